Context: an optimization exercise on an open-source flow, tuned for small area. The choices shown serve that exercise and are no tape-out recipe. RTL that was checked went through simulation tests only; none was proved equivalent to the original. Order is by start time. A run may have started before the one above it ended, and the first run may already hold edits. Not every run is shown, and edits may drop behaviour that the tests do not exercise. Function not checked in run 4: the RTL went through the layout flow alone. The flow treats the clock pin as an ideal source, which a real chip does not have. Power figures rest on the tool's default switching activity, not on a simulated workload.

==> flow/design.v <==
module axi_stream_insert_header#(
    parameter DATA_WD = 32,
    parameter DATA_BYTE_WD = DATA_WD / 8,
    parameter BYTE_CNT_WD = $clog2(DATA_BYTE_WD)
    )(
    input 						clk,
    input 						rst_n,
    input 						valid_in,
    input [DATA_WD-1 : 0]		data_in,
    input [DATA_BYTE_WD-1 : 0]	keep_in,
    input 						last_in,
    output 						ready_in,
    output 						valid_out,
    output [DATA_WD-1 : 0] 		data_out,
    output [DATA_BYTE_WD-1 : 0] keep_out,
    output 						last_out,
    input 						ready_out,
    input 						valid_insert,
    input [DATA_WD-1 : 0] 		header_insert,
    input [DATA_BYTE_WD-1 : 0] 	keep_insert,
    input [BYTE_CNT_WD : 0] 	byte_insert_cnt,
    output 						ready_insert
);
reg 				last_in_reg_1;
reg 				last_in_reg_2;
reg [DATA_WD-1 : 0] 		data_out_reg_1;
reg [DATA_WD-1 : 0] 		data_out_reg_2;
reg [DATA_BYTE_WD-1 : 0] 	keep_in_reg;
reg [DATA_WD-1 : 0]		header_out_reg;
reg 			        insert_flag;
reg [DATA_BYTE_WD-1 : 0]        keep_insert_out_reg;
reg [DATA_WD-1 : 0]	        header_data_out_reg;
reg                            ready_insert_flag;
reg [DATA_BYTE_WD-1 : 0]       keep_out_reg;      
reg [1:0]                    insert_flag_reg             ;
reg [1:0]                   last_out_reg                ;
wire 						last_in_pulse		 	    ;
wire 						axi_ready_in			    ;
wire                        last_out_pulse              ;
assign last_in_pulse  = ~last_in_reg_1 & last_in_reg_2                  ;
assign axi_ready_in   = last_in_pulse ? 1'b0 : 1'b1                     ;
assign ready_in       = axi_ready_in                                    ;
assign data_out       = ready_out ? header_data_out_reg : data_out_reg_2;
assign negedge_flag   = ~insert_flag_reg[1] & insert_flag_reg[0]        ;
assign valid_out      = negedge_flag ? 'd0 : 'd1                        ;
assign ready_insert	  =	ready_insert_flag                               ;
assign keep_out       = keep_out_reg                                    ;
assign last_out_pulse = ~last_out_reg[0]&last_out_reg[1]                ;
assign last_out       = last_out_pulse                                  ;
always@(posedge clk or negedge rst_n)begin
	  if(!rst_n)begin
	  	last_in_reg_1 <= 'd0;
	  	last_in_reg_2 <= 'd0;
	  end
	  else begin
	  	last_in_reg_1 <= last_in;
	  	last_in_reg_2 <= last_in_reg_1;
	  end
end
always@(posedge clk or negedge rst_n)begin
	  if(!rst_n)begin
	  	keep_in_reg	<= 'd0;
	  	data_out_reg_1 <= 'd0;
	  	data_out_reg_2 <= 'd0;
	  end
	  else if(valid_in && axi_ready_in)begin
	  	keep_in_reg 	<= keep_in;
	  	data_out_reg_1 <= data_in;
	  	data_out_reg_2 <= data_out_reg_1;
	  end
	  else begin
	  	keep_in_reg	<= keep_in_reg;
	  	data_out_reg_1 <= data_out_reg_1;
	  	data_out_reg_2 <= data_out_reg_2;
	  end
end
always@(posedge clk or negedge rst_n)begin
	  if(!rst_n)begin
	  	header_out_reg 		<= 'd0;
	  	insert_flag 		<= 'd0;
	  	keep_insert_out_reg	<= 'd0;
	  end
	  else if(valid_insert && ready_insert)begin
	  	case(keep_insert)
	  	4'b1111:begin 
	  		header_out_reg <= header_insert;
	  		insert_flag <= 'd1;end
	  	4'b0111:begin 
	  		header_out_reg <= {8'b0,header_insert[23:0]};
	  		insert_flag <= 'd1;end
	  	4'b0011:begin 
	  		header_out_reg <= {16'b0,header_insert[15:0]};
	  		insert_flag <= 'd1;end
	  	4'b0001:begin 
	  		header_out_reg <= {24'b0,header_insert[7:0]};
	  		insert_flag <= 'd1;end
	  	default:begin 
	  		header_out_reg <= header_out_reg;
	  		insert_flag <= 'd1;end
	  	endcase
	  	keep_insert_out_reg <= keep_insert;
	  end
	  else if(insert_flag)
	  	insert_flag <= 'd0;
end
always@(posedge clk or negedge rst_n)begin
	  if(!rst_n)begin
	  	header_data_out_reg <= 'd0;
	  end
	  else if(insert_flag)begin
	  	case(keep_insert)
	  	4'b1111: header_data_out_reg <= header_out_reg;
	  	4'b0111: header_data_out_reg <= {header_insert[23:0],data_out_reg_1[31:24]};
	  	4'b0011: header_data_out_reg <= {header_insert[15:0],data_out_reg_1[31:16]};
	  	4'b0001: header_data_out_reg <= {header_insert[7:0],data_out_reg_1[31:8]};
	  	default: header_data_out_reg <= header_data_out_reg;
	  	endcase
	  end
	  else begin
        case(keep_insert_out_reg)
        4'b1111:header_data_out_reg <= data_out_reg_2; 
        4'b0111:header_data_out_reg <= {data_out_reg_2[23:0],data_out_reg_1[31:24]};
        4'b0011:header_data_out_reg <= {data_out_reg_2[15:0],data_out_reg_1[31:16]};
        4'b0001:header_data_out_reg <= {data_out_reg_2[7:0],data_out_reg_1[31:8]};
        default:header_data_out_reg <= header_data_out_reg;
	  	endcase
      end
end
always@(posedge clk or negedge rst_n)begin
      if(!rst_n)
          ready_insert_flag <= 'd0;
      else
          ready_insert_flag <= insert_flag=='d1 ? 'd0 : 'd1;
end  
always@(posedge clk or negedge rst_n)begin
      if(!rst_n)
          insert_flag_reg <= 'd0;
      else
          insert_flag_reg <= {insert_flag_reg[0], insert_flag};
end
always@(posedge clk or negedge rst_n)begin
      if(!rst_n)
          keep_out_reg	<= 'd0;
      else if(valid_out)
          keep_out_reg 	<= 4'b1111;
      else if(last_out_pulse)begin
          case(keep_insert)
              4'b1111: keep_out_reg <= keep_in_reg;
              4'b0111: keep_out_reg <= keep_in_reg << 1;
              4'b0011: keep_out_reg <= keep_in_reg << 2;
              4'b0001: keep_out_reg <= keep_in_reg << 3;
          endcase
      end
      else
          keep_out_reg	<= 'd0;
end
always@(posedge clk or negedge rst_n)begin
      if(!rst_n)
          last_out_reg <= 'd0;
      else 
      begin
          last_out_reg <= {last_out_reg[0],last_in_pulse};
      end     
end
endmodule
==> flow/run.sh <==
#!/bin/bash
# synth_recipe.tcl (not shown) runs the flow's synth.tcl, then flattens the netlist and writes it again
# the make line also repeats each setting of config.mk as NAME=value (left out here)
make -C /OpenROAD-flow-scripts/flow DESIGN_CONFIG=/design/flow/config.mk WORK_HOME=/design/flow/orfs CLKGATE_MAP_FILE= SYNTH_SCRIPT=/design/flow/synth_recipe.tcl finish
==> flow/config.mk <==
export PLATFORM = sky130hd
export DESIGN_NAME = axi_stream_insert_header
export DESIGN_NICKNAME = axi_stream_insert_header
export VERILOG_FILES = /design/flow/design.v
export SDC_FILE = /design/flow/constraint.sdc
export NUM_CORES = 4
export LEC_CHECK = 0
export CAP_MARGIN = 20
export CORE_MARGIN = 2
export CORE_UTILIZATION = 40
export SLEW_MARGIN = 20
==> flow/constraint.sdc <==
create_clock -name core_clock -period 4.0 [get_ports {clk}]
set_input_delay 0.8000 -clock core_clock [delete_from_list [all_inputs] [get_ports {clk}]]
set_output_delay 0.8000 -clock core_clock [all_outputs]
set_load 0.01 [all_outputs]
==> reports/results.txt, run 1 <==
The run finished with no timing, DRC or antenna violations. The total via count in the routed design is 6902, and the total congestion overflow after global routing is 0. The HPWL after detailed placement is 17690 µm, and the final setup skew is 8.315 ps. The xor/xnor cell area share of the yosys netlist works out to 0. The tools report the number of detailed-route iterations in the first pass as 6. In this run the tool buffered the top-level ports with 117 buffer cells.

The largest vdd supply drop came out at 333.7 µV. For the pin with the worst max-slew slack, the measured transition is 1110 ps. In this run the remaining antenna-violating nets after routing total 0. In the final layout, the multi-input gates occupy 4174 µm². The flip-flop and latch count after synthesis is 148, and the area overhead of the layout relative to synthesis is 23.32%. Setup repair after global routing left no endpoint under its margin.

For the number of antenna violations at the first check in global routing, the log shows 1. The portion of netlist area occupied by mux cells is 0.2125. The post-cts hold buffer count is 0. In this run, post-CTS repair resized a total of 0 instances. The length in cells of the worst reg-to-reg path is 5. The most used flip-flop cell after synthesis is dfrtp_1. After clock tree synthesis, the clock-pin slew on the worst setup and hold paths is 60 ps. 121 I/O pins were placed. The maximum number of pins on one net before global-route repair is 85, and the final non-filler cell total is 1152.

STA classifies the critical path endpoint as an output port. The average instance area after synthesis was 10.61 µm². The fraction of layout instances using a drive strength above 1 came out at 0.2472. TritonCTS built the clock tree.

The sequential area share after synthesis was 0.4465. The clock latency reported for the late side of the worst-skew pair is 440 ps, and the proportion of power drawn by the clock network is 0.296. Final count of pins violating max slew: 0. The cell-internal power is 0.003500 W. The type of the tightest min-delay check was reg2reg. Counting tap cells, the placed design contains a total of 1120 instances. The final net count came out at 950. The via density per instance is 5.991. The cell count after synthesis came out at 782.

The fraction of registers with async set or reset after synthesis was 1.000; the sequential standard cell area was 3705 µm². The tightest hold path in the finished design has a slack of 369.7 ps. At the worst endpoint, the arrival time is 2480 ps. The die covers 21910 µm². The area share of and/or/nand/nor cells after synthesis is 0.07692. The number of hold violations in the final report was 0. The number of setup buffers added after CTS came out at 0. The fraction of the mapped netlist area in compound gates is 0.2119. The utilization of the core after routing was 0.5039; the vertical die dimension was 148.0 µm. The tools report the master cell of the clock root buffer as clkbuf_16. The worst hold path was traced through 0 stages. The logs give 0.4087 for the starting density of the core and 0.2454 for the total track usage. The routed design could run at a clock period as short as 3277 ps. Fill cells in the final layout number 1874. The logs give 0.419 for the relative contribution of sequential cells to total power and 0.001745 W for the net switching power. In the routed design, unresolved DRC markers number 0. The wire length per cell came out at 22.76 µm. The routed wire length was 26220 µm; the total CTS buffers was 17.

By area, the combinational part of the netlist is dominated by multiplexers. The static leakage was 4.201 nW; the relative max-transition margin was 0.2598. The arithmetic-cell share of the synthesized area counting full adders, half adders and majority gates is 0, and the final estimated routing congestion in global placement is 0.8313. The number of sinks driven by the clock tree is 148. The highest clock rate was 305.1 MHz; the critical path required time was 3200 ps. The first global-routing pass estimated 40880 µm of wire. The number of DRC markers in iteration 0 was 659. Category of the most critical setup path: in2out. The number of placement rows is 52, and the placeable core region is 20300 µm². The count of flip-flops with a built-in enable after synthesis came out at 0. Via count of the first global-routing pass: 6920. Setup violations remaining at the end of the flow were counted as 0. Switching part of the total power: 0.3326. In this run the worst path has a maximum fanout of 37. The total negative slack for setup checks was 0 ps; the die extent in x was 148.0 µm. The tools report the post-synthesis cell type count as 49. The final antenna diode count was 0.

For this design the ratio of total power to cell area is 512.7 nW/µm². In this run the cell area of the synthesized design comes to 8295 µm². Max-cap violations in this run came to 0. The H-tree was split into 4 levels. The part of the cycle the worst path needs is 0.8193. The run gives 863 as the number of nets produced by synthesis.

STA classifies the critical path startpoint as an input pin. The longest clock path from root to sink contains 2 buffers. The combinational power share was 0.285; the number of warnings reported in the yosys synthesis log was 2.
## path summary, 6_finish.rpt
kind | from | end | slack (ps)
max in group asynchronous | rst_n | header_data_out_reg[6] | 2670
min in group asynchronous | rst_n | last_in_reg_2 | 430
max reg2reg | keep_insert_out_reg[3] | header_data_out_reg[27] | 1540
min reg2reg | insert_flag_reg[0] | insert_flag_reg[1] | 370
max | ready_out | data_out[29] | 720
min | insert_flag_reg[0] | insert_flag_reg[1] | 370
## power by group through the flow
stage	registers (W)	clock network (W)	logic, W
6_report	0.00220	0.00155	0.00149
5_1_grt	0.00224	0.00163	0.00163
4_1_cts	0.00219	0.00158	0.00150
3_5_place_dp	0.00221	0	0.00149
3_3_place_gp	0.00221	0	0.00147
2_1_floorplan	0.00205	0	0.000986
## cell usage after synthesis (13+ instances only)
master	count	area (µm²)
mux2i_1	13	130.1
a21oi_1	17	85.08
inv_1	18	67.56
o21ai_0	44	220.2
o221ai_1	16	140.1
nand2_1	82	307.8
mux2_2	145	1633
clkbuf_1	25	93.84
o22ai_1	64	400.4
a211oi_1	15	112.6
a2bb2oi_1	16	140.1
dfrtp_1	148	3704
a221o_1	13	130.1
a221oi_1	20	175.2
nor2_1	13	48.80
buf_2	28	140.1
## cells by family (layout without fill, tap and decap cells)
family | count (synthesis) | after routing
buffers and inverters | 91 | 191
DFF | 148 | 148
muxes | 158 | 158
AOI/OAI and AO/OA | 246 | 246
and+or+nand+nor | 139 | 139
## area by class of cell
type	instances	share of cell area
Multi-Input combinational cell	543	0.4080
Sequential cell	148	0.3622
Timing Repair Buffer	140	0.1347
Clock buffer	17	0.04159
Tap cell	270	0.03302
Clock inverter	15	0.01358
Inverter	19	0.006972
## through the flow
step	setup WS (ps)	power (W)	area, µm²
floorplan	1334	0.003034	8295
detailed placement	725.1	0.003703	9666
finish	722.7	0.005245	10230
global placement	738.5	0.003680	9666
global route	691.4	0.005504	10230
CTS	718.7	0.005267	10230
## critical path, stage by stage
cell and delay (ps):
clkdlybuf4s50_1 510, buf_12 240, mux2_2 410, clkdlybuf4s50_1 490
## per-layer routing
| layer | global-route usage | wire length (µm) | share of wire |
|---|---|---|---|
| met3 | 0.05648 | 1750 | 0.067 |
| met5 | 0 | 0 | 0 |
| met4 | 0.1148 | 1016 | 0.039 |
| met2 | 0.3833 | 12330 | 0.47 |
| met1 | 0.3242 | 11130 | 0.42 |
## cells in the final DEF, fill, tap and decap left out, drive strengths merged, types with 11 or more instances in the layout
master / netlist / final
clkdlybuf4s50: 0 / 115
a211o: 11 / 11
o221ai: 16 / 16
nor2: 14 / 14
buf: 46 / 25
o21ai: 44 / 44
mux2i: 13 / 13
a221o: 13 / 13
a221oi: 20 / 20
a211oi: 15 / 15
clkbuf: 26 / 17
inv: 19 / 29
a2bb2oi: 16 / 16
o22ai: 68 / 68
dfrtp: 148 / 148
a21oi: 17 / 17
nand2: 82 / 82
mux2: 145 / 145
==> run 2, diff against run 1 <==
==> flow/design.v (replaced) <==
module axi_stream_insert_header#(
    parameter DATA_WD = 32,
    parameter DATA_BYTE_WD = DATA_WD / 8,
    parameter BYTE_CNT_WD = $clog2(DATA_BYTE_WD)
    )(
    input 						clk,
    input 						rst_n,
    input 						valid_in,
    input [DATA_WD-1 : 0]		data_in,
    input [DATA_BYTE_WD-1 : 0]	keep_in,
    input 						last_in,
    output 						ready_in,
    output 						valid_out,
    output [DATA_WD-1 : 0] 		data_out,
    output [DATA_BYTE_WD-1 : 0] keep_out,
    output 						last_out,
    input 						ready_out,
    input 						valid_insert,
    input [DATA_WD-1 : 0] 		header_insert,
    input [DATA_BYTE_WD-1 : 0] 	keep_insert,
    input [BYTE_CNT_WD : 0] 	byte_insert_cnt,
    output 						ready_insert
);
reg ins;         
reg rdy;         
reg vo;          
wire hs = valid_insert & rdy;
always @(posedge clk or negedge rst_n) begin
    if (!rst_n) begin
        ins <= 1'b0;
        rdy <= 1'b0;
    end else begin
        ins <= hs;
        rdy <= ~ins;
    end
end
always @(posedge clk or negedge rst_n) begin
    if (!rst_n)
        vo <= 1'b1;
    else
        vo <= ~(ins & rdy);
end
assign ready_insert = rdy;
assign valid_out    = vo;
reg l1, l2, p1, p2;
wire pulse = ~l1 & l2;
always @(posedge clk or negedge rst_n) begin
    if (!rst_n) begin
        l1 <= 1'b0;
        l2 <= 1'b0;
        p1 <= 1'b0;
        p2 <= 1'b0;
    end else begin
        l1 <= last_in;
        l2 <= l1;
        p1 <= pulse;
        p2 <= p1;
    end
end
assign ready_in = ~pulse;
assign last_out = p2;
wire c4 = (keep_insert == 4'b1111);
wire c3 = (keep_insert == 4'b0111);
wire c2 = (keep_insert == 4'b0011);
wire c1 = (keep_insert == 4'b0001);
wire cv = c4 | c3 | c2 | c1;
wire en = valid_in & ready_in;
reg [31:0] d1, d2;
reg [3:0]  kin;
reg        d1v, d2v;
always @(posedge clk) begin
    if (en) begin
        d1  <= data_in;
        d2  <= d1;
        kin <= keep_in;
    end
end
always @(posedge clk or negedge rst_n) begin
    if (!rst_n) begin
        d1v <= 1'b0;
        d2v <= 1'b0;
    end else if (en) begin
        d1v <= 1'b1;
        d2v <= d1v;
    end
end
wire [31:0] d1s = d1 & {32{d1v}};
wire [31:0] d2s = d2 & {32{d2v}};
wire [3:0]  kins = kin & {4{d1v}};
reg [31:0] hdr;
reg [3:0]  hm;       
reg [3:0]  k;        
always @(posedge clk) begin
    if (hs & cv)
        hdr <= header_insert;
end
always @(posedge clk or negedge rst_n) begin
    if (!rst_n) begin
        hm <= 4'b0;
        k  <= 4'b0;
    end else if (hs) begin
        if (cv)
            hm <= {c4, c4 | c3, c4 | c3 | c2, 1'b1};
        k <= {c4, c3, c2, c1};
    end
end
wire [31:0] hdrs = hdr & {{8{hm[3]}}, {8{hm[2]}}, {8{hm[1]}}, {8{hm[0]}}};
wire s4 = ins ? c4 : k[3];
wire s3 = ins ? c3 : k[2];
wire s2 = ins ? c2 : k[1];
wire s1 = ins ? c1 : k[0];
wire ld = s4 | s3 | s2 | s1;
wire [31:0] x = ins ? header_insert : d2s;
wire [31:0] y = ins ? hdrs : d2s;
wire [31:0] hn = ({32{s4}} & y)
               | ({32{s3}} & {x[23:0], d1s[31:24]})
               | ({32{s2}} & {x[15:0], d1s[31:16]})
               | ({32{s1}} & {x[7:0],  d1s[31:8]});
reg [31:0] h;
reg        hv;
always @(posedge clk) begin
    if (ld)
        h <= hn;
end
always @(posedge clk or negedge rst_n) begin
    if (!rst_n)
        hv <= 1'b0;
    else if (ld)
        hv <= 1'b1;
end
assign data_out = ({32{ready_out & hv}} & h) | ({32{~ready_out & d2v}} & d2);
reg [3:0] ko;
always @(posedge clk or negedge rst_n) begin
    if (!rst_n)
        ko <= 4'b0;
    else if (vo)
        ko <= 4'b1111;
    else if (p2) begin
        if (cv)
            ko <= ({4{c4}} & kins)
                | ({4{c3}} & {kins[2:0], 1'b0})
                | ({4{c2}} & {kins[1:0], 2'b0})
                | ({4{c1}} & {kins[0],   3'b0});
    end else
        ko <= 4'b0;
end
assign keep_out = ko;
endmodule
==> run 2 against run 1 <==
  * Largest power group unchanged
  * Synthesized area shrank 20%
  * Non-clock buffer count is 8 lower
  * Register-to-register slack improved by 90 ps
  * Combinational power decreased by 66%
==> reports/results.txt, run 2 <==
The run finished with no timing, DRC or antenna violations. The final setup skew was 4.465 ps. The post-route DRC violation count is 0. Using the TritonRoute via totals, the vias-per-cell ratio works out to 5.808. The detail route stage leaves a number of antenna-violating nets equal to 0. The vertical die dimension is 132.8 µm. Counting flops and latches in the post-synthesis netlist gives 154. Post-CTS timing repair inserted 0 buffers for setup. The number of hold violations in the final report came out at 0.

The H-tree was split into 4 levels. Die extent in x: 132.8 µm. The post-layout minimum cycle time is 3375 ps, and the cell area after technology mapping is 6633 µm².

Final count of pins violating max slew: 0. For the routed wire length, the log shows 17910 µm. The combinational power share is 0.127.

The tools report the type of origin of the critical path as an input pin. The floorplan step defined a die boundary enclosing 17630 µm². When the netlist entered floorplanning its net count stood at 555.

The total CTS buffers was 17. The signal on the critical path passes through clkdlybuf4s50_1 -> nor2b_2 -> buf_4 -> a22o_1 -> clkdlybuf4s50_1. For the post-synthesis cell type count, the log shows 46.

The relative contribution of sequential cells to total power is 0.485, and the wire length on met3 is 1519 µm. The run gives 0 as the max-capacitance violation count. The total track usage was 0.2087; the power density of the placed cells was 457.5 nW/µm². The fraction of layout instances using a drive strength above 1 was 0.09950.

The area share of the leading cell type in the synthesized netlist is 0.5976. Among all flip-flop cells after synthesis, the most frequent one is edfxtp_1. The total overflow left after global routing is 0. The actual transition at the worst max-transition pin works out to 815.5 ps. Ranked by total cell area, the synthesized netlist is headed by edfxtp_1 60%, a22o_1 9.4%, dfrtp_1 7.9%. The commonest cells after synthesis are 132 x edfxtp_1, 71 x a22o_1, 63 x nand2_1. In this run the static leakage power is 3.118 nW.

The number of sinks driven by the clock tree is 154. The sequential area share after synthesis came out at 0.6808. After legalization and detailed placement, the total HPWL measured 11340 µm. Along the worst path, the maximum fanout reaches 32.

The final net count came out at 671. Port buffering added 117 buffers. Setup violations remaining at the end of the flow were counted as 0. The clock transition at the registers of the reported paths works out to 60 ps.

The longest clock path from root to sink contains 2 buffers. The area growth from synthesis to layout is 30.60%. Entering global routing, the biggest net connects 43 pins. Number of detailed-route iterations in the first pass: 6. In this run the clock root is driven by a clkbuf_16. In this run the worst hold path is classified as in2async.

The critical path required time was 3200 ps; the part of the cycle the worst path needs was 0.8439. The largest vdd supply drop was 327.5 µV. For the total routed wire length on the met1 layer, the log shows 7592 µm. The net switching power was 0.0009375 W; the wire length per cell was 21.76 µm. The largest single stage delay on the critical path is 560 ps.

After clock tree synthesis, the repair step resized 0 gates. Leaving out fill and tap cells, the most frequent cell in the layout is edfxtp_1. The run gives 344.1 ps as the final hold slack. The cell-internal power was 0.003025 W.

The library cell appearing most often on the critical path was clkdlybuf4s50_1. The completed layout was analyzed and its total power is 0.003963 W. The switching part of the total power is 0.2366. The critical path is of the in2out type. The relative max-transition margin came out at 0.4563. The starting density of the core came out at 0.4043. The tools report the critical path data arrival time as 2580 ps.

Leaving out fill and tap cells, the most frequent cells in the layout are 132 x edfxtp_1, 116 x clkdlybuf4s50_1, 71 x a22o_1, 63 x nand2_1, 24 x a22oi_1. The most common cell in the synthesized netlist is edfxtp_1. The routed layout has 4780 vias. The worst-path cell with the longest stage delay was clkdlybuf4s50_1.

Fraction of registers with async set or reset after synthesis: 0.1429. TritonCTS built the clock tree. For the via count of the first global-routing pass, the log shows 4824. In this run the count of I/O pins placed on the die edge is 121. In this run the core area contains 47 standard-cell rows.

Placeable core region: 16410 µm². For the total negative slack for setup checks, the log shows 0 ps. Setup repair after global routing left no endpoint under its margin. The first global-routing pass estimated 27730 µm of wire.

In this run, synthesis inferred 132 flip-flops with an integrated enable. The largest area contributor in the netlist was edfxtp_1. The logs give 296.3 MHz for the highest clock rate and 0.388 for the proportion of power drawn by the clock network.

The run gives 1 as the number of warnings reported in the yosys synthesis log. The highest metal layer carrying signal wires in the routed design is met4. STA classifies the critical path endpoint as an output port.

The filler cell count in the final layout was 1354. The later pin in the worst-skew pair is clocked with a latency of 420 ps. Detailed routing placed a total of 8456 µm of wire on met2. For the post-cts hold buffer count, the log shows 0.

The tools report the number of DRC markers in iteration 0 as 592. The average instance area after synthesis was 13.99 µm²; the final antenna diode count was 0. The congestion estimate from routability-driven global placement came to 0.8358.

The logs give 474 for the instance count of the mapped netlist and 0 for the number of antenna violations at the first check in global routing.
[run 2: changes by cell type in the layout (fill, tap and decap cells not counted), sizes merged, moves of 14 or more]
cell	change
mux2	-140
edfxtp	+132
dfrtp	-127
a22o	+71
o22ai	-66
o21ai	-36
a22oi	+23
a221oi	-20
nand2	-19
a2bb2oi	-16
inv	-16
o221ai	-16
a211oi	-15
a21oi	-14
[run 2: critical path: cells and delay by family]
kind                   cells  cell delay, ps
AO/OA/AOI/OAI              1             260
buffers and inverters      3            1360
AND/OR/NAND/NOR            1             110
[run 2: stage by stage]
| step | util | cells | setup WS, ps | area, µm² |
|---|---|---|---|---|
| 6_report | 0.5279 | 823 | 624.6 | 8662 |
| 5_1_grt | 0.5279 | 823 | 519.9 | 8662 |
| 4_1_cts | 0.5283 | 823 | 628.2 | 8667 |
| 3_5_place_dp | 0.4940 | 791 | 652.1 | 8105 |
| 3_3_place_gp | 0.4940 | 791 | 638.8 | 8105 |
| 2_1_floorplan | - | 474 | 783.9 | 6633 |
[run 2: power groups by stage]
stage               clock (W)  combinational (W)  sequential, W
floorplan                   0           0.000246        0.00194
global route          0.00164           0.000540        0.00193
detailed placement          0           0.000503        0.00195
finish                0.00154           0.000505        0.00192
global placement            0           0.000501        0.00195
CTS                   0.00156           0.000507        0.00192
[run 2: logic make-up after synthesis]
logic type / synth area share
flops: 0.6808
compound gates: 0.2035
buf+inv: 0.03150
mux: 0.009998
simple gates: 0.07414
[run 2: worst paths after layout]
check / startpoint / cells after the start / to / slack, ps
worst max-delay path: ready_out / 5 / data_out[21] / 620
worst min-delay path: rst_n / 1 / l2 / 340
worst max register to register: ins / 6 / h[9] / 1630
worst min register to register: p1 / 0 / p2 / 360
max in group asynchronous: rst_n / 1 / vo / 3300
min in group core_clock: p1 / 0 / p2 / 360
[run 2: final cells by class]
class / count / area (µm²) / share of cell area
Clock buffer: 19 / 432.9 / 0.04998
Inverter: 13 / 48.80 / 0.005633
Tap cell: 220 / 275.3 / 0.03178
Clock inverter: 13 / 128.9 / 0.01488
Timing Repair Buffer: 132 / 1329 / 0.1534
Sequential cell: 154 / 4516 / 0.5213
Multi-Input combinational cell: 272 / 1932 / 0.2230
[run 2: routing by layer]
metal | GRT usage | up-vias
met5 | 0 | -
met4 | 0.07826 | 0
met3 | 0.05556 | 30
met2 | 0.3250 | 297
met1 | 0.2821 | 2309
li1 | - | 2144
==> run 3, diff against run 2 <==
--- a/flow/design.v
+++ b/flow/design.v
@@ -85,6 +85,4 @@
     end
 end
-wire [31:0] d1s = d1 & {32{d1v}};
-wire [31:0] d2s = d2 & {32{d2v}};
 wire [3:0]  kins = kin & {4{d1v}};
 reg [31:0] hdr;
@@ -105,5 +103,4 @@
     end
 end
-wire [31:0] hdrs = hdr & {{8{hm[3]}}, {8{hm[2]}}, {8{hm[1]}}, {8{hm[0]}}};
 wire s4 = ins ? c4 : k[3];
 wire s3 = ins ? c3 : k[2];
@@ -111,10 +108,30 @@
 wire s1 = ins ? c1 : k[0];
 wire ld = s4 | s3 | s2 | s1;
-wire [31:0] x = ins ? header_insert : d2s;
-wire [31:0] y = ins ? hdrs : d2s;
-wire [31:0] hn = ({32{s4}} & y)
-               | ({32{s3}} & {x[23:0], d1s[31:24]})
-               | ({32{s2}} & {x[15:0], d1s[31:16]})
-               | ({32{s1}} & {x[7:0],  d1s[31:8]});
+wire [3:0] th = {4{ins & c4}} & hm;         
+wire       t4 = ~ins & k[3] & d2v;          
+wire       a3 = ins & c3, b3 = ~ins & k[2] & d2v;
+wire       a2 = ins & c2, b2 = ~ins & k[1] & d2v;
+wire       a1 = ins & c1, b1 = ~ins & k[0] & d2v;
+wire       e3 = s3 & d1v, e2 = s2 & d1v, e1 = s1 & d1v;
+wire [7:0] hi0 = header_insert[7:0],  hi1 = header_insert[15:8], hi2 = header_insert[23:16];
+wire [7:0] q0 = d2[7:0], q1 = d2[15:8], q2 = d2[23:16], q3 = d2[31:24];
+wire [7:0] r1 = d1[15:8], r2 = d1[23:16], r3 = d1[31:24];
+wire [7:0] hn3 = ({8{th[3]}} & hdr[31:24]) | ({8{t4}} & q3)
+               | ({8{a3}} & hi2) | ({8{b3}} & q2)
+               | ({8{a2}} & hi1) | ({8{b2}} & q1)
+               | ({8{a1}} & hi0) | ({8{b1}} & q0);
+wire [7:0] hn2 = ({8{th[2]}} & hdr[23:16]) | ({8{t4}} & q2)
+               | ({8{a3}} & hi1) | ({8{b3}} & q1)
+               | ({8{a2}} & hi0) | ({8{b2}} & q0)
+               | ({8{e1}} & r3);
+wire [7:0] hn1 = ({8{th[1]}} & hdr[15:8]) | ({8{t4}} & q1)
+               | ({8{a3}} & hi0) | ({8{b3}} & q0)
+               | ({8{e2}} & r3)
+               | ({8{e1}} & r2);
+wire [7:0] hn0 = ({8{th[0]}} & hdr[7:0]) | ({8{t4}} & q0)
+               | ({8{e3}} & r3)
+               | ({8{e2}} & r2)
+               | ({8{e1}} & r1);
+wire [31:0] hn = {hn3, hn2, hn1, hn0};
 reg [31:0] h;
 reg        hv;
==> flow/flow/run.sh (new file) <==
#!/bin/bash
# Layout flow: the standard ORFS flow (standard.sh), with
#  - the standard synthesis script, its ABC mapping step given an area-oriented script,
#  - port buffers of the smallest buffer cell (buf_1),
#  - CTS with small clock buffers and no dummy loads.
set -euo pipefail
W=$(pwd)
cat > "$W/synth_area.tcl" <<EOT
proc abc {args} {
  set i [lsearch \$args -script]
  lset args [expr {\$i + 1}] $W/flow/abc_area.script
  yosys abc {*}\$args
}
EOT
cat "$W/synth_recipe.tcl" >> "$W/synth_area.tcl"
bash "$W/standard.sh" \
  "SYNTH_SCRIPT=$W/synth_area.tcl" \
  "BUFFER_PORTS_ARGS=-buffer_cell sky130_fd_sc_hd__buf_1" \
  "CTS_ARGS=-sink_clustering_enable -repair_clock_nets -dont_use_dummy_load -buf_list {sky130_fd_sc_hd__clkbuf_4 sky130_fd_sc_hd__clkbuf_8}" \
  finish > "$W/standard_make.log" 2>&1
==> flow/flow/abc_area.script (new file) <==
strash
&get -n
&st
&dch -f
&nf -a
&put
topo
stime -c
==> flow/standard.sh (new file) <==
#!/bin/bash
# synth_recipe.tcl (not shown) runs the flow's synth.tcl, then flattens the netlist and writes it again
# the make line also repeats each setting of config.mk as NAME=value (left out here)
make -C /OpenROAD-flow-scripts/flow DESIGN_CONFIG=/design/flow/config.mk WORK_HOME=/design/flow/orfs CLKGATE_MAP_FILE= SYNTH_SCRIPT=/design/flow/synth_recipe.tcl "${@:-finish}"
removed: flow/run.sh
==> run 3 against run 2 <==
  * Core utilization is 4.6 points lower
  * Register-to-register slack lost 330 ps
  * Total power decreased by 22%
  * Final cell count decreased by 6.6%
  * Routed wire length down 4.2%
  * Non-clock buffer count is 1 higher
  * Largest power group unchanged
==> reports/results.txt, run 3 <==
The flow ran to the end and the layout has no timing, DRC or antenna violations. After clock tree synthesis, the clock-pin slew on the worst setup and hold paths is 80 ps. The area share of and/or/nand/nor cells after synthesis came out at 0.1120. The most common flop cell mapped by yosys is edfxtp_1. The fraction of registers with async set or reset after synthesis works out to 0.1429.

In this design, the stage delay of the slowest critical-path cell is 800 ps. After filler insertion, the fill cell instance count of the layout stands at 1445. For the utilization of the core after routing, the log shows 0.4822. Relative to the synthesized area, the layout overhead comes to 16.99%.

The sequential standard cell area came out at 4516 µm². The combinational power share is 0.100, and the final antenna diode count is 0. Summing all multi-input logic gate instances after layout gives 1777 µm². The run gives 0 as the number of setup buffers added after CTS.

Dividing the detail-routed wire length by the instance count gives 22.30 µm. In this run the mean area of a mapped cell was 15.47 µm². The largest buffer count on any clock path is 2, and the xor/xnor cell area share of the yosys netlist is 0. The total track usage was 0.2128. Type of the tightest min-delay check: in2async. The routed wire length was 17150 µm.

The via density per instance was 6.027; the fraction of met2 tracks used by global routing was 0.3302. The part of the cycle the worst path needs is 0.6744, and the total I/O pin count is 121. Via count of the first global-routing pass: 4594.

For this design, the CTS-stage hold fixing added 0 buffers. The design draws 0.003106 W. The region available for standard cell placement spans 15310 µm². Setup violations remaining at the end of the flow were counted as 0. The total via count in the routed design is 4635. The largest individual stage delay along the critical path comes from the cell dfrtp_1.

The master cell of the clock root buffer is clkbuf_8. Power spread over the standard cell area amounts to 420.7 nW/µm². The first TritonRoute pass finished after 8 iterations. The global routing usage on met3 is 0.05078.

The type of origin of the critical path is a flip-flop. The arithmetic-cell share of the synthesized area counting full adders, half adders and majority gates was 0; the final setup skew was 25.43 ps. Most numerous cell in the Yosys netlist: edfxtp_1. The met1 usage in global routing is 0.2836. In this run the static leakage power is 2.522 nW. The worst path needs 2698 ps of the cycle, external delays included. The tool flagged a number of max-cap violations equal to 0. For this run, the post-layout net count is 641. Counting flops and latches in the post-synthesis netlist gives 154.

The die is 129.6 µm tall. The floorplan step set the die width to 129.6 µm. The top cell types in the final layout, fill and taps aside, are 132 x edfxtp_1, 117 x buf_1, 73 x nand3_1, 41 x a22o_1, 21 x dfrtp_1.

The fraction of the mapped netlist area in compound gates works out to 0.1495. The final count of pins violating max slew is 0. Leaving out fill and tap cells, the most frequent cell in the layout is edfxtp_1. The tools report the number of warnings reported in the yosys synthesis log as 1. After synthesis, the largest family of logic cells by area is compound AO/OA/AOI/OAI gates.

The relative contribution of sequential cells to total power is 0.625, and the proportion of power drawn by the clock network is 0.275. Sequential area share after synthesis: 0.7154. The mapped netlist covers 6312 µm². The instance count of the mapped netlist is 408, and the critical path data arrival time is 2880 ps. Sorting the synthesized cells by how often they occur yields 132 x edfxtp_1, 73 x nand3_1, 41 x a22o_1. The cell-internal power was 0.002364 W; the switching part of the total power was 0.2390.

The layer flagged by global routing as most heavily used is met2. In this run, CTS created clock tree buffers numbering 17. The run gives 0.3061 as the relative max-transition margin. The analysis attributes to net switching a power of 0.0007424 W. The post-synthesis cell type count was 33; the area share of the leading cell type in the synthesized netlist was 0.6279. For the worst setup path, the data required time is 4180 ps. The clock net in this run drives a total of 154 sinks.

The endpoint class of the critical path was a flip-flop. Walking the worst path, the cells encountered are mux2_1 -> and2_0 -> a221o_1. The number of DRC markers in iteration 0 is 763. The number of nets produced by synthesis was 489. The starting density of the core is 0.4122, and the number of placement rows is 45.

The critical path is of the reg2reg type. IR analysis of the VDD net gives a maximum drop of 239.8 µV. The count of buffers inserted at the top-level ports is 117. In the final timing run, aggregate negative setup slack is 0 ps.

The clock latency reported for the late side of the worst-skew pair was 450 ps; the post-route DRC violation count was 0. The HPWL after detailed placement is 11030 µm. For the maximum number of pins on one net before global-route repair, the log shows 37. Of all nets on the critical path, the largest fanout is 22. Sorting the synthesized cells by area gives the leading types as edfxtp_1 63%, dfrtp_1 8.3%, nand3_1 5.8%. The first global-routing pass estimated 25940 µm of wire.

The portion of netlist area occupied by mux cells works out to 0.01962. Summed over all instances, the cell type with the most area after synthesis is edfxtp_1. Counting flops with a built-in enable in the synthesized netlist gives 132.

TritonCTS built the clock tree. Summed over all layers, the global routing overflow is 0. The number of antenna violations at the first check in global routing was 0; the die outline area was 16800 µm².

For the remaining antenna violation count, the log shows 0. The fraction of layout instances using a drive strength above 1 works out to 0.06452. Setup repair after global routing left no endpoint under its margin. At the end of routability-driven placement, the weighted congestion stood at 0.8141. The number of hold violations in the final report was 0.

The clock tree synthesis step divided the H-tree into 4 levels. The actual transition at the worst max-transition pin is 1040 ps, and the number of cells upsized or downsized after cts is 0. Derived from the worst setup path, the maximum achievable clock frequency is 370.7 MHz.
==> run 3: kinds of logic after synthesis <==
logic type / after synthesis
flops: 154
simple gates: 129
compound gates: 108
mux: 11
buf+inv: 6
==> run 3: path summary, 6_finish.rpt <==
path	cells after the start	slack [ps]	start	end
max	3	1300	ins	h[10]
min reg2reg	0	360	p1	p2
min in group core_clock	0	360	p1	p2
max reg2reg	3	1300	ins	h[10]
max in group asynchronous	2	3420	rst_n	vo
min	2	310	rst_n	ko[2]
==> run 3: critical path, delay by kind of cell, from the launching register on <==
kind,cells,cell delay [ps]
flip-flops,1,800
multiplexers,1,630
AND/OR/NAND/NOR,1,540
AO/OA/AOI/OAI,1,460
==> run 3: layout make-up <==
class / instances / area share
multi-input combinational: 248 / 0.2406
clock buffer: 17 / 0.03168
timing repair buffer: 133 / 0.07743
inverter: 6 / 0.003050
sequential: 154 / 0.6115
tap: 211 / 0.03575
==> run 3: power by group through the flow <==
| stage | sequential [W] | clock [W] | combinational [W] |
|---|---|---|---|
| floorplan | 0.00195 | 0 | 0.000165 |
| global placement | 0.00197 | 0 | 0.000311 |
| detailed placement | 0.00197 | 0 | 0.000315 |
| global route | 0.00195 | 0.000939 | 0.000342 |
| CTS | 0.00194 | 0.000877 | 0.000315 |
| finish | 0.00194 | 0.000853 | 0.000312 |
==> run 3: routing by layer <==
metal,vias up,part of all wire
li1,2066,-
met4,0,0.028
met3,42,0.098
met5,-,0
met2,273,0.48
met1,2254,0.40
==> run 3: per-stage QoR <==
step | cell area [µm²] | worst slack [ps] | std cells | hold slack, ps
after floorplan | 6312 | 847.0 | 408 | 331.2
after global placement | 7151 | 968.1 | 752 | 337.4
after CTS | 7385 | 1316 | 769 | 292.9
final | 7385 | 1302 | 769 | 305.9
after detailed placement | 7151 | 931.9 | 752 | 341.7
after global routing | 7385 | 1170 | 769 | 309.0
==> run 4, diff against run 3 <==
--- a/flow/design.v
+++ b/flow/design.v
@@ -69,10 +69,9 @@
 reg [3:0]  kin;
 reg        d1v, d2v;
+wire [31:0] en32 = {32{en}};
 always @(posedge clk) begin
-    if (en) begin
-        d1  <= data_in;
-        d2  <= d1;
-        kin <= keep_in;
-    end
+    d1  <= (data_in & en32) | (d1 & ~en32);
+    d2  <= (d1 & en32) | (d2 & ~en32);
+    kin <= (keep_in & en32[3:0]) | (kin & ~en32[3:0]);
 end
 always @(posedge clk or negedge rst_n) begin
@@ -89,7 +88,7 @@
 reg [3:0]  hm;       
 reg [3:0]  k;        
+wire [31:0] he32 = {32{hs & cv}};
 always @(posedge clk) begin
-    if (hs & cv)
-        hdr <= header_insert;
+    hdr <= (header_insert & he32) | (hdr & ~he32);
 end
 always @(posedge clk or negedge rst_n) begin
@@ -117,26 +116,27 @@
 wire [7:0] q0 = d2[7:0], q1 = d2[15:8], q2 = d2[23:16], q3 = d2[31:24];
 wire [7:0] r1 = d1[15:8], r2 = d1[23:16], r3 = d1[31:24];
-wire [7:0] hn3 = ({8{th[3]}} & hdr[31:24]) | ({8{t4}} & q3)
-               | ({8{a3}} & hi2) | ({8{b3}} & q2)
-               | ({8{a2}} & hi1) | ({8{b2}} & q1)
-               | ({8{a1}} & hi0) | ({8{b1}} & q0);
-wire [7:0] hn2 = ({8{th[2]}} & hdr[23:16]) | ({8{t4}} & q2)
-               | ({8{a3}} & hi1) | ({8{b3}} & q1)
-               | ({8{a2}} & hi0) | ({8{b2}} & q0)
-               | ({8{e1}} & r3);
-wire [7:0] hn1 = ({8{th[1]}} & hdr[15:8]) | ({8{t4}} & q1)
-               | ({8{a3}} & hi0) | ({8{b3}} & q0)
-               | ({8{e2}} & r3)
-               | ({8{e1}} & r2);
-wire [7:0] hn0 = ({8{th[0]}} & hdr[7:0]) | ({8{t4}} & q0)
-               | ({8{e3}} & r3)
-               | ({8{e2}} & r2)
-               | ({8{e1}} & r1);
-wire [31:0] hn = {hn3, hn2, hn1, hn0};
 reg [31:0] h;
 reg        hv;
+wire       nld = ~ld;
+wire [7:0] h3 = h[31:24], h2 = h[23:16], h1 = h[15:8], h0 = h[7:0];
+wire [7:0] hd3 = hdr[31:24], hd2 = hdr[23:16], hd1 = hdr[15:8], hd0 = hdr[7:0];
+wire [7:0] g31 = ~(({8{th[3]}} & hd3) | ({8{t4}} & q3) | ({8{a3}} & hi2));
+wire [7:0] g32 = ~(({8{b3}} & q2) | ({8{a2}} & hi1) | ({8{b2}} & q1));
+wire [7:0] g33 = ~(({8{a1}} & hi0) | ({8{b1}} & q0) | ({8{nld}} & h3));
+wire [7:0] g21 = ~(({8{th[2]}} & hd2) | ({8{t4}} & q2) | ({8{a3}} & hi1));
+wire [7:0] g22 = ~(({8{b3}} & q1) | ({8{a2}} & hi0) | ({8{b2}} & q0));
+wire [7:0] g23 = ~(({8{e1}} & r3) | ({8{nld}} & h2));
+wire [7:0] g11 = ~(({8{th[1]}} & hd1) | ({8{t4}} & q1) | ({8{a3}} & hi0));
+wire [7:0] g12 = ~(({8{b3}} & q0) | ({8{e2}} & r3) | ({8{e1}} & r2));
+wire [7:0] g13 = ~({8{nld}} & h1);
+wire [7:0] g01 = ~(({8{th[0]}} & hd0) | ({8{t4}} & q0) | ({8{e3}} & r3));
+wire [7:0] g02 = ~(({8{e2}} & r2) | ({8{e1}} & r1) | ({8{nld}} & h0));
+wire [7:0] hn3 = ~(g31 & g32 & g33);
+wire [7:0] hn2 = ~(g21 & g22 & g23);
+wire [7:0] hn1 = ~(g11 & g12 & g13);
+wire [7:0] hn0 = ~(g01 & g02);
+wire [31:0] hn = {hn3, hn2, hn1, hn0};
 always @(posedge clk) begin
-    if (ld)
-        h <= hn;
+    h <= hn;
 end
 always @(posedge clk or negedge rst_n) begin
==> flow/flow/abc_area.script (replaced) <==
strash
&get -n
&st
&nf -R 1000 -p -a
&put
topo
==> run 4 against run 3 <==
  * Highest routed layer unchanged
  * Final area decreased by 6.7%
  * Core utilization shrank 0.44 points
  * Sequential power is 4% higher
  * Hold slack better by 27 ps
  * Die area fell by 6.7%
  * Synthesized cell count fell by 5.1%
  * Global-route usage down 0.57 points
  * Final cell count fell by 6.8%
  * Routed wire length is 5.2% lower
  * Critical path depth increased by 1
  * Still clean
  * Via count fell by 2.0%
  * Clock power hardly changed
==> reports/results.txt, run 4 <==
The flow ran to the end and the layout has no timing, DRC or antenna violations. STA classifies the critical path startpoint as a flip-flop. In the synthesized netlist, the cells that appear most often are 100 x edfxtp_1, 72 x a222oi_1, 36 x nand2_1. Entering global routing, the biggest net connects 38 pins. In this run, synthesis produced a sequential element count of 154. At the pin with the least slew margin, the transition time is 1170 ps.

The run gives 4347 as the via count of the first global-routing pass. The clock transition at the registers of the reported paths is 60 ps, and the largest vdd supply drop is 395.3 µV. The overall power after layout is 0.003344 W, and the post-layout minimum cycle time is 2695 ps. The static leakage was 2.390 nW; the final count of pins violating max slew was 0. Final hold analysis gives a worst-case slack of 333.1 ps.

Leaving out fill and tap cells, the most frequent cell in the layout is buf_1. At the end of routability-driven placement, the weighted congestion stood at 0.8339. In this run the worst hold path is classified as in2async. In this run the tool buffered the top-level ports with 117 buffer cells. Once routing completed, OpenROAD measured the worst setup slack at 1305 ps. The most common flop cell mapped by yosys was edfxtp_1. At the later pin of the worst-skew pair, clock insertion delay measures 450 ps. The worst setup path is of the reg2out kind. The number of detailed-route iterations in the first pass is 12, and the number of sinks driven by the clock tree is 154. Yosys attributes the largest share of cell area to edfxtp_1 51%, a222oi_1 12%, dfxtp_1 11%. TritonCTS built the clock tree. At the worst endpoint, the required time is 3200 ps. The sequential area share after synthesis was 0.7137. The tools report the number of DRC markers in iteration 0 as 837. The number of setup buffers added after CTS is 0. The part of the cycle the worst path needs was 0.6738; the post-synthesis cell type count was 29. The critical path data arrival time was 1900 ps; the via density per instance was 6.336.

The detail route stage leaves a number of antenna-violating nets equal to 0. The fraction of layout instances using a drive strength above 1 is 0.06379, and the routed wire length is 16250 µm. The number of placement rows was 44. In the layout the commonest cells are 117 x buf_1, 100 x edfxtp_1, 72 x a222oi_1, 36 x nand2_1.

The die extent in x was 125.2 µm; the power density of the placed cells was 485.3 nW/µm². Synthesis produced a netlist whose cell count is 387. The floorplan step set the die height to 125.2 µm. The total track usage was 0.2070; the wire length of the first global-routing pass was 24650 µm.

The floorplan step defined a core boundary enclosing 14420 µm². The tools report the setup slack after placement as 975.7 ps. For the number of cells upsized or downsized after cts, the log shows 0. Relative to the synthesized area, the layout overhead comes to 17.24%. The worst setup path is captured at an output port.

The tools report the number of hold violations in the final report as 0. Yosys instantiated no cell more often than edfxtp_1. The number of antenna diodes in the final layout is 0. The cell area after technology mapping came out at 5878 µm². The area share of the leading cell type in the synthesized netlist was 0.5109; the total CTS buffers was 17. Average instance area after synthesis: 15.19 µm². For this run, design rule violations remaining after detail routing come to 0. For the final routed database, the setup TNS stands at 0 ps. The run gives 616 as the final net count. Max-capacitance violation count: 0.

Setup repair after global routing left no endpoint under its margin. The synthesized design spends more area on one cell type than any other, namely edfxtp_1. After global routing the overflow that remains totals 0. The starting density of the core is 0.4075.

Setup violations remaining at the end of the flow were counted as 0. The largest fanout of any net on the critical path is 32, and the final setup skew is 28.04 ps. 121 I/O pins were placed. The post-place instance area is 6658 µm², and the count of flip-flops with a built-in enable after synthesis is 100. The number of antenna violations at the first check in global routing was 0; the maximum level of the CTS H-tree was 4.

The relative max-transition margin is 0.2197. In this run the clock root is driven by a clkbuf_8. Detailed placement finished with a half-perimeter wire length of 9980 µm. The number of warnings reported in the yosys synthesis log is 1, and the post-cts hold buffer count is 0. After routing the design area is 6892 µm². The total via count in the routed design came out at 4543. The fraction of registers with async set or reset after synthesis is 0.1429, and the wire length per cell is 22.67 µm. Static timing analysis puts the maximum clock frequency at 371.0 MHz. The die outline area was 15680 µm²; the number of nets produced by synthesis was 468. Counting along the longest clock path gives a buffer depth of 2.
==> run 4: cells by family (layout without fill, tap and decap cells) <==
| kind of cell | Yosys count | after routing | synth area share |
|---|---|---|---|
| flip-flops | 154 | 154 | 0.7137 |
| AO/OA/AOI/OAI | 135 | 135 | 0.2029 |
| multiplexers | 3 | 3 | 0.005747 |
| buffers and inverters | 5 | 151 | 0.003193 |
| AND/OR/NAND/NOR | 90 | 90 | 0.07450 |
==> run 4: report_power, final <==
group | total, W | leakage, nW | internal [W] | switching (W)
registers | 0.00201 | 1.46 | 0.00190 | 0.000108
clock network | 0.000851 | 0.122 | 0.000374 | 0.000477
logic | 0.000487 | 0.803 | 0.000211 | 0.000276
==> run 4: through the flow <==
| step | instances | utilization |
|---|---|---|
| 6_report | 717 | 0.4778 |
| 2_1_floorplan | 387 | - |
| 5_1_grt | 717 | 0.4778 |
| 3_3_place_gp | 700 | 0.4616 |
| 4_1_cts | 717 | 0.4778 |
| 3_5_place_dp | 700 | 0.4616 |
==> run 4: worst max-delay path, cell delays in order (launching register included) <==
cell and delay (ps):
dfrtp_1 440, nor2b_2 170, buf_4 390, a22o_1 250, buf_1 180
==> run 4: routing by layer <==
metal	share of wire	wire length, µm	track usage	vias up
met4	0.017	278	0.07190	0
met3	0.12	1986	0.07488	25
li1	-	-	-	1995
met2	0.45	7277	0.2957	318
met1	0.41	6712	0.2935	2205
met5	0	0	0	-
==> run 4: area by class of cell <==
class	count	area, µm²
inverter	5	18.77
timing repair buffer	129	541.8
clock buffer	17	234.0
multi-input combinational	228	1672
tap	184	230.2
sequential	154	4195
fill	1333	7532
==> run 4: final timing paths <==
path                                end  slack (ps)  start  cells after the start
hold / removal                       l1         330  rst_n                      2
setup reg to reg                  h[28]        1690    ins                      8
setup / recovery           data_out[29]        1300    d2v                      4
hold reg to reg                      p2         360     p1                      0
min in group core_clock              p2         360     p1                      0
max in group asynchronous            vo        3390  rst_n                      2
==> run 5, diff against run 4 <==
--- a/flow/design.v
+++ b/flow/design.v
@@ -69,9 +69,10 @@
 reg [3:0]  kin;
 reg        d1v, d2v;
-wire [31:0] en32 = {32{en}};
 always @(posedge clk) begin
-    d1  <= (data_in & en32) | (d1 & ~en32);
-    d2  <= (d1 & en32) | (d2 & ~en32);
-    kin <= (keep_in & en32[3:0]) | (kin & ~en32[3:0]);
+    if (en) begin
+        d1  <= data_in;
+        d2  <= d1;
+        kin <= keep_in;
+    end
 end
 always @(posedge clk or negedge rst_n) begin
@@ -88,7 +89,7 @@
 reg [3:0]  hm;       
 reg [3:0]  k;        
-wire [31:0] he32 = {32{hs & cv}};
 always @(posedge clk) begin
-    hdr <= (header_insert & he32) | (hdr & ~he32);
+    if (hs & cv)
+        hdr <= header_insert;
 end
 always @(posedge clk or negedge rst_n) begin
==> run 5 against run 4 <==
  * Still clean on timing, DRC and antenna
  * Global-route usage shrank 0.096 points
  * Total power grew 0.14%
  * Combinational power grew 1%
  * Sequential power about the same
  * Clock-buffer cell count is the same
  * Flip-flop and latch count unchanged
  * Synthesized area did not move
  * Clock power about the same
  * Largest cell class unchanged
  * Highest routed layer unchanged
==> reports/results.txt, run 5 <==
On the final layout, the worst clock skew is 24.16 ps. In this run the power density over the cells is 483.8 nW/µm². Master cell of the clock root buffer: clkbuf_8. The cell-internal power was 0.002490 W. After global routing the overflow that remains totals 0. The mapped netlist covers 5878 µm². Once the clock tree was built, the resizer swapped 0 gates to a different size. Largest buffer count on any clock path: 2.

edfxtp_1 takes more of the synthesized area than any other cell. The tools report the combinational power share as 0.147. In the layout the commonest cells are 117 x buf_1, 100 x edfxtp_1, 72 x a222oi_1, 36 x nand2_1.

By count the netlist is led by 100 x edfxtp_1, 72 x a222oi_1, 36 x nand2_1. The switching part of the total power was 0.2564. For the pin with the worst max-slew slack, the measured transition is 1176 ps. The run gives 363.1 MHz as the highest clock rate. Compared with the post-synthesis result, the final layout area differs by 17.75%.

The flow ran to the end and the layout has no timing, DRC or antenna violations. The number of sinks driven by the clock tree is 154, and the part of the cycle the worst path needs is 0.6885. The first global-routing pass estimated 24790 µm of wire.

For the total track usage, the log shows 0.2061. After detailed placement, the total cell area comes to 6688 µm². The number of placement rows was 44.

The worst setup path is captured at an output port. For the final routed database, the setup TNS stands at 0 ps. STA classifies the critical path startpoint as an input pin. Along the worst path, the maximum fanout reaches 32. TritonCTS created 17 clock buffers. The critical path in this run is classified as in2out.

Using the TritonRoute via totals, the vias-per-cell ratio works out to 6.244. The clock latency reported for the late side of the worst-skew pair was 460 ps; the area share of the leading cell type in the synthesized netlist was 0.5109. The number of nets produced by synthesis was 468; the count of buffers inserted at the top-level ports was 117. At the end of routability-driven placement, the weighted congestion stood at 0.8500. Once the clock tree was built, the setup fixing pass inserted 0 buffers.

The area of the multi-input gates is 1672 µm². The number of failing setup endpoints in the final timing report is 0. After routing the design area is 6922 µm². In this run, the number of DRC markers left after iteration 0 of detailed routing was 625. In the synthesized netlist, the number of instances is 387. The net switching power is 0.0008586 W, and the total I/O pin count is 121.

Wire length per cell: 22.23 µm. Entering global routing, the biggest net connects 38 pins. The tools report the number of warnings reported in the yosys synthesis log as 1. Yosys instantiated no cell more often than edfxtp_1. The tools report the filler cell count in the final layout as 1340. Across the VDD grid, the largest voltage drop is 260.1 µV. Via count of the first global-routing pass: 4417. The flip-flop and latch count after synthesis came out at 154. The remaining antenna violation count was 0; the sequential area share after synthesis was 0.7137. For the post-synthesis cell type count, the log shows 29.

HPWL after detailed placement: 10420 µm. TritonCTS built the clock tree. The relative contribution of sequential cells to total power was 0.599; the fraction of layout instances using a drive strength above 1 was 0.06903. The most common flop cell mapped by yosys is edfxtp_1. The tools report the proportion of power drawn by the clock network as 0.254.

Setup repair after global routing left no endpoint under its margin. The final count of pins violating max slew came out at 0. The tools report the routed wire length as 16000 µm. The logs give 3200 ps for the critical path required time and 15680 µm² for the die outline area. After synthesis, the mean cell area works out to 15.19 µm².

In this run the vertical extent of the chip is 125.2 µm. The repair_antennas step left the layout with diodes totalling 0. The placeable core region was 14420 µm².

The post-route DRC violation count is 0, and the maximum level of the CTS H-tree is 4. The clock transition at the registers of the reported paths was 70 ps. Leaving out fill and tap cells, the most frequent cell in the layout is buf_1. The run gives 0 as the max-capacitance violation count. The smallest clock period supported by the final layout is computed as 2754 ps. The number of antenna violations at the first check in global routing came out at 0. The die is 125.2 µm wide. For this run, the post-layout net count is 619. Ranked by total cell area, the synthesized netlist is headed by edfxtp_1 51%, a222oi_1 12%, dfxtp_1 11%. The fraction of registers with async set or reset after synthesis was 0.1429; the relative max-transition margin was 0.2155. For this block, the via count after detailed routing is 4496. After clock tree synthesis, the flow added hold-fix buffers numbering 0. Static leakage: 2.408 nW.

The tightest min-delay check is of the in2async type. The sequential standard cell area is 4195 µm², and the starting density of the core is 0.4075. Number of hold violations in the final report: 0. The number of detailed-route iterations in the first pass was 9; the count of flip-flops with a built-in enable after synthesis was 100.

For the worst setup path, the data arrival time is 1950 ps.
-- run 5: cell counts after synthesis --
No cell type changed its count.
-- run 5: cell type report --
type / instances / share of cell area
multi-input cells: 228 / 0.2415
inverters: 5 / 0.002711
well taps: 184 / 0.03326
repair buffers: 132 / 0.08261
clock buffers: 17 / 0.03380
flip-flops and latches: 154 / 0.6061
-- run 5: worst paths after layout --
check                          start  slack [ps]  depth (start not counted)           end
hold / removal                 rst_n         320                          2            l2
setup / recovery           ready_out        1250                          5  data_out[30]
min in group core_clock           p1         360                          0            p2
setup reg to reg                 ins        1640                          8         h[30]
hold reg to reg                   p1         360                          0            p2
max in group asynchronous      rst_n        3400                          2            vo
-- run 5: logic make-up (layout without fill, tap and decap cells) --
family,count (synthesis),count (layout),synth area share
flip-flops,154,154,0.7137
buffers and inverters,5,154,0.003193
AO/OA/AOI/OAI,135,135,0.2029
multiplexers,3,3,0.005747
AND/OR/NAND/NOR,90,90,0.07450
-- run 5: layer usage --
layer	part of all wire	vias to the layer above	global-route usage
met5	0	-	0
met4	0.021	0	0.07843
met3	0.12	27	0.06889
met2	0.44	313	0.2970
met1	0.41	2153	0.2905
li1	-	2003	-
-- run 5: worst max-delay path: stages --
cell and delay (ps):
buf_1 170, and2_1 160, buf_4 360, a22o_1 250, buf_1 180
-- run 5: per-stage QoR --
step                      setup slack (ps)  hold slack [ps]    util  total power [W]  instances
after global placement                1186            339.4  0.4626         0.002509        702
after CTS                             1289            325.3  0.4799         0.003369        720
after detailed placement              1085            339.4  0.4637         0.002530        703
final                                 1246            324.6  0.4799         0.003349        720
after floorplan                      904.3            331.2       -         0.002318        387
after global routing                  1154            355.2  0.4799         0.003505        720
-- run 5: power groups by stage --
stage               logic [W]  registers (W)  clock network, W
floorplan            0.000309        0.00201                 0
global placement     0.000481        0.00203                 0
detailed placement   0.000493        0.00204                 0
CTS                  0.000495        0.00200          0.000870
global route         0.000546        0.00202          0.000933
finish               0.000493        0.00201          0.000851
==> run 6, diff against run 5 <==
--- a/flow/flow/run.sh
+++ b/flow/flow/run.sh
@@ -3,5 +3,6 @@
 #  - the standard synthesis script, its ABC mapping step given an area-oriented script,
 #  - port buffers of the smallest buffer cell (buf_1),
-#  - CTS with small clock buffers and no dummy loads.
+#  - CTS with small clock buffers and no dummy loads; afterwards (POST_CTS_TCL)
+#    clock buffers whose sinks see a high estimated slew are upsized.
 set -euo pipefail
 W=$(pwd)
@@ -17,4 +18,5 @@
   "SYNTH_SCRIPT=$W/synth_area.tcl" \
   "BUFFER_PORTS_ARGS=-buffer_cell sky130_fd_sc_hd__buf_1" \
-  "CTS_ARGS=-sink_clustering_enable -repair_clock_nets -dont_use_dummy_load -buf_list {sky130_fd_sc_hd__clkbuf_4 sky130_fd_sc_hd__clkbuf_8}" \
+  "CTS_ARGS=-sink_clustering_enable -repair_clock_nets -dont_use_dummy_load -buf_list {sky130_fd_sc_hd__clkbuf_4}" \
+  "POST_CTS_TCL=$W/flow/upsize_clk.tcl" \
   finish > "$W/standard_make.log" 2>&1
==> flow/flow/upsize_clk.tcl (new file) <==
# After CTS: clock buffers whose clock pins see a high estimated slew are
# swapped for the next larger clock buffer, then placement is legalised again.
proc uck_run { th } {
  set block [ord::get_db_block]
  for {set pass 0} {$pass < 3} {incr pass} {
    estimate_parasitics -placement
    set changed 0
    foreach inst [$block getInsts] {
      set m [[$inst getMaster] getName]
      if {![string match sky130_fd_sc_hd__clkbuf_* $m]} { continue }
      set out [$inst findITerm X]
      set net [$out getNet]
      if {$net == "NULL"} { continue }
      set mx 0
      foreach it [$net getITerms] {
        if {[$it isOutputSignal]} { continue }
        set p [get_pins [$it getName]]
        set s [get_property $p slew_max]
        if {$s > $mx} { set mx $s }
      }
      if {$mx > $th} {
        set next ""
        switch $m {
          sky130_fd_sc_hd__clkbuf_2 { set next sky130_fd_sc_hd__clkbuf_4 }
          sky130_fd_sc_hd__clkbuf_4 { set next sky130_fd_sc_hd__clkbuf_8 }
          sky130_fd_sc_hd__clkbuf_8 { set next sky130_fd_sc_hd__clkbuf_16 }
        }
        if {$next ne ""} {
          puts "UCK: [$inst getName] $m -> $next (slew [format %.4f $mx])"
          replace_cell [$inst getName] $next
          incr changed
        }
      }
    }
    if {$changed == 0} { break }
  }
}
uck_run 0.105
detailed_placement
==> run 6 against run 5 <==
  * Final area down 0.83%
  * Clock skew grew 4.2 ps
  * Core utilization shrank 0.40 points
  * Sequential share of layout area increased by 0.51 points
  * Clock-buffer cell count did not move
  * Synthesized area unchanged
  * First-iteration DRC count grew 12%
==> reports/results.txt, run 6 <==
The HPWL after detailed placement was 10420 µm; the die extent in x was 125.2 µm. Among all flip-flop cells after synthesis, the most frequent one is edfxtp_1. After detailed routing, the number of vias per cell comes to 6.275. The fraction of layout instances using a drive strength above 1 is 0.06903. The tools report the via count of the first global-routing pass as 4420. The tools report the filler cell count in the final layout as 1349. The run gives 0 as the total congestion overflow after global routing. The logs give 1 for the number of warnings reported in the yosys synthesis log and 0 for the number of antenna violations at the first check in global routing.

The area share of and/or/nand/nor cells after synthesis was 0.07450. The first global-routing pass estimated 24780 µm of wire. STA puts the critical path data arrival time at 1910 ps. The part of the cycle the worst path needs is 0.6782. Startpoint of the most critical hold path: p1. Fraction of the mapped netlist area in compound gates: 0.2029. The total I/O pin count is 121. The number of hold violations in the final report is 0.

The number of DRC markers in iteration 0 was 697; the fraction of registers with async set or reset after synthesis was 0.1429. The vertical die dimension came out at 125.2 µm. The average instance area after synthesis works out to 15.19 µm². In the final timing run, aggregate negative setup slack is 0 ps. The post-route DRC violation count came out at 0. The worst hold path stage count is 0. The library cells used most frequently in the layout, excluding fill and tap cells, are 117 x buf_1, 100 x edfxtp_1, 72 x a222oi_1, 36 x nand2_1. TritonCTS built the clock tree. The final estimated routing congestion in global placement is 0.8500, and the flip-flop and latch count after synthesis is 154. Dividing total power by cell area gives a power density of 472.1 nW/µm². The sequential area share after synthesis was 0.7137. Buffers placed on the I/O ports in this run total 117. In the final layout, the multi-input gates occupy 1672 µm². By startpoint and endpoint, the worst setup path is classified as in2out. Once placement finished, the instance area stood at 6688 µm².

The flow ran to the end and the layout has no timing, DRC or antenna violations. The final count of pins violating max slew was 0; the relative max-transition margin was 0.2423. The routed design has 16070 µm of wire. In this run the cell area of the synthesized design comes to 5878 µm². The register-to-register path setup slack was 1620 ps; the number of failing setup endpoints in the final timing report was 0.

The final instance area is 6864 µm². The area overhead of the layout relative to synthesis came out at 16.77%. 0 antenna diodes ended up in the layout.

The starting density of the core is 0.4075. The wire length per cell works out to 22.32 µm. The min-delay analysis places its worst path in the category reg2reg. The initialized floorplan defines 44 standard-cell rows.

By area, the combinational part of the netlist is dominated by compound AO/OA/AOI/OAI gates. The total via count in the routed design is 4518. The library cell appearing most often on the critical path is buf_1. The arithmetic-cell share of the synthesized area counting full adders, half adders and majority gates works out to 0. The overall power after layout came out at 0.003240 W. The post-synthesis cell type count is 29.

Sorting the synthesized cells by how often they occur yields 100 x edfxtp_1, 72 x a222oi_1, 36 x nand2_1. Leaving out fill and tap cells, the most frequent cell in the layout is buf_1. The clock transition at the registers of the reported paths was 100 ps; the post-layout minimum cycle time was 2713 ps.

The largest single stage delay on the critical path is 380 ps. The signal on the critical path passes through buf_1 -> and2_1 -> buf_4 -> a22o_1 -> buf_1. The synthesized design contains 100 enable-type register cells. The die covers 15680 µm². The placeable core region was 14420 µm²; the number of detailed-route iterations in the first pass was 13. Setup repair after global routing left no endpoint under its margin. The finished layout holds 720 standard cells, fillers aside.

Among all cell types in the netlist, the one instantiated most often is edfxtp_1. The final net count was 619. Across the run, the number of max-cap violations was 0.

The largest fanout of any net on the critical path works out to 32. The tree built by TritonCTS fans out to 154 sinks. The tools report the number of placed cells counting well taps as 703.

Critical register-to-register path startpoint: ins. Portion of netlist area occupied by mux cells: 0.005747. The xor/xnor cell area share of the yosys netlist works out to 0.

Instance count of the mapped netlist: 387. The number of cells on the worst reg-to-reg path is 8. End point of the worst hold path: p2. The total track usage is 0.2067, and the critical path required time is 3200 ps.

Across the VDD grid, the largest voltage drop is 260.8 µV. The highest clock rate is 368.6 MHz, and the maximum number of pins on one net before global-route repair is 38. At the pin with the least slew margin, the transition time is 1136 ps.

Tracing the worst setup path back leads to its startpoint at ready_out. The area share of the leading cell type in the synthesized netlist works out to 0.5109. Summing all flip-flop and latch instances after layout gives 4195 µm².

Synthesis produced a netlist with a net count of 468. The slowest stage of the critical path belongs to the cell buf_4. Final setup skew: 28.35 ps. The worst register-to-register path ends at h[30].

STA classifies the critical path endpoint as an output port. The analysis attributes to cell leakage a power of 2.384 nW. In this run the remaining antenna-violating nets after routing total 0. Yosys attributes the largest share of cell area to edfxtp_1 51%, a222oi_1 12%, dfxtp_1 11%. Clock latency reported for the late side of the worst-skew pair: 380 ps. Of all cell types, the one taking the most synthesized area is edfxtp_1. The tools report the type of origin of the critical path as an input pin.
-- run 6: worst max-delay path: cells and delay by family --
family | cells | cell delay, ps
buf+inv | 3 | 710
compound gates | 1 | 250
simple gates | 1 | 150
-- run 6: area by class of cell --
cell class	count	area share
Tap cell	184	0.03354
Sequential cell	154	0.6112
Timing Repair Buffer	132	0.08330
Multi-Input combinational cell	228	0.2435
Clock buffer	17	0.02570
Inverter	5	0.002734
-- run 6: logic make-up after synthesis --
group,after synthesis
buffers and inverters,5
multiplexers,3
AO/OA/AOI/OAI,135
AND/OR/NAND/NOR,90
flip-flops,154
-- run 6: per-stage QoR --
step           worst slack, ps  hold slack, ps    util
5_1_grt                   1157           391.5  0.4759
6_report                  1287           360.3  0.4759
3_5_place_dp              1085           339.4  0.4637
3_3_place_gp              1186           339.4  0.4626
2_1_floorplan            904.3           331.2       -
-- run 6: worst max-delay path by stage --
stage,endpoint,slack [ps],cells after the start
finish,data_out[30],1290,5
global route,data_out[30],1160,5
detailed placement,h[30],1090,9
global placement,h[24],1190,9
floorplan,h[24],900,6
-- run 6: per-layer routing --
| layer | global-route usage | wire (µm) | vias up |
|---|---|---|---|
| met4 | 0.07974 | 375 | 0 |
| met5 | 0 | 0 | - |
| met3 | 0.06889 | 1653 | 34 |
| met1 | 0.2925 | 6792 | 2185 |
| li1 | - | - | 2004 |
| met2 | 0.2964 | 7249 | 295 |
-- run 6: report_power, final --
group          total (W)  leakage (nW)  switching (W)  internal [W]
combinational   0.000493         0.821       0.000274      0.000218
sequential       0.00200          1.46       0.000108       0.00190
clock           0.000744        0.0989       0.000458      0.000286
==> run 7, diff against run 6 <==
==> flow/flow/run.sh (replaced) <==
#!/bin/bash
# Layout flow: the standard ORFS flow (standard.sh), with
#  - the standard synthesis script, its ABC mapping step given an area-oriented script,
#  - port buffers of the smallest buffer cell (buf_1),
#  - CTS with small clock buffers and no dummy loads.
set -euo pipefail
W=$(pwd)
cat > "$W/synth_area.tcl" <<EOT
proc abc {args} {
  set i [lsearch \$args -script]
  lset args [expr {\$i + 1}] $W/flow/abc_area.script
  yosys abc {*}\$args
}
EOT
cat "$W/synth_recipe.tcl" >> "$W/synth_area.tcl"
bash "$W/standard.sh" \
  "SYNTH_SCRIPT=$W/synth_area.tcl" \
  "BUFFER_PORTS_ARGS=-buffer_cell sky130_fd_sc_hd__buf_1" \
  "CTS_ARGS=-sink_clustering_enable -repair_clock_nets -dont_use_dummy_load -buf_list {sky130_fd_sc_hd__clkbuf_4 sky130_fd_sc_hd__clkbuf_8}" \
  finish > "$W/standard_make.log" 2>&1
--- a/flow/config.mk
+++ b/flow/config.mk
@@ -9,3 +9,4 @@
 export CORE_MARGIN = 2
 export CORE_UTILIZATION = 40
+export GPL_TIMING_DRIVEN = 0
 export SLEW_MARGIN = 20
removed: flow/flow/upsize_clk.tcl
==> run 7 against run 6 <==
  * Critical path type is now in2reg
  * Via count up 0.91%
  * Sequential power hardly changed
  * First-iteration DRC count is 20% higher
  * Die area unchanged
  * Combinational power decreased by 1%
  * Global-route usage rose by 0.13 points
  * Total power rose by 3.2%
  * Synthesized area unchanged
==> reports/results.txt, run 7 <==
Across the run, the number of max-cap violations was 0. The die outline area is 15680 µm². The worst hold path belongs to the class in2async. For this run, design rule violations remaining after detail routing come to 0. Counting flops with a built-in enable in the synthesized netlist gives 100. The switching part of the total power is 0.2571, and the total negative slack for setup checks is 0 ps. The number of detailed-route iterations in the first pass came out at 6. Detailed placement ended at an HPWL of 10410 µm. The logs give 2 for the largest buffer count on any clock path and 0 for the post-cts hold buffer count. The critical path in this run is classified as in2reg.

Summing all multi-input logic gate instances after layout gives 1689 µm². The worst register-to-register path begins at ins. The worst path buffer plus inverter count came out at 1. The run gives 0.4761 as the utilization of the core after routing. The area share of the leading cell type in the synthesized netlist is 0.5109. The number of hold violations in the final report is 0. The number of antenna violations at the first check in global routing was 0. The most critical setup path has its endpoint at h[30]. After synthesis, the largest family of logic cells by area is compound AO/OA/AOI/OAI gates.

The number of sinks driven by the clock tree came out at 154. The run gives 333.7 MHz as the highest clock rate. Measured in cells, the most critical reg-to-reg path has a length of 6.

The fraction of the mapped netlist area in compound gates came out at 0.2029. The maximum level of the CTS H-tree was 4; the arithmetic-cell share of the synthesized area counting full adders, half adders and majority gates was 0. Type of origin of the critical path: an input pin. The run gives 0 as the final count of pins violating max slew. The critical path required time is 4320 ps. The starting density of the core was 0.4075. The run gives 0.1967 as the relative max-transition margin. The number of DRC markers in iteration 0 was 837. Counting buffers and inverters, the worst setup path is 8 cells deep. Clock transition at the registers of the reported paths: 70 ps. Counting flops and latches in the post-synthesis netlist gives 154.

The total CTS buffers was 17. During placement, the flow inserted port buffers numbering 117. Yosys attributes the largest share of cell area to edfxtp_1 51%, a222oi_1 12%, dfxtp_1 11%. The worst setup path is captured at a flip-flop. The relative contribution of sequential cells to total power was 0.600; the post-synthesis cell type count was 29.

The power density of the placed cells came out at 486.9 nW/µm². The floorplan step defined a core boundary enclosing 14420 µm². Of all nets on the critical path, the largest fanout is 33. The cell area that synthesis handed to floorplanning was 5878 µm². Between clock sinks in the finished design, the worst skew comes to 12.98 ps. The tools report the number of placement rows as 44. The slowest stage of the critical path is the nor2_1 cell.

Dividing the synthesized area by the synthesized cell count gives 15.19 µm². The critical path goes through buf_1 -> nor2_1 -> nand3b_1 -> nor2_1 -> a21oi_1 -> and4_2 -> a222oi_1 -> nand3_1. For the combinational power share, the log shows 0.146. Dividing the detail-routed via count by the number of cells gives 6.439.

The instance count of the mapped netlist is 387, and the largest stage delay on the critical path is 760 ps. For the total track usage, the log shows 0.2080. Post-place instance area: 6634 µm².

Setup repair after global routing left no endpoint under its margin. The portion of netlist area occupied by mux cells is 0.005747, and the actual transition at the worst max-transition pin is 1204 ps. Most frequent standard cell in the layout excluding fill and tap cells: buf_1. The most common cell in the synthesized netlist is edfxtp_1. The total congestion overflow after global routing is 0. The xor/xnor cell area share of the yosys netlist is 0.

edfxtp_1 takes more of the synthesized area than any other cell. In this run the static leakage power is 2.368 nW. Entering global routing, the biggest net connects 69 pins. The final antenna diode count was 0; the largest vdd supply drop was 226.1 µV. The later pin in the worst-skew pair is clocked with a latency of 450 ps. Measured along the y axis, the die boundary spans 125.2 µm. Final estimated routing congestion in global placement: 0.8611. The register-to-register path setup slack came out at 1050 ps. The number of failing setup endpoints in the final timing report is 0, and the total via count in the routed design is 4559. The logs give 4469 for the via count of the first global-routing pass and 468 for the number of nets produced by synthesis. Counting I/O delays and the setup requirement, the final critical path takes 2997 ps.

TritonCTS built the clock tree. For the cell-internal power, the log shows 0.002484 W. The cell type group with the largest total delay on the critical path is simple AND/OR/NAND/NOR gates.

The routed wire length is 16260 µm. The number of gates resized after CTS was 0. Remaining antenna violation count: 0. The wire length per cell was 22.96 µm; the total I/O pin count was 121. The library cells used most frequently in the layout, excluding fill and tap cells, are 116 x buf_1, 100 x edfxtp_1, 72 x a222oi_1, 36 x nand2_1. The most common flop cell mapped by yosys is edfxtp_1. The sequential area share after synthesis was 0.7137. For the sequential standard cell area, the log shows 4195 µm². By count the netlist is led by 100 x edfxtp_1, 72 x a222oi_1, 36 x nand2_1. The tightest hold path in the finished design has a slack of 317.3 ps. The tools report the net switching power as 0.0008595 W. Compared with the post-synthesis result, the final layout area differs by 16.84%. The area share of and/or/nand/nor cells after synthesis was 0.07450. The wire length of the first global-routing pass was 24700 µm; the die extent in x was 125.2 µm. The final net count is 607, and the critical path data arrival time is 3310 ps.

The flow ran to the end and the layout has no timing, DRC or antenna violations. The run gives 0.254 as the proportion of power drawn by the clock network. After clock tree synthesis, the setup repair step added 0 buffers. After routing the design area is 6868 µm².

In this run the critical register-to-register path is captured at h[30]. The startpoint of the worst setup timing path was keep_insert[3]. Counting the fill cells in the layout gives 1332. The number of warnings reported in the yosys synthesis log came out at 1. The tools report the master cell of the clock root buffer as clkbuf_8.

By instance count, the cell type seen most on the critical path is nor2_1. The fraction of layout instances using a drive strength above 1 works out to 0.05916. The part of the cycle the worst path needs came out at 0.7492. The fraction of registers with async set or reset after synthesis came out at 0.1429.
==> run 7: cell counts after synthesis <==
No cell type changed its count.
==> run 7: kinds of logic (layout without fill, tap and decap cells) <==
| kind of cell | count (synthesis) | in the layout |
|---|---|---|
| buf+inv | 5 | 142 |
| mux | 3 | 3 |
| flops | 154 | 154 |
| compound gates | 135 | 135 |
| simple gates | 90 | 90 |
==> run 7: worst min-delay path by stage <==
stage | end | cells after the start | startpoint
finish | l1 | 1 | rst_n
global route | d2v | 1 | rst_n
CTS | l1 | 1 | rst_n
detailed placement | p2 | 0 | p1
global placement | p2 | 0 | p1
floorplan | p2 | 0 | p1
==> run 7: layer usage <==
layer	GRT usage	part of all wire	vias to the layer above
met2	0.3127	0.46	317
met3	0.05220	0.12	30
met5	0	0	-
li1	-	-	1981
met1	0.2889	0.40	2231
met4	0.08954	0.025	0
==> run 7: power by group through the flow <==
stage	combinational, W	clock, W	sequential, W
3_5_place_dp	0.000487	0	0.00204
6_report	0.000488	0.000850	0.00201
3_3_place_gp	0.000468	0	0.00203
2_1_floorplan	0.000309	0	0.00201
4_1_cts	0.000489	0.000882	0.00200
5_1_grt	0.000540	0.000945	0.00202
==> run 7: metrics by stage <==
| stage | power [W] | setup WS, ps | std cells |
|---|---|---|---|
| 3_3_place_gp | 0.002500 | -442.7 | 688 |
| 3_5_place_dp | 0.002524 | 595.8 | 691 |
| 5_1_grt | 0.003510 | 747.8 | 708 |
| 4_1_cts | 0.003375 | 1086 | 708 |
| 2_1_floorplan | 0.002318 | 904.3 | 387 |
| 6_report | 0.003344 | 1003 | 708 |
==> run 7: layout make-up <==
class,count,area share
clock buffer,17,0.03407
inverter,5,0.003644
multi-input combinational,228,0.2459
sequential,154,0.6109
tap,184,0.03352
timing repair buffer,120,0.07196
==> run 8, diff against run 7 <==
--- a/flow/flow/run.sh
+++ b/flow/flow/run.sh
@@ -3,5 +3,6 @@
 #  - the standard synthesis script, its ABC mapping step given an area-oriented script,
 #  - port buffers of the smallest buffer cell (buf_1),
-#  - CTS with small clock buffers and no dummy loads.
+#  - CTS with small clock buffers and no dummy loads; afterwards (POST_CTS_TCL)
+#    clock buffers whose sinks see a high estimated slew are upsized.
 set -euo pipefail
 W=$(pwd)
@@ -17,4 +18,5 @@
   "SYNTH_SCRIPT=$W/synth_area.tcl" \
   "BUFFER_PORTS_ARGS=-buffer_cell sky130_fd_sc_hd__buf_1" \
-  "CTS_ARGS=-sink_clustering_enable -repair_clock_nets -dont_use_dummy_load -buf_list {sky130_fd_sc_hd__clkbuf_4 sky130_fd_sc_hd__clkbuf_8}" \
+  "CTS_ARGS=-sink_clustering_enable -repair_clock_nets -dont_use_dummy_load -buf_list {sky130_fd_sc_hd__clkbuf_4}" \
+  "POST_CTS_TCL=$W/flow/upsize_clk.tcl" \
   finish > "$W/standard_make.log" 2>&1
==> flow/flow/upsize_clk.tcl (new file) <==
# After CTS: clock buffers whose clock pins see a high estimated slew are
# swapped for the next larger clock buffer, then placement is legalised again.
proc uck_run { th } {
  set block [ord::get_db_block]
  for {set pass 0} {$pass < 3} {incr pass} {
    estimate_parasitics -placement
    set changed 0
    foreach inst [$block getInsts] {
      set m [[$inst getMaster] getName]
      if {![string match sky130_fd_sc_hd__clkbuf_* $m]} { continue }
      set out [$inst findITerm X]
      set net [$out getNet]
      if {$net == "NULL"} { continue }
      set mx 0
      foreach it [$net getITerms] {
        if {[$it isOutputSignal]} { continue }
        set p [get_pins [$it getName]]
        set s [get_property $p slew_max]
        if {$s > $mx} { set mx $s }
      }
      if {$mx > $th} {
        set next ""
        switch $m {
          sky130_fd_sc_hd__clkbuf_2 { set next sky130_fd_sc_hd__clkbuf_4 }
          sky130_fd_sc_hd__clkbuf_4 { set next sky130_fd_sc_hd__clkbuf_8 }
          sky130_fd_sc_hd__clkbuf_8 { set next sky130_fd_sc_hd__clkbuf_16 }
        }
        if {$next ne ""} {
          puts "UCK: [$inst getName] $m -> $next (slew [format %.4f $mx])"
          replace_cell [$inst getName] $next
          incr changed
        }
      }
    }
    if {$changed == 0} { break }
  }
}
uck_run 0.105
detailed_placement
==> run 8 against run 7 <==
  * First-iteration DRC count shrank 8.2%
  * Worst setup slack got worse by 140 ps
  * Non-clock buffer count is the same
  * Critical path type unchanged
  * Clock power shrank 9.5%
  * Final area down 0.66%
  * Maximum frequency shrank 4.4%
  * Hold slack better by 43 ps
  * Via count shrank 0.42%
  * Synthesized area is the same
==> reports/results.txt, run 8 <==
The smallest clock period supported by the final layout is computed as 3134 ps. The detail route stage leaves a number of antenna-violating nets equal to 0. Setup repair after global routing left no endpoint under its margin. The number of nets handed over by synthesis was 468. Summing every instance area after synthesis gives 5878 µm².

Category of the most critical setup path: in2reg. The count of buffers inserted at the top-level ports is 117. For the instance count of the mapped netlist, the log shows 387. For the max-capacitance violation count, the log shows 0. The relative max-transition margin is 0.1943, and the final estimated routing congestion in global placement is 0.8611. The run gives 0.7137 as the sequential area share after synthesis.

The fraction of layout instances using a drive strength above 1 is 0.05916, and the total negative slack for setup checks is 0 ps. The run gives 28.47 ps as the final setup skew. Part of the cycle the worst path needs: 0.7836. The clock drives 154 sinks. The tools report the via count of the first global-routing pass as 4474.

In this run the critical register-to-register path is launched from ins. For the number of hold violations in the final report, the log shows 0. The largest total area in the synthesized netlist belongs to edfxtp_1. The count of flip-flops with a built-in enable after synthesis came out at 100. The most frequent standard cell in the layout excluding fill and tap cells is buf_1. After detailed routing, the number of remaining DRC violations is 0.

In the post-synthesis netlist, the biggest area contributors are edfxtp_1 51%, a222oi_1 12%, dfxtp_1 11%. TritonCTS built the clock tree. Vertical die dimension: 125.2 µm. Summing over every cut layer, the via total after detailed routing is 4540.

Setup violations remaining at the end of the flow were counted as 0. Largest fanout of any net on the critical path: 33. The run gives 1338 as the filler cell count in the final layout.

The area share of the leading cell type in the synthesized netlist is 0.5109, and the average instance area after synthesis is 15.19 µm². In this run the cell area measured after placement is 6634 µm². After synthesis the netlist holds a flip-flop and latch count of 154. In the final layout, the multi-input gates occupy 1689 µm². Type of the tightest min-delay check: reg2reg. The number of detailed-route iterations in the first pass is 6, and the area overhead of the layout relative to synthesis is 16.07%.

The slack of the critical path came out at 865.7 ps. Global routing finished with a remaining overflow of 0. Clock latency on the worst-skew pair, taken at its later pin, is 380 ps. The tools report the startpoint of the most critical hold path as p1. The final count of pins violating max slew is 0, and the total I/O pin count is 121. For the HPWL after detailed placement, the log shows 10410 µm. At the placement stage, the worst setup path has a slack of 595.8 ps. After floorplanning, the core was sized to cover 14420 µm².

The fraction of registers with async set or reset after synthesis is 0.1429, and the critical path required time is 4230 ps. The wire length per cell is 22.83 µm, and the via density per instance is 6.412. The final instance area was 6823 µm²; the starting density of the core was 0.4075.

The number of antenna violations at the first check in global routing came out at 0. STA classifies the critical path endpoint as a flip-flop. The wire length of the first global-routing pass came out at 24720 µm. The commonest cells after synthesis are 100 x edfxtp_1, 72 x a222oi_1, 36 x nand2_1. The final net count was 607; the clock transition at the registers of the reported paths was 90 ps.

For the number of warnings reported in the yosys synthesis log, the log shows 1. The die covers 15680 µm². 0 antenna diodes ended up in the layout. The actual transition at the worst max-transition pin was 1208 ps. In the layout the commonest cells are 116 x buf_1, 100 x edfxtp_1, 72 x a222oi_1, 36 x nand2_1.

The flow ran to the end and the layout has no timing, DRC or antenna violations. The tools report the startpoint of the worst setup timing path as keep_insert[3]. The sequential standard cell area was 4195 µm². The die is 125.2 µm wide.

The total track usage was 0.2081. The routed wire length is 16160 µm, and the highest clock rate is 319.0 MHz. VDD sags by at most 228.6 µV.

The run gives 69 as the maximum number of pins on one net before global-route repair. The worst setup path is launched from an input pin. The floorplan has 44 rows. Data arrives at the worst endpoint at 3360 ps.

In the synthesized netlist the dominant register cell turns out to be edfxtp_1. In this run the static leakage power is 2.349 nW. After synthesis, the netlist uses 29 different library cells.

The power density of the placed cells is 477.9 nW/µm². After the first detailed-routing iteration, the DRC count stood at 768. The most numerous cell in the Yosys netlist is edfxtp_1.
-- run 8: worst paths after layout --
check / to / slack, ps / cells after the start
min in group asynchronous: l1 / 380 / 1
min reg2reg: p2 / 360 / 0
max in group asynchronous: vo / 3260 / 1
max reg2reg: h[30] / 980 / 6
min: p2 / 360 / 0
max: h[30] / 870 / 8
-- run 8: cells by family after synthesis --
kind of cell           count (synthesis)  synth area share
muxes                                  3          0.005747
and+or+nand+nor                       90           0.07450
buffers and inverters                  5          0.003193
DFF                                  154            0.7137
AOI/OAI and AO/OA                    135            0.2029
-- run 8: metal layers --
layer | up-vias | wire length (µm) | global-route usage
met1 | 2226 | 6475 | 0.2883
met4 | 0 | 268 | 0.07516
met2 | 302 | 7496 | 0.3149
li1 | 1985 | - | -
met3 | 27 | 1921 | 0.05991
met5 | - | 0 | 0
-- run 8: area by class of cell --
cell class | instances | share of cell area
clock buffers | 17 | 0.02769
inverters | 5 | 0.003668
multi-input cells | 228 | 0.2476
flip-flops and latches | 154 | 0.6149
well taps | 184 | 0.03374
repair buffers | 120 | 0.07244
-- run 8: per-stage QoR --
stage	util	cells	hold WS [ps]	total power, W
after global routing	0.4730	708	379.0	0.003427
after detailed placement	0.4599	691	342.6	0.002524
after floorplan	-	387	331.2	0.002318
after global placement	0.4539	688	341.1	0.002500
final	0.4730	708	360.6	0.003261
-- run 8: worst max-delay path, cell delays in order --
cell and delay, ps:
buf_1 90, nor2_1 180, nand3b_1 180, nor2_1 800, a21oi_1 150, and4_2 560
a222oi_1 470, nand3_1 110
-- run 8: where the power goes --
group | internal (W) | switching, W | leakage (nW) | total (W)
registers | 0.00190 | 0.000108 | 1.46 | 0.00200
clock network | 0.000307 | 0.000462 | 0.104 | 0.000769
logic | 0.000211 | 0.000276 | 0.781 | 0.000487
total | 0.00242 | 0.000845 | 2.35 | 0.00326
==> run 9, diff against run 8 <==
--- a/flow/config.mk
+++ b/flow/config.mk
@@ -6,7 +6,7 @@
 export NUM_CORES = 4
 export LEC_CHECK = 0
-export CAP_MARGIN = 20
+export CAP_MARGIN = 0
 export CORE_MARGIN = 2
 export CORE_UTILIZATION = 40
 export GPL_TIMING_DRIVEN = 0
-export SLEW_MARGIN = 20
+export SLEW_MARGIN = 0
==> run 9 against run 8 <==
  * Final area rose by 0.64%
  * Global-route usage shrank 0.11 points
  * Critical endpoint unchanged
  * Die area unchanged
  * Hold slack got worse by 67 ps
  * Synthesized cell count stayed put
  * Still clean
  * Sequential power about the same
  * Via count barely moved
  * Combinational power up 1%
  * Core utilization grew 0.30 points
  * Maximum frequency down 1.1%
==> reports/results.txt, run 9 <==
Setup repair after global routing left no endpoint under its margin. Dividing the synthesized area by the synthesized cell count gives 15.19 µm². The area overhead of the layout relative to synthesis works out to 16.82%. The final instance area came out at 6867 µm². The type of the tightest min-delay check is in2async. The cell area that synthesis handed to floorplanning was 5878 µm².

During placement, the flow inserted port buffers numbering 117. The run gives 121 as the total I/O pin count. The run gives 6650 µm² as the post-place instance area. The most numerous cell in the Yosys netlist was edfxtp_1. The logs give 0.09192 for the relative max-transition margin and 0.7137 for the sequential area share after synthesis. The total congestion overflow after global routing came out at 0. Yosys mapped a number of flops with a built-in enable equal to 100.

Traced cell by cell, the critical path runs through buf_1 -> nor2_1 -> nand3b_1 -> nor2_1 -> a21oi_1 -> and4_2 -> a222oi_1 -> nand3_1. The largest vdd supply drop is 242.3 µV. The tool flagged a number of max-cap violations equal to 0.

Among cell families on the critical path, the largest total delay comes from simple AND/OR/NAND/NOR gates. In this run the vertical extent of the chip is 125.2 µm. Data arrives at the worst endpoint at 3390 ps.

The run gives 2.369 nW as the static leakage. The later pin in the worst-skew pair is clocked with a latency of 380 ps. The instance count of the mapped netlist came out at 387.

The endpoint class of the critical path was a flip-flop. The first TritonRoute pass finished after 7 iterations. The utilization of the core after routing was 0.4761; the largest fanout of any net on the critical path was 33. The post-synthesis cell type count came out at 29. After detailed routing, the number of vias per cell comes to 6.390. The largest stage delay on the critical path came out at 810 ps. Derived from the worst setup path, the maximum achievable clock frequency is 315.6 MHz. The largest individual stage delay along the critical path comes from the cell nor2_1. The HPWL after detailed placement is 10440 µm.

In the routed design, unresolved DRC markers number 0. The commonest cells after synthesis are 100 x edfxtp_1, 72 x a222oi_1, 36 x nand2_1. TritonCTS built the clock tree. The largest area contributor in the netlist was edfxtp_1. For the number of warnings reported in the yosys synthesis log, the log shows 1.

The run gives 0.4075 as the starting density of the core. The die covers 15680 µm². The logs give 4468 for the via count of the first global-routing pass and 293.5 ps for the final hold slack. In this run the core area contains 44 standard-cell rows. Number of failing setup endpoints in the final timing report: 0.

Subtracting the final worst setup slack from the clock period gives 3169 ps. At the pin with the least slew margin, the transition time is 1362 ps. The run gives 0.2070 as the total track usage.

The critical path in this run is classified as in2reg. The final antenna diode count is 0. Ranked by total cell area, the synthesized netlist is headed by edfxtp_1 51%, a222oi_1 12%, dfxtp_1 11%. The tools report the final setup skew as 30.85 ps. The congestion estimate from routability-driven global placement came to 0.8611. The most used flip-flop cell after synthesis is edfxtp_1.

The fraction of layout instances using a drive strength above 1 is 0.05693, and the final net count is 610. After clock tree synthesis, the clock-pin slew on the worst setup and hold paths is 100 ps. Data on the critical path is required at its endpoint by 4220 ps. Type of origin of the critical path: an input pin.

The tools report the number of DRC markers in iteration 0 as 642. The flow ran to the end and the layout has no timing, DRC or antenna violations. The part of the cycle the worst path needs works out to 0.7921. The fraction of registers with async set or reset after synthesis is 0.1429, and the total via count in the routed design is 4543. The number of hold violations in the final report is 0. Summed over all layers, the routed wires come to 16270 µm.

After synthesis the netlist holds a flip-flop and latch count of 154. The power density of the placed cells came out at 476.7 nW/µm². The library cell appearing most often on the critical path was nor2_1. After floorplanning, the core was sized to cover 14420 µm². Once detail routing completed, the nets flagged for antenna violations numbered 0. The worst path buffer plus inverter count is 1, and the number of antenna violations at the first check in global routing is 0. After detailed routing, the average wire length per cell comes to 22.89 µm. The die extent in x is 125.2 µm. Wire length of the first global-routing pass: 24850 µm. The most frequent standard cell in the layout excluding fill and tap cells is buf_1. Area share of the leading cell type in the synthesized netlist: 0.5109.

The run gives 154 as the number of sinks driven by the clock tree. Entering global routing, the biggest net connects 52 pins. The number of nets handed over by synthesis was 468. In the layout the commonest cells are 117 x buf_1, 100 x edfxtp_1, 72 x a222oi_1, 36 x nand2_1. Final count of pins violating max slew: 0.
-- run 9: through the flow --
step / std cells / total power (W) / worst slack [ps] / TNS, ps
after floorplan: 387 / 0.002318 / 904.3 / 0
after global placement: 688 / 0.002500 / -442.7 / -21280
after detailed placement: 692 / 0.002526 / 269.0 / 0
after global routing: 711 / 0.003422 / 686.7 / 0
final: 711 / 0.003273 / 831.4 / 0
-- run 9: area by class of cell --
type,instances,area (µm²)
Tap cell,184,230.2
Timing Repair Buffer,123,550.5
Clock buffer,17,188.9
Inverter,5,20.02
Multi-Input combinational cell,228,1682
Fill cell,1320,7557
Sequential cell,154,4195
-- run 9: layer usage --
metal	global-route usage	share of wire	vias up
met2	0.3149	0.47	302
met5	0	0	-
li1	-	-	1987
met3	0.04536	0.10	20
met1	0.2941	0.42	2234
met4	0.07647	0.014	0
-- run 9: power breakdown --
group / leakage (nW) / total [W] / switching (W) / internal [W]
sequential: 1.46 / 0.00201 / 0.000109 / 0.00190
clock: 0.104 / 0.000774 / 0.000467 / 0.000307
combinational: 0.801 / 0.000494 / 0.000278 / 0.000216
total: 2.37 / 0.00327 / 0.000854 / 0.00242
-- run 9: path summary, 6_finish.rpt --
| check | from | endpoint | slack, ps | cells after the start |
|---|---|---|---|---|
| hold / removal | rst_n | ko[2] | 290 | 1 |
| setup / recovery | keep_insert[3] | h[30] | 830 | 8 |
| hold reg to reg | p1 | p2 | 320 | 0 |
| setup reg to reg | ins | h[30] | 950 | 6 |
| min in group core_clock | p1 | p2 | 320 | 0 |
| max in group asynchronous | rst_n | vo | 3190 | 2 |
-- run 9: cells by family (layout without fill, tap and decap cells) --
logic type,count (synthesis),after routing,synth area share
flip-flops,154,154,0.7137
AO/OA/AOI/OAI,135,135,0.2029
AND/OR/NAND/NOR,90,90,0.07450
buffers and inverters,5,145,0.003193
multiplexers,3,3,0.005747
==> run 10, diff against run 9 <==
--- a/flow/design.v
+++ b/flow/design.v
@@ -87,20 +87,24 @@
 wire [3:0]  kins = kin & {4{d1v}};
 reg [31:0] hdr;
-reg [3:0]  hm;       
-reg [3:0]  k;        
+reg [1:0]  ks;
+reg        kv, hm0;
 always @(posedge clk) begin
-    if (hs & cv)
+    if (hs & cv) begin
         hdr <= header_insert;
+        ks  <= {c4 | c3, c4 | c2};
+    end
 end
 always @(posedge clk or negedge rst_n) begin
     if (!rst_n) begin
-        hm <= 4'b0;
-        k  <= 4'b0;
+        kv  <= 1'b0;
+        hm0 <= 1'b0;
     end else if (hs) begin
+        kv <= cv;
         if (cv)
-            hm <= {c4, c4 | c3, c4 | c3 | c2, 1'b1};
-        k <= {c4, c3, c2, c1};
+            hm0 <= 1'b1;
     end
 end
+wire [3:0] hm = {4{hm0}} & {ks == 2'd3, ks[1], ks != 2'd0, 1'b1};
+wire [3:0] k  = {4{kv}} & {ks == 2'd3, ks == 2'd2, ks == 2'd1, ks == 2'd0};
 wire s4 = ins ? c4 : k[3];
 wire s3 = ins ? c3 : k[2];
--- a/flow/config.mk
+++ b/flow/config.mk
@@ -6,7 +6,7 @@
 export NUM_CORES = 4
 export LEC_CHECK = 0
-export CAP_MARGIN = 0
+export CAP_MARGIN = 20
 export CORE_MARGIN = 2
 export CORE_UTILIZATION = 40
 export GPL_TIMING_DRIVEN = 0
-export SLEW_MARGIN = 0
+export SLEW_MARGIN = 20
==> run 10 against run 9 <==
  * Clock power shrank 5.3%
  * Sequential share of layout area decreased by 0.27 points
  * Die area shrank 1.9%
  * Synthesized cell count down 3.1%
  * First-iteration DRC count increased by 29%
  * Largest power group unchanged
  * Critical path depth is 2 lower
  * Critical path type is now reg2reg
  * Final area decreased by 1.7%
  * Via count shrank 0.77%
  * Maximum frequency grew 8.9%
  * Hold slack improved by 42 ps
  * Clock skew rose by 5.1 ps
==> reports/results.txt, run 10 <==
The count of buffers inserted at the top-level ports is 117. Summed over all layers, the global routing overflow is 0. The number of antenna violations at the first check in global routing was 0; the final net count was 599. Measured in cells, the most critical reg-to-reg path has a length of 6. The tools report the endpoint class of the critical path as a flip-flop. Dividing total power by cell area gives a power density of 443.3 nW/µm². The fraction of registers with async set or reset after synthesis came out at 0.1067. In this run the critical register-to-register path is launched from ins. After synthesis, the cell types taking the most area are edfxtp_1 53%, a222oi_1 13%, dfxtp_1 11%.

The largest fanout of any net on the critical path is 33, and the placeable core region is 13990 µm². The run gives 4220 ps as the critical path required time. Measured along the y axis, the die boundary spans 124.0 µm. Derived from the worst setup path, the maximum achievable clock frequency is 343.6 MHz.

In this run, distinct cell masters in the synthesized netlist total 33. The worst hold path belongs to the class reg2reg. The critical path data arrival time is 3130 ps, and the total track usage is 0.2160. The logs give 0.2634 for the relative max-transition margin and 121 for the total I/O pin count. The die extent in x was 124.0 µm.

The startpoint of the most critical hold path was p1. The repair_antennas step left the layout with diodes totalling 0. Setup repair after global routing left no endpoint under its margin. The tools report the type of origin of the critical path as a flip-flop.

For this run, design rule violations remaining after detail routing come to 0. The worst-path cell with the longest stage delay is nor2_4. The flip-flop and latch count after synthesis was 150. The tools report the total via count in the routed design as 4508. The most used flip-flop cell after synthesis is edfxtp_1.

The tools report the end point of the worst hold path as p2. The remaining antenna violation count was 0. For this run, the slowest stage of the critical path takes 730 ps.

Max-cap violations in this run came to 0. Summing every instance area after synthesis gives 5761 µm². edfxtp_1 is the most common cell in the netlist. After clock tree synthesis, the clock-pin slew on the worst setup and hold paths is 100 ps. The run gives 6749 µm² as the final instance area.

The starting density of the core was 0.4118. The final setup skew is 35.96 ps. The logs give 1 for the number of warnings reported in the yosys synthesis log and 1837 µm for the wire length on met3. Summed over all instances, the cell type with the most area after synthesis is edfxtp_1. The top cell types in the final layout, fill and taps aside, are 117 x buf_1, 102 x edfxtp_1, 72 x a222oi_1, 32 x a22o_1, 32 x dfxtp_1. The category of the most critical setup path is reg2reg. The clock reaches the later pin of the worst-skew pair after 380 ps.

The number of nets produced by synthesis was 456. The run finished with no timing, DRC or antenna violations. The tools report the instance count of the mapped netlist as 375. The endpoint identified for the worst register-to-register timing path is h[24]. In the final timing run, aggregate negative setup slack is 0 ps. The number of detailed-route iterations in the first pass was 6; the met2 wire length was 7442 µm. Summed over all nets, the half-perimeter wirelength after detailed placement is 10190 µm. TritonCTS built the clock tree.

The part of the cycle the worst path needs was 0.7277. Entering global routing, the biggest net connects 69 pins. A synthesized cell averages 15.36 µm².

Wires add up to 16130 µm. Via density per instance: 6.477. The synthesized design contains 102 enable-type register cells. Once placement finished, the instance area stood at 6573 µm². After synthesis, the most frequently instantiated cells are 102 x edfxtp_1, 72 x a222oi_1, 32 x a22o_1, 32 x dfxtp_1, 29 x nand2_1. Traced cell by cell, the critical path runs through clkinv_1 -> nor2_4 -> a311oi_1 -> and3_2 -> a222oi_1 -> nand3_1. The number of DRC markers in iteration 0 is 830, and the area share of the leading cell type in the synthesized netlist is 0.5317. The final count of pins violating max slew was 0; the wire length per cell was 23.17 µm.

After detailed routing, the wire length on met1 is 6408 µm. Row generation in the floorplan step produced 43 rows. The worst path buffer plus inverter count is 1. In this run the top signal layer used is met4. Subtracting the final worst setup slack from the clock period gives 2911 ps.

The worst hold path passes through 0 cells. The number of hold violations in the final report is 0. The most frequent standard cell in the layout excluding fill and tap cells was buf_1.

The via count of the first global-routing pass came out at 4325. Setup slack on the worst reg-to-reg path comes out at 1090 ps. The die covers 15380 µm². The fraction of layout instances using a drive strength above 1 is 0.06977. The cell type group with the largest total delay on the critical path was simple AND/OR/NAND/NOR gates. Setup violations remaining at the end of the flow were counted as 0. CTS saw 150 sinks. The tools report the sequential area share after synthesis as 0.7126.

The first global-routing pass estimated 24060 µm of wire. The worst-case IR drop observed on VDD is 236.0 µV. The area growth from synthesis to layout is 17.16%. The static leakage was 2.308 nW; the actual transition at the worst max-transition pin was 1105 ps.

The congestion estimate from routability-driven global placement came to 0.8834.
## run 10: cell type report
| type | instances | area, µm² |
|---|---|---|
| fillers | 1266 | 7239 |
| multi-input cells | 221 | 1689 |
| inverters | 4 | 20.02 |
| repair buffers | 124 | 533.0 |
| well taps | 180 | 225.2 |
| flip-flops and latches | 150 | 4105 |
| clock buffers | 17 | 176.4 |
## run 10: metrics by stage
step / hold WS (ps) / cells / worst slack [ps] / util / total power (W)
2_1_floorplan: 331.2 / 375 / 875.5 / - / 0.002110
3_3_place_gp: 333.2 / 672 / -585.4 / 0.4593 / 0.002268
3_5_place_dp: 335.8 / 679 / 793.4 / 0.4699 / 0.002290
5_1_grt: 358.5 / 696 / 876.7 / 0.4825 / 0.003121
6_report: 336.0 / 696 / 1089 / 0.4825 / 0.002992
## run 10: cells by family after synthesis
logic type / Yosys count / share of synthesized area
buf+inv: 4 / 0.002606
simple gates: 89 / 0.07841
compound gates: 131 / 0.2044
flops: 150 / 0.7126
mux: 1 / 0.001955
## run 10: worst reg2reg max path: stages (launching register included)
cell,delay (ps)
dfrtp_1,520
clkinv_1,350
nor2_4,730
a311oi_1,90
and3_2,490
a222oi_1,470
nand3_1,110
## run 10: worst max path at each step
stage                        start      to  slack (ps)  cells past startpoint
detailed placement  keep_insert[0]   h[26]         790                      7
finish                         ins   h[24]        1090                      6
global route                   ins   h[26]         880                      6
floorplan           keep_insert[3]  hdr[0]         880                      4
global placement                kv   h[11]        -590                      4
## run 10: report_power, final
group | leakage (nW) | switching [W] | total, W | internal [W]
Sequential | 1.40 | 0.0000795 | 0.00188 | 0.00180
Clock | 0.0989 | 0.000448 | 0.000733 | 0.000286
Combinational | 0.806 | 0.000228 | 0.000380 | 0.000152
Total | 2.31 | 0.000755 | 0.00299 | 0.00224
## run 10: layer usage
| layer | up-vias | track usage |
|---|---|---|
| met4 | 0 | 0.1074 |
| met2 | 317 | 0.3190 |
| li1 | 1965 | - |
| met5 | - | 0 |
| met1 | 2186 | 0.2911 |
| met3 | 40 | 0.06364 |
==> run 11, diff against run 10 <==
--- a/flow/flow/upsize_clk.tcl
+++ b/flow/flow/upsize_clk.tcl
@@ -36,4 +36,4 @@
   }
 }
-uck_run 0.105
+uck_run 0.115
 detailed_placement
==> run 11 against run 10 <==
  * Final area shrank 0.37%
  * Largest power group unchanged
  * Clock power shrank 6.8%
  * Register-to-register slack gained 70 ps
  * Highest routed layer unchanged
  * Global-route usage is essentially flat
  * Still clean
==> reports/results.txt, run 11 <==
The flow ran to the end and the layout has no timing, DRC or antenna violations. TritonCTS built the clock tree. In the synthesized netlist the dominant register cell turns out to be edfxtp_1. The flip-flop and latch count after synthesis is 150. The final route contains 4442 vias. For this design the ratio of total power to cell area is 437.2 nW/µm². Clock latency reported for the late side of the worst-skew pair: 370 ps. The path class of the tightest hold or removal check is reg2reg. Counting every net in the synthesized netlist gives 456. The run gives 4250 ps as the critical path required time. The starting density of the core was 0.4118. Setup repair after global routing left no endpoint under its margin. In this run, distinct cell masters in the synthesized netlist total 33. The tools report the die outline area as 15380 µm². Largest area contributor in the netlist: edfxtp_1. The die extent in x was 124.0 µm. Startpoint of the worst setup timing path: keep_insert[0]. The actual transition at the worst max-transition pin works out to 1105 ps. Most numerous cell in the Yosys netlist: edfxtp_1. Relative to the synthesized area, the layout overhead comes to 16.72%. Summing every instance area after synthesis gives 5761 µm². Counting flops with a built-in enable in the synthesized netlist gives 102. The wire-length estimate of the detail-placed layout is 10190 µm.

The die is 124.0 µm tall. The logs give 0 for the final count of pins violating max slew and 0.7126 for the sequential area share after synthesis. Number of sinks driven by the clock tree: 150. The tools report the number of failing setup endpoints in the final timing report as 0. The critical path data arrival time came out at 3100 ps. The instance count of the mapped netlist is 375. The slowest stage of the critical path is the nor2_4 cell.

At the end of routability-driven placement, the weighted congestion stood at 0.8834. The count of buffers inserted at the top-level ports works out to 117. Startpoint of the most critical hold path: l1. The fraction of layout instances using a drive strength above 1 came out at 0.06977. After synthesis, the cell types taking the most area are edfxtp_1 53%, a222oi_1 13%, dfxtp_1 11%. Number of placed cells counting well taps: 679. Category of the most critical setup path: in2reg.

For the routed wire length, the log shows 16030 µm. The total I/O pin count came out at 121. Summing internal, switching and leakage power gives 0.002940 W. The number of antenna violations at the first check in global routing came out at 0. The post-layout minimum cycle time was 2848 ps; the total track usage was 0.2158. The run gives 0.4807 as the utilization of the core after routing. Along the worst path, the maximum fanout reaches 33.

The most frequent standard cell in the layout excluding fill and tap cells is buf_1. The largest vdd supply drop is 235.8 µV, and the relative max-transition margin is 0.2636. On the final layout, the worst clock skew is 31.61 ps. The worst setup path is launched from an input pin. Walking the worst path, the cells encountered are buf_1 -> nand4b_1 -> nor2_4 -> a311oi_1 -> and3_2 -> a222oi_1 -> nand3_1. The maximum number of pins on one net before global-route repair is 69, and the via density per instance is 6.382.

The number of DRC markers in iteration 0 was 752. The static leakage is 2.297 nW. The tools report the highest clock rate as 351.1 MHz. The via count of the first global-routing pass was 4319.

The total area inside the core boundary comes to 13990 µm². The tools report the critical register-to-register path startpoint as ins. The area share of the leading cell type in the synthesized netlist works out to 0.5317. After the last flow step, the layout net total stands at 599.

The remaining antenna violation count is 0, and the number of hold violations in the final report is 0. Leaving out fill and tap cells, the most frequent cells in the layout are 117 x buf_1, 102 x edfxtp_1, 72 x a222oi_1, 32 x a22o_1, 32 x dfxtp_1. Row generation in the floorplan step produced 43 rows.

For this run the aggregate overflow at the end of global routing stands at 0. Before antenna repair, the detailed router went through 8 iterations. The largest stage delay on the critical path was 670 ps. The commonest cells after synthesis are 102 x edfxtp_1, 72 x a222oi_1, 32 x a22o_1, 32 x dfxtp_1, 29 x nand2_1.

The endpoint class of the critical path is a flip-flop. The wire length of the first global-routing pass was 24030 µm; the filler cell count in the final layout was 1271. Clock-pin slew was measured on the worst setup and hold paths at 100 ps. The number of warnings reported in the yosys synthesis log was 1; the fraction of registers with async set or reset after synthesis was 0.1067. The average instance area after synthesis was 15.36 µm². Dividing the detail-routed wire length by the instance count gives 23.03 µm. Part of the cycle the worst path needs: 0.7121.

The run gives 696 as the final non-filler cell total. The repair_antennas step left the layout with diodes totalling 0. In the routed design, unresolved DRC markers number 0. Across the run, the number of max-cap violations was 0.
## run 11: cell families after synthesis
kind of cell / Yosys count / synth area share
compound gates: 131 / 0.2044
mux: 1 / 0.001955
simple gates: 89 / 0.07841
buf+inv: 4 / 0.002606
flops: 150 / 0.7126
## run 11: where the power goes
part | total [W] | leakage, nW | internal, W | switching [W]
clock network | 0.000683 | 0.0885 | 0.000243 | 0.000439
registers | 0.00188 | 1.40 | 0.00180 | 0.0000797
logic | 0.000379 | 0.806 | 0.000152 | 0.000227
total | 0.00294 | 2.30 | 0.00219 | 0.000746
## run 11: path summary, 6_finish.rpt
kind                              end  slack [ps]  cells past startpoint
max in group asynchronous       ko[2]        2950                      1
worst min register to register     l2         380                      0
worst max register to register  h[24]        1160                      6
min in group asynchronous          l1         500                      1
worst max-delay path            h[24]        1150                      7
worst min-delay path               l2         380                      0
## run 11: cell type report
| class | instances | area (µm²) | area share |
|---|---|---|---|
| clock buffer | 17 | 151.4 | 0.02252 |
| sequential | 150 | 4105 | 0.6105 |
| timing repair buffer | 124 | 533.0 | 0.07927 |
| multi-input combinational | 221 | 1689 | 0.2512 |
| inverter | 4 | 20.02 | 0.002977 |
| tap | 180 | 225.2 | 0.03349 |
## run 11: routing by layer
layer / vias to the layer above / part of all wire / global-route usage
met5: - / 0 / 0
met2: 289 / 0.48 / 0.3177
met4: 0 / 0.023 / 0.1159
met3: 28 / 0.11 / 0.05815
li1: 1964 / - / -
met1: 2161 / 0.39 / 0.2917
## run 11: metrics by stage
step	TNS (ps)	hold WS, ps	instance area (µm²)	setup WS [ps]
final	0	380.4	6724	1152
after global routing	0	396.7	6724	902.1
after detailed placement	0	335.8	6573	793.4
after global placement	-45680	333.2	6425	-585.4
after floorplan	0	331.2	5761	875.5
## run 11: worst max-delay path: cells and delay by family
family,cells,cell delay (ps)
buffers and inverters,1,190
AO/OA/AOI/OAI,2,530
AND/OR/NAND/NOR,4,1560
==> run 12, diff against run 11 <==
--- a/flow/config.mk
+++ b/flow/config.mk
@@ -10,3 +10,4 @@
 export CORE_UTILIZATION = 40
 export GPL_TIMING_DRIVEN = 0
+export PLACE_DENSITY = 0.8
 export SLEW_MARGIN = 20
==> run 12 against run 11 <==
  * Still clean on timing, DRC and antenna
  * Core utilization grew 0.11 points
  * Routed wire length shrank 0.31%
  * Flip-flop and latch count unchanged
  * Synthesized cell count unchanged
  * Critical path depth is 1 lower
  * Clock skew fell by 2.0 ps
  * Largest power group unchanged
==> reports/results.txt, run 12 <==
For the final database, setup skew stands at 29.64 ps. The number of nets produced by synthesis is 456. The average instance area after synthesis came out at 15.36 µm². The area share of the leading cell type in the synthesized netlist is 0.5317.

In the synthesized netlist the dominant register cell turns out to be edfxtp_1. The part of the cycle the worst path needs was 0.7431; the register-to-register path setup slack was 1030 ps. Timing would allow up to 336.4 MHz. The path class of the tightest hold or removal check is reg2reg. The worst setup path is launched from a flip-flop. The first global-routing pass estimated 24050 µm of wire.

The most frequent standard cell in the layout excluding fill and tap cells was buf_1. Cell type group with the largest total delay on the critical path: simple AND/OR/NAND/NOR gates. The HPWL after detailed placement was 10480 µm; the number of DRC markers in iteration 0 was 785. In this run, synthesis inferred 102 flip-flops with an integrated enable. Sequential area share after synthesis: 0.7126. The die covers 15380 µm².

At the end of routability-driven placement, the weighted congestion stood at 0.8328. The startpoint identified for the worst register-to-register timing path is ins. The run gives 0 as the number of hold violations in the final report. The actual transition at the worst max-transition pin is 1049 ps. Count of buffers inserted at the top-level ports: 117. The final hold slack was 354.8 ps. On the critical path, the stage with the largest delay is an instance of nor2_4. After detailed routing, the number of remaining DRC violations is 0. Total negative slack for setup checks: 0 ps. The number of sinks driven by the clock tree is 150.

The worst hold path begins at p1. The run gives 0.3007 as the relative max-transition margin. Vertical die dimension: 124.0 µm.

The total via count in the routed design is 4525. The run gives 0.4118 as the starting density of the core. The critical path is of the reg2reg type.

Along the worst path, the maximum fanout reaches 33. The total track usage was 0.2150; the final net count was 599. The largest area contributor in the netlist is edfxtp_1. The wire length per cell was 22.96 µm; the via density per instance was 6.501. The largest vdd supply drop came out at 279.3 µV. The tools report the critical path data arrival time as 3200 ps. By area the synthesized netlist is led by edfxtp_1 53%, a222oi_1 13%, dfxtp_1 11%. The logs give 121 for the total I/O pin count and 4220 ps for the critical path required time. The final antenna diode count is 0. Max-cap violations in this run came to 0. The critical register-to-register path endpoint was h[26]. The number of placement rows was 43; the length in cells of the worst reg-to-reg path was 6. Number of warnings reported in the yosys synthesis log: 1. After layout, the minimum clock period comes to 2972 ps. Clock latency on the worst-skew pair, taken at its later pin, is 370 ps.

Setup repair after global routing left no endpoint under its margin. The worst setup path is captured at a flip-flop. The remaining antenna violation count came out at 0.

Power spread over the standard cell area amounts to 439.1 nW/µm². Worst hold path stage count: 0. The tools report the instance count of the mapped netlist as 375.

The fraction of layout instances using a drive strength above 1 was 0.06977; the largest stage delay on the critical path was 710 ps. The via count of the first global-routing pass is 4390. Traced cell by cell, the critical path runs through clkinv_1 -> nor2_4 -> a311oi_1 -> and3_2 -> a222oi_1 -> nand3_1. The post-synthesis cell type count was 33. Entering global routing, the biggest net connects 69 pins. In the layout the commonest cells are 117 x buf_1, 102 x edfxtp_1, 72 x a222oi_1, 32 x a22o_1, 32 x dfxtp_1. The fraction of registers with async set or reset after synthesis is 0.1067. Before antenna repair, the detailed router went through 11 iterations.

The number of antenna violations at the first check in global routing came out at 0. The final count of pins violating max slew is 0. The worst path buffer plus inverter count is 1, and the routed wire length is 15980 µm. The path with the worst hold slack has its endpoint at p2. TritonCTS built the clock tree. In the synthesized netlist, the cells that appear most often are 102 x edfxtp_1, 72 x a222oi_1, 32 x a22o_1, 32 x dfxtp_1, 29 x nand2_1.

Relative to the synthesized area, the layout overhead comes to 16.99%. Setup violations remaining at the end of the flow were counted as 0. The flip-flop and latch count after synthesis is 150, and the placeable core region is 13990 µm². Clock-pin slew was measured on the worst setup and hold paths at 100 ps.

The die is 124.0 µm wide. The flow ran to the end and the layout has no timing, DRC or antenna violations. Yosys instantiated no cell more often than edfxtp_1. After synthesis the cells add up to 5761 µm². For this design the static power due to leakage is 2.298 nW. For this run the aggregate overflow at the end of global routing stands at 0.
[run 12: how the worst max path moves through the flow]
stage	from	endpoint	slack [ps]	depth (start not counted)
after floorplan	keep_insert[3]	hdr[0]	880	4
after global placement	ready_out	data_out[13]	-330	4
after detailed placement	keep_insert[0]	h[26]	780	7
after global routing	ins	h[25]	910	6
final	ins	h[26]	1030	6
[run 12: metrics by stage]
step / cell area, µm² / worst slack, ps / total power [W] / instances / util
floorplan: 5761 / 875.5 / 0.002110 / 375 / -
global placement: 6425 / -329.6 / 0.002259 / 672 / 0.4593
detailed placement: 6581 / 781.0 / 0.002295 / 679 / 0.4705
global route: 6739 / 907.6 / 0.003090 / 696 / 0.4818
finish: 6739 / 1028 / 0.002959 / 696 / 0.4818
[run 12: logic make-up (layout without fill, tap and decap cells)]
kind of cell / after synthesis / in the layout / share of synthesized area
buffers and inverters: 4 / 145 / 0.002606
AOI/OAI and AO/OA: 131 / 131 / 0.2044
DFF: 150 / 150 / 0.7126
muxes: 1 / 1 / 0.001955
and+or+nand+nor: 89 / 89 / 0.07841
[run 12: worst reg2reg max path: cells and delay by family (launching register included)]
kind,cells,cell delay [ps]
AO/OA/AOI/OAI,2,590
buffers and inverters,1,360
flip-flops,1,530
AND/OR/NAND/NOR,3,1340
[run 12: layer usage]
| layer | share of wire | GRT usage | up-vias |
|---|---|---|---|
| met4 | 0.033 | 0.1081 | 0 |
| met2 | 0.47 | 0.3359 | 359 |
| met3 | 0.11 | 0.05769 | 59 |
| met5 | 0 | 0 | - |
| met1 | 0.38 | 0.2768 | 2149 |
| li1 | - | - | 1958 |
[run 12: cell type report]
cell class              count  area (µm²)
well taps                 180       225.2
repair buffers            124       546.8
fillers                  1257        7249
multi-input cells         221        1684
clock buffers              17       157.7
inverters                   4       20.02
flip-flops and latches    150        4105
[run 12: power breakdown]
group	switching, W	internal, W	total [W]	leakage, nW
clock	0.000439	0.000254	0.000693	0.0911
combinational	0.000231	0.000154	0.000385	0.805
sequential	0.0000821	0.00180	0.00188	1.40
==> run 13, diff against run 12 <==
--- a/flow/config.mk
+++ b/flow/config.mk
@@ -8,6 +8,6 @@
 export CAP_MARGIN = 20
 export CORE_MARGIN = 2
-export CORE_UTILIZATION = 40
+export CORE_UTILIZATION = 55
 export GPL_TIMING_DRIVEN = 0
-export PLACE_DENSITY = 0.8
+export PLACE_DENSITY = 0.7
 export SLEW_MARGIN = 20
==> run 13 against run 12 <==
  * Non-clock buffer count unchanged
  * Worst setup slack better by 79 ps
  * Final cell count down 6.3%
  * Sequential share of layout area up 0.55 points
  * First-iteration DRC count down 3.2%
  * Synthesized cell count unchanged
  * Total power down 0.25%
  * Global-route usage up 6.0 points
  * Sequential power about the same
  * Clock skew up 3.1 ps
  * Core utilization up 17 points
  * Critical endpoint is now h[25]
==> reports/results.txt, run 13 <==
In this run the remaining antenna-violating nets after routing total 0. The area share of the leading cell type in the synthesized netlist is 0.5317, and the cell area after technology mapping is 5761 µm². For the final routed database, the setup TNS stands at 0 ps. The logs give 4105 µm² for the sequential standard cell area and 1110 ps for the register-to-register path setup slack. Relative contribution of sequential cells to total power: 0.637. Setup repair after global routing left no endpoint under its margin. The post-place instance area is 6515 µm². The die outline area is 11310 µm². After routing the design area is 6679 µm². The worst setup path is of the reg2reg kind. The tools report the endpoint class of the critical path as a flip-flop. Subtracting the final worst setup slack from the clock period gives 2893 ps. Walking the worst path, the cells encountered are clkinv_1 -> nor2_4 -> a311oi_1 -> and3_2 -> a222oi_1 -> nand3_1. The worst register-to-register path has a depth of 6.

IR analysis of the VDD net gives a maximum drop of 299.6 µV. The clock transition at the registers of the reported paths came out at 80 ps. The worst hold path begins at p1.

The count of buffers added on input and output ports is 117. The library cell used most frequently in the layout, excluding fill and tap cells, is buf_1. The cell-internal power was 0.002214 W; the highest clock rate was 345.6 MHz. The clock drives 150 sinks. Counting instances, the worst hold path has a depth of 0. Number of nets produced by synthesis: 456.

The wire length of the first global-routing pass came out at 23010 µm. The proportion of power drawn by the clock network came out at 0.236. For this block, the routed nets add up to 15000 µm of wire.

For the number of placed cells counting well taps, the log shows 635. Part of the cycle the worst path needs: 0.7234. Among all flip-flop cells after synthesis, the most frequent one is edfxtp_1. By area the synthesized netlist is led by edfxtp_1 53%, a222oi_1 13%, dfxtp_1 11%.

The tools report the end point of the worst hold path as p2. The final route contains 4428 vias. The total congestion overflow after global routing was 0; the max-capacitance violation count was 0. The fraction of registers with async set or reset after synthesis was 0.1067; the sequential area share after synthesis was 0.7126. The worst path buffer plus inverter count was 1. The number of detailed-route iterations in the first pass is 8, and the maximum number of pins on one net before global-route repair is 69. The type of origin of the critical path is a flip-flop. The number of hold violations in the final report is 0, and the final non-filler cell total is 652. The endpoint identified for the worst register-to-register timing path is h[25].

The critical path data arrival time is 3110 ps, and the final count of pins violating max slew is 0. Setup violations remaining at the end of the flow were counted as 0. Fraction of layout instances using a drive strength above 1: 0.06977. The run finished with no timing, DRC or antenna violations. Hold is met by 353.6 ps.

The run gives 0 as the post-route DRC violation count. edfxtp_1 is the most common cell in the netlist. In the layout the commonest cells are 117 x buf_1, 102 x edfxtp_1, 72 x a222oi_1, 32 x a22o_1, 32 x dfxtp_1. Total track usage: 0.2749. Vertical die dimension: 106.3 µm. Worst-path cell with the longest stage delay: nor2_4. The commonest cells after synthesis are 102 x edfxtp_1, 72 x a222oi_1, 32 x a22o_1, 32 x dfxtp_1, 29 x nand2_1. The final layout contains 599 nets. The via density per instance is 6.791, and the die extent in x is 106.3 µm. The post-synthesis cell type count is 33, and the switching part of the total power is 0.2499. Compared with the post-synthesis result, the final layout area differs by 15.94%.

The tools report the area of the multi-input gates as 1684 µm². The detailed router finished its first iteration with 760 violations. Between clock sinks in the finished design, the worst skew comes to 32.77 ps.

Fill cells in the final layout number 808. The relative max-transition margin was 0.2944; the final estimated routing congestion in global placement was 0.8501. TritonCTS built the clock tree.

The total area inside the core boundary comes to 10230 µm². The logs give 37 for the number of placement rows and 0.5630 for the starting density of the core. Pin placement for this block handled 121 I/O pins. A synthesized cell averages 15.36 µm².

The via count of the first global-routing pass is 4300. The analysis attributes to net switching a power of 0.0007378 W. The critical path required time is 4220 ps, and the largest fanout of any net on the critical path is 33. The final antenna diode count is 0, and the actual transition at the worst max-transition pin is 1058 ps.

The most critical setup path has its startpoint at ins. The min-delay analysis places its worst path in the category reg2reg. The wire length per cell was 23.00 µm; the power density of the placed cells was 442.0 nW/µm².

Number of warnings reported in the yosys synthesis log: 1. For the clock latency reported for the late side of the worst-skew pair, the log shows 370 ps. Counting flops with a built-in enable in the synthesized netlist gives 102. For the combinational power share, the log shows 0.127. In this run the static leakage power is 2.296 nW. Counting every instance in the synthesized netlist gives 375.

For the HPWL after detailed placement, the log shows 9606 µm. The number of antenna violations at the first check in global routing is 0, and the flip-flop and latch count after synthesis is 150. The largest total area in the synthesized netlist belongs to edfxtp_1.

In this design, the stage delay of the slowest critical-path cell is 700 ps. The critical register-to-register path startpoint was ins. Cell type group with the largest total delay on the critical path: simple AND/OR/NAND/NOR gates.
==> run 13: cell counts after synthesis <==
No cell type changed its count.
==> run 13: layout make-up <==
| class | instances | share of cell area |
|---|---|---|
| clock buffer | 17 | 0.02454 |
| sequential | 150 | 0.6146 |
| timing repair buffer | 124 | 0.08018 |
| tap | 136 | 0.02548 |
| inverter | 4 | 0.002997 |
| multi-input combinational | 221 | 0.2522 |
==> run 13: worst reg2reg max path, cell delays in order (launching register included) <==
cell and delay [ps]:
dfrtp_1 560, clkinv_1 370, nor2_4 700, a311oi_1 90, and3_2 480, a222oi_1 440
nand3_1 130
==> run 13: how the worst max path moves through the flow <==
stage / to / cells after the start
after floorplan: hdr[0] / 4
after global placement: h[10] / 4
after detailed placement: h[25] / 7
after global routing: h[28] / 7
final: h[25] / 6
==> run 13: logic make-up after synthesis <==
logic type	share of synthesized area
muxes	0.001955
and+or+nand+nor	0.07841
DFF	0.7126
AOI/OAI and AO/OA	0.2044
buffers and inverters	0.002606
==> run 13: power groups by stage <==
stage          clock network (W)  logic [W]  registers [W]
6_report                0.000697   0.000374        0.00188
5_1_grt                 0.000777   0.000408        0.00189
3_5_place_dp                   0   0.000371        0.00191
3_3_place_gp                   0   0.000349        0.00191
2_1_floorplan                  0   0.000219        0.00189
==> run 13: layer usage <==
metal / GRT usage / wire length (µm)
met1: 0.3580 / 5719
met2: 0.4148 / 7094
met3: 0.1024 / 1885
met4: 0.1184 / 299
met5: 0 / 0
==> run 13: metrics by stage <==
step	total power (W)	setup slack (ps)	utilization
after global placement	0.002258	-483.7	0.6226
after global routing	0.003079	980.6	0.6528
after floorplan	0.002110	875.5	-
final	0.002952	1107	0.6528
after detailed placement	0.002284	850.9	0.6368
==> run 14, diff against run 13 <==
--- a/flow/design.v
+++ b/flow/design.v
@@ -85,5 +85,4 @@
     end
 end
-wire [3:0]  kins = kin & {4{d1v}};
 reg [31:0] hdr;
 reg [1:0]  ks;
@@ -153,17 +152,18 @@
 assign data_out = ({32{ready_out & hv}} & h) | ({32{~ready_out & d2v}} & d2);
 reg [3:0] ko;
+wire       kp4 = p2 & d1v & c4, kp3 = p2 & d1v & c3;
+wire       kp2 = p2 & d1v & c2, kp1 = p2 & d1v & c1;
+wire       khold = p2 & ~cv;
+wire [3:0] kon = {4{vo}}
+               | ({4{kp4}} & kin)
+               | ({4{kp3}} & {kin[2:0], 1'b0})
+               | ({4{kp2}} & {kin[1:0], 2'b0})
+               | ({4{kp1}} & {kin[0],   3'b0})
+               | ({4{khold}} & ko);
 always @(posedge clk or negedge rst_n) begin
     if (!rst_n)
         ko <= 4'b0;
-    else if (vo)
-        ko <= 4'b1111;
-    else if (p2) begin
-        if (cv)
-            ko <= ({4{c4}} & kins)
-                | ({4{c3}} & {kins[2:0], 1'b0})
-                | ({4{c2}} & {kins[1:0], 2'b0})
-                | ({4{c1}} & {kins[0],   3'b0});
-    end else
-        ko <= 4'b0;
+    else
+        ko <= kon;
 end
 assign keep_out = ko;
--- a/flow/config.mk
+++ b/flow/config.mk
@@ -8,6 +8,5 @@
 export CAP_MARGIN = 20
 export CORE_MARGIN = 2
-export CORE_UTILIZATION = 55
+export CORE_UTILIZATION = 40
 export GPL_TIMING_DRIVEN = 0
-export PLACE_DENSITY = 0.7
 export SLEW_MARGIN = 20
==> run 14 against run 13 <==
  * Register-to-register slack improved by 120 ps
  * Final area rose by 0.43%
  * Core utilization fell by 17 points
  * Flip-flop and latch count did not move
  * Die area rose by 35%
  * Hold slack improved by 3.2 ps
  * Largest power group unchanged
  * Routed wire length rose by 4.0%
  * Synthesized area fell by 0.50%
  * Synthesized cell count fell by 2.1%
  * First-iteration DRC count fell by 6.4%
  * Highest routed layer unchanged
  * Clock skew fell by 3.2 ps
==> reports/results.txt, run 14 <==
The fraction of the mapped netlist area in compound gates came out at 0.2032. The run finished with no timing, DRC or antenna violations. The post-layout minimum cycle time is 2871 ps, and the critical path data arrival time is 2070 ps.

The number of DRC markers in iteration 0 is 711, and the average instance area after synthesis is 15.62 µm². The type of the tightest min-delay check was reg2reg. Entering global routing, the biggest net connects 69 pins. The end of the critical path was data_out[12].

The startpoint of the worst setup timing path was ready_out. The most common flop cell mapped by yosys was edfxtp_1. Setup violations remaining at the end of the flow were counted as 0. Setup repair after global routing left no endpoint under its margin. Counting every instance in the synthesized netlist gives 367. Ranked by instance count, the synthesized netlist is headed by 102 x edfxtp_1, 72 x a222oi_1, 32 x a22o_1, 32 x dfxtp_1, 27 x nand2_1.

The clock transition at the registers of the reported paths is 80 ps. Summed over all instances, the cell type with the most area after synthesis is edfxtp_1. Counting distinct cell types in the post-synthesis netlist gives 32.

Fraction of registers with async set or reset after synthesis: 0.1067. After layout, the design draws a total of 0.002933 W. After detailed routing, the number of remaining DRC violations is 0.

Yosys attributes the largest share of cell area to edfxtp_1 53%, a222oi_1 13%, dfxtp_1 11%. Row generation in the floorplan step produced 43 rows. The area share of the leading cell type in the synthesized netlist is 0.5344, and the sequential area share after synthesis is 0.7162. The tools report the clock latency reported for the late side of the worst-skew pair as 370 ps. The library cells used most frequently in the layout, excluding fill and tap cells, are 117 x buf_1, 102 x edfxtp_1, 72 x a222oi_1, 32 x a22o_1, 32 x dfxtp_1.

The logs give 0 for the final count of pins violating max slew and 2.275 nW for the static leakage. Once placement finished, the instance area stood at 6556 µm². The logs give 1230 ps for the register-to-register path setup slack and 29.56 ps for the final setup skew. The number of warnings reported in the yosys synthesis log was 1; the total congestion overflow after global routing was 0. The run gives 0.231 as the proportion of power drawn by the clock network. The critical path required time came out at 3200 ps. Based on the critical path, the design can be clocked at up to 348.4 MHz.

Detailed placement finished with a half-perimeter wire length of 10150 µm. The power density of the placed cells was 437.2 nW/µm²; the count of buffers inserted at the top-level ports was 117. The filler cell count in the final layout was 1242.

In this run the critical register-to-register path is launched from ins. The total via count in the routed design came out at 4325. Portion of netlist area occupied by mux cells: 0.001965. The via count of the first global-routing pass was 4317; the vertical die dimension was 123.7 µm. At the pin with the least slew margin, the transition time is 1030 ps. IR analysis of the VDD net gives a maximum drop of 219.9 µV.

The run gives 0 as the remaining antenna violation count. In this run the critical register-to-register path is captured at h[24]. Via density per instance: 6.277.

The analysis attributes to net switching a power of 0.0007376 W. Number of hold violations in the final report: 0. The flip-flop and latch count after synthesis was 150; the combinational power share was 0.129. The wire length per cell is 22.63 µm, and the number of nets produced by synthesis is 448. The category of the most critical setup path is in2out. The area share of and/or/nand/nor cells after synthesis was 0.07597. The number of detailed-route iterations in the first pass is 11, and the count of flip-flops with a built-in enable after synthesis is 102. Most frequent standard cell in the layout excluding fill and tap cells: buf_1. The mapped netlist covers 5732 µm².

The relative max-transition margin is 0.3110. The largest family of logic cells by synthesized area is compound AO/OA/AOI/OAI gates. The total track usage is 0.2124, and the number of sinks driven by the clock tree is 150. The tool flagged a number of max-cap violations equal to 0. The first global-routing pass estimated 23620 µm of wire. At the end of routability-driven placement, the weighted congestion stood at 0.8696. The part of the cycle the worst path needs came out at 0.7176.

The final net count is 592. The internal portion of the total power is 0.002195 W. The worst hold path begins at p1. Along the worst path, the maximum fanout reaches 32. edfxtp_1 is the most common cell in the netlist. The final antenna diode count came out at 0. The fraction of layout instances using a drive strength above 1 was 0.07269; the die extent in x was 123.7 µm. Type of origin of the critical path: an input pin. The arithmetic-cell share of the synthesized area counting full adders, half adders and majority gates came out at 0. The number of antenna violations at the first check in global routing was 0. The length in cells of the worst reg-to-reg path came out at 6. TritonCTS built the clock tree.

For this block, the routed nets add up to 15590 µm of wire. For the final routed database, the setup TNS stands at 0 ps. The tools report the endpoint class of the critical path as an output port. From synthesis to final layout, the design area changed by 17.03%.

The xor/xnor cell area share of the yosys netlist was 0; the starting density of the core was 0.4113. The switching part of the total power is 0.2515, and the total I/O pin count is 121. The final instance area was 6708 µm². The relative contribution of sequential cells to total power is 0.640. The region available for standard cell placement spans 13930 µm². The run gives 15300 µm² as the die outline area.
run 14: worst min-delay path by stage:
| stage | to | slack (ps) | cells after the start |
|---|---|---|---|
| 3_5_place_dp | p2 | 340 | 0 |
| 5_1_grt | p2 | 390 | 0 |
| 3_3_place_gp | p2 | 330 | 0 |
| 2_1_floorplan | p2 | 330 | 0 |
| 6_report | p2 | 360 | 0 |
run 14: layer usage:
metal / track usage / vias up / part of all wire
li1: - / 1939 / -
met4: 0.08807 / 0 / 0.018
met1: 0.2808 / 2119 / 0.41
met5: 0 / - / 0
met2: 0.3235 / 245 / 0.47
met3: 0.06822 / 22 / 0.10
run 14: layout make-up:
class | count | area (µm²) | share of cell area
multi-input cells | 213 | 1655 | 0.2468
well taps | 180 | 225.2 | 0.03358
clock buffers | 17 | 151.4 | 0.02257
flip-flops and latches | 150 | 4105 | 0.6120
repair buffers | 125 | 550.5 | 0.08207
inverters | 4 | 20.02 | 0.002985
run 14: worst max-delay path, cell delays in order:
cell    delay, ps
buf_1         140
and2_2        660
a22o_1        280
buf_1         160
run 14: power groups by stage:
stage / Sequential, W / Clock, W / Combinational (W)
5_1_grt: 0.00189 / 0.000768 / 0.000416
2_1_floorplan: 0.00189 / 0 / 0.000218
3_5_place_dp: 0.00191 / 0 / 0.000377
6_report: 0.00188 / 0.000677 / 0.000378
3_3_place_gp: 0.00191 / 0 / 0.000357
run 14: cell families after synthesis:
kind of cell | after synthesis
buffers and inverters | 4
and+or+nand+nor | 87
DFF | 150
muxes | 1
AOI/OAI and AO/OA | 125
run 14: stage by stage:
stage	utilization	std cells	hold slack [ps]	worst slack [ps]
3_5_place_dp	0.4705	672	339.7	893.7
2_1_floorplan	-	367	331.2	918.8
6_report	0.4814	689	356.8	1129
3_3_place_gp	0.4590	664	331.3	-590.7
5_1_grt	0.4814	689	386.0	1067
==> run 15, diff against run 14 <==
--- a/flow/flow/run.sh
+++ b/flow/flow/run.sh
@@ -4,5 +4,6 @@
 #  - port buffers of the smallest buffer cell (buf_1),
 #  - CTS with small clock buffers and no dummy loads; afterwards (POST_CTS_TCL)
-#    clock buffers whose sinks see a high estimated slew are upsized.
+#    clock buffers whose sinks see a high estimated slew are upsized,
+#  - power recovery (downsizing of non-critical cells) after global routing.
 set -euo pipefail
 W=$(pwd)
@@ -20,3 +21,4 @@
   "CTS_ARGS=-sink_clustering_enable -repair_clock_nets -dont_use_dummy_load -buf_list {sky130_fd_sc_hd__clkbuf_4}" \
   "POST_CTS_TCL=$W/flow/upsize_clk.tcl" \
+  "RECOVER_POWER=100" \
   finish > "$W/standard_make.log" 2>&1
==> run 15 against run 14 <==
  * Now fails the layout checks on capacitance limit, slew limit
  * Synthesized cell count is the same
  * Non-clock buffer count is the same
  * Combinational power is essentially flat
  * Register-to-register slack got worse by 330 ps
  * Sequential power is essentially flat
  * Core utilization fell by 0.081 points
  * Die area is the same
  * Critical path depth is the same
  * Critical endpoint is now data_out[16]
==> reports/results.txt, run 15 <==
For the relative max-transition margin, the log shows -0.02277. Setup repair after global routing left no endpoint under its margin. On the worst path, the slowest cell contributes a delay of 1140 ps. For the worst setup path, the data arrival time is 2590 ps.

Timing would allow up to 294.6 MHz. The flip-flop and latch count after synthesis is 150, and the largest vdd supply drop is 220.1 µV. The count of buffers inserted at the top-level ports is 117. The final antenna diode count was 0; the number of cells on the critical path was 4.

The tools report the final setup skew as 28.06 ps. The worst path meets setup with 605.0 ps of slack. The number of placement rows came out at 43. Yosys attributes the largest share of cell area to edfxtp_1 53%, a222oi_1 13%, dfxtp_1 11%. Starting density of the core: 0.4113.

The library cell appearing most often on the critical path was buf_1. The tools report the number of nets produced by synthesis as 448. The number of DRC markers in iteration 0 was 693. The area share of the leading cell type in the synthesized netlist is 0.5344. Max-cap violations in this run came to 3. The run gives 32 as the post-synthesis cell type count.

Traced cell by cell, the critical path runs through buf_1 -> and2_1 -> a22o_1 -> buf_1. The final count of pins violating max slew was 102. Entering global routing, the biggest net connects 69 pins. For this run, the post-layout net count is 592. The overall power after layout came out at 0.002935 W.

The top cell types in the final layout, fill and taps aside, are 116 x buf_1, 102 x edfxtp_1, 72 x a222oi_1, 32 x a22o_1, 32 x dfxtp_1. The run gives 0 as the number of antenna violations at the first check in global routing. The area growth from synthesis to layout is 16.83%. The final instance area was 6696 µm².

The tools report the sequential area share after synthesis as 0.7162. After filler insertion, the fill cell instance count of the layout stands at 1246. TritonCTS built the clock tree.

The run did not pass the layout checks because of capacitance limit, slew limit. Synthesis handed over a netlist of 367 instances. The tools report the total track usage as 0.2124. STA classifies the critical path startpoint as an input pin. In the synthesized netlist the dominant register cell turns out to be edfxtp_1.

The final hold slack came out at 356.6 ps. For the relative contribution of sequential cells to total power, the log shows 0.640. The fraction of registers with async set or reset after synthesis was 0.1067; the clock transition at the registers of the reported paths was 80 ps. The switching part of the total power was 0.2518; the placeable core region was 13930 µm².

By count the netlist is led by 102 x edfxtp_1, 72 x a222oi_1, 32 x a22o_1, 32 x dfxtp_1, 27 x nand2_1. The wire length per cell was 22.80 µm; the total congestion overflow after global routing was 0. The pre-antenna-repair detailed-routing pass consisted of 9 iterations. The fraction of layout instances using a drive strength above 1 was 0.06483. At the later pin of the worst-skew pair, clock insertion delay measures 370 ps. Summed over all failing endpoints, the final setup total negative slack is 0 ps.

After detailed placement, the total cell area comes to 6556 µm². The analysis attributes to cell leakage a power of 2.269 nW. The wire length of the first global-routing pass is 23620 µm. The cell area after technology mapping is 5732 µm².

The endpoint class of the critical path was an output port. The count of nets left with antenna violations once routing finished came out at 0. HPWL after detailed placement: 10150 µm. Among all stages on the critical path, the largest delay is contributed by and2_1.

The length in cells of the worst reg-to-reg path came out at 6. The most common cell in the synthesized netlist is edfxtp_1. The library cell used most frequently in the layout, excluding fill and tap cells, is buf_1. The routed wire length came out at 15710 µm. The total via count in the routed design was 4352; the die extent in x was 123.7 µm. CTS saw 150 sinks. The cell-internal power was 0.002196 W. Number of warnings reported in the yosys synthesis log: 1.

The logs give 0 for the number of hold violations in the final report and 893.7 ps for the setup slack after placement. The proportion of power drawn by the clock network was 0.231; the number of failing setup endpoints in the final timing report was 0. The critical path contains buffers and inverters numbering 2 combined. By startpoint and endpoint, the worst setup path is classified as in2out. In the routed design, unresolved DRC markers number 0. The path class of the tightest hold or removal check is reg2reg.

The combinational power share is 0.129. The synthesized design contains 102 enable-type register cells. The via count of the first global-routing pass was 4317.

After synthesis, the mean cell area works out to 15.62 µm². Of all nets on the critical path, the largest fanout is 32. At the end of routability-driven placement, the weighted congestion stood at 0.8696. The clock period could shrink to 3395 ps. In the routed layout, each cell is associated on average with a via count of 6.316. Largest area contributor in the netlist: edfxtp_1. The run gives 0.0007391 W as the net switching power. The vertical die dimension came out at 123.7 µm. Cell type group with the largest total delay on the critical path: simple AND/OR/NAND/NOR gates. Pin placement for this block handled 121 I/O pins. The actual transition at the worst max-transition pin is 1534 ps. The flow ran to the end, but the layout failed its checks. The critical path required time was 3200 ps. Power spread over the standard cell area amounts to 438.3 nW/µm². Part of the cycle the worst path needs: 0.8487. The floorplan step defined a die boundary enclosing 15300 µm².

Worst hold path stage count: 0.
run 15: cell counts after synthesis:
Identical to the previous run, type by type.
run 15: final cells by class:
cell class	count	area, µm²	area share
Clock buffer	17	151.4	0.02261
Inverter	4	18.77	0.002803
Multi-Input combinational cell	213	1645	0.2457
Sequential cell	150	4105	0.6130
Tap cell	180	225.2	0.03363
Timing Repair Buffer	125	550.5	0.08221
run 15: logic make-up after synthesis:
kind of cell,Yosys count,share of synthesized area
muxes,1,0.001964
and+or+nand+nor,87,0.07597
buffers and inverters,4,0.002619
DFF,150,0.7162
AOI/OAI and AO/OA,125,0.2032
run 15: per-stage QoR:
stage | std cells | util
finish | 689 | 0.4806
global route | 689 | 0.4806
detailed placement | 672 | 0.4705
global placement | 664 | 0.4590
floorplan | 367 | -
run 15: layer usage:
metal / share of wire / up-vias / track usage
met3: 0.098 / 26 / 0.06822
met5: 0 / - / 0
li1: - / 1936 / -
met4: 0.017 / 0 / 0.08807
met1: 0.41 / 2137 / 0.2808
met2: 0.48 / 253 / 0.3235
run 15: worst paths after layout:
kind	from	endpoint	slack, ps
hold reg to reg	p1	p2	360
setup / recovery	ready_out	data_out[16]	610
min in group asynchronous	rst_n	l2	520
max in group asynchronous	rst_n	rdy	2940
hold / removal	p1	p2	360
setup reg to reg	ins	h[24]	900
run 15: power by group through the flow:
stage	Clock (W)	Sequential, W	Combinational (W)
final	0.000678	0.00188	0.000378
after floorplan	0	0.00189	0.000218
after detailed placement	0	0.00191	0.000377
after global placement	0	0.00191	0.000357
after global routing	0.000768	0.00189	0.000415
==> run 16, diff against run 15 <==
--- a/flow/flow/run.sh
+++ b/flow/flow/run.sh
@@ -5,5 +5,5 @@
 #  - CTS with small clock buffers and no dummy loads; afterwards (POST_CTS_TCL)
 #    clock buffers whose sinks see a high estimated slew are upsized,
-#  - power recovery (downsizing of non-critical cells) after global routing.
+#  - no buffers larger than buf_4 for the resizer's repairs.
 set -euo pipefail
 W=$(pwd)
@@ -21,4 +21,7 @@
   "CTS_ARGS=-sink_clustering_enable -repair_clock_nets -dont_use_dummy_load -buf_list {sky130_fd_sc_hd__clkbuf_4}" \
   "POST_CTS_TCL=$W/flow/upsize_clk.tcl" \
-  "RECOVER_POWER=100" \
+  "PRE_GLOBAL_PLACE_TCL=$W/flow/dont_use_big_bufs.tcl" \
+  "PRE_RESIZE_TCL=$W/flow/dont_use_big_bufs.tcl" \
+  "PRE_CTS_TCL=$W/flow/dont_use_big_bufs.tcl" \
+  "PRE_GLOBAL_ROUTE_TCL=$W/flow/dont_use_big_bufs.tcl" \
   finish > "$W/standard_make.log" 2>&1
==> flow/flow/dont_use_big_bufs.tcl (new file) <==
set_dont_use {sky130_fd_sc_hd__buf_6 sky130_fd_sc_hd__buf_8 sky130_fd_sc_hd__buf_12 sky130_fd_sc_hd__buf_16 sky130_fd_sc_hd__bufbuf_8 sky130_fd_sc_hd__bufbuf_16}
==> run 16 against run 15 <==
  * The run now finishes clean
  * Combinational power shrank 2%
  * Clock skew is essentially flat
  * Die area is the same
  * First-iteration DRC count grew 6.6%
  * Total power grew 0.77%
  * Sequential share of layout area grew 0.35 points
  * Final area shrank 0.56%
  * Clock-buffer cell count is the same
  * Largest power group unchanged
==> reports/results.txt, run 16 <==
The routed layout has 4385 vias. In the routed layout, each cell is associated on average with a via count of 6.364. In the routed design, unresolved DRC markers number 0.

The fraction of layout instances using a drive strength above 1 is 0.07269, and the critical path required time is 3200 ps. The tools report the sequential area share after synthesis as 0.7162. For the number of antenna violations at the first check in global routing, the log shows 0. The average instance area after synthesis came out at 15.62 µm². The cell area that synthesis handed to floorplanning was 5732 µm². The logs give 28.10 ps for the final setup skew and 69 for the maximum number of pins on one net before global-route repair. The net count of the finished layout is 592.

The die is 123.7 µm tall. The tools report the die outline area as 15300 µm². The run gives 0.4113 as the starting density of the core. The final count of pins violating max slew was 0; the count of buffers inserted at the top-level ports was 117.

After technology mapping, the gate count stands at 367. The critical path in this run is classified as in2out. Type of the tightest min-delay check: reg2reg. After layout, the minimum clock period comes to 2925 ps. Along the worst hold path, the cell count comes to 0. The power density of the placed cells was 444.2 nW/µm²; the wire length per cell was 22.74 µm. The post-synthesis cell type count was 32. For this run, the leading register cell type out of synthesis is edfxtp_1. The biggest area contributor in the post-synthesis netlist is edfxtp_1. Ranked by total cell area, the synthesized netlist is headed by edfxtp_1 53%, a222oi_1 13%, dfxtp_1 11%. The floorplan has 43 rows. In this run the standard cell core region covers 13930 µm². Setup repair after global routing left no endpoint under its margin. For the relative contribution of sequential cells to total power, the log shows 0.635. With fillers left out, the area of the finished cells amounts to 6659 µm².

For the post-place instance area, the log shows 6495 µm². The number of sinks driven by the clock tree is 150. By count the netlist is led by 102 x edfxtp_1, 72 x a222oi_1, 32 x a22o_1, 32 x dfxtp_1, 27 x nand2_1.

The count of nets left with antenna violations once routing finished came out at 0. The switching part of the total power came out at 0.2527. The number of nets produced by synthesis was 448; the number of warnings reported in the yosys synthesis log was 1.

STA classifies the critical path endpoint as an output port. The area share of the leading cell type in the synthesized netlist was 0.5344; the final antenna diode count was 0. For the largest vdd supply drop, the log shows 256.7 µV.

The part of the cycle the worst path needs is 0.7312. Number of detailed-route iterations in the first pass: 9. The number of failing setup endpoints in the final timing report is 0.

The total congestion overflow after global routing was 0. The top cell types in the final layout, fill and taps aside, are 117 x buf_1, 102 x edfxtp_1, 72 x a222oi_1, 32 x a22o_1, 32 x dfxtp_1. The wire length of the first global-routing pass was 23720 µm; the number of hold violations in the final report was 0. The clock transition at the registers of the reported paths was 80 ps. Count of flip-flops with a built-in enable after synthesis: 102. The flow ran to the end and the layout has no timing, DRC or antenna violations. Hold timing on the final database bottoms out at a slack of 357.2 ps.

For the worst flop-to-flop path, the logic depth is 6. Highest clock rate: 341.9 MHz. The number of DRC markers in iteration 0 came out at 739.

The max-capacitance violation count was 0. In this run, synthesis produced a sequential element count of 150. The HPWL after detailed placement is 10080 µm.

The area overhead of the layout relative to synthesis was 16.18%. The tools report the net switching power as 0.0007474 W. Overall power after layout: 0.002958 W. The via count of the first global-routing pass was 4257. The clock latency reported for the late side of the worst-skew pair is 370 ps. The proportion of power drawn by the clock network is 0.239.

The type of origin of the critical path was an input pin. Cell-internal power: 0.002210 W. Summed over all layers, the routed wires come to 15670 µm.

Pin placement for this block handled 121 I/O pins. The library cell used most frequently in the layout, excluding fill and tap cells, is buf_1. The run gives 0.8696 as the final estimated routing congestion in global placement.

For the pin with the worst max-slew slack, the measured transition is 1112 ps. The fraction of registers with async set or reset after synthesis is 0.1067, and the relative max-transition margin is 0.2562. The total track usage is 0.2131, and the die extent in x is 123.7 µm. STA puts the critical path data arrival time at 2120 ps. TritonCTS built the clock tree.

The most numerous cell in the Yosys netlist is edfxtp_1. The largest fanout of any net on the critical path is 32, and the combinational power share is 0.125. The static leakage was 2.265 nW.
==> run 16: cell counts after synthesis <==
Identical to the previous run, type by type.
==> run 16: area by class of cell <==
cell class,instances,area [µm²]
clock buffers,17,163.9
fillers,1273,7276
inverters,4,20.02
multi-input cells,213,1655
flip-flops and latches,150,4105
well taps,180,225.2
repair buffers,125,489.2
==> run 16: path summary, 6_finish.rpt <==
path / startpoint / slack, ps / to
hold reg to reg: p1 / 360 / p2
setup / recovery: ready_out / 1080 / data_out[12]
min in group asynchronous: rst_n / 520 / l2
hold / removal: p1 / 360 / p2
max in group asynchronous: rst_n / 2920 / ko[0]
setup reg to reg: ins / 1240 / h[26]
==> run 16: logic make-up (layout without fill, tap and decap cells) <==
group	Yosys count	count (layout)	share of synthesized area
flip-flops	150	150	0.7162
AO/OA/AOI/OAI	125	125	0.2032
AND/OR/NAND/NOR	87	87	0.07597
buffers and inverters	4	146	0.002619
multiplexers	1	1	0.001964
==> run 16: routing by layer <==
metal,part of all wire,GRT usage,wire length [µm],vias to the layer above
li1,-,-,-,1936
met1,0.41,0.2864,6396,2136
met3,0.095,0.06227,1496,30
met5,0,0,0,-
met4,0.023,0.08310,358,0
met2,0.47,0.3266,7419,283
==> run 16: per-stage QoR <==
| step | setup TNS, ps | util | cells | setup slack, ps |
|---|---|---|---|---|
| final | 0 | 0.4779 | 689 | 1075 |
| after global routing | 0 | 0.4779 | 689 | 1039 |
| after detailed placement | 0 | 0.4661 | 672 | 910.6 |
| after global placement | -44620 | 0.4590 | 664 | -590.7 |
| after floorplan | 0 | - | 367 | 918.8 |
==> run 16: worst max-delay path: stages <==
cell and delay, ps:
buf_1 140, and2_2 700, a22o_1 300, buf_1 170
==> run 16: power groups by stage <==
stage	Sequential (W)	Combinational, W	Clock, W
floorplan	0.00189	0.000218	0
global placement	0.00191	0.000357	0
detailed placement	0.00191	0.000370	0
global route	0.00189	0.000409	0.000794
finish	0.00188	0.000370	0.000708

==> separate check: timing with driven ports <==
The results above use ideal ports. As a check the final layouts listed here were re-extracted and re-timed, cells and wires unchanged.
Step 1 sets driving cells, clkbuf_16 on the clock port and buf_2 on the other inputs (assumed; they add their load-dependent delay and slew).
Step 2 times the ports against the registers' clock, not the clock port: input delays grow and output delays shrink by t, the midpoint of the rising clock arrivals with the driver on.
a / b / c = ideal ports / drivers / drivers and shift; a / b = the first two.
run	shift t [ns]	setup WS [ns]	hold WS [ns]	clock arrival spread, ns	worst data-port slew with drivers (ns)
run 1	0.484	0.723 / 0.689 / 0.669	0.370 / 0.370 / 0.370	0.010 / 0.010	0.04
run 2	0.462	0.625 / 0.598 / 0.598	0.344 / 0.321 / 0.359	0.004 / 0.005	0.04
run 3	0.475	1.302 / 1.302 / 0.889	0.306 / 0.292 / 0.363	0.026 / 0.026	0.04
run 4	0.469	1.305 / 1.270 / 0.931	0.333 / 0.320 / 0.359	0.028 / 0.028	0.05
run 5	0.482	1.246 / 1.214 / 1.022	0.325 / 0.313 / 0.356	0.024 / 0.025	0.05
run 6	0.404	1.287 / 1.255 / 1.029	0.360 / 0.360 / 0.360	0.031 / 0.031	0.05
run 7	0.478	1.003 / 1.020 / 0.542	0.317 / 0.299 / 0.355	0.016 / 0.016	0.06
run 8	0.406	0.866 / 0.887 / 0.480	0.361 / 0.353 / 0.361	0.031 / 0.031	0.06
run 9	0.402	0.831 / 0.853 / 0.451	0.294 / 0.273 / 0.325	0.032 / 0.032	0.05
run 10	0.400	1.089 / 1.089 / 0.709	0.336 / 0.336 / 0.336	0.037 / 0.037	0.05
run 11	0.395	1.152 / 1.161 / 0.775	0.380 / 0.380 / 0.380	0.032 / 0.032	0.05
run 12	0.400	1.028 / 1.028 / 0.661	0.355 / 0.355 / 0.355	0.037 / 0.038	0.05
run 13	0.390	1.107 / 1.096 / 0.753	0.354 / 0.354 / 0.354	0.033 / 0.033	0.05
run 14	0.397	1.129 / 1.099 / 0.838	0.357 / 0.357 / 0.357	0.031 / 0.030	0.05
run 15	0.397	0.605 / 0.574 / 0.496	0.357 / 0.357 / 0.357	0.029 / 0.029	0.05
run 16	0.396	1.075 / 1.044 / 0.880	0.357 / 0.357 / 0.357	0.032 / 0.032	0.04
For run 7, which loses most, drivers alone change the setup slack by +0.017 ns; drivers and shift together by -0.461 ns.
